From an optimization exercise on the open Yosys and OpenROAD flow, aimed at small area; shortcuts taken in it are not production practice.
RTL that was checked went through simulation tests only; none was proved equivalent to the original.
Order is by start time. A run may have started before the one above it ended, and the first run may already hold edits.
Some runs may be left out. An edit can pass the tests and still lose a function that they never use.
No functional check of the RTL was part of runs 3, 4 and 12.
Power is estimated from default activity; no workload was simulated.

==> design.v <==
module zero_det_neg #(
    parameter IA_W = 16,
    parameter IB_W = 16,
    parameter TH_W = 2
)(
    input  logic [IA_W-1:0]   	i_a,	 
	input  logic [IB_W-1:0]		i_b,	 
	input  logic [TH_W-1:0]		i_thres,         
	output  logic               o_zero_det 	     
);
logic exact_zero_det, neg_det_a, neg_det_b, neg_det;
localparam dec_bits = 2**TH_W -1;
logic [dec_bits-1:0] thres_dec;
logic [IA_W-1:1] a_neg_inputs_p, a_neg_inputs_n;     
logic [IB_W-1:1] b_neg_inputs_p, b_neg_inputs_n;
localparam a_exp_bit_max = 14;
localparam a_exp_bit_min = 10;
localparam b_exp_bit_max = 14;
localparam b_exp_bit_min = 10;
logic [a_exp_bit_max:a_exp_bit_min+1] a_exp_inputs;      
logic [b_exp_bit_max:b_exp_bit_min+1] b_exp_inputs;
always_comb begin
    if ((i_a == 0) || (i_b == 0)) begin
        exact_zero_det = 1;
    end else begin
        exact_zero_det = 0;
    end
end
    always_comb begin
        for (integer b=0; b<dec_bits; b=b+1) begin
            if (b<i_thres) begin
                thres_dec[b] = 1;
            end else begin
                thres_dec[b] = 0;
            end
        end
    end
        always_comb begin
            if (i_thres==0) begin
                a_neg_inputs_p = '1;
                a_neg_inputs_n = '0;
                b_neg_inputs_p = '1;
                b_neg_inputs_n = '0;
            end else begin
                for (integer ba=1; ba<IA_W; ba=ba+1) begin
                    if(ba<dec_bits) begin
                        if (thres_dec[ba]) begin
                            a_neg_inputs_p[ba] = 0;            
                            a_neg_inputs_n[ba] = 1;            
                        end else begin
                            a_neg_inputs_p[ba] = i_a[ba];
                            a_neg_inputs_n[ba] = i_a[ba];
                        end
                    end else begin
                        a_neg_inputs_p[ba] = i_a[ba];
                        a_neg_inputs_n[ba] = i_a[ba];
                    end
                end
                for (integer bb=1; bb<IB_W; bb=bb+1) begin
                    if(bb<dec_bits) begin
                        if (thres_dec[bb]) begin
                            b_neg_inputs_p[bb] = 0;            
                            b_neg_inputs_n[bb] = 1;            
                        end else begin
                            b_neg_inputs_p[bb] = i_b[bb];
                            b_neg_inputs_n[bb] = i_b[bb];
                        end
                    end else begin
                        b_neg_inputs_p[bb] = i_b[bb];
                        b_neg_inputs_n[bb] = i_b[bb];
                    end
                end
            end
            neg_det_a = (a_neg_inputs_p=='0) || (a_neg_inputs_n=='1);
            neg_det_b = (b_neg_inputs_p=='0) || (b_neg_inputs_n=='1);
            neg_det = neg_det_a & neg_det_b;
        end
    assign o_zero_det = exact_zero_det | neg_det;
endmodule
module multiplier_ideal #(
    parameter SIGNED = 0,
	parameter STAGES = 0,    
    parameter IA_W = 16,
    parameter IB_W = 16,
    parameter MUL_W = 32
)(
	input logic 				i_clk,
    input logic                 i_en_ff,
	input logic					i_rstn,
    input  logic [IA_W-1:0]   	i_a,	 
	input  logic [IB_W-1:0]		i_b,	 
	output logic [MUL_W-1:0]  	o_prod 	 
);
logic signed [IA_W-1:0] a;
logic signed [IB_W-1:0] b;
logic signed [MUL_W-1:0] prod_d;
logic [0:STAGES][MUL_W-1:0] buff;         
assign a = i_a;
assign b = i_b;
generate
    if (SIGNED==1) begin
        assign prod_d = a * b;
    end else begin
        assign prod_d = i_a * i_b;
    end
endgenerate
assign buff[0] = prod_d;
genvar k;
generate
    for (k=1; k < STAGES+1; k++) begin
        always_ff @(posedge i_clk or negedge i_rstn) begin : a_b_reg
            if(~i_rstn) begin
                buff[k] <= 0;
            end else begin
                if (i_en_ff) begin
                    buff[k] <= buff[k-1];
                end
            end
        end
    end
endgenerate
generate
    if (STAGES>0) begin
        assign o_prod = buff[STAGES];
    end
    else begin
        assign o_prod = prod_d;
    end
endgenerate
endmodule
module multiplier_generic #(
    parameter MUL_TYPE = 0,
    parameter STAGES = 0,
    parameter SIGNED = 0,
    parameter M_APPROX = 0,
    parameter MM_APPROX = 0,
    parameter IA_W = 16,
    parameter IB_W = 16,
    localparam MUL_W = IA_W+IB_W
)(
	input logic 				i_clk,
    input logic                 i_en_ff,
	input logic					i_rstn,
    input  logic [IA_W-1:0]   	i_a,
	input  logic [IB_W-1:0]		i_b,
	output logic [MUL_W-1:0]  	o_prod
);
generate
    if (MUL_TYPE == 0) begin
        multiplier_ideal #(
                .SIGNED(SIGNED),
                .STAGES(STAGES),
                .IA_W(IA_W),
                .IB_W(IB_W),
                .MUL_W(MUL_W)
            ) multiplier_i
                (.i_clk		(i_clk),
                .i_rstn		(i_rstn),
                .i_en_ff    (i_en_ff),
                .i_a		(i_a),
                .i_b		(i_b),
                .o_prod		(o_prod));
    end else if (MUL_TYPE == 1) begin
        multiplier_wallace #(
                .APPROX_TYPE(0),
                .SIGNED(SIGNED),
                .STAGES(STAGES),
                .IA_W(IA_W),
                .IB_W(IB_W),
                .MUL_W(MUL_W)
            ) multiplier_i
                (.i_clk		(i_clk),
                .i_rstn		(i_rstn),
                .i_en_ff    (i_en_ff),
                .i_a		(i_a),
                .i_b		(i_b),
                .o_prod		(o_prod));
    end else if (MUL_TYPE == 2) begin
        multiplier_wallace #(
                .APPROX_TYPE(1),
                .SIGNED(SIGNED),
                .STAGES(STAGES),
                .IA_W(IA_W),
                .IB_W(IB_W),
                .MUL_W(MUL_W)
            ) multiplier_i
                (.i_clk		(i_clk),
                .i_rstn		(i_rstn),
                .i_en_ff    (i_en_ff),
                .i_a		(i_a),
                .i_b		(i_b),
                .o_prod		(o_prod));
    end else if (MUL_TYPE == 3) begin
        multiplier_wallace #(
                .APPROX_TYPE(2),
                .SIGNED(SIGNED),
                .STAGES(STAGES),
                .IA_W(IA_W),
                .IB_W(IB_W),
                .MUL_W(MUL_W)
            ) multiplier_i
                (.i_clk		(i_clk),
                .i_rstn		(i_rstn),
                .i_en_ff    (i_en_ff),
                .i_a		(i_a),
                .i_b		(i_b),
                .o_prod		(o_prod));
    end else if (MUL_TYPE == 4) begin
        multiplier_booth #(
                .APPROX_TYPE(0),
                .SIGNED(SIGNED),
                .M_APPROX(M_APPROX),
                .IA_W(IA_W),
                .IB_W(IB_W),
                .MUL_W(MUL_W)
            ) multiplier_i
                (.i_clk		(i_clk),
                .i_rstn		(i_rstn),
                .i_en_ff    (i_en_ff),
                .i_a		(i_a),
                .i_b		(i_b),
                .o_prod		(o_prod));
    end else if (MUL_TYPE == 5) begin
        multiplier_booth #(
                .APPROX_TYPE(1),
                .SIGNED(SIGNED),
                .M_APPROX(M_APPROX),
                .IA_W(IA_W),
                .IB_W(IB_W),
                .MUL_W(MUL_W)
            ) multiplier_i
                (.i_clk		(i_clk),
                .i_rstn		(i_rstn),
                .i_en_ff    (i_en_ff),
                .i_a		(i_a),
                .i_b		(i_b),
                .o_prod		(o_prod));
    end else if (MUL_TYPE == 6) begin
        multiplier_booth #(
                .APPROX_TYPE(2),
                .SIGNED(SIGNED),
                .M_APPROX(M_APPROX),
                .IA_W(IA_W),
                .IB_W(IB_W),
                .MUL_W(MUL_W)
            ) multiplier_i
                (.i_clk		(i_clk),
                .i_rstn		(i_rstn),
                .i_en_ff    (i_en_ff),
                .i_a		(i_a),
                .i_b		(i_b),
                .o_prod		(o_prod));
    end else if (MUL_TYPE == 7) begin
        multiplier_log #(
                .APPROX_TYPE(0),
                .SIGNED(SIGNED),
                .M_APPROX(M_APPROX),
                .IA_W(IA_W),
                .IB_W(IB_W),
                .MUL_W(MUL_W)
            ) multiplier_i
                (.i_clk		(i_clk),
                .i_rstn		(i_rstn),
                .i_en_ff    (i_en_ff),
                .i_a		(i_a),
                .i_b		(i_b),
                .o_prod		(o_prod));
    end else if (MUL_TYPE == 8) begin
        multiplier_log #(
                .APPROX_TYPE(1),
                .SIGNED(SIGNED),
                .M_APPROX(M_APPROX),
                .IA_W(IA_W),
                .IB_W(IB_W),
                .MUL_W(MUL_W)
            ) multiplier_i
                (.i_clk		(i_clk),
                .i_rstn		(i_rstn),
                .i_en_ff    (i_en_ff),
                .i_a		(i_a),
                .i_b		(i_b),
                .o_prod		(o_prod));
    end else if (MUL_TYPE == 9) begin
        multiplier_bam #(
                .SIGNED(SIGNED),
                .VBL(M_APPROX),
                .HBL(MM_APPROX),
                .IA_W(IA_W),
                .IB_W(IB_W),
                .MUL_W(MUL_W)
            ) multiplier_i
                (.i_clk		(i_clk),
                .i_rstn		(i_rstn),
                .i_en_ff    (i_en_ff),
                .i_a		(i_a),
                .i_b		(i_b),
                .o_prod		(o_prod));
    end
endgenerate
endmodule
module adder_ideal #(
    parameter IP_W = 16,
    parameter OC_W = 16
)(
    input  logic [IP_W-1:0]   	i_p,	     
	input  logic [OC_W-1:0]		i_c,	     
    input  logic                i_carry,     
	output logic [OC_W-1:0]     o_c 	         
);
logic signed                carry;
logic signed [IP_W-1:0]     p;
logic signed [OC_W-1:0]     c, sum;
assign carry = i_carry;
assign p = i_p;
assign c = i_c;
assign sum = p + c + carry;
assign o_c = sum;
endmodule
module adder_generic #(
    parameter ADD_TYPE = 0,
    parameter A_APPROX = 0,
    parameter AA_APPROX = 0,
    parameter IP_W = 16,
    parameter OC_W = 16
)(
    input  logic [IP_W-1:0]   	i_p,
    input  logic [OC_W-1:0]		i_c,
    input  logic                i_carry,
	output logic [OC_W-1:0]  	o_c 	 
);
generate
    if (ADD_TYPE == 0) begin
        adder_ideal #(
                .IP_W(IP_W),
                .OC_W(OC_W)
            ) adder_i
                (.i_p		(i_p),
                .i_c		(i_c),
                .i_carry    (i_carry),
                .o_c		(o_c));
    end else if (ADD_TYPE == 1) begin
        adder_gear #(
                .R(A_APPROX),
                .P(AA_APPROX),
                .IP_W(IP_W),
                .OC_W(OC_W)
            ) adder_i
                (.i_p		(i_p),
                .i_c		(i_c),
                .i_carry    (i_carry),
                .o_c		(o_c));
    end else if (ADD_TYPE == 2) begin
        adder_gear_2c #(
                .R(A_APPROX),
                .P(AA_APPROX),
                .IP_W(IP_W),
                .OC_W(OC_W)
            ) adder_i
                (.i_p		(i_p),
                .i_c		(i_c),
                .i_carry    (i_carry),
                .o_c		(o_c));
    end else if (ADD_TYPE == 3) begin
        adder_trua #(
                .A_APPROX(A_APPROX),
                .IP_W(IP_W),
                .OC_W(OC_W)
            ) adder_i
                (.i_p		(i_p),
                .i_c		(i_c),
                .i_carry    (i_carry),
                .o_c		(o_c));
    end else if (ADD_TYPE == 4) begin
        adder_truah #(
                .A_APPROX(A_APPROX),
                .IP_W(IP_W),
                .OC_W(OC_W)
            ) adder_i
                (.i_p		(i_p),
                .i_c		(i_c),
                .i_carry    (i_carry),
                .o_c		(o_c));
    end else if (ADD_TYPE == 5) begin
        adder_loa #(
                .A_APPROX(A_APPROX),
                .IP_W(IP_W),
                .OC_W(OC_W)
            ) adder_i
                (.i_p		(i_p),
                .i_c		(i_c),
                .i_carry    (i_carry),
                .o_c		(o_c));
    end
endgenerate
endmodule
module sa_processing_element #(
    parameter ARITHMETIC = 0,
	parameter MUL_TYPE = 0,         
	parameter M_APPROX = 0,
	parameter MM_APPROX = 0,
	parameter ADD_TYPE = 0,         
	parameter A_APPROX = 0,       	
	parameter AA_APPROX = 0,  
    parameter IA_W = 16,
    parameter IB_W = 16,
    parameter OC_W = 48,
    parameter TH_W = 2,
	parameter STAGES_MUL = 2,
    parameter INTERMEDIATE_PIPELINE_STAGE = 1,
    parameter ZERO_GATING_MULT = 1,
    parameter ZERO_GATING_ADD = 1,
    parameter ZD_LOOKAHEAD = 1,
    parameter EXTRA_CSREG = 0
)(
	input logic 				i_clk,
	input logic					i_rstn,
    input  logic [IA_W-1:0]   	i_a,	 
	input  logic [IB_W-1:0]		i_b,	 
	input  logic [OC_W-1:0] 	i_c,	 
    input logic                 i_reg_clear,     
	input logic					i_cell_en,       
	input logic					i_cell_sc_en,    
    input logic					i_pipeline_en,   
    input logic					i_cswitch,       
    input logic					i_cscan_en,      
    input logic [TH_W-1:0]      i_thres,         
	output  logic               o_cswitch, 	 
    output  logic               o_cell_en, 	 
	output  logic [IA_W-1:0]  	o_a, 	 
    output  logic [IB_W-1:0]  	o_b, 	 
	output  logic [OC_W-1:0]  	o_c 	 
);
localparam ZERO_DETECTOR = ZERO_GATING_MULT | ZERO_GATING_ADD;
localparam MUL_W = (ARITHMETIC == 0)? (IA_W + IB_W) : OC_W;
logic pipeline_ff_en;
logic [IA_W-1:0] a_q;
logic [IB_W-1:0] b_q;
logic            cswitch_q;
logic            cell_en_q;
logic            cswitch_q_ext;
logic               mul_mux_sel;
logic [MUL_W-1:0]   mul_d, mul_q, mul_q_zd;
logic [OC_W-1:0]    mac_d, mac_q, mac_q_mux, mac_q_zd;
logic                   zero_det_d, zero_det_q0, zero_det_q1;
logic                   zd_lookahead;
logic                   acc_read_en;
logic [STAGES_MUL:0]    zero_det_q_shim;     
logic [IA_W-1:0]        a_zd_q;
logic [IB_W-1:0]        b_zd_q;
logic [OC_W-1:0]        mhold_q;
logic [OC_W-1:0]        mac_sc_d, mac_sc_q;
logic                   sc_reg_en;
assign pipeline_ff_en = i_cell_en & i_pipeline_en;
generate
    if (ARITHMETIC == 0) begin
        multiplier_generic #(
                .MUL_TYPE(MUL_TYPE),
                .M_APPROX(M_APPROX),
                .MM_APPROX(MM_APPROX),
                .SIGNED(1'b1),
                .STAGES(STAGES_MUL),
                .IA_W(IA_W),
                .IB_W(IB_W)
            ) multiplier_i
                (.i_clk		(i_clk),
                .i_rstn		(i_rstn && (!i_reg_clear)),
                .i_en_ff    (pipeline_ff_en),
                .i_a		(a_zd_q),
                .i_b		(b_zd_q),
                .o_prod		(mul_d));
        adder_generic #(
                .ADD_TYPE(ADD_TYPE),
                .A_APPROX(A_APPROX),
                .AA_APPROX(AA_APPROX),
                .IP_W(MUL_W),
                .OC_W(OC_W)
            ) adder_i
                (.i_p		(mul_q_zd),
                .i_c		(mac_q_zd),
                .i_carry    (1'b0),
                .o_c		(mac_d));
    end else begin
        fma_wrapper #(
            .MUL_TYPE(MUL_TYPE),
            .M_APPROX(M_APPROX),
            .MM_APPROX(MM_APPROX),
            .ADD_TYPE(ADD_TYPE),
            .A_APPROX(A_APPROX),
            .AA_APPROX(AA_APPROX),
            .STAGES(STAGES_MUL),
            .INTERMEDIATE_PIPELINE_STAGE(INTERMEDIATE_PIPELINE_STAGE),
            .ZERO_GATING_MULT(ZERO_GATING_MULT),
            .FP_W(IA_W)
        ) fma_i
            (.i_clk		        (i_clk),
            .i_rstn		        (i_rstn && (!i_reg_clear)),
            .i_a		        (a_zd_q),
            .i_b		        (b_zd_q),
            .i_c                (mac_q_zd),
            .i_msel             (mul_mux_sel),
            .i_pipeline_en      (pipeline_ff_en),
            .o_c		        (mac_d));
    end
endgenerate
generate
    if(EXTRA_CSREG == 1) begin
        always_ff @(posedge i_clk or negedge i_rstn) begin : prop_reg
            if(~i_rstn) begin
                cswitch_q_ext <= 0;
            end else begin
                if (i_reg_clear) begin
                    cswitch_q_ext <= 0;
                end else if(pipeline_ff_en) begin
                    cswitch_q_ext <= i_cswitch;
                end
            end
        end
    end else begin
        assign cswitch_q_ext = i_cswitch;
    end
endgenerate
generate
    if(ZERO_DETECTOR == 1) begin
        zero_det_neg #(
            .IA_W(IA_W),
            .IB_W(IB_W),
            .TH_W(TH_W)
        ) zero_det_neg_i
        (.i_a		    (i_a),
            .i_b		    (i_b),
            .i_thres	    (i_thres),
            .o_zero_det		(zero_det_d));
        always_ff @(posedge i_clk or negedge i_rstn) begin : zd_reg0
            if(~i_rstn) begin
                zero_det_q0 <= 0;
            end else begin
                if (i_reg_clear) begin
                    zero_det_q0 <= 0;
                end else if(pipeline_ff_en) begin
                    zero_det_q0 <= zero_det_d;
                end
            end
        end
    end
endgenerate
generate
    if(ZERO_GATING_MULT == 1) begin
        always_ff @(posedge i_clk or negedge i_rstn) begin : sil_reg
            if(~i_rstn) begin
                a_zd_q <= 0;
                b_zd_q <= 0;
            end else begin
                if (i_reg_clear) begin
                    a_zd_q <= 0;
                    b_zd_q <= 0;
                end else if ((pipeline_ff_en) && !(zero_det_d)) begin
                    a_zd_q <= i_a;
                    b_zd_q <= i_b;
                end
            end
        end
    end else begin
        assign a_zd_q = i_a;
        assign b_zd_q = i_b;
    end
endgenerate
genvar k;
generate
    if(ZERO_DETECTOR == 1) begin
        if (STAGES_MUL>0) begin
            for (k=1; k<STAGES_MUL+1; k=k+1) begin
                always_ff @(posedge i_clk or negedge i_rstn) begin : buff_reg
                    if(~i_rstn) begin
                        zero_det_q_shim[k] <= 0;
                    end else begin
                        if (i_reg_clear) begin
                            zero_det_q_shim[k] <= 0;
                        end else if(pipeline_ff_en) begin
                            if (k==1) begin
                                zero_det_q_shim[1] <= zero_det_q0;
                            end else begin
                                zero_det_q_shim[k] <= zero_det_q_shim[k-1];
                            end
                        end
                    end
                end
            end
        end else begin
            assign zero_det_q_shim[0] = zero_det_q0;
        end
    end
endgenerate
generate
    if(INTERMEDIATE_PIPELINE_STAGE == 1) begin
        if (ARITHMETIC == 0) begin
            always_ff @(posedge i_clk or negedge i_rstn) begin : mul_reg
                if(~i_rstn) begin
                    mul_q <= 0;
                end else begin
                    if (i_reg_clear) begin
                        mul_q <= 0;
                    end else if(pipeline_ff_en) begin
                        mul_q <= mul_d;
                    end
                end
            end
        end
        if(ZERO_DETECTOR == 1) begin
            always_ff @(posedge i_clk or negedge i_rstn) begin : zd_reg1
                if(~i_rstn) begin
                    zero_det_q1 <= 0;
                end else begin
                    if (i_reg_clear) begin
                        zero_det_q1 <= 0;
                    end else if(pipeline_ff_en) begin
                        zero_det_q1 <= zero_det_q_shim[STAGES_MUL];
                    end
                end
            end
        end
    end else begin
        assign mul_q = mul_d;
        assign zero_det_q1 = zero_det_q_shim[STAGES_MUL];
    end
endgenerate
generate
    if(ZERO_DETECTOR == 1) begin
        assign mul_mux_sel = zero_det_q1 && cswitch_q_ext;
        if (ARITHMETIC == 0) begin
            assign mul_q_zd = (mul_mux_sel) ? 0 : mul_q;
        end
        assign acc_read_en = pipeline_ff_en & (cswitch_q_ext | (~zero_det_q1));
    end else begin
        assign mul_q_zd = mul_q;
        assign acc_read_en = pipeline_ff_en;
    end
endgenerate
generate
    if(ZERO_GATING_ADD == 1) begin
        if(ZD_LOOKAHEAD == 1) begin
            if(INTERMEDIATE_PIPELINE_STAGE == 1) begin
                assign zd_lookahead = zero_det_q_shim[STAGES_MUL];
            end else begin
                if (STAGES_MUL>0) begin
                    assign zd_lookahead = zero_det_q_shim[STAGES_MUL-1];
                end else begin
                    assign zd_lookahead = zero_det_d;
                end
            end
        end else begin
            assign zd_lookahead = 1;
        end
        always_ff @(posedge i_clk or negedge i_rstn) begin : mhold_reg
            if(~i_rstn) begin
                mhold_q <= 0;
            end else begin
                if (i_reg_clear) begin
                    mhold_q <= 0;
                end else if(zd_lookahead) begin
                    mhold_q <= mac_q_zd;
                end
            end
        end
        assign mac_q_zd = (zero_det_q1 && (!cswitch_q_ext)) ? mhold_q : mac_q_mux;
    end else begin
        assign mac_q_zd = mac_q_mux;
    end
endgenerate
always_ff @(posedge i_clk or negedge i_rstn) begin : acc_reg
	if(~i_rstn) begin
		mac_q <= 0;
	end else begin
        if (i_reg_clear) begin
            mac_q <= 0;
        end else if(acc_read_en) begin
		    mac_q <= mac_d;
        end
	end
end
assign mac_q_mux = (cswitch_q_ext) ? mac_sc_q : mac_q;
assign sc_reg_en = (i_cscan_en | cswitch_q_ext ) & i_pipeline_en;
assign mac_sc_d = (cswitch_q_ext) ? mac_q : i_c;
always_ff @(posedge i_clk or negedge i_rstn) begin : sc_reg
	if(~i_rstn) begin
		mac_sc_q <= 0;
	end else begin
        if (i_reg_clear) begin
            mac_sc_q <= 0;
        end else if(sc_reg_en) begin
		    mac_sc_q <= mac_sc_d;
        end
	end
end
always_ff @(posedge i_clk or negedge i_rstn) begin : prop_reg
	if(~i_rstn) begin
		a_q <= 0;
		b_q <= 0;
        cswitch_q <= 0;
	end else begin
        if (i_reg_clear) begin
            a_q <= 0;
            b_q <= 0;
            cswitch_q <= 0;
        end else if(pipeline_ff_en) begin
		    a_q <= i_a;
		    b_q <= i_b;
            cswitch_q <= i_cswitch;
        end
	end
end
always_ff @(posedge i_clk or negedge i_rstn) begin : cell_en_reg
	if(~i_rstn) begin
		cell_en_q <= 0;
	end else begin
        if (i_reg_clear) begin
            cell_en_q <= 0;
        end else if(i_cell_sc_en) begin
		    cell_en_q <= i_cell_en;
        end
	end
end
assign o_a = a_q;
assign o_b = b_q;
assign o_c = mac_sc_q;
assign o_cswitch = cswitch_q;
assign o_cell_en = cell_en_q;
endmodule
module sa_array #(
    parameter ARITHMETIC = 0,
	parameter MUL_TYPE = 0,         
	parameter M_APPROX = 0,
	parameter MM_APPROX = 0,
	parameter ADD_TYPE = 0,         
	parameter A_APPROX = 0,       	
	parameter AA_APPROX = 0,  
    parameter X = 3,
    parameter Y = 3,
    parameter IA_W = 16,
    parameter IB_W = 16,
    parameter OC_W = 48,
    parameter TH_W = 2,
	parameter STAGES_MUL = 2,
    parameter INTERMEDIATE_PIPELINE_STAGE = 1,
    parameter ZERO_GATING_MULT = 1,
    parameter ZERO_GATING_ADD = 1,
    parameter ZD_LOOKAHEAD = 1,
    parameter EXTRA_CSREG = 0
)(
	input logic 				        i_clk,
	input logic					        i_rstn,
    input  logic [0:Y-1][IA_W-1:0]      i_a_arr,	         
	input  logic [0:X-1][IB_W-1:0]	    i_b_arr,	         
	input  logic [0:Y-1][OC_W-1:0] 	    i_c_arr,	         
    input logic                         i_reg_clear,         
    input logic					        i_pipeline_en,       
    input logic	[0:X-1]				    i_cswitch_arr,       
    input logic					        i_cscan_en,          
    input logic [TH_W-1:0]              i_thres,             
	output  logic [0:Y-1][OC_W-1:0]  	o_c_arr              
);
logic [0:Y-1][0:X][IA_W-1:0]   	mat_A;
logic [0:Y][0:X-1][IB_W-1:0]	mat_B;
logic [0:Y-1][0:X][OC_W-1:0]	mat_C;
logic [0:Y][0:X-1]              mat_cswitch;
logic [0:Y][0:X-1]              mat_cell_en;
genvar jj;
    generate
        for (jj=0; jj < Y; jj++) begin : y_ios
            assign mat_A[jj][0] = i_a_arr[jj];       
            assign mat_C[jj][X] = i_c_arr[jj];       
            assign o_c_arr[jj] = mat_C[jj][0];       
        end
    endgenerate
genvar ii;
    generate
        for (ii=0; ii < X; ii++) begin : x_ios
            assign mat_B[0][ii] = i_b_arr[ii];                   
            assign mat_cswitch[0][ii] = i_cswitch_arr[ii];       
        end
    endgenerate
genvar i,j;
    generate
        for (j=0; j < Y; j++) begin : y_axis
			for (i=0; i < X; i++) begin : x_axis
                sa_processing_element #(
                    .ARITHMETIC(ARITHMETIC),
                    .MUL_TYPE(MUL_TYPE),
                    .M_APPROX(M_APPROX),
                    .MM_APPROX(MM_APPROX),
                    .ADD_TYPE(ADD_TYPE),
                    .A_APPROX(A_APPROX),
                    .AA_APPROX(AA_APPROX),
                    .IA_W(IA_W),
                    .IB_W(IB_W),
                    .OC_W(OC_W),
                    .TH_W(TH_W),
                    .STAGES_MUL(STAGES_MUL),
                    .INTERMEDIATE_PIPELINE_STAGE(INTERMEDIATE_PIPELINE_STAGE),
                    .ZERO_GATING_MULT(ZERO_GATING_MULT),
                    .ZERO_GATING_ADD(ZERO_GATING_ADD),
                    .ZD_LOOKAHEAD(ZD_LOOKAHEAD),
                    .EXTRA_CSREG(EXTRA_CSREG)
                ) sa_processing_element_i (
                    .i_clk		    (i_clk),
                    .i_rstn		    (i_rstn),
                    .i_a		    (mat_A[j][i]),          
                    .i_b		    (mat_B[j][i]),
                    .i_c		    (mat_C[j][i+1]),         
                    .i_thres        (i_thres),
                    .i_reg_clear    (i_reg_clear),
                    .i_cell_en		(1'b1),                  
                    .i_cell_sc_en   (1'b1),                  
                    .i_pipeline_en	(i_pipeline_en),
                    .i_cswitch		(mat_cswitch[j][i]),
                    .i_cscan_en		(i_cscan_en),
                    .o_cswitch		(mat_cswitch[j+1][i]),   
                    .o_cell_en		(),                      
                    .o_a		    (mat_A[j][i+1]),         
                    .o_b		    (mat_B[j+1][i]),         
                    .o_c		    (mat_C[j][i]));          
            end
        end
    endgenerate
endmodule
module sauria_sa_top #(
    parameter X = 4,
    parameter Y = 4,
    parameter IA_W = 8,
    parameter IB_W = 8,
    parameter OC_W = 32,
    parameter TH_W = 2
)(
    input  logic                 i_clk,
    input  logic                 i_rstn,
    input  logic [Y*IA_W-1:0]    i_a,
    input  logic [X*IB_W-1:0]    i_b,
    input  logic [Y*OC_W-1:0]    i_c,
    input  logic                 i_reg_clear,
    input  logic                 i_pipeline_en,
    input  logic [X-1:0]         i_cswitch,
    input  logic                 i_cscan_en,
    input  logic [TH_W-1:0]      i_thres,
    output logic [Y*OC_W-1:0]    o_c
);
logic [0:Y-1][IA_W-1:0] a_arr;
logic [0:X-1][IB_W-1:0] b_arr;
logic [0:Y-1][OC_W-1:0] c_arr, oc_arr;
logic [0:X-1]           cs_arr;
genvar j, i;
generate
    for (j = 0; j < Y; j++) begin : rows
        assign a_arr[j] = i_a[IA_W*j +: IA_W];
        assign c_arr[j] = i_c[OC_W*j +: OC_W];
        assign o_c[OC_W*j +: OC_W] = oc_arr[j];
    end
    for (i = 0; i < X; i++) begin : cols
        assign b_arr[i]  = i_b[IB_W*i +: IB_W];
        assign cs_arr[i] = i_cswitch[i];
    end
endgenerate
sa_array #(
    .X                           (X),
    .Y                           (Y),
    .ARITHMETIC                  (0),
    .MUL_TYPE                    (0),
    .M_APPROX                    (0),
    .MM_APPROX                   (0),
    .ADD_TYPE                    (0),
    .A_APPROX                    (0),
    .AA_APPROX                   (0),
    .STAGES_MUL                  (0),
    .INTERMEDIATE_PIPELINE_STAGE (1),
    .ZERO_GATING_MULT            (1),
    .ZERO_GATING_ADD             (0),
    .ZD_LOOKAHEAD                (1),
    .EXTRA_CSREG                 (1),
    .IA_W                        (IA_W),
    .IB_W                        (IB_W),
    .OC_W                        (OC_W),
    .TH_W                        (TH_W)
) sa_array_i (
    .i_clk         (i_clk),
    .i_rstn        (i_rstn),
    .i_a_arr       (a_arr),
    .i_b_arr       (b_arr),
    .i_c_arr       (c_arr),
    .i_reg_clear   (i_reg_clear),
    .i_pipeline_en (i_pipeline_en),
    .i_cswitch_arr (cs_arr),
    .i_cscan_en    (i_cscan_en),
    .i_thres       (i_thres),
    .o_c_arr       (oc_arr)
);
endmodule
==> run.sh <==
#!/bin/bash
# synth_recipe.tcl (not shown) runs the flow's synth.tcl, then flattens the netlist and writes it again
# the make line also repeats each setting of config.mk as NAME=value (left out here)
make -C /OpenROAD-flow-scripts/flow DESIGN_CONFIG=/design/flow/config.mk WORK_HOME=/design/flow/orfs CLKGATE_MAP_FILE= SYNTH_SCRIPT=/design/flow/synth_recipe.tcl finish
==> config.mk <==
export PLATFORM = sky130hd
export DESIGN_NAME = sauria_sa_top
export DESIGN_NICKNAME = sauria_sa_top
export VERILOG_FILES = /design/flow/design.v
export SDC_FILE = /design/flow/constraint.sdc
export NUM_CORES = 4
export LEC_CHECK = 0
export CAP_MARGIN = 20
export CORE_MARGIN = 2
export CORE_UTILIZATION = 40
export PLACE_DENSITY = 0.6
export SLEW_MARGIN = 20
==> constraint.sdc <==
create_clock -name core_clock -period 5.5 [get_ports {i_clk}]
set_input_delay 1.1000 -clock core_clock [delete_from_list [all_inputs] [get_ports {i_clk}]]
set_output_delay 1.1000 -clock core_clock [all_outputs]
set_load 0.01 [all_outputs]
==> results of run 1 <==
[through the flow]
stage	area, µm²	cells
after detailed placement	154000	20000
after global routing	161000	20400
after CTS	161000	20400
final	161000	20400
after global placement	154000	20000
after floorplan	146000	15500
[path summary, 6_finish.rpt]
kind                            depth (start not counted)  startpoint  slack, ns                    endpoint
worst min-delay path                                    1      i_rstn       0.03  asynchronous set/reset pin
min in group core_clock                                 2        flop       0.45                        flop
worst max register to register                         19        flop       0.48                        flop
max in group asynchronous                               2      i_rstn       3.75  asynchronous set/reset pin
worst max-delay path                                   19        flop       0.48                        flop
worst min register to register                          2        flop       0.45                        flop
[cell usage after synthesis, types with 10 or more instances]
master / n
nand4_1: 49
o21ai_1: 18
nand2b_1: 158
o31a_1: 11
and2_1: 950
xor2_1: 273
xnor2_1: 431
o22ai_1: 38
a211o_1: 43
and3_1: 51
a31oi_1: 62
a21o_1: 232
clkbuf_1: 538
nor3_1: 132
mux2_2: 515
o31ai_1: 563
and4_1: 10
nor4_1: 25
a2111oi_0: 11
o21ai_0: 742
a221oi_1: 10
nand2_1: 1455
nor2b_1: 170
a21oi_1: 618
nand3_1: 146
dfrtp_1: 1776
a211oi_1: 120
ha_1: 960
a32o_1: 29
or3_1: 34
a22o_1: 69
inv_1: 1498
o41ai_1: 34
fa_1: 896
o21a_1: 115
nor2_1: 1009
buf_2: 34
buf_4: 128
nor3b_1: 12
buf_1: 80
o21bai_1: 97
o211ai_1: 21
or2_2: 26
mux2i_1: 1162
[kinds of logic after synthesis]
kind of cell / synth area share [%]
XOR/XNOR: 4.22
AND/OR/NAND/NOR: 13.8
AO/OA/AOI/OAI: 13.0
buffers and inverters: 6.21
multiplexers: 11.9
adder cells (fa/ha/maj): 20.5
flip-flops: 30.4
[worst register-to-register path, delay by kind of cell, from the launching register on]
kind,cells,cell delay (ns)
AOI/OAI and AO/OA,6,1.36
adders and majority gates,5,2.36
xor gates and xnor gates,1,0.13
DFF,1,0.49
and+or+nand+nor,2,0.29
buffers and inverters,5,0.27
[state kept, by name, summed over array words and instances, names as in the netlist, named ones only]
register and cells:
sa_array_i.y_axis.x_axis.sa_processing_element_i.a_q 96, sa_array_i.y_axis.x_axis.sa_processing_element_i.mac_sc_q 512, sa_array_i.y_axis.x_axis.sa_processing_element_i.zero_det_q0 16, sa_array_i.y_axis.x_axis.sa_processing_element_i.mac_q 512, sa_array_i.y_axis.x_axis.sa_processing_element_i.cswitch_q 3, sa_array_i.y_axis.x_axis.sa_processing_element_i.zero_det_q1 16
sa_array_i.y_axis.x_axis.sa_processing_element_i.b_q 96, sa_array_i.y_axis.x_axis.sa_processing_element_i.b_zd_q 128, sa_array_i.y_axis.x_axis.sa_processing_element_i.a_zd_q 128, sa_array_i.y_axis.x_axis.sa_processing_element_i.mul_q 256
[final cells by class]
type | instances | area, µm² | share of cell area, %
Inverter | 1498 | 5620 | 3.48
Multi-Input combinational cell | 11400 | 93100 | 57.7
Clock buffer | 295 | 6150 | 3.81
Antenna cell | 17 | 42.5 | 0.0264
Timing Repair Buffer | 490 | 4840 | 3.00
Tap cell | 4816 | 6030 | 3.73
Sequential cell | 1776 | 44500 | 27.6
Clock inverter | 96 | 1080 | 0.670
[power breakdown]
group / internal, mW / total [mW] / switching [mW]
clock network: 8.66 / 14.8 / 6.19
logic: 1.72 / 4.41 / 2.69
registers: 13.6 / 14.4 / 0.796
[per-layer routing]
layer | vias to the layer above | share of wire (%)
li1 | 52300 | -
met1 | 53800 | 47
met2 | 2061 | 45
met3 | 514 | 4.1
met4 | 4 | 3.6
met5 | - | 0.0073
==> impl_metrics.py, run 1 <==
metrics = {
    "setup_path": {
        "criticalPathCategory": "flop to flop",
        "slowest_stage": "fa_1",
        "crit_path_frequent_cell": "inv_1",
        "cp_cell_sequence": "and2_1 -> fa_1 -> inv_1 -> fa_1 -> inv_1 -> fa_1 -> inv_1 -> fa_1 -> inv_1 -> ha_1 -> inv_1 -> o21bai_1 -> a211o_1 -> a31oi_1 -> nor2b_1 -> o21a_1 -> o41ai_1 -> xnor2_1 -> a211oi_1",
        "critPathLaunchType": "flop",
        "crit_fanout": 9,
        "end_kind": "flop",
        "required_ns": 6.31,
        "path_buf_inv": 5,
        "crit_family": "adder cells",
        "slowest_delay_ns": 0.57,
        "worstPathArrival_ns": 5.83,
    },
    "floorplanning": {
        "dieArea_um2": 371000,
        "core_area_um2": 365000,
        "pin_count": 331,
        "fp.dieH_um": 609,
        "fp.dieW_um": 609,
        "start_util_pct": 40.1,
        "rows": 222,
    },
    "timing": {
        "finalCritPeriodShare_pct": 91.4,
        "whs_ns": 0.0335,
        "fin_ws_ns": 0.475,
        "clock_skew_ns": 0.102,
        "drv_slew": 0,
        "max_freq_mhz": 199,
        "final-hold-violation-count": 0,
        "rsz0062_at_grt": "false",
        "relSlewSlack_pct": 26.9,
        "finalSetupTns_ns": 0,
        "worst_pin_slew_ns": 1.09,
        "min_period_ns": 5.03,
        "finalSetupViolations": 0,
    },
    "flow_run": {
        "drv_cap": 0,
    },
    "clock_network": {
        "ctsLongestPathBuffers": 4,
        "cts_buffers": 214,
        "cts.sinks": 1776,
        "ctsHoldBuffers": 0,
        "ctsResizeCount": 0,
        "root_buffer": "clkbuf_16",
        "clkSlewWorstSetupHoldPaths_ns": 0.06,
        "cts_setup_buffers": 0,
        "cts_max_level": 4,
        "cts_tree": "built",
        "insertion_delay_ns": 0.97,
    },
    "finish": {
        "post-route-util_pct": 44.3,
        "syn2layout_area_growth_pct": 10.3,
        "layout_commonest_cell": "dfrtp_1",
        "drive_gt1_share_pct": 7.48,
        "fin_nets": 17500,
        "fill_cells": 35100,
        "layout_common_cells": "dfrtp_1 (1760), inv_1 (1498), nand2_1 (1453)",
    },
    "yosys": {
        "seq_area_frac_synth_pct": 30.4,
        "synth_cell_types": 92,
        "synth_warnings": 2,
        "syn_inst": 15500,
        "synth-main-ff-cell": "dfrtp_1",
        "yosys.area.top_type": "dfrtp_1",
        "ys_seq_elements": 1776,
        "synth_area_leaders": "dfrtp_1 (30%), fa_1 (12%), ha_1 (8.2%)",
        "synth_top_cell_area_share_pct": 30.4,
        "syn_area_um2": 146000,
        "synth_edf_count": 0,
        "synth_area_per_cell_um2": 9.45,
        "async_flop_share_pct": 100,
    },
    "placed_design": {
        "place_hpwl_mm": 312,
        "port_buffers": 330,
        "pre_cts_ws_ns": 0.501,
        "gp_congestion": 0.903,
    },
    "power": {
        "leakage_nw": 75.8,
        "powerDensity_nw_per_um2": 209,
        "vdd_drop_max_mv": 0.267,
        "power_mw": 33.7,
    },
    "outcome": {
        "status": "finished clean",
    },
    "global_route": {
        "overflow": 0,
        "grt_first_pass_wirelength_mm": 648,
        "grt_use_met3_pct": 2.22,
        "busiest_layer": "met2",
        "grt_max_degree": 191,
        "antenna_found_initial": 39,
        "use_met2_pct": 34.9,
        "gr-usage-met1_pct": 31.4,
        "grt_use_total_pct": 22.0,
        "grt_pass1_vias": 108000,
    },
    "route": {
        "drt_iter0_markers": 7401,
        "drc": 0,
        "ant_nets": 0,
        "viasPerCell": 5.32,
        "firstDrtPassIters": 6,
        "vias": 109000,
        "routed_wl_mm": 411,
        "wl_per_cell_um": 20.1,
    },
    "worst_hold_path": {
        "hold_path.class": "input port to asynchronous set/reset pin",
    },
}
==> inputs of run 2 (changes only) <==
==> design.v (replaced) <==
module sauria_sa_top #(
    parameter X = 4,
    parameter Y = 4,
    parameter IA_W = 8,
    parameter IB_W = 8,
    parameter OC_W = 32,
    parameter TH_W = 2
)(
    input  logic                 i_clk,
    input  logic                 i_rstn,
    input  logic [Y*IA_W-1:0]    i_a,
    input  logic [X*IB_W-1:0]    i_b,
    input  logic [Y*OC_W-1:0]    i_c,
    input  logic                 i_reg_clear,
    input  logic                 i_pipeline_en,
    input  logic [X-1:0]         i_cswitch,
    input  logic                 i_cscan_en,
    input  logic [TH_W-1:0]      i_thres,
    output logic [Y*OC_W-1:0]    o_c
);
logic en, clr;
assign en  = i_pipeline_en;
assign clr = i_reg_clear;
logic [TH_W-1:0] thr1_q, thr2_q;
always_ff @(posedge i_clk or negedge i_rstn) begin
    if (!i_rstn) begin
        thr1_q <= '0;
        thr2_q <= '0;
    end else if (clr) begin
        thr1_q <= '0;
        thr2_q <= '0;
    end else if (en) begin
        thr1_q <= i_thres;
        thr2_q <= thr1_q;
    end
end
logic [Y*(X+1)*IA_W-1:0] a_w;
logic [(Y+1)*X*IB_W-1:0] b_w;
logic [Y*X-1:0]          cs_w;
logic [Y*(X+1)*OC_W-1:0] sc_w;
genvar j, i;
generate
    for (j = 0; j < Y; j++) begin : rows
        assign sc_w[((j)*(X+1)+(X))*OC_W +: OC_W] = i_c[OC_W*j +: OC_W];
        assign o_c[OC_W*j +: OC_W] = sc_w[((j)*(X+1)+(0))*OC_W +: OC_W];
        for (i = 0; i <= X; i++) begin : a_chain
            logic [IA_W-1:0] a_q, a_d;
            if (i == 0) begin : in
                assign a_d = i_a[IA_W*j +: IA_W];
            end else begin : prev
                assign a_d = a_w[((j)*(X+1)+(i-1))*IA_W +: IA_W];
            end
            always_ff @(posedge i_clk or negedge i_rstn) begin
                if (!i_rstn)  a_q <= '0;
                else if (clr) a_q <= '0;
                else if (en)  a_q <= a_d;
            end
            assign a_w[((j)*(X+1)+(i))*IA_W +: IA_W] = a_q;
        end
    end
    for (j = 0; j <= Y; j++) begin : b_rows
        for (i = 0; i < X; i++) begin : b_chain
            logic [IB_W-1:0] b_q, b_d;
            if (j == 0) begin : in
                assign b_d = i_b[IB_W*i +: IB_W];
            end else begin : prev
                assign b_d = b_w[((j-1)*X+(i))*IB_W +: IB_W];
            end
            always_ff @(posedge i_clk or negedge i_rstn) begin
                if (!i_rstn)  b_q <= '0;
                else if (clr) b_q <= '0;
                else if (en)  b_q <= b_d;
            end
            assign b_w[((j)*X+(i))*IB_W +: IB_W] = b_q;
        end
    end
    for (j = 0; j < Y; j++) begin : pe_rows
        for (i = 0; i < X; i++) begin : pe
            logic            cs_q, cs_d;
            logic [OC_W-1:0] acc_q, sc_q;
            logic [IA_W-1:0] opa;
            logic [IB_W-1:0] opb;
            logic            small_a, small_b, negl, kill;
            logic [IA_W-1:0] opa_g;
            logic signed [IA_W-1:0] mul_a;
            logic signed [IB_W-1:0] mul_b;
            logic signed [IA_W+IB_W-1:0] prod;
            logic [OC_W-1:0] addend, acc_d;
            logic            swap;
            if (j == 0) begin : in
                assign cs_d = i_cswitch[i];
            end else begin : prev
                assign cs_d = cs_w[(j-1)*X+(i)];
            end
            always_ff @(posedge i_clk or negedge i_rstn) begin
                if (!i_rstn)  cs_q <= 1'b0;
                else if (clr) cs_q <= 1'b0;
                else if (en)  cs_q <= cs_d;
            end
            assign cs_w[(j)*X+(i)] = cs_q;
            assign opa = a_w[((j)*(X+1)+(i+1))*IA_W +: IA_W];
            assign opb = b_w[((j+1)*X+(i))*IB_W +: IB_W];
            always_comb begin
                case (thr2_q)
                    2'd1:    begin small_a = &opa[7:1] | ~|opa[7:1]; small_b = &opb[7:1] | ~|opb[7:1]; end
                    2'd2:    begin small_a = &opa[7:2] | ~|opa[7:2]; small_b = &opb[7:2] | ~|opb[7:2]; end
                    2'd3:    begin small_a = &opa[7:3] | ~|opa[7:3]; small_b = &opb[7:3] | ~|opb[7:3]; end
                    default: begin small_a = 1'b0;                   small_b = 1'b0;                   end
                endcase
            end
            assign negl = small_a & small_b;
            assign kill  = negl | ~en | clr;
            assign opa_g = kill ? '0 : opa;
            assign mul_a = opa_g;
            assign mul_b = opb;
            assign prod  = mul_a * mul_b;
            assign swap   = en & cs_q;
            assign addend = clr ? '0 : (swap ? sc_q : acc_q);
            assign acc_d  = addend + {{(OC_W-IA_W-IB_W){prod[IA_W+IB_W-1]}}, prod};
            always_ff @(posedge i_clk or negedge i_rstn) begin
                if (!i_rstn) acc_q <= '0;
                else         acc_q <= acc_d;
            end
            always_ff @(posedge i_clk or negedge i_rstn) begin
                if (!i_rstn)              sc_q <= '0;
                else if (clr)             sc_q <= '0;
                else if (swap)            sc_q <= acc_q;
                else if (en & i_cscan_en) sc_q <= sc_w[((j)*(X+1)+(i+1))*OC_W +: OC_W];
            end
            assign sc_w[((j)*(X+1)+(i))*OC_W +: OC_W] = sc_q;
        end
    end
endgenerate
endmodule
==> run 2 against run 1 <==
  * The layout now fails its checks (setup timing)
  * Total power down 22%
  * Worst hold slack better by 0.075 ns
  * Clock-buffer cell count down 45
  * Sequential share of layout area down 6.3 points
  * Clock skew down 0.040 ns
  * Sequential cell count down 412
  * Via count down 0.74%
  * Non-clock buffer count up 2542
  * Final area down 0.45%
  * Clock power down 17%
  * Worst setup slack worse by 2.9 ns
==> impl_metrics.py, run 2 <==
metrics = {
    "power": {
        "vdd_drop_max_mv": 0.241,
        "leakage_nw": 81.9,
        "power_mw": 26.3,
        "powerDensity_nw_per_um2": 163,
    },
    "outcome": {
        "failed_checks": "setup timing",
        "status": "finished with violations",
    },
    "route": {
        "ant_nets": 0,
        "firstDrtPassIters": 8,
        "wl_per_cell_um": 18.4,
        "viasPerCell": 5.30,
        "drt_iter0_markers": 7308,
        "routed_wl_mm": 374,
        "vias": 108000,
        "drc": 0,
    },
    "setup_path": {
        "criticalPathCategory": "flop to flop",
        "end_kind": "flop",
        "crit_start": "thr2_q[0]",
        "worstPathArrival_ns": 8.70,
        "reg2reg_from": "thr2_q[0]",
        "r2r_cells": 36,
        "rrSetupSlack_ns": -2.45,
        "slowest_stage": "fa_1",
        "crit_path_frequent_cell": "fa_1",
        "reg2reg_to": "pe_rows[1].pe[2].acc_q[26]",
        "slowest_delay_ns": 0.56,
        "required_ns": 6.25,
        "crit_path_end": "pe_rows[1].pe[2].acc_q[26]",
        "crit_fanout": 7,
        "critPathLaunchType": "flop",
    },
    "yosys": {
        "synth-main-ff-cell": "dfrtp_1",
        "yosys.area.top_type": "dfrtp_1",
        "synth_warnings": 1,
        "synth_edf_count": 0,
        "synthMuxAreaShare_pct": 3.14,
        "synthAdderAreaFrac_pct": 23.8,
        "synth_xor_area_share_pct": 5.73,
        "synth_top_cell_area_share_pct": 28.0,
        "ys_seq_elements": 1364,
        "syn_inst": 13800,
        "synth_top_family_by_area": "adder cells",
        "synth_cell_types": 88,
        "synth.most_common_cell": "nand2_1",
        "async_flop_share_pct": 100,
        "yosys.area_share.simple_pct": 15.5,
        "ys_top_cells_by_count": "nand2_1 (1508), inv_1 (1488), dfrtp_1 (1364)",
        "synth_area_leaders": "dfrtp_1 (28%), fa_1 (15%), ha_1 (9.0%)",
        "synth_area_per_cell_um2": 8.87,
        "seq_area_frac_synth_pct": 28.0,
        "syn_area_um2": 122000,
        "synth_compound_area_share_pct": 17.1,
    },
    "finish": {
        "layout_common_cells": "buf_4 (2571), nand2_1 (1459), inv_1 (1419)",
        "post-route-util_pct": 53.0,
        "drive_gt1_share_pct": 24.3,
        "layout_commonest_cell": "buf_4",
        "syn2layout_area_growth_pct": 31.6,
        "fin_nets": 18200,
        "fin_area_um2": 161000,
        "finalNonFillerCells": 20400,
        "reg_top3": "pe_rows.pe.acc_q (512), pe_rows.pe.sc_q (512)",
    },
    "timing": {
        "max_freq_mhz": 126,
        "rsz0062_at_grt": "true",
        "finalCritPeriodShare_pct": 145,
        "relSlewSlack_pct": 32.8,
        "whs_ns": 0.109,
        "fin_ws_ns": -2.45,
        "clock_skew_ns": 0.0613,
        "finalSetupViolations": 399,
        "worst_pin_slew_ns": 1.01,
        "final-hold-violation-count": 0,
        "min_period_ns": 7.95,
        "drv_slew": 0,
        "finalSetupTns_ns": -615.32,
    },
    "clock_network": {
        "ctsLongestPathBuffers": 4,
        "cts.sinks": 1364,
        "cts_tree": "built",
        "clkSlewWorstSetupHoldPaths_ns": 0.06,
        "root_buffer": "clkbuf_16",
        "cts_max_level": 4,
        "insertion_delay_ns": 0.88,
        "cts_buffers": 173,
    },
    "worst_hold_path": {
        "hold_path.class": "input port to asynchronous set/reset pin",
    },
    "global_route": {
        "overflow": 0,
        "grt_pass1_vias": 107000,
        "grt_first_pass_wirelength_mm": 594,
        "grt_max_degree": 157,
        "grt_use_total_pct": 23.8,
        "antenna_found_initial": 17,
    },
    "flow_run": {
        "drv_cap": 0,
    },
    "floorplanning": {
        "core_area_um2": 303000,
        "pin_count": 331,
        "dieArea_um2": 310000,
        "start_util_pct": 40.2,
        "fp.dieW_um": 556,
        "fp.dieH_um": 556,
        "rows": 202,
    },
    "placed_design": {
        "place_hpwl_mm": 286,
        "pre_cts_ws_ns": -2.90,
        "gp_congestion": 0.918,
        "port_buffers": 330,
        "dp.cells": 19800,
        "dpl-instance-area_um2": 150000,
    },
}
==> run 2: cell count changes in the layout (fill, tap and decap cells not counted), sizes merged, moves of 176 or more <==
cell | previous run | this run
mux2 | 515 | 3
a311oi | 7 | 232
buf | 166 | 2696
and3 | 51 | 714
mux2i | 1162 | 379
and2 | 951 | 173
xnor2 | 431 | 607
o31ai | 566 | 27
a22o | 69 | 301
a22oi | 5 | 326
dfrtp | 1776 | 1364
==> run 2: logic make-up (layout without fill, tap and decap cells) <==
logic type / after synthesis / count (layout)
AO/OA/AOI/OAI: 3115 / 3117
XOR/XNOR: 782 / 782
adder cells (fa/ha/maj): 1780 / 1780
buffers and inverters: 2241 / 4849
flip-flops: 1364 / 1364
multiplexers: 382 / 382
other: 0 / 13
AND/OR/NAND/NOR: 4095 / 4096
==> run 2: timing repair <==
action / 4_1_cts / 5_1_grt
endpoints found under the setup margin: 406 / 412
pin swaps: 198 / 258
gates cloned: 10 / 12
setup buffers: 79 / 92
gates resized for setup: 395 / 331
hold buffers: 0 / 0
==> run 2: area by class of cell <==
type                       count  area, µm²
fill                       27700     143000
sequential                  1364      34100
clock inverter                62       1020
tap                         3978       4980
inverter                    1505       5680
timing repair buffer        3032      24900
clock buffer                 250       5060
multi-input combinational  10200      84900
antenna                       13       32.5
==> run 2: critical path: cells and delay by family, from the launching register on <==
family | cells | cell delay (ns)
xor gates and xnor gates | 2 | 0.38
buffers and inverters | 10 | 0.92
AOI/OAI and AO/OA | 11 | 2.14
DFF | 1 | 0.42
and+or+nand+nor | 7 | 1.49
adders and majority gates | 6 | 2.49
==> run 2: report_power, final <==
group | internal (mW) | switching (mW)
sequential | 10.4 | 0.424
clock | 7.42 | 4.88
combinational | 1.32 | 1.78
total | 19.2 | 7.09
==> run 2: metal layers <==
layer | global-route usage, % | share of wire (%)
met1 | 33.3 | 46
met3 | 2.32 | 4.4
met5 | 0 | 0
met4 | 6.74 | 3.0
met2 | 38.9 | 47
==> run 2: worst min path at each step <==
stage	from	end	slack, ns	cells past startpoint
4_1_cts	i_rstn	pe_rows[3].pe[0].acc_q[6]	0.05	1
6_report	i_rstn	pe_rows[3].pe[0].acc_q[6]	0.11	1
2_1_floorplan	pe_rows[1].pe[0].cs_q	pe_rows[1].pe[0].cs_q	0.46	1
5_1_grt	i_rstn	pe_rows[3].pe[0].sc_q[7]	0.09	1
3_3_place_gp	pe_rows[1].pe[1].sc_q[29]	pe_rows[1].pe[1].sc_q[29]	0.49	2
3_5_place_dp	pe_rows[1].pe[1].sc_q[29]	pe_rows[1].pe[1].sc_q[29]	0.50	2
==> inputs of run 3 (changes only) <==
==> design.v (replaced) <==
module sa_mac (
    input  logic [7:0]  a,
    input  logic [7:0]  b,
    input  logic        kill,
    input  logic [31:0] x,
    output logic [31:0] y
);
logic nk;
assign nk = ~kill;
logic pp1;
logic pp2;
logic pp3;
logic pp4;
logic pp5;
logic pp6;
logic pp7;
logic pp8;
logic pp9;
logic pp10;
logic pp11;
logic pp12;
logic pp13;
logic pp14;
logic pp15;
logic pp16;
logic pp17;
logic pp18;
logic pp19;
logic pp20;
logic pp21;
logic pp22;
logic pp23;
logic pp24;
logic pp25;
logic pp26;
logic pp27;
logic pp28;
logic pp29;
logic pp30;
logic pp31;
logic pp32;
logic pp33;
logic pp34;
logic pp35;
logic pp36;
logic pp37;
logic pp38;
logic pp39;
logic pp40;
logic pp41;
logic pp42;
logic pp43;
logic pp44;
logic pp45;
logic pp46;
logic pp47;
logic pp48;
logic pp49;
logic pp50;
logic pp51;
logic pp52;
logic pp53;
logic pp54;
logic pp55;
logic pp56;
logic pp57;
logic pp58;
logic pp59;
logic pp60;
logic pp61;
logic pp62;
logic pp63;
logic pp64;
logic s65;
logic c66;
logic s67;
logic c68;
logic s69;
logic c70;
logic s71;
logic c72;
logic s73;
logic c74;
logic s75;
logic c76;
logic s77;
logic c78;
logic s79;
logic c80;
logic s81;
logic c82;
logic s83;
logic c84;
logic s85;
logic c86;
logic s87;
logic c88;
logic s89;
logic c90;
logic s91;
logic c92;
logic s93;
logic c94;
logic s95;
logic c96;
logic s97;
logic c98;
logic s99;
logic c100;
logic s101;
logic c102;
logic s103;
logic c104;
logic s105;
logic c106;
logic s107;
logic c108;
logic s109;
logic c110;
logic s111;
logic c112;
logic s113;
logic c114;
logic s115;
logic c116;
logic s117;
logic c118;
logic s119;
logic c120;
logic s121;
logic c122;
logic s123;
logic c124;
logic s125;
logic c126;
logic s127;
logic c128;
logic s129;
logic c130;
logic s131;
logic c132;
logic s133;
logic c134;
logic s135;
logic c136;
logic s137;
logic c138;
logic s139;
logic c140;
logic s141;
logic c142;
logic s143;
logic c144;
logic s145;
logic c146;
logic s147;
logic c148;
logic s149;
logic c150;
logic s151;
logic c152;
logic s153;
logic c154;
logic s155;
logic c156;
logic s157;
logic c158;
logic s159;
logic c160;
logic s161;
logic c162;
logic s163;
logic c164;
logic s165;
logic c166;
logic s167;
logic c168;
logic s169;
logic c170;
logic s171;
logic c172;
logic s173;
logic c174;
logic s175;
logic c176;
logic s177;
assign pp1 = a[0] & b[0] & nk;
assign pp2 = a[1] & b[0] & nk;
assign pp3 = a[2] & b[0] & nk;
assign pp4 = a[3] & b[0] & nk;
assign pp5 = a[4] & b[0] & nk;
assign pp6 = a[5] & b[0] & nk;
assign pp7 = a[6] & b[0] & nk;
assign pp8 = ~(a[7] & b[0] & nk);
assign pp9 = a[0] & b[1] & nk;
assign pp10 = a[1] & b[1] & nk;
assign pp11 = a[2] & b[1] & nk;
assign pp12 = a[3] & b[1] & nk;
assign pp13 = a[4] & b[1] & nk;
assign pp14 = a[5] & b[1] & nk;
assign pp15 = a[6] & b[1] & nk;
assign pp16 = ~(a[7] & b[1] & nk);
assign pp17 = a[0] & b[2] & nk;
assign pp18 = a[1] & b[2] & nk;
assign pp19 = a[2] & b[2] & nk;
assign pp20 = a[3] & b[2] & nk;
assign pp21 = a[4] & b[2] & nk;
assign pp22 = a[5] & b[2] & nk;
assign pp23 = a[6] & b[2] & nk;
assign pp24 = ~(a[7] & b[2] & nk);
assign pp25 = a[0] & b[3] & nk;
assign pp26 = a[1] & b[3] & nk;
assign pp27 = a[2] & b[3] & nk;
assign pp28 = a[3] & b[3] & nk;
assign pp29 = a[4] & b[3] & nk;
assign pp30 = a[5] & b[3] & nk;
assign pp31 = a[6] & b[3] & nk;
assign pp32 = ~(a[7] & b[3] & nk);
assign pp33 = a[0] & b[4] & nk;
assign pp34 = a[1] & b[4] & nk;
assign pp35 = a[2] & b[4] & nk;
assign pp36 = a[3] & b[4] & nk;
assign pp37 = a[4] & b[4] & nk;
assign pp38 = a[5] & b[4] & nk;
assign pp39 = a[6] & b[4] & nk;
assign pp40 = ~(a[7] & b[4] & nk);
assign pp41 = a[0] & b[5] & nk;
assign pp42 = a[1] & b[5] & nk;
assign pp43 = a[2] & b[5] & nk;
assign pp44 = a[3] & b[5] & nk;
assign pp45 = a[4] & b[5] & nk;
assign pp46 = a[5] & b[5] & nk;
assign pp47 = a[6] & b[5] & nk;
assign pp48 = ~(a[7] & b[5] & nk);
assign pp49 = a[0] & b[6] & nk;
assign pp50 = a[1] & b[6] & nk;
assign pp51 = a[2] & b[6] & nk;
assign pp52 = a[3] & b[6] & nk;
assign pp53 = a[4] & b[6] & nk;
assign pp54 = a[5] & b[6] & nk;
assign pp55 = a[6] & b[6] & nk;
assign pp56 = ~(a[7] & b[6] & nk);
assign pp57 = ~(a[0] & b[7] & nk);
assign pp58 = ~(a[1] & b[7] & nk);
assign pp59 = ~(a[2] & b[7] & nk);
assign pp60 = ~(a[3] & b[7] & nk);
assign pp61 = ~(a[4] & b[7] & nk);
assign pp62 = ~(a[5] & b[7] & nk);
assign pp63 = ~(a[6] & b[7] & nk);
assign pp64 = a[7] & b[7] & nk;
assign s65 = pp13 ^ pp20;
assign c66 = pp13 & pp20;
assign s67 = pp14 ^ pp21 ^ pp28;
assign c68 = (pp14 & pp21) | (pp28 & (pp14 ^ pp21));
assign s69 = pp35 ^ pp42;
assign c70 = pp35 & pp42;
assign s71 = pp15 ^ pp22 ^ pp29;
assign c72 = (pp15 & pp22) | (pp29 & (pp15 ^ pp22));
assign s73 = pp36 ^ pp43 ^ pp50;
assign c74 = (pp36 & pp43) | (pp50 & (pp36 ^ pp43));
assign s75 = pp57 ^ pp8;
assign c76 = pp57 & pp8;
assign s77 = ~(pp16 ^ pp23);
assign c78 = pp16 | pp23;
assign s79 = pp30 ^ pp37 ^ pp44;
assign c80 = (pp30 & pp37) | (pp44 & (pp30 ^ pp37));
assign s81 = pp51 ^ pp58 ^ x[8];
assign c82 = (pp51 & pp58) | (x[8] & (pp51 ^ pp58));
assign s83 = pp24 ^ pp31 ^ pp38;
assign c84 = (pp24 & pp31) | (pp38 & (pp24 ^ pp31));
assign s85 = pp45 ^ pp52 ^ pp59;
assign c86 = (pp45 & pp52) | (pp59 & (pp45 ^ pp52));
assign s87 = pp32 ^ pp39 ^ pp46;
assign c88 = (pp32 & pp39) | (pp46 & (pp32 ^ pp39));
assign s89 = pp11 ^ pp18;
assign c90 = pp11 & pp18;
assign s91 = pp12 ^ pp19 ^ pp26;
assign c92 = (pp12 & pp19) | (pp26 & (pp12 ^ pp19));
assign s93 = pp33 ^ pp5;
assign c94 = pp33 & pp5;
assign s95 = pp27 ^ pp34 ^ pp41;
assign c96 = (pp27 & pp34) | (pp41 & (pp27 ^ pp34));
assign s97 = pp6 ^ x[5] ^ s65;
assign c98 = (pp6 & x[5]) | (s65 & (pp6 ^ x[5]));
assign s99 = pp49 ^ pp7 ^ x[6];
assign c100 = (pp49 & pp7) | (x[6] & (pp49 ^ pp7));
assign s101 = c66 ^ s69 ^ s67;
assign c102 = (c66 & s69) | (s67 & (c66 ^ s69));
assign s103 = x[7] ^ c70 ^ s75;
assign c104 = (x[7] & c70) | (s75 & (x[7] ^ c70));
assign s105 = c68 ^ s71 ^ s73;
assign c106 = (c68 & s71) | (s73 & (c68 ^ s71));
assign s107 = c76 ^ s77 ^ c72;
assign c108 = (c76 & s77) | (c72 & (c76 ^ s77));
assign s109 = c74 ^ s79 ^ s81;
assign c110 = (c74 & s79) | (s81 & (c74 ^ s79));
assign s111 = x[9] ^ c78 ^ c80;
assign c112 = (x[9] & c78) | (c80 & (x[9] ^ c78));
assign s113 = c82 ^ s83 ^ s85;
assign c114 = (c82 & s83) | (s85 & (c82 ^ s83));
assign s115 = pp53 ^ pp60 ^ x[10];
assign c116 = (pp53 & pp60) | (x[10] & (pp53 ^ pp60));
assign s117 = c84 ^ c86 ^ s87;
assign c118 = (c84 & c86) | (s87 & (c84 ^ c86));
assign s119 = pp40 ^ pp47 ^ pp54;
assign c120 = (pp40 & pp47) | (pp54 & (pp40 ^ pp47));
assign s121 = pp61 ^ x[11] ^ c88;
assign c122 = (pp61 & x[11]) | (c88 & (pp61 ^ x[11]));
assign s123 = pp48 ^ pp55 ^ pp62;
assign c124 = (pp48 & pp55) | (pp62 & (pp48 ^ pp55));
assign s125 = pp10 ^ pp17;
assign c126 = pp10 & pp17;
assign s127 = pp25 ^ pp4 ^ x[3];
assign c128 = (pp25 & pp4) | (x[3] & (pp25 ^ pp4));
assign s129 = x[4] ^ c90 ^ s93;
assign c130 = (x[4] & c90) | (s93 & (x[4] ^ c90));
assign s131 = c94 ^ c92 ^ s95;
assign c132 = (c94 & c92) | (s95 & (c94 ^ c92));
assign s133 = c96 ^ s99 ^ c98;
assign c134 = (c96 & s99) | (c98 & (c96 ^ s99));
assign s135 = c100 ^ s103 ^ c102;
assign c136 = (c100 & s103) | (c102 & (c100 ^ s103));
assign s137 = c104 ^ c106 ^ s107;
assign c138 = (c104 & c106) | (s107 & (c104 ^ c106));
assign s139 = c108 ^ c110 ^ s111;
assign c140 = (c108 & c110) | (s111 & (c108 ^ c110));
assign s141 = s115 ^ c112 ^ c114;
assign c142 = (s115 & c112) | (c114 & (s115 ^ c112));
assign s143 = c116 ^ s119 ^ c118;
assign c144 = (c116 & s119) | (c118 & (c116 ^ s119));
assign s145 = x[12] ^ c120 ^ s123;
assign c146 = (x[12] & c120) | (s123 & (x[12] ^ c120));
assign s147 = pp56 ^ pp63 ^ x[13];
assign c148 = (pp56 & pp63) | (x[13] & (pp56 ^ pp63));
assign s149 = pp2 ^ pp9;
assign c150 = pp2 & pp9;
assign s151 = pp3 ^ x[2] ^ s125;
assign c152 = (pp3 & x[2]) | (s125 & (pp3 ^ x[2]));
assign s153 = c126 ^ s89 ^ s127;
assign c154 = (c126 & s89) | (s127 & (c126 ^ s89));
assign s155 = c128 ^ s91 ^ s129;
assign c156 = (c128 & s91) | (s129 & (c128 ^ s91));
assign s157 = c130 ^ s97 ^ s131;
assign c158 = (c130 & s97) | (s131 & (c130 ^ s97));
assign s159 = c132 ^ s101 ^ s133;
assign c160 = (c132 & s101) | (s133 & (c132 ^ s101));
assign s161 = s105 ^ c134 ^ s135;
assign c162 = (s105 & c134) | (s135 & (s105 ^ c134));
assign s163 = s109 ^ c136 ^ s137;
assign c164 = (s109 & c136) | (s137 & (s109 ^ c136));
assign s165 = s113 ^ c138 ^ s139;
assign c166 = (s113 & c138) | (s139 & (s113 ^ c138));
assign s167 = s117 ^ c140 ^ s141;
assign c168 = (s117 & c140) | (s141 & (s117 ^ c140));
assign s169 = s121 ^ c142 ^ s143;
assign c170 = (s121 & c142) | (s143 & (s121 ^ c142));
assign s171 = c122 ^ s145 ^ c144;
assign c172 = (c122 & s145) | (c144 & (c122 ^ s145));
assign s173 = c124 ^ s147 ^ c146;
assign c174 = (c124 & s147) | (c146 & (c124 ^ s147));
assign s175 = pp64 ^ x[14] ^ c148;
assign c176 = (pp64 & x[14]) | (c148 & (pp64 ^ x[14]));
assign s177 = ~x[15];
logic [17:0] r0, r1;
logic [15:0] g, p, t;
logic [16:0] c;
assign r0[0] = pp1;
assign r1[0] = x[0];
assign r0[1] = s149;
assign r1[1] = x[1];
assign r0[2] = c150;
assign r1[2] = s151;
assign r0[3] = c152;
assign r1[3] = s153;
assign r0[4] = c154;
assign r1[4] = s155;
assign r0[5] = c156;
assign r1[5] = s157;
assign r0[6] = c158;
assign r1[6] = s159;
assign r0[7] = c160;
assign r1[7] = s161;
assign r0[8] = c162;
assign r1[8] = s163;
assign r0[9] = c164;
assign r1[9] = s165;
assign r0[10] = c166;
assign r1[10] = s167;
assign r0[11] = c168;
assign r1[11] = s169;
assign r0[12] = c170;
assign r1[12] = s171;
assign r0[13] = c172;
assign r1[13] = s173;
assign r0[14] = c174;
assign r1[14] = s175;
assign r0[15] = c176;
assign r1[15] = s177;
assign r0[16] = x[15];
assign r1[16] = 1'b0;
assign r0[17] = 1'b0;
assign r1[17] = 1'b0;
assign g = r0[15:0] & r1[15:0];
assign p = r0[15:0] ^ r1[15:0];
assign c[0] = 1'b0;
assign c[1] = g[0] | (p[0] & c[0]);
assign c[2] = g[1] | (p[1] & c[1]);
logic gg_0_0; assign gg_0_0 = g[2] | (p[2] & c[2]);
logic gg_0_1; assign gg_0_1 = g[3] | (p[3] & gg_0_0);
logic gg_2_3, pp_2_3; assign gg_2_3 = g[5] | (p[5] & g[4]); assign pp_2_3 = p[5] & p[4];
logic gg_0_2; assign gg_0_2 = g[4] | (p[4] & gg_0_1);
logic gg_0_3; assign gg_0_3 = gg_2_3 | (pp_2_3 & gg_0_1);
logic gg_4_5, pp_4_5; assign gg_4_5 = g[7] | (p[7] & g[6]); assign pp_4_5 = p[7] & p[6];
logic gg_4_6, pp_4_6; assign gg_4_6 = g[8] | (p[8] & gg_4_5); assign pp_4_6 = p[8] & pp_4_5;
logic gg_0_4; assign gg_0_4 = g[6] | (p[6] & gg_0_3);
logic gg_0_5; assign gg_0_5 = gg_4_5 | (pp_4_5 & gg_0_3);
logic gg_0_6; assign gg_0_6 = gg_4_6 | (pp_4_6 & gg_0_3);
logic gg_7_8, pp_7_8; assign gg_7_8 = g[10] | (p[10] & g[9]); assign pp_7_8 = p[10] & p[9];
logic gg_9_10, pp_9_10; assign gg_9_10 = g[12] | (p[12] & g[11]); assign pp_9_10 = p[12] & p[11];
logic gg_7_9, pp_7_9; assign gg_7_9 = g[11] | (p[11] & gg_7_8); assign pp_7_9 = p[11] & pp_7_8;
logic gg_7_10, pp_7_10; assign gg_7_10 = gg_9_10 | (pp_9_10 & gg_7_8); assign pp_7_10 = pp_9_10 & pp_7_8;
logic gg_11_12, pp_11_12; assign gg_11_12 = g[14] | (p[14] & g[13]); assign pp_11_12 = p[14] & p[13];
logic gg_11_13, pp_11_13; assign gg_11_13 = g[15] | (p[15] & gg_11_12); assign pp_11_13 = p[15] & pp_11_12;
logic gg_7_11, pp_7_11; assign gg_7_11 = g[13] | (p[13] & gg_7_10); assign pp_7_11 = p[13] & pp_7_10;
logic gg_7_12, pp_7_12; assign gg_7_12 = gg_11_12 | (pp_11_12 & gg_7_10); assign pp_7_12 = pp_11_12 & pp_7_10;
logic gg_7_13, pp_7_13; assign gg_7_13 = gg_11_13 | (pp_11_13 & gg_7_10); assign pp_7_13 = pp_11_13 & pp_7_10;
logic gg_0_7; assign gg_0_7 = g[9] | (p[9] & gg_0_6);
logic gg_0_8; assign gg_0_8 = gg_7_8 | (pp_7_8 & gg_0_6);
logic gg_0_9; assign gg_0_9 = gg_7_9 | (pp_7_9 & gg_0_6);
logic gg_0_10; assign gg_0_10 = gg_7_10 | (pp_7_10 & gg_0_6);
logic gg_0_11; assign gg_0_11 = gg_7_11 | (pp_7_11 & gg_0_6);
logic gg_0_12; assign gg_0_12 = gg_7_12 | (pp_7_12 & gg_0_6);
logic gg_0_13; assign gg_0_13 = gg_7_13 | (pp_7_13 & gg_0_6);
assign c[3] = gg_0_0;
assign c[4] = gg_0_1;
assign c[5] = gg_0_2;
assign c[6] = gg_0_3;
assign c[7] = gg_0_4;
assign c[8] = gg_0_5;
assign c[9] = gg_0_6;
assign c[10] = gg_0_7;
assign c[11] = gg_0_8;
assign c[12] = gg_0_9;
assign c[13] = gg_0_10;
assign c[14] = gg_0_11;
assign c[15] = gg_0_12;
assign c[16] = gg_0_13;
assign t = p ^ c[15:0];
logic [1:0] rh;
logic inc, dec;
assign rh = r0[17:16] + r1[17:16];
assign inc = rh[1] | (rh[0] & c[16]);
assign dec = ~rh[1] & ~rh[0] & ~c[16];
logic [15:0] xh, an, on;
assign xh = x[31:16];
assign an[0] = 1'b1;
assign on[0] = 1'b1;
assign an[1] = an[0] & xh[0];
assign on[1] = on[0] & ~xh[0];
assign an[2] = an[1] & xh[1];
assign on[2] = on[1] & ~xh[1];
assign an[3] = an[2] & xh[2];
assign on[3] = on[2] & ~xh[2];
assign an[4] = an[3] & xh[3];
assign on[4] = on[3] & ~xh[3];
assign an[5] = an[4] & xh[4];
assign on[5] = on[4] & ~xh[4];
assign an[6] = an[5] & xh[5];
assign on[6] = on[5] & ~xh[5];
assign an[7] = an[6] & xh[6];
assign on[7] = on[6] & ~xh[6];
assign an[8] = an[7] & xh[7];
assign on[8] = on[7] & ~xh[7];
assign an[9] = an[8] & xh[8];
assign on[9] = on[8] & ~xh[8];
assign an[10] = an[9] & xh[9];
assign on[10] = on[9] & ~xh[9];
assign an[11] = an[10] & xh[10];
assign on[11] = on[10] & ~xh[10];
assign an[12] = an[11] & xh[11];
assign on[12] = on[11] & ~xh[11];
assign an[13] = an[12] & xh[12];
assign on[13] = on[12] & ~xh[12];
assign an[14] = an[13] & xh[13];
assign on[14] = on[13] & ~xh[13];
assign an[15] = an[14] & xh[14];
assign on[15] = on[14] & ~xh[14];
assign y[15:0] = t;
assign y[31:16] = xh ^ (({16{inc}} & an) | ({16{dec}} & on));
endmodule
module sauria_sa_top #(
    parameter X = 4,
    parameter Y = 4,
    parameter IA_W = 8,
    parameter IB_W = 8,
    parameter OC_W = 32,
    parameter TH_W = 2
)(
    input  logic                 i_clk,
    input  logic                 i_rstn,
    input  logic [Y*IA_W-1:0]    i_a,
    input  logic [X*IB_W-1:0]    i_b,
    input  logic [Y*OC_W-1:0]    i_c,
    input  logic                 i_reg_clear,
    input  logic                 i_pipeline_en,
    input  logic [X-1:0]         i_cswitch,
    input  logic                 i_cscan_en,
    input  logic [TH_W-1:0]      i_thres,
    output logic [Y*OC_W-1:0]    o_c
);
logic en, clr;
assign en  = i_pipeline_en;
assign clr = i_reg_clear;
logic [TH_W-1:0] thr_q;
always_ff @(posedge i_clk or negedge i_rstn) begin
    if (!i_rstn)  thr_q <= '0;
    else if (clr) thr_q <= '0;
    else if (en)  thr_q <= i_thres;
end
logic [Y*(X+1)*IA_W-1:0] a_w;
logic [(Y+1)*X*IB_W-1:0] b_w;
logic [Y*X-1:0]          cs_w;
logic [Y*(X+1)*OC_W-1:0] sc_w;
genvar j, i;
generate
    for (j = 0; j < Y; j++) begin : rows
        assign sc_w[((j)*(X+1)+(X))*OC_W +: OC_W] = i_c[OC_W*j +: OC_W];
        assign o_c[OC_W*j +: OC_W] = sc_w[((j)*(X+1)+(0))*OC_W +: OC_W];
        for (i = 0; i <= X; i++) begin : a_chain
            logic [IA_W-1:0] a_q, a_d;
            if (i == 0) begin : in
                assign a_d = i_a[IA_W*j +: IA_W];
            end else begin : prev
                assign a_d = a_w[((j)*(X+1)+(i-1))*IA_W +: IA_W];
            end
            always_ff @(posedge i_clk or negedge i_rstn) begin
                if (!i_rstn)  a_q <= '0;
                else if (clr) a_q <= '0;
                else if (en)  a_q <= a_d;
            end
            assign a_w[((j)*(X+1)+(i))*IA_W +: IA_W] = a_q;
        end
    end
    for (j = 0; j <= Y; j++) begin : b_rows
        for (i = 0; i < X; i++) begin : b_chain
            logic [IB_W-1:0] b_q, b_d;
            if (j == 0) begin : in
                assign b_d = i_b[IB_W*i +: IB_W];
            end else begin : prev
                assign b_d = b_w[((j-1)*X+(i))*IB_W +: IB_W];
            end
            always_ff @(posedge i_clk or negedge i_rstn) begin
                if (!i_rstn)  b_q <= '0;
                else if (clr) b_q <= '0;
                else if (en)  b_q <= b_d;
            end
            assign b_w[((j)*X+(i))*IB_W +: IB_W] = b_q;
        end
    end
    for (j = 0; j < Y; j++) begin : pe_rows
        for (i = 0; i < X; i++) begin : pe
            logic            cs_q, cs_d;
            logic            negl_q, negl_d;
            logic [IA_W-1:0] za;
            logic [IB_W-1:0] zb;
            logic            small_a, small_b;
            logic [OC_W-1:0] acc_q, sc_q, sc_in, addend, acc_d;
            logic            swap, kill;
            if (j == 0) begin : in
                assign cs_d = i_cswitch[i];
            end else begin : prev
                assign cs_d = cs_w[(j-1)*X+(i)];
            end
            always_ff @(posedge i_clk or negedge i_rstn) begin
                if (!i_rstn)  cs_q <= 1'b0;
                else if (clr) cs_q <= 1'b0;
                else if (en)  cs_q <= cs_d;
            end
            assign cs_w[(j)*X+(i)] = cs_q;
            assign za = a_w[((j)*(X+1)+(i))*IA_W +: IA_W];
            assign zb = b_w[((j)*X+(i))*IB_W +: IB_W];
            always_comb begin
                case (thr_q)
                    2'd1:    begin small_a = &za[7:1] | ~|za[7:1]; small_b = &zb[7:1] | ~|zb[7:1]; end
                    2'd2:    begin small_a = &za[7:2] | ~|za[7:2]; small_b = &zb[7:2] | ~|zb[7:2]; end
                    2'd3:    begin small_a = &za[7:3] | ~|za[7:3]; small_b = &zb[7:3] | ~|zb[7:3]; end
                    default: begin small_a = 1'b0;                 small_b = 1'b0;                 end
                endcase
            end
            assign negl_d = small_a & small_b;
            always_ff @(posedge i_clk or negedge i_rstn) begin
                if (!i_rstn)  negl_q <= 1'b0;
                else if (clr) negl_q <= 1'b0;
                else if (en)  negl_q <= negl_d;
            end
            assign swap   = en & cs_q;
            assign kill   = negl_q | ~en | clr;
            assign addend = clr ? '0 : (swap ? sc_q : acc_q);
            sa_mac mac (
                .a    (a_w[((j)*(X+1)+(i+1))*IA_W +: IA_W]),
                .b    (b_w[((j+1)*X+(i))*IB_W +: IB_W]),
                .kill (kill),
                .x    (addend),
                .y    (acc_d)
            );
            always_ff @(posedge i_clk or negedge i_rstn) begin
                if (!i_rstn) acc_q <= '0;
                else         acc_q <= acc_d;
            end
            assign sc_in = sc_w[((j)*(X+1)+(i+1))*OC_W +: OC_W];
            always_ff @(posedge i_clk or negedge i_rstn) begin
                if (!i_rstn)              sc_q <= '0;
                else if (clr)             sc_q <= '0;
                else if (swap)            sc_q <= acc_q;
                else if (en & i_cscan_en) sc_q <= sc_in;
            end
            assign sc_w[((j)*(X+1)+(i))*OC_W +: OC_W] = sc_q;
        end
    end
endgenerate
endmodule
==> run 3 against run 2 <==
  * The layout still fails its checks (setup timing)
  * Fmax increased by 18%
  * Clock power fell by 5%
  * Die area decreased by 15%
  * Sequential share of layout area increased by 5.0 points
  * Critical path depth fell by 7
  * Synthesized area fell by 15%
  * Critical path type is now input port to flop
==> impl_metrics.py, run 3 <==
metrics = {
    "power": {
        "clock_power_share_pct": 32.7,
        "cellInternalPower_mw": 24.0,
        "powerDensity_nw_per_um2": 271,
        "p_seq_share_pct": 34.7,
        "vdd_drop_max_mv": 0.351,
        "p_sw_mw": 11.7,
        "combPwrFrac_pct": 32.6,
        "p_sw_share_pct": 32.7,
        "leakage_nw": 63.8,
    },
    "global_route": {
        "grt_pass1_vias": 92100,
        "grt_use_total_pct": 27.2,
        "grt_first_pass_wirelength_mm": 558,
        "grt_max_degree": 160,
        "antenna_found_initial": 14,
        "overflow": 0,
    },
    "timing": {
        "finalSetupViolations": 253,
        "fin_ws_ns": -1.25,
        "finalSetupTns_ns": -182.10,
        "min_period_ns": 6.75,
        "drv_slew": 0,
        "relSlewSlack_pct": 28.0,
        "max_freq_mhz": 148,
        "clock_skew_ns": 0.0657,
        "finalCritPeriodShare_pct": 123,
        "final-hold-violation-count": 0,
        "whs_ns": 0.211,
        "worst_pin_slew_ns": 1.08,
        "rsz0062_at_grt": "true",
    },
    "finish": {
        "reg_top3": "pe_rows.pe.acc_q (512), pe_rows.pe.sc_q (512)",
        "layout_common_cells": "nand2_1 (1536), buf_4 (1530), dfrtp_1 (1375)",
        "fin_nets": 14200,
        "drive_gt1_share_pct": 22.2,
        "final-seq-area_um2": 34500,
        "fill_cells": 23400,
        "finalNonFillerCells": 16300,
        "multi_input_area_um2": 64700,
        "syn2layout_area_growth_pct": 27.1,
        "layout_commonest_cell": "nand2_1",
    },
    "setup_path": {
        "crit_fanout": 7,
        "criticalPathCategory": "input port to flop",
        "critPathLaunchType": "input port",
        "slowest_stage": "fa_2",
        "required_ns": 6.23,
        "slowest_delay_ns": 0.59,
        "worstPathArrival_ns": 7.48,
        "end_kind": "flop",
    },
    "clock_network": {
        "cts_tree": "built",
        "cts.sinks": 1378,
        "insertion_delay_ns": 0.89,
        "ctsHoldBuffers": 0,
        "root_buffer": "clkbuf_16",
        "clkSlewWorstSetupHoldPaths_ns": 0.06,
        "ctsLongestPathBuffers": 3,
        "cts_buffers": 169,
        "cts_max_level": 4,
    },
    "floorplanning": {
        "fp.dieW_um": 513,
        "fp.dieH_um": 513,
        "rows": 186,
        "start_util_pct": 40.3,
        "pin_count": 331,
        "dieArea_um2": 263000,
        "core_area_um2": 257000,
    },
    "yosys": {
        "synth-main-ff-cell": "dfrtp_1",
        "synth_area_per_cell_um2": 9.13,
        "seq_area_frac_synth_pct": 33.3,
        "ys_top_cells_by_count": "nand2_1 (1589), dfrtp_1 (1378), inv_1 (1189)",
        "syn_inst": 11300,
        "yosys.area.top_type": "dfrtp_1",
        "synth_top_cell_area_share_pct": 33.3,
        "async_flop_share_pct": 100,
        "synth_cell_types": 90,
        "ys_seq_elements": 1378,
        "syn_area_um2": 104000,
        "synth_edf_count": 0,
        "synth_warnings": 1,
        "synth.most_common_cell": "nand2_1",
        "synth_area_leaders": "dfrtp_1 (33%), fa_1 (17%), nand2_1 (5.8%)",
    },
    "placed_design": {
        "dp.cells": 15700,
        "port_buffers": 330,
        "place_hpwl_mm": 269,
        "gp_congestion": 0.923,
    },
    "route": {
        "viasPerCell": 5.51,
        "drc": 0,
        "drt_iter0_markers": 7408,
        "firstDrtPassIters": 6,
        "vias": 89600,
        "ant_nets": 0,
        "routed_wl_mm": 361,
        "wl_per_cell_um": 22.2,
    },
    "outcome": {
        "failed_checks": "setup timing",
        "status": "finished with violations",
    },
    "worst_hold_path": {
        "hold_path.class": "input port to asynchronous set/reset pin",
    },
    "flow_run": {
        "drv_cap": 0,
    },
}
run 3: changes by cell type after synthesis, moves of 119 or more:
| cell | delta |
|---|---|
| a21o_1 | -138 |
| a21oi_1 | -416 |
| a22o_1 | -151 |
| and3_1 | -175 |
| ha_1 | -496 |
| inv_1 | -299 |
| nand3_1 | +415 |
| nor2_1 | -199 |
| o21ai_0 | -256 |
| o21bai_1 | -119 |
| xnor2_1 | -423 |
run 3: final cells by class:
type	instances	share of cell area, %
clock inverters	67	0.672
clock buffers	239	3.69
inverters	1190	3.41
well taps	3384	3.22
repair buffers	2055	13.6
multi-input cells	7945	49.2
diodes	9	0.0171
flip-flops and latches	1378	26.2
run 3: timing repair:
action / 4_1_cts / 5_1_grt
setup buffers: 191 / 89
resized for setup: 613 / 322
cloned: 17 / 2
endpoints found under the setup margin: 261 / 277
pin swaps: 341 / 287
run 3: worst paths after layout:
kind	startpoint	to	slack, ns	depth (start not counted)
worst max-delay path	i_reg_clear	pe_rows[0].pe[3].acc_q[28]	-1.25	29
min in group core_clock	pe_rows[1].pe[1].sc_q[14]	pe_rows[1].pe[1].sc_q[14]	0.51	2
worst min register to register	pe_rows[1].pe[1].sc_q[14]	pe_rows[1].pe[1].sc_q[14]	0.51	2
worst min-delay path	i_rstn	pe_rows[3].pe[3].sc_q[5]	0.21	1
max in group asynchronous	i_rstn	pe_rows[3].pe[0].acc_q[28]	3.86	3
worst max register to register	pe_rows[1].pe[0].negl_q	pe_rows[1].pe[0].acc_q[30]	-1.20	22
run 3: layer usage:
layer,part of all wire (%),track usage (%)
met1,43,36.9
met2,46,43.5
met3,5.5,3.63
met4,4.8,11.8
met5,0.021,0
run 3: metrics by stage:
stage	worst slack (ns)	total power [mW]	utilization [%]	instance area, µm²
2_1_floorplan	-2.52	18.7	-	104000
3_3_place_gp	-2.33	21.9	46.6	120000
3_5_place_dp	-2.44	22.2	46.6	120000
4_1_cts	-1.21	35.1	50.5	130000
5_1_grt	-1.43	37.5	51.1	132000
6_report	-1.25	35.7	51.2	132000
run 3: power groups by stage:
stage	combinational, mW	clock (mW)	sequential (mW)
after floorplan	6.60	0	12.1
after global placement	9.44	0	12.5
after detailed placement	9.66	0	12.5
after CTS	10.9	11.9	12.3
after global routing	12.7	12.3	12.5
final	11.6	11.7	12.4
run 3: cell families (layout without fill, tap and decap cells):
| kind of cell | Yosys count | after routing | synth area share, % |
|---|---|---|---|
| buffers and inverters | 2016 | 3551 | 7.53 |
| AND/OR/NAND/NOR | 4041 | 4041 | 17.8 |
| multiplexers | 416 | 416 | 4.02 |
| flip-flops | 1378 | 1378 | 33.3 |
| XOR/XNOR | 353 | 353 | 2.99 |
| adder cells (fa/ha/maj) | 1248 | 1248 | 21.3 |
| AO/OA/AOI/OAI | 1887 | 1887 | 13.0 |
| other | 0 | 9 | 0 |
run 3: critical path, delay by kind of cell:
kind,cells,cell delay (ns)
AOI/OAI and AO/OA,7,1.16
and+or+nand+nor,7,1.92
buffers and inverters,8,0.76
xor gates and xnor gates,1,0.17
adders and majority gates,6,2.36
==> inputs of run 4 (changes only) <==
--- a/design.v
+++ b/design.v
@@ -248,118 +248,63 @@
 assign pp62 = ~(a[5] & b[7] & nk);
 assign pp63 = ~(a[6] & b[7] & nk);
 assign pp64 = a[7] & b[7] & nk;
-assign s65 = pp13 ^ pp20;
-assign c66 = pp13 & pp20;
-assign s67 = pp14 ^ pp21 ^ pp28;
-assign c68 = (pp14 & pp21) | (pp28 & (pp14 ^ pp21));
-assign s69 = pp35 ^ pp42;
-assign c70 = pp35 & pp42;
-assign s71 = pp15 ^ pp22 ^ pp29;
-assign c72 = (pp15 & pp22) | (pp29 & (pp15 ^ pp22));
-assign s73 = pp36 ^ pp43 ^ pp50;
-assign c74 = (pp36 & pp43) | (pp50 & (pp36 ^ pp43));
-assign s75 = pp57 ^ pp8;
-assign c76 = pp57 & pp8;
+sa_ha u_s65 (.a(pp13), .b(pp20), .s(s65), .co(c66));
+sa_fa u_s67 (.a(pp14), .b(pp21), .ci(pp28), .s(s67), .co(c68));
+sa_ha u_s69 (.a(pp35), .b(pp42), .s(s69), .co(c70));
+sa_fa u_s71 (.a(pp15), .b(pp22), .ci(pp29), .s(s71), .co(c72));
+sa_fa u_s73 (.a(pp36), .b(pp43), .ci(pp50), .s(s73), .co(c74));
+sa_ha u_s75 (.a(pp57), .b(pp8), .s(s75), .co(c76));
 assign s77 = ~(pp16 ^ pp23);
 assign c78 = pp16 | pp23;
-assign s79 = pp30 ^ pp37 ^ pp44;
-assign c80 = (pp30 & pp37) | (pp44 & (pp30 ^ pp37));
-assign s81 = pp51 ^ pp58 ^ x[8];
-assign c82 = (pp51 & pp58) | (x[8] & (pp51 ^ pp58));
-assign s83 = pp24 ^ pp31 ^ pp38;
-assign c84 = (pp24 & pp31) | (pp38 & (pp24 ^ pp31));
-assign s85 = pp45 ^ pp52 ^ pp59;
-assign c86 = (pp45 & pp52) | (pp59 & (pp45 ^ pp52));
-assign s87 = pp32 ^ pp39 ^ pp46;
-assign c88 = (pp32 & pp39) | (pp46 & (pp32 ^ pp39));
-assign s89 = pp11 ^ pp18;
-assign c90 = pp11 & pp18;
-assign s91 = pp12 ^ pp19 ^ pp26;
-assign c92 = (pp12 & pp19) | (pp26 & (pp12 ^ pp19));
-assign s93 = pp33 ^ pp5;
-assign c94 = pp33 & pp5;
-assign s95 = pp27 ^ pp34 ^ pp41;
-assign c96 = (pp27 & pp34) | (pp41 & (pp27 ^ pp34));
-assign s97 = pp6 ^ x[5] ^ s65;
-assign c98 = (pp6 & x[5]) | (s65 & (pp6 ^ x[5]));
-assign s99 = pp49 ^ pp7 ^ x[6];
-assign c100 = (pp49 & pp7) | (x[6] & (pp49 ^ pp7));
-assign s101 = c66 ^ s69 ^ s67;
-assign c102 = (c66 & s69) | (s67 & (c66 ^ s69));
-assign s103 = x[7] ^ c70 ^ s75;
-assign c104 = (x[7] & c70) | (s75 & (x[7] ^ c70));
-assign s105 = c68 ^ s71 ^ s73;
-assign c106 = (c68 & s71) | (s73 & (c68 ^ s71));
-assign s107 = c76 ^ s77 ^ c72;
-assign c108 = (c76 & s77) | (c72 & (c76 ^ s77));
-assign s109 = c74 ^ s79 ^ s81;
-assign c110 = (c74 & s79) | (s81 & (c74 ^ s79));
-assign s111 = x[9] ^ c78 ^ c80;
-assign c112 = (x[9] & c78) | (c80 & (x[9] ^ c78));
-assign s113 = c82 ^ s83 ^ s85;
-assign c114 = (c82 & s83) | (s85 & (c82 ^ s83));
-assign s115 = pp53 ^ pp60 ^ x[10];
-assign c116 = (pp53 & pp60) | (x[10] & (pp53 ^ pp60));
-assign s117 = c84 ^ c86 ^ s87;
-assign c118 = (c84 & c86) | (s87 & (c84 ^ c86));
-assign s119 = pp40 ^ pp47 ^ pp54;
-assign c120 = (pp40 & pp47) | (pp54 & (pp40 ^ pp47));
-assign s121 = pp61 ^ x[11] ^ c88;
-assign c122 = (pp61 & x[11]) | (c88 & (pp61 ^ x[11]));
-assign s123 = pp48 ^ pp55 ^ pp62;
-assign c124 = (pp48 & pp55) | (pp62 & (pp48 ^ pp55));
-assign s125 = pp10 ^ pp17;
-assign c126 = pp10 & pp17;
-assign s127 = pp25 ^ pp4 ^ x[3];
-assign c128 = (pp25 & pp4) | (x[3] & (pp25 ^ pp4));
-assign s129 = x[4] ^ c90 ^ s93;
-assign c130 = (x[4] & c90) | (s93 & (x[4] ^ c90));
-assign s131 = c94 ^ c92 ^ s95;
-assign c132 = (c94 & c92) | (s95 & (c94 ^ c92));
-assign s133 = c96 ^ s99 ^ c98;
-assign c134 = (c96 & s99) | (c98 & (c96 ^ s99));
-assign s135 = c100 ^ s103 ^ c102;
-assign c136 = (c100 & s103) | (c102 & (c100 ^ s103));
-assign s137 = c104 ^ c106 ^ s107;
-assign c138 = (c104 & c106) | (s107 & (c104 ^ c106));
-assign s139 = c108 ^ c110 ^ s111;
-assign c140 = (c108 & c110) | (s111 & (c108 ^ c110));
-assign s141 = s115 ^ c112 ^ c114;
-assign c142 = (s115 & c112) | (c114 & (s115 ^ c112));
-assign s143 = c116 ^ s119 ^ c118;
-assign c144 = (c116 & s119) | (c118 & (c116 ^ s119));
-assign s145 = x[12] ^ c120 ^ s123;
-assign c146 = (x[12] & c120) | (s123 & (x[12] ^ c120));
-assign s147 = pp56 ^ pp63 ^ x[13];
-assign c148 = (pp56 & pp63) | (x[13] & (pp56 ^ pp63));
-assign s149 = pp2 ^ pp9;
-assign c150 = pp2 & pp9;
-assign s151 = pp3 ^ x[2] ^ s125;
-assign c152 = (pp3 & x[2]) | (s125 & (pp3 ^ x[2]));
-assign s153 = c126 ^ s89 ^ s127;
-assign c154 = (c126 & s89) | (s127 & (c126 ^ s89));
-assign s155 = c128 ^ s91 ^ s129;
-assign c156 = (c128 & s91) | (s129 & (c128 ^ s91));
-assign s157 = c130 ^ s97 ^ s131;
-assign c158 = (c130 & s97) | (s131 & (c130 ^ s97));
-assign s159 = c132 ^ s101 ^ s133;
-assign c160 = (c132 & s101) | (s133 & (c132 ^ s101));
-assign s161 = s105 ^ c134 ^ s135;
-assign c162 = (s105 & c134) | (s135 & (s105 ^ c134));
-assign s163 = s109 ^ c136 ^ s137;
-assign c164 = (s109 & c136) | (s137 & (s109 ^ c136));
-assign s165 = s113 ^ c138 ^ s139;
-assign c166 = (s113 & c138) | (s139 & (s113 ^ c138));
-assign s167 = s117 ^ c140 ^ s141;
-assign c168 = (s117 & c140) | (s141 & (s117 ^ c140));
-assign s169 = s121 ^ c142 ^ s143;
-assign c170 = (s121 & c142) | (s143 & (s121 ^ c142));
-assign s171 = c122 ^ s145 ^ c144;
-assign c172 = (c122 & s145) | (c144 & (c122 ^ s145));
-assign s173 = c124 ^ s147 ^ c146;
-assign c174 = (c124 & s147) | (c146 & (c124 ^ s147));
-assign s175 = pp64 ^ x[14] ^ c148;
-assign c176 = (pp64 & x[14]) | (c148 & (pp64 ^ x[14]));
+sa_fa u_s79 (.a(pp30), .b(pp37), .ci(pp44), .s(s79), .co(c80));
+sa_fa u_s81 (.a(pp51), .b(pp58), .ci(x[8]), .s(s81), .co(c82));
+sa_fa u_s83 (.a(pp24), .b(pp31), .ci(pp38), .s(s83), .co(c84));
+sa_fa u_s85 (.a(pp45), .b(pp52), .ci(pp59), .s(s85), .co(c86));
+sa_fa u_s87 (.a(pp32), .b(pp39), .ci(pp46), .s(s87), .co(c88));
+sa_ha u_s89 (.a(pp11), .b(pp18), .s(s89), .co(c90));
+sa_fa u_s91 (.a(pp12), .b(pp19), .ci(pp26), .s(s91), .co(c92));
+sa_ha u_s93 (.a(pp33), .b(pp5), .s(s93), .co(c94));
+sa_fa u_s95 (.a(pp27), .b(pp34), .ci(pp41), .s(s95), .co(c96));
+sa_fa u_s97 (.a(pp6), .b(x[5]), .ci(s65), .s(s97), .co(c98));
+sa_fa u_s99 (.a(pp49), .b(pp7), .ci(x[6]), .s(s99), .co(c100));
+sa_fa u_s101 (.a(c66), .b(s69), .ci(s67), .s(s101), .co(c102));
+sa_fa u_s103 (.a(x[7]), .b(c70), .ci(s75), .s(s103), .co(c104));
+sa_fa u_s105 (.a(c68), .b(s71), .ci(s73), .s(s105), .co(c106));
+sa_fa u_s107 (.a(c76), .b(s77), .ci(c72), .s(s107), .co(c108));
+sa_fa u_s109 (.a(c74), .b(s79), .ci(s81), .s(s109), .co(c110));
+sa_fa u_s111 (.a(x[9]), .b(c78), .ci(c80), .s(s111), .co(c112));
+sa_fa u_s113 (.a(c82), .b(s83), .ci(s85), .s(s113), .co(c114));
+sa_fa u_s115 (.a(pp53), .b(pp60), .ci(x[10]), .s(s115), .co(c116));
+sa_fa u_s117 (.a(c84), .b(c86), .ci(s87), .s(s117), .co(c118));
+sa_fa u_s119 (.a(pp40), .b(pp47), .ci(pp54), .s(s119), .co(c120));
+sa_fa u_s121 (.a(pp61), .b(x[11]), .ci(c88), .s(s121), .co(c122));
+sa_fa u_s123 (.a(pp48), .b(pp55), .ci(pp62), .s(s123), .co(c124));
+sa_ha u_s125 (.a(pp10), .b(pp17), .s(s125), .co(c126));
+sa_fa u_s127 (.a(pp25), .b(pp4), .ci(x[3]), .s(s127), .co(c128));
+sa_fa u_s129 (.a(x[4]), .b(c90), .ci(s93), .s(s129), .co(c130));
+sa_fa u_s131 (.a(c94), .b(c92), .ci(s95), .s(s131), .co(c132));
+sa_fa u_s133 (.a(c96), .b(s99), .ci(c98), .s(s133), .co(c134));
+sa_fa u_s135 (.a(c100), .b(s103), .ci(c102), .s(s135), .co(c136));
+sa_fa u_s137 (.a(c104), .b(c106), .ci(s107), .s(s137), .co(c138));
+sa_fa u_s139 (.a(c108), .b(c110), .ci(s111), .s(s139), .co(c140));
+sa_fa u_s141 (.a(s115), .b(c112), .ci(c114), .s(s141), .co(c142));
+sa_fa u_s143 (.a(c116), .b(s119), .ci(c118), .s(s143), .co(c144));
+sa_fa u_s145 (.a(x[12]), .b(c120), .ci(s123), .s(s145), .co(c146));
+sa_fa u_s147 (.a(pp56), .b(pp63), .ci(x[13]), .s(s147), .co(c148));
+sa_ha u_s149 (.a(pp2), .b(pp9), .s(s149), .co(c150));
+sa_fa u_s151 (.a(pp3), .b(x[2]), .ci(s125), .s(s151), .co(c152));
+sa_fa u_s153 (.a(c126), .b(s89), .ci(s127), .s(s153), .co(c154));
+sa_fa u_s155 (.a(c128), .b(s91), .ci(s129), .s(s155), .co(c156));
+sa_fa u_s157 (.a(c130), .b(s97), .ci(s131), .s(s157), .co(c158));
+sa_fa u_s159 (.a(c132), .b(s101), .ci(s133), .s(s159), .co(c160));
+sa_fa u_s161 (.a(s105), .b(c134), .ci(s135), .s(s161), .co(c162));
+sa_fa u_s163 (.a(s109), .b(c136), .ci(s137), .s(s163), .co(c164));
+sa_fa u_s165 (.a(s113), .b(c138), .ci(s139), .s(s165), .co(c166));
+sa_fa u_s167 (.a(s117), .b(c140), .ci(s141), .s(s167), .co(c168));
+sa_fa u_s169 (.a(s121), .b(c142), .ci(s143), .s(s169), .co(c170));
+sa_fa u_s171 (.a(c122), .b(s145), .ci(c144), .s(s171), .co(c172));
+sa_fa u_s173 (.a(c124), .b(s147), .ci(c146), .s(s173), .co(c174));
+sa_fa u_s175 (.a(pp64), .b(x[14]), .ci(c148), .s(s175), .co(c176));
 assign s177 = ~x[15];
 logic [17:0] r0, r1;
 logic [15:0] g, p, t;
@@ -400,37 +345,78 @@
 assign r1[16] = 1'b0;
 assign r0[17] = 1'b0;
 assign r1[17] = 1'b0;
-assign g = r0[15:0] & r1[15:0];
-assign p = r0[15:0] ^ r1[15:0];
 assign c[0] = 1'b0;
-assign c[1] = g[0] | (p[0] & c[0]);
-assign c[2] = g[1] | (p[1] & c[1]);
-logic gg_0_0; assign gg_0_0 = g[2] | (p[2] & c[2]);
-logic gg_0_1; assign gg_0_1 = g[3] | (p[3] & gg_0_0);
-logic gg_2_3, pp_2_3; assign gg_2_3 = g[5] | (p[5] & g[4]); assign pp_2_3 = p[5] & p[4];
-logic gg_0_2; assign gg_0_2 = g[4] | (p[4] & gg_0_1);
-logic gg_0_3; assign gg_0_3 = gg_2_3 | (pp_2_3 & gg_0_1);
-logic gg_4_5, pp_4_5; assign gg_4_5 = g[7] | (p[7] & g[6]); assign pp_4_5 = p[7] & p[6];
-logic gg_4_6, pp_4_6; assign gg_4_6 = g[8] | (p[8] & gg_4_5); assign pp_4_6 = p[8] & pp_4_5;
-logic gg_0_4; assign gg_0_4 = g[6] | (p[6] & gg_0_3);
-logic gg_0_5; assign gg_0_5 = gg_4_5 | (pp_4_5 & gg_0_3);
-logic gg_0_6; assign gg_0_6 = gg_4_6 | (pp_4_6 & gg_0_3);
-logic gg_7_8, pp_7_8; assign gg_7_8 = g[10] | (p[10] & g[9]); assign pp_7_8 = p[10] & p[9];
-logic gg_9_10, pp_9_10; assign gg_9_10 = g[12] | (p[12] & g[11]); assign pp_9_10 = p[12] & p[11];
-logic gg_7_9, pp_7_9; assign gg_7_9 = g[11] | (p[11] & gg_7_8); assign pp_7_9 = p[11] & pp_7_8;
-logic gg_7_10, pp_7_10; assign gg_7_10 = gg_9_10 | (pp_9_10 & gg_7_8); assign pp_7_10 = pp_9_10 & pp_7_8;
-logic gg_11_12, pp_11_12; assign gg_11_12 = g[14] | (p[14] & g[13]); assign pp_11_12 = p[14] & p[13];
-logic gg_11_13, pp_11_13; assign gg_11_13 = g[15] | (p[15] & gg_11_12); assign pp_11_13 = p[15] & pp_11_12;
-logic gg_7_11, pp_7_11; assign gg_7_11 = g[13] | (p[13] & gg_7_10); assign pp_7_11 = p[13] & pp_7_10;
-logic gg_7_12, pp_7_12; assign gg_7_12 = gg_11_12 | (pp_11_12 & gg_7_10); assign pp_7_12 = pp_11_12 & pp_7_10;
-logic gg_7_13, pp_7_13; assign gg_7_13 = gg_11_13 | (pp_11_13 & gg_7_10); assign pp_7_13 = pp_11_13 & pp_7_10;
-logic gg_0_7; assign gg_0_7 = g[9] | (p[9] & gg_0_6);
-logic gg_0_8; assign gg_0_8 = gg_7_8 | (pp_7_8 & gg_0_6);
-logic gg_0_9; assign gg_0_9 = gg_7_9 | (pp_7_9 & gg_0_6);
-logic gg_0_10; assign gg_0_10 = gg_7_10 | (pp_7_10 & gg_0_6);
-logic gg_0_11; assign gg_0_11 = gg_7_11 | (pp_7_11 & gg_0_6);
-logic gg_0_12; assign gg_0_12 = gg_7_12 | (pp_7_12 & gg_0_6);
-logic gg_0_13; assign gg_0_13 = gg_7_13 | (pp_7_13 & gg_0_6);
+logic [15:0] t_r;
+sa_fa u_cpa0 (.a(r0[0]), .b(r1[0]), .ci(c[0]), .s(t_r[0]), .co(c[1]));
+assign g[0] = 1'b0; assign p[0] = 1'b0;
+sa_fa u_cpa1 (.a(r0[1]), .b(r1[1]), .ci(c[1]), .s(t_r[1]), .co(c[2]));
+assign g[1] = 1'b0; assign p[1] = 1'b0;
+sa_ha u_pg2 (.a(r0[2]), .b(r1[2]), .s(p[2]), .co(g[2]));
+assign t_r[2] = p[2] ^ c[2];
+sa_ha u_pg3 (.a(r0[3]), .b(r1[3]), .s(p[3]), .co(g[3]));
+assign t_r[3] = p[3] ^ c[3];
+sa_ha u_pg4 (.a(r0[4]), .b(r1[4]), .s(p[4]), .co(g[4]));
+assign t_r[4] = p[4] ^ c[4];
+sa_ha u_pg5 (.a(r0[5]), .b(r1[5]), .s(p[5]), .co(g[5]));
+assign t_r[5] = p[5] ^ c[5];
+sa_ha u_pg6 (.a(r0[6]), .b(r1[6]), .s(p[6]), .co(g[6]));
+assign t_r[6] = p[6] ^ c[6];
+sa_ha u_pg7 (.a(r0[7]), .b(r1[7]), .s(p[7]), .co(g[7]));
+assign t_r[7] = p[7] ^ c[7];
+sa_ha u_pg8 (.a(r0[8]), .b(r1[8]), .s(p[8]), .co(g[8]));
+assign t_r[8] = p[8] ^ c[8];
+sa_ha u_pg9 (.a(r0[9]), .b(r1[9]), .s(p[9]), .co(g[9]));
+assign t_r[9] = p[9] ^ c[9];
+sa_ha u_pg10 (.a(r0[10]), .b(r1[10]), .s(p[10]), .co(g[10]));
+assign t_r[10] = p[10] ^ c[10];
+sa_ha u_pg11 (.a(r0[11]), .b(r1[11]), .s(p[11]), .co(g[11]));
+assign t_r[11] = p[11] ^ c[11];
+sa_ha u_pg12 (.a(r0[12]), .b(r1[12]), .s(p[12]), .co(g[12]));
+assign t_r[12] = p[12] ^ c[12];
+sa_ha u_pg13 (.a(r0[13]), .b(r1[13]), .s(p[13]), .co(g[13]));
+assign t_r[13] = p[13] ^ c[13];
+sa_ha u_pg14 (.a(r0[14]), .b(r1[14]), .s(p[14]), .co(g[14]));
+assign t_r[14] = p[14] ^ c[14];
+sa_ha u_pg15 (.a(r0[15]), .b(r1[15]), .s(p[15]), .co(g[15]));
+assign t_r[15] = p[15] ^ c[15];
+logic gg_0_0; sa_ao21 u_gg_0_0 (.a1(p[2]), .a2(c[2]), .b1(g[2]), .x(gg_0_0));
+logic gg_0_1; sa_ao21 u_gg_0_1 (.a1(p[3]), .a2(gg_0_0), .b1(g[3]), .x(gg_0_1));
+logic gg_2_3; sa_ao21 u_gg_2_3 (.a1(p[5]), .a2(g[4]), .b1(g[5]), .x(gg_2_3));
+logic pp_2_3; assign pp_2_3 = p[5] & p[4];
+logic gg_0_2; sa_ao21 u_gg_0_2 (.a1(p[4]), .a2(gg_0_1), .b1(g[4]), .x(gg_0_2));
+logic gg_0_3; sa_ao21 u_gg_0_3 (.a1(pp_2_3), .a2(gg_0_1), .b1(gg_2_3), .x(gg_0_3));
+logic gg_4_5; sa_ao21 u_gg_4_5 (.a1(p[7]), .a2(g[6]), .b1(g[7]), .x(gg_4_5));
+logic pp_4_5; assign pp_4_5 = p[7] & p[6];
+logic gg_4_6; sa_ao21 u_gg_4_6 (.a1(p[8]), .a2(gg_4_5), .b1(g[8]), .x(gg_4_6));
+logic pp_4_6; assign pp_4_6 = p[8] & pp_4_5;
+logic gg_0_4; sa_ao21 u_gg_0_4 (.a1(p[6]), .a2(gg_0_3), .b1(g[6]), .x(gg_0_4));
+logic gg_0_5; sa_ao21 u_gg_0_5 (.a1(pp_4_5), .a2(gg_0_3), .b1(gg_4_5), .x(gg_0_5));
+logic gg_0_6; sa_ao21 u_gg_0_6 (.a1(pp_4_6), .a2(gg_0_3), .b1(gg_4_6), .x(gg_0_6));
+logic gg_7_8; sa_ao21 u_gg_7_8 (.a1(p[10]), .a2(g[9]), .b1(g[10]), .x(gg_7_8));
+logic pp_7_8; assign pp_7_8 = p[10] & p[9];
+logic gg_9_10; sa_ao21 u_gg_9_10 (.a1(p[12]), .a2(g[11]), .b1(g[12]), .x(gg_9_10));
+logic pp_9_10; assign pp_9_10 = p[12] & p[11];
+logic gg_7_9; sa_ao21 u_gg_7_9 (.a1(p[11]), .a2(gg_7_8), .b1(g[11]), .x(gg_7_9));
+logic pp_7_9; assign pp_7_9 = p[11] & pp_7_8;
+logic gg_7_10; sa_ao21 u_gg_7_10 (.a1(pp_9_10), .a2(gg_7_8), .b1(gg_9_10), .x(gg_7_10));
+logic pp_7_10; assign pp_7_10 = pp_9_10 & pp_7_8;
+logic gg_11_12; sa_ao21 u_gg_11_12 (.a1(p[14]), .a2(g[13]), .b1(g[14]), .x(gg_11_12));
+logic pp_11_12; assign pp_11_12 = p[14] & p[13];
+logic gg_11_13; sa_ao21 u_gg_11_13 (.a1(p[15]), .a2(gg_11_12), .b1(g[15]), .x(gg_11_13));
+logic pp_11_13; assign pp_11_13 = p[15] & pp_11_12;
+logic gg_7_11; sa_ao21 u_gg_7_11 (.a1(p[13]), .a2(gg_7_10), .b1(g[13]), .x(gg_7_11));
+logic pp_7_11; assign pp_7_11 = p[13] & pp_7_10;
+logic gg_7_12; sa_ao21 u_gg_7_12 (.a1(pp_11_12), .a2(gg_7_10), .b1(gg_11_12), .x(gg_7_12));
+logic pp_7_12; assign pp_7_12 = pp_11_12 & pp_7_10;
+logic gg_7_13; sa_ao21 u_gg_7_13 (.a1(pp_11_13), .a2(gg_7_10), .b1(gg_11_13), .x(gg_7_13));
+logic pp_7_13; assign pp_7_13 = pp_11_13 & pp_7_10;
+logic gg_0_7; sa_ao21 u_gg_0_7 (.a1(p[9]), .a2(gg_0_6), .b1(g[9]), .x(gg_0_7));
+logic gg_0_8; sa_ao21 u_gg_0_8 (.a1(pp_7_8), .a2(gg_0_6), .b1(gg_7_8), .x(gg_0_8));
+logic gg_0_9; sa_ao21 u_gg_0_9 (.a1(pp_7_9), .a2(gg_0_6), .b1(gg_7_9), .x(gg_0_9));
+logic gg_0_10; sa_ao21 u_gg_0_10 (.a1(pp_7_10), .a2(gg_0_6), .b1(gg_7_10), .x(gg_0_10));
+logic gg_0_11; sa_ao21 u_gg_0_11 (.a1(pp_7_11), .a2(gg_0_6), .b1(gg_7_11), .x(gg_0_11));
+logic gg_0_12; sa_ao21 u_gg_0_12 (.a1(pp_7_12), .a2(gg_0_6), .b1(gg_7_12), .x(gg_0_12));
+logic gg_0_13; sa_ao21 u_gg_0_13 (.a1(pp_7_13), .a2(gg_0_6), .b1(gg_7_13), .x(gg_0_13));
 assign c[3] = gg_0_0;
 assign c[4] = gg_0_1;
 assign c[5] = gg_0_2;
@@ -445,7 +431,7 @@
 assign c[14] = gg_0_11;
 assign c[15] = gg_0_12;
 assign c[16] = gg_0_13;
-assign t = p ^ c[15:0];
+assign t = t_r;
 logic [1:0] rh;
 logic inc, dec;
 assign rh = r0[17:16] + r1[17:16];
@@ -486,7 +472,36 @@
 assign an[15] = an[14] & xh[14];
 assign on[15] = on[14] & ~xh[14];
 assign y[15:0] = t;
-assign y[31:16] = xh ^ (({16{inc}} & an) | ({16{dec}} & on));
+sa_hsel u_hs0 (.x(xh[0]), .an(an[0]), .on(on[0]), .inc(inc), .dec(dec), .y(y[16]));
+sa_hsel u_hs1 (.x(xh[1]), .an(an[1]), .on(on[1]), .inc(inc), .dec(dec), .y(y[17]));
+sa_hsel u_hs2 (.x(xh[2]), .an(an[2]), .on(on[2]), .inc(inc), .dec(dec), .y(y[18]));
+sa_hsel u_hs3 (.x(xh[3]), .an(an[3]), .on(on[3]), .inc(inc), .dec(dec), .y(y[19]));
+sa_hsel u_hs4 (.x(xh[4]), .an(an[4]), .on(on[4]), .inc(inc), .dec(dec), .y(y[20]));
+sa_hsel u_hs5 (.x(xh[5]), .an(an[5]), .on(on[5]), .inc(inc), .dec(dec), .y(y[21]));
+sa_hsel u_hs6 (.x(xh[6]), .an(an[6]), .on(on[6]), .inc(inc), .dec(dec), .y(y[22]));
+sa_hsel u_hs7 (.x(xh[7]), .an(an[7]), .on(on[7]), .inc(inc), .dec(dec), .y(y[23]));
+sa_hsel u_hs8 (.x(xh[8]), .an(an[8]), .on(on[8]), .inc(inc), .dec(dec), .y(y[24]));
+sa_hsel u_hs9 (.x(xh[9]), .an(an[9]), .on(on[9]), .inc(inc), .dec(dec), .y(y[25]));
+sa_hsel u_hs10 (.x(xh[10]), .an(an[10]), .on(on[10]), .inc(inc), .dec(dec), .y(y[26]));
+sa_hsel u_hs11 (.x(xh[11]), .an(an[11]), .on(on[11]), .inc(inc), .dec(dec), .y(y[27]));
+sa_hsel u_hs12 (.x(xh[12]), .an(an[12]), .on(on[12]), .inc(inc), .dec(dec), .y(y[28]));
+sa_hsel u_hs13 (.x(xh[13]), .an(an[13]), .on(on[13]), .inc(inc), .dec(dec), .y(y[29]));
+sa_hsel u_hs14 (.x(xh[14]), .an(an[14]), .on(on[14]), .inc(inc), .dec(dec), .y(y[30]));
+sa_hsel u_hs15 (.x(xh[15]), .an(an[15]), .on(on[15]), .inc(inc), .dec(dec), .y(y[31]));
+endmodule
+module sa_fa (input logic a, b, ci, output logic s, co);
+assign s  = a ^ b ^ ci;
+assign co = (a & b) | (ci & (a ^ b));
+endmodule
+module sa_ha (input logic a, b, output logic s, co);
+assign s  = a ^ b;
+assign co = a & b;
+endmodule
+module sa_ao21 (input logic a1, a2, b1, output logic x);
+assign x = (a1 & a2) | b1;
+endmodule
+module sa_hsel (input logic x, an, on, inc, dec, output logic y);
+assign y = x ^ ((inc & an) | (dec & on));
 endmodule
 module sauria_sa_top #(
     parameter X = 4,
@@ -511,11 +526,12 @@
 logic en, clr;
 assign en  = i_pipeline_en;
 assign clr = i_reg_clear;
+logic ld, hd;
+sa_ld_hd u_ld_hd (.en(en), .clr(clr), .ld(ld), .hd(hd));
 logic [TH_W-1:0] thr_q;
 always_ff @(posedge i_clk or negedge i_rstn) begin
-    if (!i_rstn)  thr_q <= '0;
-    else if (clr) thr_q <= '0;
-    else if (en)  thr_q <= i_thres;
+    if (!i_rstn) thr_q <= '0;
+    else         thr_q <= ({TH_W{ld}} & i_thres) | ({TH_W{hd}} & thr_q);
 end
 logic [Y*(X+1)*IA_W-1:0] a_w;
 logic [(Y+1)*X*IB_W-1:0] b_w;
@@ -534,9 +550,8 @@
                 assign a_d = a_w[((j)*(X+1)+(i-1))*IA_W +: IA_W];
             end
             always_ff @(posedge i_clk or negedge i_rstn) begin
-                if (!i_rstn)  a_q <= '0;
-                else if (clr) a_q <= '0;
-                else if (en)  a_q <= a_d;
+                if (!i_rstn) a_q <= '0;
+                else         a_q <= ({IA_W{ld}} & a_d) | ({IA_W{hd}} & a_q);
             end
             assign a_w[((j)*(X+1)+(i))*IA_W +: IA_W] = a_q;
         end
@@ -550,9 +565,8 @@
                 assign b_d = b_w[((j-1)*X+(i))*IB_W +: IB_W];
             end
             always_ff @(posedge i_clk or negedge i_rstn) begin
-                if (!i_rstn)  b_q <= '0;
-                else if (clr) b_q <= '0;
-                else if (en)  b_q <= b_d;
+                if (!i_rstn) b_q <= '0;
+                else         b_q <= ({IB_W{ld}} & b_d) | ({IB_W{hd}} & b_q);
             end
             assign b_w[((j)*X+(i))*IB_W +: IB_W] = b_q;
         end
@@ -565,16 +579,15 @@
             logic [IB_W-1:0] zb;
             logic            small_a, small_b;
             logic [OC_W-1:0] acc_q, sc_q, sc_in, addend, acc_d;
-            logic            swap, kill;
+            logic            kill, x_sc, x_acc, s_acc, s_in, s_hold;
             if (j == 0) begin : in
                 assign cs_d = i_cswitch[i];
             end else begin : prev
                 assign cs_d = cs_w[(j-1)*X+(i)];
             end
             always_ff @(posedge i_clk or negedge i_rstn) begin
-                if (!i_rstn)  cs_q <= 1'b0;
-                else if (clr) cs_q <= 1'b0;
-                else if (en)  cs_q <= cs_d;
+                if (!i_rstn) cs_q <= 1'b0;
+                else         cs_q <= (ld & cs_d) | (hd & cs_q);
             end
             assign cs_w[(j)*X+(i)] = cs_q;
             assign za = a_w[((j)*(X+1)+(i))*IA_W +: IA_W];
@@ -589,13 +602,14 @@
             end
             assign negl_d = small_a & small_b;
             always_ff @(posedge i_clk or negedge i_rstn) begin
-                if (!i_rstn)  negl_q <= 1'b0;
-                else if (clr) negl_q <= 1'b0;
-                else if (en)  negl_q <= negl_d;
+                if (!i_rstn) negl_q <= 1'b0;
+                else         negl_q <= (ld & negl_d) | (hd & negl_q);
             end
-            assign swap   = en & cs_q;
-            assign kill   = negl_q | ~en | clr;
-            assign addend = clr ? '0 : (swap ? sc_q : acc_q);
+            sa_pe_sel u_sel (
+                .en(en), .clr(clr), .cscan(i_cscan_en), .cs(cs_q), .negl(negl_q),
+                .kill(kill), .x_sc(x_sc), .x_acc(x_acc), .s_acc(s_acc), .s_in(s_in), .s_hold(s_hold)
+            );
+            assign addend = ({OC_W{x_sc}} & sc_q) | ({OC_W{x_acc}} & acc_q);
             sa_mac mac (
                 .a    (a_w[((j)*(X+1)+(i+1))*IA_W +: IA_W]),
                 .b    (b_w[((j+1)*X+(i))*IB_W +: IB_W]),
@@ -609,13 +623,42 @@
             end
             assign sc_in = sc_w[((j)*(X+1)+(i+1))*OC_W +: OC_W];
             always_ff @(posedge i_clk or negedge i_rstn) begin
-                if (!i_rstn)              sc_q <= '0;
-                else if (clr)             sc_q <= '0;
-                else if (swap)            sc_q <= acc_q;
-                else if (en & i_cscan_en) sc_q <= sc_in;
+                if (!i_rstn) sc_q <= '0;
+                else         sc_q <= ({OC_W{s_acc}} & acc_q) | ({OC_W{s_in}} & sc_in) | ({OC_W{s_hold}} & sc_q);
             end
             assign sc_w[((j)*(X+1)+(i))*OC_W +: OC_W] = sc_q;
         end
     end
 endgenerate
 endmodule
+module sa_ld_hd (
+    input  logic en,
+    input  logic clr,
+    output logic ld,
+    output logic hd
+);
+assign ld = en & ~clr;
+assign hd = ~en & ~clr;
+endmodule
+module sa_pe_sel (
+    input  logic en,
+    input  logic clr,
+    input  logic cscan,
+    input  logic cs,
+    input  logic negl,
+    output logic kill,
+    output logic x_sc,
+    output logic x_acc,
+    output logic s_acc,
+    output logic s_in,
+    output logic s_hold
+);
+logic swap;
+assign swap   = en & cs;
+assign kill   = negl | ~en | clr;
+assign x_sc   = swap & ~clr;
+assign x_acc  = ~swap & ~clr;
+assign s_acc  = swap & ~clr;
+assign s_in   = ~swap & en & cscan & ~clr;
+assign s_hold = ~swap & ~(en & cscan) & ~clr;
+endmodule
--- a/config.mk
+++ b/config.mk
@@ -10,3 +10,4 @@
 export CORE_UTILIZATION = 40
 export PLACE_DENSITY = 0.6
 export SLEW_MARGIN = 20
+export SYNTH_HIERARCHICAL = 1
==> run 4 against run 3 <==
  * The run now finishes clean
  * Global-route usage is 3.8 points lower
  * Worst hold slack gained 0.069 ns
  * First-iteration DRC count down 5.0%
  * Clock-buffer cell count is 13 lower
  * Largest cell class unchanged
  * Synthesized cell count down 25%
  * Final area is 12% lower
  * Wire length shrank 20%
  * Final cell count fell by 21%
  * Critical endpoint is now pe_rows[1].pe[3].acc_q[25]
  * Clock skew shrank 0.019 ns
  * Register-to-register slack improved by 1.6 ns
==> impl_metrics.py, run 4 <==
metrics = {
    "clock_network": {
        "cts_tree": "built",
        "root_buffer": "clkbuf_16",
        "cts_max_level": 4,
        "cts.sinks": 1378,
        "cts_setup_buffers": 0,
        "cts_buffers": 161,
        "clkSlewWorstSetupHoldPaths_ns": 0.06,
        "insertion_delay_ns": 0.86,
        "ctsLongestPathBuffers": 3,
    },
    "global_route": {
        "overflow": 0,
        "grt_max_degree": 171,
        "grt_use_total_pct": 23.4,
        "grt_first_pass_wirelength_mm": 450,
        "gr-usage-met1_pct": 31.4,
        "use_met2_pct": 38.7,
        "grt_pass1_vias": 76100,
        "antenna_found_initial": 11,
        "busiest_layer": "met2",
        "grt_use_met3_pct": 3.33,
    },
    "route": {
        "viasPerCell": 5.72,
        "firstDrtPassIters": 10,
        "wl_per_cell_um": 22.4,
        "drt_iter0_markers": 7034,
        "vias": 73300,
        "drc": 0,
        "routed_wl_mm": 288,
        "ant_nets": 0,
    },
    "yosys": {
        "ys_seq_elements": 1378,
        "syn_area_um2": 96500,
        "async_flop_share_pct": 100,
        "synth_cell_types": 51,
        "synth_edf_count": 0,
        "seq_area_frac_synth_pct": 35.7,
        "yosys.area.top_type": "dfrtp_1",
        "ys_top_cells_by_count": "dfrtp_1 (1378), and2_1 (945), a22o_1 (850)",
        "synth-main-ff-cell": "dfrtp_1",
        "synth_area_per_cell_um2": 11.3,
        "syn_inst": 8560,
        "synth_warnings": 7,
        "synth.most_common_cell": "dfrtp_1",
        "synth_area_leaders": "dfrtp_1 (36%), fa_1 (17%), a22o_1 (7.7%)",
        "synth_top_cell_area_share_pct": 35.7,
    },
    "finish": {
        "fin_area_um2": 115000,
        "post-route-util_pct": 48.0,
        "syn2layout_area_growth_pct": 19.5,
        "layout_commonest_cell": "dfrtp_1",
        "fill_cells": 21700,
        "drive_gt1_share_pct": 17.2,
        "layout_common_cells": "dfrtp_1 (1376), and2_1 (929), a22o_1 (850)",
        "fin_nets": 10900,
        "reg_top3": "pe_rows.pe.acc_q (512), pe_rows.pe.sc_q (512)",
    },
    "setup_path": {
        "cp_cell_sequence": "buf_4 -> buf_12 -> or3b_4 -> nor2b_1 -> nand2_1 -> fa_1 -> fa_1 -> fa_1 -> fa_1 -> ha_1 -> a21o_1 -> a21o_1 -> a21o_1 -> a21o_1 -> and2_4 -> a22oi_2 -> xnor2_1",
        "slowest_stage": "fa_1",
        "criticalPathCategory": "input port to flop",
        "required_ns": 6.23,
        "slowest_delay_ns": 0.52,
        "critPathLaunchType": "input port",
        "worstPathArrival_ns": 6.08,
        "crit_fanout": 16,
        "end_kind": "flop",
    },
    "timing": {
        "finalSetupViolations": 0,
        "finalCritPeriodShare_pct": 97.3,
        "worst_pin_slew_ns": 1.14,
        "final-hold-violation-count": 0,
        "min_period_ns": 5.35,
        "rsz0062_at_grt": "false",
        "finalSetupTns_ns": 0,
        "drv_slew": 0,
        "relSlewSlack_pct": 24.1,
        "max_freq_mhz": 187,
        "clock_skew_ns": 0.0470,
    },
    "outcome": {
        "status": "finished clean",
    },
    "placed_design": {
        "port_buffers": 330,
        "gp_congestion": 0.896,
        "dpl-instance-area_um2": 110000,
        "place_hpwl_mm": 214,
    },
    "power": {
        "leakage_nw": 59.5,
        "powerDensity_nw_per_um2": 296,
        "vdd_drop_max_mv": 0.294,
    },
    "floorplanning": {
        "pin_count": 331,
        "fp.dieH_um": 495,
        "rows": 180,
        "dieArea_um2": 245000,
        "core_area_um2": 240000,
        "fp.dieW_um": 495,
        "start_util_pct": 40.2,
    },
    "worst_hold_path": {
        "hold_path.class": "input port to asynchronous set/reset pin",
    },
    "flow_run": {
        "drv_cap": 0,
    },
}
run 4: layout make-up:
type	instances	area, µm²	share of cell area [%]
diodes	5	12.5	0.0109
clock buffers	226	4660	4.04
multi-input cells	6130	58800	51.0
clock inverters	63	912	0.791
repair buffers	1144	9900	8.59
inverters	690	2590	2.25
well taps	3185	3990	3.46
flip-flops and latches	1378	34500	29.9
run 4: path summary, 6_finish.rpt:
check                                           startpoint  cells past startpoint  slack, ns                    endpoint
worst max-delay path                         i_pipeline_en                     17       0.15  pe_rows[1].pe[3].acc_q[25]
worst min-delay path                                i_rstn                      1       0.28   pe_rows[1].pe[2].sc_q[26]
worst max register to register     pe_rows[1].pe[3].negl_q                     15       0.36  pe_rows[1].pe[3].acc_q[25]
worst min register to register  pe_rows[1].pe[2].acc_q[16]                      2       0.47   pe_rows[1].pe[2].sc_q[16]
max in group asynchronous                           i_rstn                      3       3.69   rows[2].a_chain[3].a_q[3]
min in group core_clock         pe_rows[1].pe[2].acc_q[16]                      2       0.47   pe_rows[1].pe[2].sc_q[16]
run 4: repair_timing:
action | in CTS | in global routing
hold endpoints to repair | 0 | 0
hold buffers | 0 | 0
setup endpoints to repair | 0 | 152
gates resized for setup | 0 | 30
run 4: kinds of logic (layout without fill, tap and decap cells):
family                     after synthesis  count (layout)  synth area share, %
other                                   32              53                0.124
adders and majority gates             1152            1152                 21.2
DFF                                   1378            1378                 35.7
buffers and inverters                 1068            2123                 4.24
xor gates and xnor gates               480             480                 4.36
AOI/OAI and AO/OA                     2209            2209                 20.7
and+or+nand+nor                       2241            2241                 13.6
run 4: metal layers:
layer  vias to the layer above  routed length, µm
li1                      33000                  -
met2                      1903             139000
met1                     38000             123000
met3                       395              15200
met5                         -                  0
met4                         0              10300
run 4: worst max-delay path, delay by kind of cell:
family                   cells  cell delay [ns]
adder cells (fa/ha/maj)      5             2.21
AND/OR/NAND/NOR              4             1.16
AO/OA/AOI/OAI                5             1.01
buffers and inverters        2             0.42
XOR/XNOR                     1             0.15
run 4: power by group:
group	internal, mW	total (mW)	switching (mW)
clock network	6.66	11.3	4.66
logic	4.89	10.6	5.66
registers	11.4	12.2	0.836
total	22.9	34.1	11.2
run 4: stage by stage:
step | hold WS, ns | setup WS, ns | cells | power (mW)
2_1_floorplan | 0.453 | 0.0201 | 8576 | 19.6
4_1_cts | 0.259 | 0.118 | 12800 | 34.4
3_3_place_gp | 0.464 | -0.726 | 12500 | 22.6
3_5_place_dp | 0.469 | -0.758 | 12500 | 22.9
5_1_grt | 0.283 | 0.000191 | 12800 | 35.9
6_report | 0.281 | 0.151 | 12800 | 34.1
run 4: per-module statistics from Yosys, one instance, submodules excluded:
module | cells | copies in the design | area, µm² | flip-flops and latches
sauria_sa_top | 3902 | 1 | 52000 | 1378
sa_pe_sel | 7 | 16 | 52.6 | 0
sa_ao21 | 1 | 416 | 7.51 | 0
sa_fa | 1 | 800 | 20.0 | 0
sa_hsel | 2 | 256 | 21.3 | 0
sa_mac | 155 | 16 | 926 | 0
sa_ld_hd | 2 | 1 | 17.5 | 0
sa_ha | 1 | 336 | 12.5 | 0
==> inputs of run 5 (changes only) <==
--- a/design.v
+++ b/design.v
@@ -605,9 +605,10 @@
                 if (!i_rstn) negl_q <= 1'b0;
                 else         negl_q <= (ld & negl_d) | (hd & negl_q);
             end
+            assign kill   = negl_q;
             sa_pe_sel u_sel (
-                .en(en), .clr(clr), .cscan(i_cscan_en), .cs(cs_q), .negl(negl_q),
-                .kill(kill), .x_sc(x_sc), .x_acc(x_acc), .s_acc(s_acc), .s_in(s_in), .s_hold(s_hold)
+                .en(en), .clr(clr), .cscan(i_cscan_en), .cs(cs_q),
+                .x_sc(x_sc), .x_acc(x_acc), .s_acc(s_acc), .s_in(s_in), .s_hold(s_hold)
             );
             assign addend = ({OC_W{x_sc}} & sc_q) | ({OC_W{x_acc}} & acc_q);
             sa_mac mac (
@@ -619,7 +620,7 @@
             );
             always_ff @(posedge i_clk or negedge i_rstn) begin
                 if (!i_rstn) acc_q <= '0;
-                else         acc_q <= acc_d;
+                else         acc_q <= ({OC_W{ld}} & acc_d) | ({OC_W{hd}} & acc_q);
             end
             assign sc_in = sc_w[((j)*(X+1)+(i+1))*OC_W +: OC_W];
             always_ff @(posedge i_clk or negedge i_rstn) begin
@@ -645,8 +646,6 @@
     input  logic clr,
     input  logic cscan,
     input  logic cs,
-    input  logic negl,
-    output logic kill,
     output logic x_sc,
     output logic x_acc,
     output logic s_acc,
@@ -655,9 +654,8 @@
 );
 logic swap;
 assign swap   = en & cs;
-assign kill   = negl | ~en | clr;
-assign x_sc   = swap & ~clr;
-assign x_acc  = ~swap & ~clr;
+assign x_sc   = cs;
+assign x_acc  = ~cs;
 assign s_acc  = swap & ~clr;
 assign s_in   = ~swap & en & cscan & ~clr;
 assign s_hold = ~swap & ~(en & cscan) & ~clr;
==> run 5 against run 4 <==
  * Non-clock buffer count decreased by 529
  * Global-route usage increased by 0.89 points
  * Worst hold slack improved by 0.013 ns
  * Highest routed layer is now met5
  * Final cell count increased by 1.1%
==> impl_metrics.py, run 5 <==
metrics = {
    "yosys": {
        "synth-main-ff-cell": "dfrtp_1",
        "synth.most_common_cell": "dfrtp_1",
        "synth_edf_count": 0,
        "ys_seq_elements": 1378,
        "yosys.area.top_type": "dfrtp_1",
        "synth_area_per_cell_um2": 11.1,
        "syn_inst": 9168,
        "synth_top_cell_area_share_pct": 34.0,
        "synth_cell_types": 51,
        "ys_top_cells_by_count": "dfrtp_1 (1378), a22o_1 (1362), and2_1 (944)",
        "seq_area_frac_synth_pct": 34.0,
        "async_flop_share_pct": 100,
        "synth_area_leaders": "dfrtp_1 (34%), fa_1 (16%), a22o_1 (12%)",
        "synth_warnings": 7,
        "syn_area_um2": 101000,
    },
    "global_route": {
        "grt_pass1_vias": 80100,
        "overflow": 0,
        "grt_first_pass_wirelength_mm": 492,
        "grt_max_degree": 173,
        "grt_use_total_pct": 24.3,
        "antenna_found_initial": 7,
    },
    "timing": {
        "final-hold-violation-count": 0,
        "relSlewSlack_pct": 25.9,
        "rsz0062_at_grt": "false",
        "finalSetupViolations": 0,
        "drv_slew": 0,
        "finalCritPeriodShare_pct": 95.2,
        "fin_ws_ns": 0.263,
        "max_freq_mhz": 191,
        "clock_skew_ns": 0.0323,
        "worst_pin_slew_ns": 1.11,
        "whs_ns": 0.293,
        "min_period_ns": 5.24,
        "finalSetupTns_ns": 0,
    },
    "route": {
        "wl_per_cell_um": 24.4,
        "drt_iter0_markers": 9142,
        "viasPerCell": 6.04,
        "ant_nets": 0,
        "vias": 78200,
        "drc": 0,
        "firstDrtPassIters": 10,
        "routed_wl_mm": 316,
    },
    "clock_network": {
        "cts_tree": "built",
        "clkSlewWorstSetupHoldPaths_ns": 0.06,
        "root_buffer": "clkbuf_16",
        "ctsLongestPathBuffers": 3,
        "insertion_delay_ns": 0.85,
        "cts_max_level": 4,
        "cts.sinks": 1378,
        "cts_buffers": 165,
        "ctsHoldBuffers": 0,
    },
    "setup_path": {
        "criticalPathCategory": "flop to flop",
        "crit_start": "pe_rows[1].pe[1].negl_q",
        "worstPathArrival_ns": 5.94,
        "reg2reg_from": "pe_rows[1].pe[1].negl_q",
        "required_ns": 6.21,
        "crit_fanout": 16,
        "end_kind": "flop",
        "critPathLaunchType": "flop",
    },
    "finish": {
        "fin_nets": 10800,
        "fill_cells": 23000,
        "post-route-util_pct": 45.8,
        "drive_gt1_share_pct": 10.6,
        "fin_area_um2": 115000,
        "layout_commonest_cell": "dfrtp_1",
        "reg_top3": "pe_rows.pe.acc_q (512), pe_rows.pe.sc_q (512)",
        "syn2layout_area_growth_pct": 13.7,
        "layout_common_cells": "dfrtp_1 (1376), a22o_1 (1362), and2_1 (929)",
    },
    "power": {
        "cellInternalPower_mw": 25.4,
        "p_sw_mw": 14.6,
        "combPwrFrac_pct": 40.7,
        "p_seq_share_pct": 30.4,
        "p_sw_share_pct": 36.5,
        "leakage_nw": 58.6,
        "powerDensity_nw_per_um2": 347,
        "vdd_drop_max_mv": 0.419,
        "clock_power_share_pct": 29.0,
    },
    "floorplanning": {
        "pin_count": 331,
        "fp.dieH_um": 507,
        "rows": 184,
        "start_util_pct": 40.3,
        "dieArea_um2": 257000,
        "core_area_um2": 252000,
        "fp.dieW_um": 507,
    },
    "worst_hold_path": {
        "hold_path.class": "input port to asynchronous set/reset pin",
    },
    "placed_design": {
        "port_buffers": 330,
        "dpl-instance-area_um2": 110000,
        "gp_congestion": 0.891,
        "place_hpwl_mm": 227,
        "pre_cts_ws_ns": -0.000879,
    },
    "flow_run": {
        "drv_cap": 0,
    },
    "outcome": {
        "status": "finished clean",
    },
}
==> run 5: cell count changes in the layout (fill, tap and decap cells not counted), moves of 16 or more <==
cell / previous run / this run
buf_4: 777 / 263
a22o_1: 850 / 1362
nor2b_1: 58 / 129
nor2b_2: 58 / 1
nor2_1: 216 / 234
a21oi_2: 16 / 0
and3b_2: 16 / 0
and4bb_2: 0 / 16
nor3b_4: 0 / 16
nor4bb_4: 16 / 0
or3b_4: 16 / 0
==> run 5: cell type report <==
| type | count | area (µm²) | area share (%) |
|---|---|---|---|
| Multi-Input combinational cell | 6609 | 62500 | 54.2 |
| Antenna cell | 3 | 7.51 | 0.00651 |
| Tap cell | 3348 | 4190 | 3.63 |
| Clock buffer | 220 | 4600 | 3.99 |
| Clock inverter | 81 | 1110 | 0.959 |
| Sequential cell | 1378 | 34500 | 29.9 |
| Inverter | 706 | 2650 | 2.30 |
| Timing Repair Buffer | 615 | 5750 | 4.99 |
==> run 5: worst paths after layout <==
kind	to	slack [ns]	cells after the start
setup / recovery	pe_rows[1].pe[1].acc_q[28]	0.26	15
hold / removal	pe_rows[1].pe[0].sc_q[24]	0.29	1
setup reg to reg	pe_rows[1].pe[1].acc_q[28]	0.26	15
hold reg to reg	rows[3].a_chain[4].a_q[6]	0.48	1
max in group asynchronous	pe_rows[3].pe[0].sc_q[20]	3.62	2
min in group core_clock	rows[3].a_chain[4].a_q[6]	0.48	1
==> run 5: stage by stage <==
| step | std cells | power, mW |
|---|---|---|
| 6_report | 13000 | 40.0 |
| 3_3_place_gp | 12700 | 28.1 |
| 2_1_floorplan | 9184 | 25.0 |
| 5_1_grt | 13000 | 42.3 |
| 3_5_place_dp | 12700 | 28.4 |
| 4_1_cts | 13000 | 40.2 |
==> run 5: modules after synthesis (local to each module, per instance) <==
module,cells inside,copies in the design
sauria_sa_top,4526,1
sa_ha,1,336
sa_ld_hd,2,1
sa_fa,1,800
sa_ao21,1,416
sa_pe_sel,6,16
sa_mac,155,16
sa_hsel,2,256
==> run 5: power groups by stage <==
stage	Combinational, mW	Clock, mW	Sequential, mW
3_3_place_gp	15.9	0	12.2
4_1_cts	16.2	11.8	12.1
5_1_grt	17.8	12.2	12.3
6_report	16.3	11.6	12.1
2_1_floorplan	13.1	0	11.9
3_5_place_dp	16.1	0	12.3
==> run 5: what timing repair did <==
action / in CTS / in global routing
gates resized for setup: 2 / 14
setup buffers: 0 / 0
endpoints found under the setup margin: 2 / 209
==> run 5: metal layers <==
layer | up-vias | GRT usage [%] | part of all wire, %
met4 | 4 | 7.91 | 3.3
li1 | 34400 | - | -
met1 | 40700 | 33.4 | 43
met5 | - | 0 | 0.0082
met2 | 2626 | 39.1 | 47
met3 | 412 | 3.99 | 6.9
==> run 5: cells by family after synthesis <==
logic type / count (synthesis) / share of synthesized area [%]
flops: 1378 / 34.0
fa+ha+maj: 1152 / 20.1
other cells: 32 / 0.118
simple gates: 2224 / 12.9
xor+xnor: 480 / 4.15
buf+inv: 1197 / 4.58
compound gates: 2705 / 24.1
==> run 5: worst max-delay path, cell delays in order (launching register included) <==
cell and delay, ns:
dfrtp_1 0.48, nor2b_1 0.54, nand2_1 0.17, fa_1 0.54, fa_1 0.44, fa_1 0.51, fa_1 0.42, ha_1 0.33
a21o_1 0.22, a21o_1 0.20, a21o_1 0.16, a21o_1 0.19, and2_2 0.35, a22oi_2 0.26, xnor2_1 0.09, a22o_1 0.19
==> inputs of run 6 (changes only) <==
--- a/config.mk
+++ b/config.mk
@@ -8,6 +8,8 @@
 export CAP_MARGIN = 20
 export CORE_MARGIN = 2
 export CORE_UTILIZATION = 40
+export CTS_BUF_LIST = sky130_fd_sc_hd__clkbuf_8
+export CTS_CLUSTER_SIZE = 20
 export PLACE_DENSITY = 0.6
 export SLEW_MARGIN = 20
 export SYNTH_HIERARCHICAL = 1
==> run 6 against run 5 <==
  * Critical endpoint is now pe_rows[3].pe[3].acc_q[25]
  * Critical path depth stayed put
  * Final area hardly changed
  * Total power is 1.6% lower
  * Global-route usage is 0.098 points higher
  * Largest power group unchanged
  * Clock power is 5% lower
  * Synthesized cell count stayed put
==> impl_metrics.py, run 6 <==
metrics = {
    "flow_run": {
        "drv_cap": 0,
    },
    "finish": {
        "syn2layout_area_growth_pct": 13.6,
        "fin_nets": 10900,
        "finalNonFillerCells": 13100,
        "reg_top3": "pe_rows.pe.acc_q (512), pe_rows.pe.sc_q (512)",
        "layout_commonest_cell": "dfrtp_1",
        "drive_gt1_share_pct": 11.8,
        "layout_common_cells": "dfrtp_1 (1376), a22o_1 (1362), and2_1 (929)",
        "post-route-util_pct": 45.8,
    },
    "floorplanning": {
        "start_util_pct": 40.3,
        "dieArea_um2": 257000,
        "fp.dieH_um": 507,
        "core_area_um2": 252000,
        "rows": 184,
        "fp.dieW_um": 507,
        "pin_count": 331,
    },
    "route": {
        "firstDrtPassIters": 11,
        "drc": 0,
        "ant_nets": 0,
        "drt_iter0_markers": 8556,
        "wl_per_cell_um": 24.3,
        "vias": 78900,
        "viasPerCell": 6.01,
        "routed_wl_mm": 319,
    },
    "clock_network": {
        "cts_buffers": 281,
        "cts_max_level": 5,
        "root_buffer": "clkbuf_8",
        "ctsLongestPathBuffers": 4,
        "insertion_delay_ns": 1.05,
        "cts_setup_buffers": 0,
        "cts.sinks": 1378,
        "cts_tree": "built",
        "clkSlewWorstSetupHoldPaths_ns": 0.05,
    },
    "yosys": {
        "synth_compound_area_share_pct": 24.1,
        "syn_inst": 9168,
        "yosys.area_share.simple_pct": 12.9,
        "synth_edf_count": 0,
        "synth_top_family_by_area": "compound AO/OA/AOI/OAI gates",
        "synth_warnings": 7,
        "yosys.area.top_type": "dfrtp_1",
        "seq_area_frac_synth_pct": 34.0,
        "synth_xor_area_share_pct": 4.15,
        "synth.most_common_cell": "dfrtp_1",
        "synth_cell_types": 51,
        "synth_area_leaders": "dfrtp_1 (34%), fa_1 (16%), a22o_1 (12%)",
        "synthMuxAreaShare_pct": 0,
        "ys_seq_elements": 1378,
        "synth_top_cell_area_share_pct": 34.0,
        "synth-main-ff-cell": "dfrtp_1",
        "synthAdderAreaFrac_pct": 20.1,
        "syn_area_um2": 101000,
        "async_flop_share_pct": 100,
        "ys_top_cells_by_count": "dfrtp_1 (1378), a22o_1 (1362), and2_1 (944)",
        "synth_area_per_cell_um2": 11.1,
    },
    "timing": {
        "whs_ns": 0.0898,
        "finalSetupViolations": 0,
        "clock_skew_ns": 0.0635,
        "worst_pin_slew_ns": 1.11,
        "max_freq_mhz": 191,
        "rsz0062_at_grt": "false",
        "drv_slew": 0,
        "relSlewSlack_pct": 25.7,
        "finalCritPeriodShare_pct": 95.3,
        "min_period_ns": 5.24,
        "final-hold-violation-count": 0,
    },
    "setup_path": {
        "reg2reg_from": "pe_rows[3].pe[3].negl_q",
        "required_ns": 6.38,
        "reg2reg_to": "pe_rows[3].pe[3].acc_q[25]",
        "critPathLaunchType": "flop",
        "end_kind": "flop",
        "criticalPathCategory": "flop to flop",
        "worstPathArrival_ns": 6.12,
        "r2r_cells": 15,
        "crit_fanout": 16,
        "rrSetupSlack_ns": 0.26,
    },
    "placed_design": {
        "dp.cells": 12700,
        "place_hpwl_mm": 227,
        "port_buffers": 330,
        "gp_congestion": 0.891,
    },
    "global_route": {
        "grt_first_pass_wirelength_mm": 494,
        "grt_pass1_vias": 81100,
        "grt_max_degree": 173,
        "overflow": 0,
        "antenna_found_initial": 8,
        "grt_use_total_pct": 24.4,
    },
    "power": {
        "vdd_drop_max_mv": 0.365,
        "powerDensity_nw_per_um2": 342,
        "leakage_nw": 59.0,
    },
    "outcome": {
        "status": "finished clean",
    },
    "worst_hold_path": {
        "hold_path.class": "input port to asynchronous set/reset pin",
    },
}
[run 6: cell count changes in the layout (fill, tap and decap cells not counted), moves of 6 or more]
cell,change
bufinv_16,-10
clkbuf_16,-166
clkinv_2,+10
inv_6,-6
inv_1,+66
clkinv_8,-6
clkbuf_8,+325
clkbuf_1,-30
[run 6: area by class of cell]
type	count	area (µm²)
tap	3348	4190
fill	23200	136000
sequential	1378	34500
timing repair buffer	615	5750
clock inverter	128	823
multi-input combinational	6609	62500
clock buffer	349	4800
antenna	4	10.0
inverter	706	2650
[run 6: layer usage]
metal	routed length, µm	up-vias	GRT usage [%]	share of wire [%]
met5	28	-	0	0.0088
met4	11400	4	8.54	3.6
met3	21800	540	4.13	6.8
met2	150000	2754	39.1	47
met1	136000	40900	33.3	43
li1	-	34700	-	-
[run 6: repair_timing]
item                                    in CTS  in global routing
hold buffers                                 0                  0
cloned                                       0                  0
endpoints found under the setup margin       1                224
resized for setup                            1                 14
[run 6: logic make-up (layout without fill, tap and decap cells)]
family          Yosys count  in the layout
simple gates           2224           2224
flops                  1378           1378
compound gates         2705           2705
buf+inv                1197           1798
other cells              32             52
fa+ha+maj              1152           1152
xor+xnor                480            480
[run 6: worst max-delay path, cell delays in order, from the launching register on]
cell and delay (ns):
dfrtp_1 0.50, nor2b_1 0.59, and2_1 0.24, fa_1 0.45, fa_1 0.41, fa_1 0.46, fa_1 0.43, ha_1 0.37
a21o_1 0.24, a21o_1 0.20, a21o_1 0.16, a21o_1 0.17, and2_2 0.34, a22oi_2 0.26, xnor2_1 0.09, a22o_1 0.19
[run 6: power by group]
part	leakage, nW	total (mW)	switching, mW	internal (mW)
combinational	36.9	16.2	8.80	7.44
sequential	19.0	12.2	1.01	11.1
clock	3.15	11.0	4.83	6.13
total	59.0	39.4	14.6	24.7
[run 6: worst max path at each step]
| stage | slack, ns | start | to | depth (start not counted) |
|---|---|---|---|---|
| 3_5_place_dp | -0.0009 | pe_rows[0].pe[3].negl_q | pe_rows[0].pe[3].acc_q[17] | 15 |
| 5_1_grt | 0.02 | pe_rows[1].pe[3].negl_q | pe_rows[1].pe[3].acc_q[24] | 15 |
| 3_3_place_gp | 0.08 | pe_rows[1].pe[1].negl_q | pe_rows[1].pe[1].acc_q[24] | 15 |
| 2_1_floorplan | 0.25 | pe_rows[3].pe[3].cs_q | pe_rows[3].pe[3].acc_q[30] | 16 |
| 4_1_cts | 0.005 | rows[2].a_chain[1].a_q[3] | pe_rows[2].pe[0].acc_q[21] | 15 |
| 6_report | 0.26 | pe_rows[3].pe[3].negl_q | pe_rows[3].pe[3].acc_q[25] | 15 |
[run 6: metrics by stage]
stage                     power (mW)  setup slack [ns]   TNS (ns)  instance area [µm²]
final                           39.4             0.257          0               115000
after global routing            41.7            0.0158          0               115000
after CTS                       39.6           0.00463          0               115000
after detailed placement        28.4         -0.000879  -0.000879               110000
after global placement          28.1            0.0779          0               110000
after floorplan                 25.0             0.250          0               101000
[run 6: Yosys stat by module (local to each module, per instance)]
| module | copies in the design | flip-flops and latches | cell area [µm²] | cells |
|---|---|---|---|---|
| sa_ao21 | 416 | 0 | 7.51 | 1 |
| sa_fa | 800 | 0 | 20.0 | 1 |
| sa_ha | 336 | 0 | 12.5 | 1 |
| sa_hsel | 256 | 0 | 21.3 | 2 |
| sa_ld_hd | 1 | 0 | 17.5 | 2 |
| sa_mac | 16 | 0 | 926 | 155 |
| sa_pe_sel | 16 | 0 | 47.5 | 6 |
| sauria_sa_top | 1 | 1378 | 57000 | 4526 |
==> inputs of run 7 (changes only) <==
==> flow/run.sh (new file) <==
#!/bin/bash
set -euo pipefail
export BUFFER_PORTS_ARGS="-buffer_cell sky130_fd_sc_hd__buf_1"
export CTS_ARGS="-sink_clustering_enable -repair_clock_nets -dont_use_dummy_load -buf_list sky130_fd_sc_hd__clkbuf_8 -sink_clustering_size 20"
bash standard.sh > standard.log 2>&1
==> standard.sh (new file) <==
#!/bin/bash
# synth_recipe.tcl (not shown) runs the flow's synth.tcl, then flattens the netlist and writes it again
# the make line also repeats each setting of config.mk as NAME=value (left out here)
make -C /OpenROAD-flow-scripts/flow DESIGN_CONFIG=/design/flow/config.mk WORK_HOME=/design/flow/orfs CLKGATE_MAP_FILE= SYNTH_SCRIPT=/design/flow/synth_recipe.tcl "${@:-finish}"
--- a/config.mk
+++ b/config.mk
@@ -8,8 +8,6 @@
 export CAP_MARGIN = 20
 export CORE_MARGIN = 2
 export CORE_UTILIZATION = 40
-export CTS_BUF_LIST = sky130_fd_sc_hd__clkbuf_8
-export CTS_CLUSTER_SIZE = 20
 export PLACE_DENSITY = 0.6
 export SLEW_MARGIN = 20
 export SYNTH_HIERARCHICAL = 1
removed: run.sh
==> run 7 against run 6 <==
  * Worst setup slack lost 0.0039 ns
  * Highest routed layer unchanged
  * Combinational power is essentially flat
  * Critical path type unchanged
  * Register-to-register slack is essentially flat
  * Die area is the same
==> impl_metrics.py, run 7 <==
metrics = {
    "clock_network": {
        "ctsLongestPathBuffers": 4,
        "cts_max_level": 5,
        "cts.sinks": 1378,
        "clkSlewWorstSetupHoldPaths_ns": 0.06,
        "insertion_delay_ns": 1.03,
        "cts_buffers": 281,
        "cts_setup_buffers": 0,
        "ctsHoldBuffers": 0,
        "cts_tree": "built",
        "root_buffer": "clkbuf_8",
    },
    "yosys": {
        "ys_top_cells_by_count": "dfrtp_1 (1378), a22o_1 (1362), and2_1 (944)",
        "synth_top_cell_area_share_pct": 34.0,
        "yosys.area.top_type": "dfrtp_1",
        "synth-main-ff-cell": "dfrtp_1",
        "async_flop_share_pct": 100,
        "ys_seq_elements": 1378,
        "seq_area_frac_synth_pct": 34.0,
        "synth_area_leaders": "dfrtp_1 (34%), fa_1 (16%), a22o_1 (12%)",
        "synth_cell_types": 51,
        "synth_warnings": 7,
        "synth.most_common_cell": "dfrtp_1",
        "synth_edf_count": 0,
        "syn_inst": 9168,
        "synth_area_per_cell_um2": 11.1,
        "syn_area_um2": 101000,
    },
    "placed_design": {
        "port_buffers": 330,
        "pre_cts_ws_ns": -0.00492,
        "gp_congestion": 0.884,
        "dp.cells": 12700,
        "place_hpwl_mm": 228,
        "dpl-instance-area_um2": 108000,
    },
    "timing": {
        "fin_ws_ns": 0.253,
        "final-hold-violation-count": 0,
        "max_freq_mhz": 191,
        "worst_pin_slew_ns": 1.13,
        "whs_ns": 0.260,
        "rsz0062_at_grt": "false",
        "finalCritPeriodShare_pct": 95.4,
        "finalSetupTns_ns": 0,
        "relSlewSlack_pct": 24.4,
        "drv_slew": 0,
        "clock_skew_ns": 0.0666,
        "min_period_ns": 5.25,
        "finalSetupViolations": 0,
    },
    "finish": {
        "reg_top3": "pe_rows.pe.acc_q (512), pe_rows.pe.sc_q (512)",
        "layout_common_cells": "dfrtp_1 (1376), a22o_1 (1362), and2_1 (928)",
        "fin_nets": 11000,
        "syn2layout_area_growth_pct": 10.1,
        "post-route-util_pct": 44.4,
        "finalNonFillerCells": 13000,
        "fin_area_um2": 112000,
        "drive_gt1_share_pct": 11.0,
        "layout_commonest_cell": "dfrtp_1",
    },
    "setup_path": {
        "worstPathArrival_ns": 6.10,
        "critPathLaunchType": "flop",
        "reg2reg_from": "pe_rows[1].pe[3].negl_q",
        "end_kind": "flop",
        "required_ns": 6.35,
        "crit_fanout": 16,
        "rrSetupSlack_ns": 0.25,
        "criticalPathCategory": "flop to flop",
        "reg2reg_to": "pe_rows[1].pe[3].acc_q[24]",
        "r2r_cells": 15,
    },
    "global_route": {
        "use_met2_pct": 38.7,
        "grt_max_degree": 194,
        "overflow": 0,
        "grt_pass1_vias": 80600,
        "grt_use_met3_pct": 4.44,
        "antenna_found_initial": 5,
        "grt_use_total_pct": 24.3,
        "busiest_layer": "met2",
        "grt_first_pass_wirelength_mm": 493,
        "gr-usage-met1_pct": 33.1,
    },
    "outcome": {
        "status": "finished clean",
    },
    "floorplanning": {
        "fp.dieH_um": 507,
        "pin_count": 331,
        "core_area_um2": 252000,
        "rows": 184,
        "start_util_pct": 40.3,
        "dieArea_um2": 257000,
        "fp.dieW_um": 507,
    },
    "flow_run": {
        "drv_cap": 0,
    },
    "worst_hold_path": {
        "hp-start": "i_a[14]",
        "hold_path.class": "input port to flop",
        "whs_path_depth": 2,
        "worstHoldEndpoint": "rows[1].a_chain[0].a_q[6]",
    },
    "power": {
        "leakage_nw": 57.2,
        "powerDensity_nw_per_um2": 331,
        "power_mw": 37.0,
        "vdd_drop_max_mv": 0.279,
    },
    "route": {
        "routed_wl_mm": 316,
        "drc": 0,
        "wl_per_cell_um": 24.4,
        "firstDrtPassIters": 13,
        "drt_iter0_markers": 8565,
        "viasPerCell": 6.02,
        "ant_nets": 0,
        "vias": 78100,
    },
}
## run 7: worst max path at each step
stage	from	to	slack, ns	depth (start not counted)
6_report	pe_rows[1].pe[3].negl_q	pe_rows[1].pe[3].acc_q[24]	0.25	15
5_1_grt	pe_rows[1].pe[3].negl_q	pe_rows[1].pe[3].acc_q[22]	0.001	15
4_1_cts	pe_rows[3].pe[2].negl_q	pe_rows[3].pe[2].acc_q[19]	0.01	15
3_5_place_dp	rows[2].a_chain[1].a_q[4]	pe_rows[2].pe[0].acc_q[27]	-0.005	15
3_3_place_gp	rows[2].a_chain[2].a_q[7]	pe_rows[2].pe[1].acc_q[16]	0.11	15
2_1_floorplan	pe_rows[3].pe[3].cs_q	pe_rows[3].pe[3].acc_q[30]	0.25	16
## run 7: critical path, cell delays in order, from the launching register on
cell and delay [ns]:
dfrtp_1 0.47, nor2b_1 0.57, and2_1 0.26, fa_1 0.46, fa_1 0.43, fa_1 0.43, fa_1 0.47, ha_1 0.33
a21o_1 0.22, a21o_1 0.20, a21o_1 0.18, a21o_1 0.17, and2_2 0.33, a22oi_2 0.25, xnor2_1 0.09, a22o_1 0.19
## run 7: Yosys stat by module (local to each module, per instance), a selection
module	cells inside	area, µm²	copies in the design
sa_fa	1	20.0	800
sa_pe_sel	6	47.5	16
sa_hsel	2	21.3	256
sa_ld_hd	2	17.5	1
sauria_sa_top	4526	57000	1
sa_ha	1	12.5	336
## run 7: cell type report
type / count / area, µm²
Fill cell: 23700 / 140000
Timing Repair Buffer: 647 / 3960
Antenna cell: 3 / 7.51
Sequential cell: 1378 / 34500
Tap cell: 3348 / 4190
Inverter: 706 / 2650
Multi-Input combinational cell: 6609 / 62500
Clock buffer: 281 / 3870
## run 7: power by group
| group | internal (mW) | switching, mW |
|---|---|---|
| Sequential | 11.2 | 0.976 |
| Clock | 4.49 | 4.27 |
| Combinational | 7.32 | 8.79 |
| Total | 23.0 | 14.0 |
## run 7: layer usage
metal	vias up	share of wire, %
li1	34500	-
met1	40400	43
met2	2655	47
met3	475	6.7
met4	4	3.7
met5	-	0.0070
## run 7: repair_timing
action / CTS / global route
resized for setup: 1 / 16
hold endpoints to repair: 0 / 0
endpoints found under the setup margin: 7 / 240
## run 7: logic make-up (layout without fill, tap and decap cells)
family                     Yosys count  after routing  synth area share, %
AOI/OAI and AO/OA                 2705           2705                 24.1
and+or+nand+nor                   2224           2224                 12.9
DFF                               1378           1378                 34.0
buffers and inverters             1197           1634                 4.58
adders and majority gates         1152           1152                 20.1
xor gates and xnor gates           480            480                 4.15
other                               32             51                0.118
==> inputs of run 8 (changes only) <==
--- a/design.v
+++ b/design.v
@@ -2,7 +2,7 @@
     input  logic [7:0]  a,
     input  logic [7:0]  b,
     input  logic        kill,
-    input  logic [31:0] x,
+    input  logic [31:0] x_n,
     output logic [31:0] y
 );
 logic nk;
@@ -184,104 +184,103 @@
 logic s175;
 logic c176;
 logic s177;
-assign pp1 = a[0] & b[0] & nk;
-assign pp2 = a[1] & b[0] & nk;
-assign pp3 = a[2] & b[0] & nk;
-assign pp4 = a[3] & b[0] & nk;
-assign pp5 = a[4] & b[0] & nk;
-assign pp6 = a[5] & b[0] & nk;
-assign pp7 = a[6] & b[0] & nk;
-assign pp8 = ~(a[7] & b[0] & nk);
-assign pp9 = a[0] & b[1] & nk;
-assign pp10 = a[1] & b[1] & nk;
-assign pp11 = a[2] & b[1] & nk;
-assign pp12 = a[3] & b[1] & nk;
-assign pp13 = a[4] & b[1] & nk;
-assign pp14 = a[5] & b[1] & nk;
-assign pp15 = a[6] & b[1] & nk;
-assign pp16 = ~(a[7] & b[1] & nk);
-assign pp17 = a[0] & b[2] & nk;
-assign pp18 = a[1] & b[2] & nk;
-assign pp19 = a[2] & b[2] & nk;
-assign pp20 = a[3] & b[2] & nk;
-assign pp21 = a[4] & b[2] & nk;
-assign pp22 = a[5] & b[2] & nk;
-assign pp23 = a[6] & b[2] & nk;
-assign pp24 = ~(a[7] & b[2] & nk);
-assign pp25 = a[0] & b[3] & nk;
-assign pp26 = a[1] & b[3] & nk;
-assign pp27 = a[2] & b[3] & nk;
-assign pp28 = a[3] & b[3] & nk;
-assign pp29 = a[4] & b[3] & nk;
-assign pp30 = a[5] & b[3] & nk;
-assign pp31 = a[6] & b[3] & nk;
-assign pp32 = ~(a[7] & b[3] & nk);
-assign pp33 = a[0] & b[4] & nk;
-assign pp34 = a[1] & b[4] & nk;
-assign pp35 = a[2] & b[4] & nk;
-assign pp36 = a[3] & b[4] & nk;
-assign pp37 = a[4] & b[4] & nk;
-assign pp38 = a[5] & b[4] & nk;
-assign pp39 = a[6] & b[4] & nk;
-assign pp40 = ~(a[7] & b[4] & nk);
-assign pp41 = a[0] & b[5] & nk;
-assign pp42 = a[1] & b[5] & nk;
-assign pp43 = a[2] & b[5] & nk;
-assign pp44 = a[3] & b[5] & nk;
-assign pp45 = a[4] & b[5] & nk;
-assign pp46 = a[5] & b[5] & nk;
-assign pp47 = a[6] & b[5] & nk;
-assign pp48 = ~(a[7] & b[5] & nk);
-assign pp49 = a[0] & b[6] & nk;
-assign pp50 = a[1] & b[6] & nk;
-assign pp51 = a[2] & b[6] & nk;
-assign pp52 = a[3] & b[6] & nk;
-assign pp53 = a[4] & b[6] & nk;
-assign pp54 = a[5] & b[6] & nk;
-assign pp55 = a[6] & b[6] & nk;
-assign pp56 = ~(a[7] & b[6] & nk);
-assign pp57 = ~(a[0] & b[7] & nk);
-assign pp58 = ~(a[1] & b[7] & nk);
-assign pp59 = ~(a[2] & b[7] & nk);
-assign pp60 = ~(a[3] & b[7] & nk);
-assign pp61 = ~(a[4] & b[7] & nk);
-assign pp62 = ~(a[5] & b[7] & nk);
-assign pp63 = ~(a[6] & b[7] & nk);
-assign pp64 = a[7] & b[7] & nk;
-sa_ha u_s65 (.a(pp13), .b(pp20), .s(s65), .co(c66));
+assign pp1 = ~(a[0] & b[0] & nk);
+assign pp2 = ~(a[1] & b[0] & nk);
+assign pp3 = ~(a[2] & b[0] & nk);
+assign pp4 = ~(a[3] & b[0] & nk);
+assign pp5 = ~(a[4] & b[0] & nk);
+assign pp6 = ~(a[5] & b[0] & nk);
+assign pp7 = ~(a[6] & b[0] & nk);
+assign pp8 = a[7] & b[0] & nk;
+assign pp9 = ~(a[0] & b[1] & nk);
+assign pp10 = ~(a[1] & b[1] & nk);
+assign pp11 = ~(a[2] & b[1] & nk);
+assign pp12 = ~(a[3] & b[1] & nk);
+assign pp13 = ~(a[4] & b[1] & nk);
+assign pp14 = ~(a[5] & b[1] & nk);
+assign pp15 = ~(a[6] & b[1] & nk);
+assign pp16 = a[7] & b[1] & nk;
+assign pp17 = ~(a[0] & b[2] & nk);
+assign pp18 = ~(a[1] & b[2] & nk);
+assign pp19 = ~(a[2] & b[2] & nk);
+assign pp20 = ~(a[3] & b[2] & nk);
+assign pp21 = ~(a[4] & b[2] & nk);
+assign pp22 = ~(a[5] & b[2] & nk);
+assign pp23 = ~(a[6] & b[2] & nk);
+assign pp24 = a[7] & b[2] & nk;
+assign pp25 = ~(a[0] & b[3] & nk);
+assign pp26 = ~(a[1] & b[3] & nk);
+assign pp27 = ~(a[2] & b[3] & nk);
+assign pp28 = ~(a[3] & b[3] & nk);
+assign pp29 = ~(a[4] & b[3] & nk);
+assign pp30 = ~(a[5] & b[3] & nk);
+assign pp31 = ~(a[6] & b[3] & nk);
+assign pp32 = a[7] & b[3] & nk;
+assign pp33 = ~(a[0] & b[4] & nk);
+assign pp34 = ~(a[1] & b[4] & nk);
+assign pp35 = ~(a[2] & b[4] & nk);
+assign pp36 = ~(a[3] & b[4] & nk);
+assign pp37 = ~(a[4] & b[4] & nk);
+assign pp38 = ~(a[5] & b[4] & nk);
+assign pp39 = ~(a[6] & b[4] & nk);
+assign pp40 = a[7] & b[4] & nk;
+assign pp41 = ~(a[0] & b[5] & nk);
+assign pp42 = ~(a[1] & b[5] & nk);
+assign pp43 = ~(a[2] & b[5] & nk);
+assign pp44 = ~(a[3] & b[5] & nk);
+assign pp45 = ~(a[4] & b[5] & nk);
+assign pp46 = ~(a[5] & b[5] & nk);
+assign pp47 = ~(a[6] & b[5] & nk);
+assign pp48 = a[7] & b[5] & nk;
+assign pp49 = ~(a[0] & b[6] & nk);
+assign pp50 = ~(a[1] & b[6] & nk);
+assign pp51 = ~(a[2] & b[6] & nk);
+assign pp52 = ~(a[3] & b[6] & nk);
+assign pp53 = ~(a[4] & b[6] & nk);
+assign pp54 = ~(a[5] & b[6] & nk);
+assign pp55 = ~(a[6] & b[6] & nk);
+assign pp56 = a[7] & b[6] & nk;
+assign pp57 = a[0] & b[7] & nk;
+assign pp58 = a[1] & b[7] & nk;
+assign pp59 = a[2] & b[7] & nk;
+assign pp60 = a[3] & b[7] & nk;
+assign pp61 = a[4] & b[7] & nk;
+assign pp62 = a[5] & b[7] & nk;
+assign pp63 = a[6] & b[7] & nk;
+assign pp64 = ~(a[7] & b[7] & nk);
+sa_hai u_s65 (.a(pp13), .b(pp20), .s(s65), .co(c66));
 sa_fa u_s67 (.a(pp14), .b(pp21), .ci(pp28), .s(s67), .co(c68));
-sa_ha u_s69 (.a(pp35), .b(pp42), .s(s69), .co(c70));
+sa_hai u_s69 (.a(pp35), .b(pp42), .s(s69), .co(c70));
 sa_fa u_s71 (.a(pp15), .b(pp22), .ci(pp29), .s(s71), .co(c72));
 sa_fa u_s73 (.a(pp36), .b(pp43), .ci(pp50), .s(s73), .co(c74));
-sa_ha u_s75 (.a(pp57), .b(pp8), .s(s75), .co(c76));
-assign s77 = ~(pp16 ^ pp23);
-assign c78 = pp16 | pp23;
+sa_hai u_s75 (.a(pp57), .b(pp8), .s(s75), .co(c76));
+sa_ha u_s77 (.a(pp16), .b(pp23), .s(s77), .co(c78));
 sa_fa u_s79 (.a(pp30), .b(pp37), .ci(pp44), .s(s79), .co(c80));
-sa_fa u_s81 (.a(pp51), .b(pp58), .ci(x[8]), .s(s81), .co(c82));
+sa_fa u_s81 (.a(pp51), .b(pp58), .ci(x_n[8]), .s(s81), .co(c82));
 sa_fa u_s83 (.a(pp24), .b(pp31), .ci(pp38), .s(s83), .co(c84));
 sa_fa u_s85 (.a(pp45), .b(pp52), .ci(pp59), .s(s85), .co(c86));
 sa_fa u_s87 (.a(pp32), .b(pp39), .ci(pp46), .s(s87), .co(c88));
-sa_ha u_s89 (.a(pp11), .b(pp18), .s(s89), .co(c90));
+sa_hai u_s89 (.a(pp11), .b(pp18), .s(s89), .co(c90));
 sa_fa u_s91 (.a(pp12), .b(pp19), .ci(pp26), .s(s91), .co(c92));
-sa_ha u_s93 (.a(pp33), .b(pp5), .s(s93), .co(c94));
+sa_hai u_s93 (.a(pp33), .b(pp5), .s(s93), .co(c94));
 sa_fa u_s95 (.a(pp27), .b(pp34), .ci(pp41), .s(s95), .co(c96));
-sa_fa u_s97 (.a(pp6), .b(x[5]), .ci(s65), .s(s97), .co(c98));
-sa_fa u_s99 (.a(pp49), .b(pp7), .ci(x[6]), .s(s99), .co(c100));
+sa_fa u_s97 (.a(pp6), .b(x_n[5]), .ci(s65), .s(s97), .co(c98));
+sa_fa u_s99 (.a(pp49), .b(pp7), .ci(x_n[6]), .s(s99), .co(c100));
 sa_fa u_s101 (.a(c66), .b(s69), .ci(s67), .s(s101), .co(c102));
-sa_fa u_s103 (.a(x[7]), .b(c70), .ci(s75), .s(s103), .co(c104));
+sa_fa u_s103 (.a(x_n[7]), .b(c70), .ci(s75), .s(s103), .co(c104));
 sa_fa u_s105 (.a(c68), .b(s71), .ci(s73), .s(s105), .co(c106));
 sa_fa u_s107 (.a(c76), .b(s77), .ci(c72), .s(s107), .co(c108));
 sa_fa u_s109 (.a(c74), .b(s79), .ci(s81), .s(s109), .co(c110));
-sa_fa u_s111 (.a(x[9]), .b(c78), .ci(c80), .s(s111), .co(c112));
+sa_fa u_s111 (.a(x_n[9]), .b(c78), .ci(c80), .s(s111), .co(c112));
 sa_fa u_s113 (.a(c82), .b(s83), .ci(s85), .s(s113), .co(c114));
-sa_fa u_s115 (.a(pp53), .b(pp60), .ci(x[10]), .s(s115), .co(c116));
+sa_fa u_s115 (.a(pp53), .b(pp60), .ci(x_n[10]), .s(s115), .co(c116));
 sa_fa u_s117 (.a(c84), .b(c86), .ci(s87), .s(s117), .co(c118));
 sa_fa u_s119 (.a(pp40), .b(pp47), .ci(pp54), .s(s119), .co(c120));
-sa_fa u_s121 (.a(pp61), .b(x[11]), .ci(c88), .s(s121), .co(c122));
+sa_fa u_s121 (.a(pp61), .b(x_n[11]), .ci(c88), .s(s121), .co(c122));
 sa_fa u_s123 (.a(pp48), .b(pp55), .ci(pp62), .s(s123), .co(c124));
-sa_ha u_s125 (.a(pp10), .b(pp17), .s(s125), .co(c126));
-sa_fa u_s127 (.a(pp25), .b(pp4), .ci(x[3]), .s(s127), .co(c128));
-sa_fa u_s129 (.a(x[4]), .b(c90), .ci(s93), .s(s129), .co(c130));
+sa_hai u_s125 (.a(pp10), .b(pp17), .s(s125), .co(c126));
+sa_fa u_s127 (.a(pp25), .b(pp4), .ci(x_n[3]), .s(s127), .co(c128));
+sa_fa u_s129 (.a(x_n[4]), .b(c90), .ci(s93), .s(s129), .co(c130));
 sa_fa u_s131 (.a(c94), .b(c92), .ci(s95), .s(s131), .co(c132));
 sa_fa u_s133 (.a(c96), .b(s99), .ci(c98), .s(s133), .co(c134));
 sa_fa u_s135 (.a(c100), .b(s103), .ci(c102), .s(s135), .co(c136));
@@ -289,10 +288,10 @@
 sa_fa u_s139 (.a(c108), .b(c110), .ci(s111), .s(s139), .co(c140));
 sa_fa u_s141 (.a(s115), .b(c112), .ci(c114), .s(s141), .co(c142));
 sa_fa u_s143 (.a(c116), .b(s119), .ci(c118), .s(s143), .co(c144));
-sa_fa u_s145 (.a(x[12]), .b(c120), .ci(s123), .s(s145), .co(c146));
-sa_fa u_s147 (.a(pp56), .b(pp63), .ci(x[13]), .s(s147), .co(c148));
-sa_ha u_s149 (.a(pp2), .b(pp9), .s(s149), .co(c150));
-sa_fa u_s151 (.a(pp3), .b(x[2]), .ci(s125), .s(s151), .co(c152));
+sa_fa u_s145 (.a(x_n[12]), .b(c120), .ci(s123), .s(s145), .co(c146));
+sa_fa u_s147 (.a(pp56), .b(pp63), .ci(x_n[13]), .s(s147), .co(c148));
+sa_hai u_s149 (.a(pp2), .b(pp9), .s(s149), .co(c150));
+sa_fa u_s151 (.a(pp3), .b(x_n[2]), .ci(s125), .s(s151), .co(c152));
 sa_fa u_s153 (.a(c126), .b(s89), .ci(s127), .s(s153), .co(c154));
 sa_fa u_s155 (.a(c128), .b(s91), .ci(s129), .s(s155), .co(c156));
 sa_fa u_s157 (.a(c130), .b(s97), .ci(s131), .s(s157), .co(c158));
@@ -304,15 +303,15 @@
 sa_fa u_s169 (.a(s121), .b(c142), .ci(s143), .s(s169), .co(c170));
 sa_fa u_s171 (.a(c122), .b(s145), .ci(c144), .s(s171), .co(c172));
 sa_fa u_s173 (.a(c124), .b(s147), .ci(c146), .s(s173), .co(c174));
-sa_fa u_s175 (.a(pp64), .b(x[14]), .ci(c148), .s(s175), .co(c176));
-assign s177 = ~x[15];
+sa_fa u_s175 (.a(pp64), .b(x_n[14]), .ci(c148), .s(s175), .co(c176));
+assign s177 = ~x_n[15];
 logic [17:0] r0, r1;
 logic [15:0] g, p, t;
 logic [16:0] c;
 assign r0[0] = pp1;
-assign r1[0] = x[0];
+assign r1[0] = x_n[0];
 assign r0[1] = s149;
-assign r1[1] = x[1];
+assign r1[1] = x_n[1];
 assign r0[2] = c150;
 assign r1[2] = s151;
 assign r0[3] = c152;
@@ -341,44 +340,44 @@
 assign r1[14] = s175;
 assign r0[15] = c176;
 assign r1[15] = s177;
-assign r0[16] = x[15];
-assign r1[16] = 1'b0;
-assign r0[17] = 1'b0;
-assign r1[17] = 1'b0;
-assign c[0] = 1'b0;
+assign r0[16] = x_n[15];
+assign r1[16] = 1'b1;
+assign r0[17] = 1'b1;
+assign r1[17] = 1'b1;
+assign c[0] = 1'b1;
 logic [15:0] t_r;
-sa_fa u_cpa0 (.a(r0[0]), .b(r1[0]), .ci(c[0]), .s(t_r[0]), .co(c[1]));
+logic ts0; sa_fa u_cpa0 (.a(r0[0]), .b(r1[0]), .ci(c[0]), .s(ts0), .co(c[1])); assign t_r[0] = ~ts0;
 assign g[0] = 1'b0; assign p[0] = 1'b0;
-sa_fa u_cpa1 (.a(r0[1]), .b(r1[1]), .ci(c[1]), .s(t_r[1]), .co(c[2]));
+logic ts1; sa_fa u_cpa1 (.a(r0[1]), .b(r1[1]), .ci(c[1]), .s(ts1), .co(c[2])); assign t_r[1] = ~ts1;
 assign g[1] = 1'b0; assign p[1] = 1'b0;
 sa_ha u_pg2 (.a(r0[2]), .b(r1[2]), .s(p[2]), .co(g[2]));
-assign t_r[2] = p[2] ^ c[2];
+assign t_r[2] = ~(p[2] ^ c[2]);
 sa_ha u_pg3 (.a(r0[3]), .b(r1[3]), .s(p[3]), .co(g[3]));
-assign t_r[3] = p[3] ^ c[3];
+assign t_r[3] = ~(p[3] ^ c[3]);
 sa_ha u_pg4 (.a(r0[4]), .b(r1[4]), .s(p[4]), .co(g[4]));
-assign t_r[4] = p[4] ^ c[4];
+assign t_r[4] = ~(p[4] ^ c[4]);
 sa_ha u_pg5 (.a(r0[5]), .b(r1[5]), .s(p[5]), .co(g[5]));
-assign t_r[5] = p[5] ^ c[5];
+assign t_r[5] = ~(p[5] ^ c[5]);
 sa_ha u_pg6 (.a(r0[6]), .b(r1[6]), .s(p[6]), .co(g[6]));
-assign t_r[6] = p[6] ^ c[6];
+assign t_r[6] = ~(p[6] ^ c[6]);
 sa_ha u_pg7 (.a(r0[7]), .b(r1[7]), .s(p[7]), .co(g[7]));
-assign t_r[7] = p[7] ^ c[7];
+assign t_r[7] = ~(p[7] ^ c[7]);
 sa_ha u_pg8 (.a(r0[8]), .b(r1[8]), .s(p[8]), .co(g[8]));
-assign t_r[8] = p[8] ^ c[8];
+assign t_r[8] = ~(p[8] ^ c[8]);
 sa_ha u_pg9 (.a(r0[9]), .b(r1[9]), .s(p[9]), .co(g[9]));
-assign t_r[9] = p[9] ^ c[9];
+assign t_r[9] = ~(p[9] ^ c[9]);
 sa_ha u_pg10 (.a(r0[10]), .b(r1[10]), .s(p[10]), .co(g[10]));
-assign t_r[10] = p[10] ^ c[10];
+assign t_r[10] = ~(p[10] ^ c[10]);
 sa_ha u_pg11 (.a(r0[11]), .b(r1[11]), .s(p[11]), .co(g[11]));
-assign t_r[11] = p[11] ^ c[11];
+assign t_r[11] = ~(p[11] ^ c[11]);
 sa_ha u_pg12 (.a(r0[12]), .b(r1[12]), .s(p[12]), .co(g[12]));
-assign t_r[12] = p[12] ^ c[12];
+assign t_r[12] = ~(p[12] ^ c[12]);
 sa_ha u_pg13 (.a(r0[13]), .b(r1[13]), .s(p[13]), .co(g[13]));
-assign t_r[13] = p[13] ^ c[13];
+assign t_r[13] = ~(p[13] ^ c[13]);
 sa_ha u_pg14 (.a(r0[14]), .b(r1[14]), .s(p[14]), .co(g[14]));
-assign t_r[14] = p[14] ^ c[14];
+assign t_r[14] = ~(p[14] ^ c[14]);
 sa_ha u_pg15 (.a(r0[15]), .b(r1[15]), .s(p[15]), .co(g[15]));
-assign t_r[15] = p[15] ^ c[15];
+assign t_r[15] = ~(p[15] ^ c[15]);
 logic gg_0_0; sa_ao21 u_gg_0_0 (.a1(p[2]), .a2(c[2]), .b1(g[2]), .x(gg_0_0));
 logic gg_0_1; sa_ao21 u_gg_0_1 (.a1(p[3]), .a2(gg_0_0), .b1(g[3]), .x(gg_0_1));
 logic gg_2_3; sa_ao21 u_gg_2_3 (.a1(p[5]), .a2(g[4]), .b1(g[5]), .x(gg_2_3));
@@ -435,59 +434,59 @@
 logic [1:0] rh;
 logic inc, dec;
 assign rh = r0[17:16] + r1[17:16];
-assign inc = rh[1] | (rh[0] & c[16]);
-assign dec = ~rh[1] & ~rh[0] & ~c[16];
+assign inc = (rh == 2'd1 & ~c[16]) | (rh == 2'd0 & c[16]);
+assign dec = (rh == 2'd3 & ~c[16]) | (rh == 2'd2 & c[16]);
 logic [15:0] xh, an, on;
-assign xh = x[31:16];
+assign xh = x_n[31:16];
 assign an[0] = 1'b1;
 assign on[0] = 1'b1;
-assign an[1] = an[0] & xh[0];
-assign on[1] = on[0] & ~xh[0];
-assign an[2] = an[1] & xh[1];
-assign on[2] = on[1] & ~xh[1];
-assign an[3] = an[2] & xh[2];
-assign on[3] = on[2] & ~xh[2];
-assign an[4] = an[3] & xh[3];
-assign on[4] = on[3] & ~xh[3];
-assign an[5] = an[4] & xh[4];
-assign on[5] = on[4] & ~xh[4];
-assign an[6] = an[5] & xh[5];
-assign on[6] = on[5] & ~xh[5];
-assign an[7] = an[6] & xh[6];
-assign on[7] = on[6] & ~xh[6];
-assign an[8] = an[7] & xh[7];
-assign on[8] = on[7] & ~xh[7];
-assign an[9] = an[8] & xh[8];
-assign on[9] = on[8] & ~xh[8];
-assign an[10] = an[9] & xh[9];
-assign on[10] = on[9] & ~xh[9];
-assign an[11] = an[10] & xh[10];
-assign on[11] = on[10] & ~xh[10];
-assign an[12] = an[11] & xh[11];
-assign on[12] = on[11] & ~xh[11];
-assign an[13] = an[12] & xh[12];
-assign on[13] = on[12] & ~xh[12];
-assign an[14] = an[13] & xh[13];
-assign on[14] = on[13] & ~xh[13];
-assign an[15] = an[14] & xh[14];
-assign on[15] = on[14] & ~xh[14];
+assign an[1] = an[0] & ~xh[0];
+assign on[1] = on[0] & xh[0];
+assign an[2] = an[1] & ~xh[1];
+assign on[2] = on[1] & xh[1];
+assign an[3] = an[2] & ~xh[2];
+assign on[3] = on[2] & xh[2];
+assign an[4] = an[3] & ~xh[3];
+assign on[4] = on[3] & xh[3];
+assign an[5] = an[4] & ~xh[4];
+assign on[5] = on[4] & xh[4];
+assign an[6] = an[5] & ~xh[5];
+assign on[6] = on[5] & xh[5];
+assign an[7] = an[6] & ~xh[6];
+assign on[7] = on[6] & xh[6];
+assign an[8] = an[7] & ~xh[7];
+assign on[8] = on[7] & xh[7];
+assign an[9] = an[8] & ~xh[8];
+assign on[9] = on[8] & xh[8];
+assign an[10] = an[9] & ~xh[9];
+assign on[10] = on[9] & xh[9];
+assign an[11] = an[10] & ~xh[10];
+assign on[11] = on[10] & xh[10];
+assign an[12] = an[11] & ~xh[11];
+assign on[12] = on[11] & xh[11];
+assign an[13] = an[12] & ~xh[12];
+assign on[13] = on[12] & xh[12];
+assign an[14] = an[13] & ~xh[13];
+assign on[14] = on[13] & xh[13];
+assign an[15] = an[14] & ~xh[14];
+assign on[15] = on[14] & xh[14];
 assign y[15:0] = t;
-sa_hsel u_hs0 (.x(xh[0]), .an(an[0]), .on(on[0]), .inc(inc), .dec(dec), .y(y[16]));
-sa_hsel u_hs1 (.x(xh[1]), .an(an[1]), .on(on[1]), .inc(inc), .dec(dec), .y(y[17]));
-sa_hsel u_hs2 (.x(xh[2]), .an(an[2]), .on(on[2]), .inc(inc), .dec(dec), .y(y[18]));
-sa_hsel u_hs3 (.x(xh[3]), .an(an[3]), .on(on[3]), .inc(inc), .dec(dec), .y(y[19]));
-sa_hsel u_hs4 (.x(xh[4]), .an(an[4]), .on(on[4]), .inc(inc), .dec(dec), .y(y[20]));
-sa_hsel u_hs5 (.x(xh[5]), .an(an[5]), .on(on[5]), .inc(inc), .dec(dec), .y(y[21]));
-sa_hsel u_hs6 (.x(xh[6]), .an(an[6]), .on(on[6]), .inc(inc), .dec(dec), .y(y[22]));
-sa_hsel u_hs7 (.x(xh[7]), .an(an[7]), .on(on[7]), .inc(inc), .dec(dec), .y(y[23]));
-sa_hsel u_hs8 (.x(xh[8]), .an(an[8]), .on(on[8]), .inc(inc), .dec(dec), .y(y[24]));
-sa_hsel u_hs9 (.x(xh[9]), .an(an[9]), .on(on[9]), .inc(inc), .dec(dec), .y(y[25]));
-sa_hsel u_hs10 (.x(xh[10]), .an(an[10]), .on(on[10]), .inc(inc), .dec(dec), .y(y[26]));
-sa_hsel u_hs11 (.x(xh[11]), .an(an[11]), .on(on[11]), .inc(inc), .dec(dec), .y(y[27]));
-sa_hsel u_hs12 (.x(xh[12]), .an(an[12]), .on(on[12]), .inc(inc), .dec(dec), .y(y[28]));
-sa_hsel u_hs13 (.x(xh[13]), .an(an[13]), .on(on[13]), .inc(inc), .dec(dec), .y(y[29]));
-sa_hsel u_hs14 (.x(xh[14]), .an(an[14]), .on(on[14]), .inc(inc), .dec(dec), .y(y[30]));
-sa_hsel u_hs15 (.x(xh[15]), .an(an[15]), .on(on[15]), .inc(inc), .dec(dec), .y(y[31]));
+sa_hseli u_hs0 (.x(xh[0]), .an(an[0]), .on(on[0]), .inc(inc), .dec(dec), .y(y[16]));
+sa_hseli u_hs1 (.x(xh[1]), .an(an[1]), .on(on[1]), .inc(inc), .dec(dec), .y(y[17]));
+sa_hseli u_hs2 (.x(xh[2]), .an(an[2]), .on(on[2]), .inc(inc), .dec(dec), .y(y[18]));
+sa_hseli u_hs3 (.x(xh[3]), .an(an[3]), .on(on[3]), .inc(inc), .dec(dec), .y(y[19]));
+sa_hseli u_hs4 (.x(xh[4]), .an(an[4]), .on(on[4]), .inc(inc), .dec(dec), .y(y[20]));
+sa_hseli u_hs5 (.x(xh[5]), .an(an[5]), .on(on[5]), .inc(inc), .dec(dec), .y(y[21]));
+sa_hseli u_hs6 (.x(xh[6]), .an(an[6]), .on(on[6]), .inc(inc), .dec(dec), .y(y[22]));
+sa_hseli u_hs7 (.x(xh[7]), .an(an[7]), .on(on[7]), .inc(inc), .dec(dec), .y(y[23]));
+sa_hseli u_hs8 (.x(xh[8]), .an(an[8]), .on(on[8]), .inc(inc), .dec(dec), .y(y[24]));
+sa_hseli u_hs9 (.x(xh[9]), .an(an[9]), .on(on[9]), .inc(inc), .dec(dec), .y(y[25]));
+sa_hseli u_hs10 (.x(xh[10]), .an(an[10]), .on(on[10]), .inc(inc), .dec(dec), .y(y[26]));
+sa_hseli u_hs11 (.x(xh[11]), .an(an[11]), .on(on[11]), .inc(inc), .dec(dec), .y(y[27]));
+sa_hseli u_hs12 (.x(xh[12]), .an(an[12]), .on(on[12]), .inc(inc), .dec(dec), .y(y[28]));
+sa_hseli u_hs13 (.x(xh[13]), .an(an[13]), .on(on[13]), .inc(inc), .dec(dec), .y(y[29]));
+sa_hseli u_hs14 (.x(xh[14]), .an(an[14]), .on(on[14]), .inc(inc), .dec(dec), .y(y[30]));
+sa_hseli u_hs15 (.x(xh[15]), .an(an[15]), .on(on[15]), .inc(inc), .dec(dec), .y(y[31]));
 endmodule
 module sa_fa (input logic a, b, ci, output logic s, co);
 assign s  = a ^ b ^ ci;
@@ -501,7 +500,27 @@
 assign x = (a1 & a2) | b1;
 endmodule
 module sa_hsel (input logic x, an, on, inc, dec, output logic y);
-assign y = x ^ ((inc & an) | (dec & on));
+logic f;
+sa_ao22 u_f (.a1(inc), .a2(an), .b1(dec), .b2(on), .x(f));
+assign y = x ^ f;
+endmodule
+module sa_hseli (input logic x, an, on, inc, dec, output logic y);
+logic f;
+sa_ao22 u_f (.a1(inc), .a2(an), .b1(dec), .b2(on), .x(f));
+assign y = ~(x ^ f);
+endmodule
+module sa_ao22 (input logic a1, a2, b1, b2, output logic x);
+assign x = (a1 & a2) | (b1 & b2);
+endmodule
+module sa_hai (input logic a, b, output logic s, co);
+sa_xnor2 u_s (.a(a), .b(b), .y(s));
+sa_or2 u_co (.a(a), .b(b), .x(co));
+endmodule
+module sa_xnor2 (input logic a, b, output logic y);
+assign y = ~(a ^ b);
+endmodule
+module sa_or2 (input logic a, b, output logic x);
+assign x = a | b;
 endmodule
 module sauria_sa_top #(
     parameter X = 4,
@@ -578,7 +597,7 @@
             logic [IA_W-1:0] za;
             logic [IB_W-1:0] zb;
             logic            small_a, small_b;
-            logic [OC_W-1:0] acc_q, sc_q, sc_in, addend, acc_d;
+            logic [OC_W-1:0] acc_q, sc_q, sc_in, addend_n, acc_d;
             logic            kill, x_sc, x_acc, s_acc, s_in, s_hold;
             if (j == 0) begin : in
                 assign cs_d = i_cswitch[i];
@@ -610,12 +629,12 @@
                 .en(en), .clr(clr), .cscan(i_cscan_en), .cs(cs_q),
                 .x_sc(x_sc), .x_acc(x_acc), .s_acc(s_acc), .s_in(s_in), .s_hold(s_hold)
             );
-            assign addend = ({OC_W{x_sc}} & sc_q) | ({OC_W{x_acc}} & acc_q);
+            assign addend_n = ~(({OC_W{x_sc}} & sc_q) | ({OC_W{x_acc}} & acc_q));
             sa_mac mac (
                 .a    (a_w[((j)*(X+1)+(i+1))*IA_W +: IA_W]),
                 .b    (b_w[((j+1)*X+(i))*IB_W +: IB_W]),
                 .kill (kill),
-                .x    (addend),
+                .x_n  (addend_n),
                 .y    (acc_d)
             );
             always_ff @(posedge i_clk or negedge i_rstn) begin
==> flow/run.sh (replaced) <==
#!/bin/bash
set -euo pipefail
export BUFFER_PORTS_ARGS="-buffer_cell sky130_fd_sc_hd__buf_1"
export CTS_ARGS="-sink_clustering_enable -repair_clock_nets -dont_use_dummy_load -buf_list sky130_fd_sc_hd__clkbuf_8 -sink_clustering_size 12 -sink_clustering_max_diameter 80"
bash standard.sh > standard.log 2>&1
--- a/config.mk
+++ b/config.mk
@@ -8,6 +8,7 @@
 export CAP_MARGIN = 20
 export CORE_MARGIN = 2
 export CORE_UTILIZATION = 40
+export GPL_TIMING_DRIVEN = 0
 export PLACE_DENSITY = 0.6
 export SLEW_MARGIN = 20
 export SYNTH_HIERARCHICAL = 1
==> run 8 against run 7 <==
  * Via count up 2.3%
  * Final cell count increased by 2.6%
  * Sequential cell count stayed put
  * Synthesized cell count grew 3.1%
  * Worst hold slack worse by 0.049 ns
  * Synthesized area is 2.1% lower
  * Wire length is 1.6% higher
  * Clock power down 33%
  * Non-clock buffer count is 399 higher
  * Highest routed layer unchanged
==> impl_metrics.py, run 8 <==
metrics = {
    "outcome": {
        "status": "finished clean",
    },
    "finish": {
        "drive_gt1_share_pct": 5.35,
        "fin_nets": 11200,
        "fin_area_um2": 108000,
        "layout_common_cells": "dfrtp_1 (1368), a22o_1 (1106), nand2_1 (881)",
        "syn2layout_area_growth_pct": 8.80,
        "reg_top3": "pe_rows.pe.acc_q (512), pe_rows.pe.sc_q (512)",
        "layout_commonest_cell": "dfrtp_1",
        "fill_cells": 23600,
    },
    "yosys": {
        "synth_cell_types": 51,
        "ys_seq_elements": 1378,
        "synth_area_leaders": "dfrtp_1 (35%), fa_1 (16%), a22o_1 (9.8%)",
        "synth_area_per_cell_um2": 10.5,
        "synth_edf_count": 0,
        "seq_area_frac_synth_pct": 34.7,
        "synth_warnings": 7,
        "async_flop_share_pct": 100,
        "synth-main-ff-cell": "dfrtp_1",
        "yosys.area.top_type": "dfrtp_1",
        "syn_inst": 9456,
        "synth.most_common_cell": "dfrtp_1",
        "ys_top_cells_by_count": "dfrtp_1 (1378), a22o_1 (1106), nand2_1 (881)",
        "synth_top_cell_area_share_pct": 34.7,
        "syn_area_um2": 99300,
    },
    "clock_network": {
        "ctsResizeCount": 47,
        "cts.sinks": 1378,
        "cts_buffers": 140,
        "ctsHoldBuffers": 0,
        "insertion_delay_ns": 0.96,
        "root_buffer": "clkbuf_8",
        "cts_setup_buffers": 0,
        "cts_max_level": 4,
        "clkSlewWorstSetupHoldPaths_ns": 0.09,
        "ctsLongestPathBuffers": 3,
        "cts_tree": "built",
    },
    "worst_hold_path": {
        "hold_path.class": "input port to asynchronous set/reset pin",
    },
    "setup_path": {
        "r2r_cells": 15,
        "reg2reg_to": "pe_rows[3].pe[3].acc_q[30]",
        "required_ns": 6.28,
        "worstPathArrival_ns": 6.13,
        "criticalPathCategory": "flop to flop",
        "reg2reg_from": "pe_rows[3].pe[3].negl_q",
        "crit_fanout": 16,
        "critPathLaunchType": "flop",
        "crit_start": "pe_rows[3].pe[3].negl_q",
        "end_kind": "flop",
        "crit_path_end": "pe_rows[3].pe[3].acc_q[30]",
        "rrSetupSlack_ns": 0.15,
    },
    "global_route": {
        "grt_pass1_vias": 80600,
        "grt_use_total_pct": 25.1,
        "antenna_found_initial": 11,
        "grt_max_degree": 35,
        "overflow": 0,
        "grt_first_pass_wirelength_mm": 494,
    },
    "floorplanning": {
        "fp.dieH_um": 502,
        "core_area_um2": 246000,
        "dieArea_um2": 252000,
        "rows": 182,
        "fp.dieW_um": 502,
        "start_util_pct": 40.3,
        "pin_count": 331,
    },
    "timing": {
        "drv_slew": 0,
        "worst_pin_slew_ns": 1.23,
        "final-hold-violation-count": 0,
        "finalCritPeriodShare_pct": 97.3,
        "finalSetupViolations": 0,
        "relSlewSlack_pct": 18.0,
        "max_freq_mhz": 187,
        "min_period_ns": 5.35,
        "rsz0062_at_grt": "true",
        "whs_ns": 0.211,
        "clock_skew_ns": 0.0967,
    },
    "route": {
        "firstDrtPassIters": 13,
        "drc": 0,
        "viasPerCell": 6.01,
        "wl_per_cell_um": 24.1,
        "drt_iter0_markers": 8809,
        "ant_nets": 0,
        "routed_wl_mm": 321,
        "vias": 79900,
    },
    "placed_design": {
        "gp_congestion": 0.899,
        "place_hpwl_mm": 253,
        "dpl-instance-area_um2": 106000,
        "port_buffers": 330,
    },
    "power": {
        "leakage_nw": 48.0,
        "powerDensity_nw_per_um2": 304,
        "vdd_drop_max_mv": 0.275,
    },
    "flow_run": {
        "drv_cap": 0,
    },
}
==> run 8: cell types whose count changed in the layout (fill, tap and decap cells not counted), sizes merged <==
cell,previous run,this run
ha,352,240
xor2,224,0
and2,960,384
or2,0,112
nand2,305,881
a22o,1362,1106
xnor2,256,592
a22oi,256,512
clkbuf,285,582
buf,643,604
diode,3,4
==> run 8: stage by stage <==
stage          utilization [%]  TNS [ns]  cells  setup WS, ns  power (mW)
6_report                  43.8         0  13300         0.148        32.8
5_1_grt                   43.8  -0.00916  13300      -0.00916        34.9
4_1_cts                   43.8         0  13300       0.00316        32.8
3_5_place_dp              43.0   -110.82  13200        -0.695        26.7
3_3_place_gp              42.5         -  13100        -70.96        26.4
2_1_floorplan                -         0   9488         0.612        23.6
==> run 8: worst min path at each step <==
stage	startpoint	to	slack, ns	cells past startpoint
2_1_floorplan	rows[0].a_chain[4].a_q[0]	rows[0].a_chain[4].a_q[0]	0.46	1
3_3_place_gp	rows[3].a_chain[4].a_q[1]	rows[3].a_chain[4].a_q[1]	0.47	1
3_5_place_dp	rows[0].a_chain[4].a_q[3]	rows[0].a_chain[4].a_q[3]	0.48	1
4_1_cts	i_rstn	pe_rows[3].pe[3].acc_q[16]	0.14	1
5_1_grt	i_rstn	pe_rows[3].pe[3].acc_q[20]	0.20	1
6_report	i_rstn	pe_rows[3].pe[3].acc_q[16]	0.21	1
==> run 8: power breakdown <==
group | internal [mW] | total (mW) | switching [mW] | leakage, nW
logic | 6.97 | 14.9 | 7.90 | 28.0
clock network | 2.27 | 5.88 | 3.62 | 1.01
registers | 11.1 | 12.0 | 0.953 | 19.0
==> run 8: area by class of cell <==
cell class	instances	area (µm²)	area share (%)
multi-input combinational	6721	59700	55.3
sequential	1378	34500	31.9
tap	3312	4140	3.84
buffer	659	2660	2.47
inverter	706	2650	2.45
timing repair buffer	387	2410	2.23
clock buffer	140	1930	1.78
antenna	4	10.0	0.00927
==> run 8: critical path, cell delays in order, from the launching register on <==
cell	delay (ns)
dfrtp_1	0.51
nor2b_1	0.63
and2_1	0.25
fa_1	0.42
fa_1	0.42
fa_1	0.50
fa_1	0.42
ha_1	0.33
a21o_1	0.23
a21o_1	0.20
a21o_1	0.17
a21o_1	0.19
and2_2	0.31
a22o_1	0.25
xnor2_1	0.15
a22o_1	0.22
==> run 8: kinds of logic (layout without fill, tap and decap cells) <==
group | after synthesis | count (layout) | share of synthesized area (%)
buf+inv | 1389 | 1892 | 5.41
flops | 1378 | 1378 | 34.7
fa+ha+maj | 1040 | 1040 | 19.2
simple gates | 2336 | 2336 | 12.4
other cells | 16 | 52 | 0.0605
compound gates | 2705 | 2705 | 23.0
xor+xnor | 592 | 592 | 5.22
==> run 8: Yosys stat by module (local to each module, per instance), a selection <==
module / area (µm²) / flip-flops and latches
sa_xnor2: 8.76 / 0
sa_ha: 12.5 / 0
sa_or2: 6.26 / 0
sa_ao22: 8.76 / 0
sa_fa: 20.0 / 0
sa_hseli: 8.76 / 0
sauria_sa_top: 56400 / 1378
sa_pe_sel: 47.5 / 0
sa_mac: 865 / 0
sa_ao21: 7.51 / 0
sa_ld_hd: 17.5 / 0
==> run 8: metal layers <==
metal / part of all wire [%] / GRT usage, %
met1: 42 / 34.0
met2: 46 / 39.9
met3: 7.3 / 4.54
met4: 4.4 / 9.98
met5: 0.027 / 0
==> inputs of run 9 (changes only) <==
--- a/design.v
+++ b/design.v
@@ -624,10 +624,9 @@
                 if (!i_rstn) negl_q <= 1'b0;
                 else         negl_q <= (ld & negl_d) | (hd & negl_q);
             end
-            assign kill   = negl_q;
             sa_pe_sel u_sel (
-                .en(en), .clr(clr), .cscan(i_cscan_en), .cs(cs_q),
-                .x_sc(x_sc), .x_acc(x_acc), .s_acc(s_acc), .s_in(s_in), .s_hold(s_hold)
+                .en(en), .clr(clr), .cscan(i_cscan_en), .cs(cs_q), .negl(negl_q),
+                .kill(kill), .x_sc(x_sc), .x_acc(x_acc), .s_acc(s_acc), .s_in(s_in), .s_hold(s_hold)
             );
             assign addend_n = ~(({OC_W{x_sc}} & sc_q) | ({OC_W{x_acc}} & acc_q));
             sa_mac mac (
@@ -639,7 +638,7 @@
             );
             always_ff @(posedge i_clk or negedge i_rstn) begin
                 if (!i_rstn) acc_q <= '0;
-                else         acc_q <= ({OC_W{ld}} & acc_d) | ({OC_W{hd}} & acc_q);
+                else         acc_q <= acc_d;
             end
             assign sc_in = sc_w[((j)*(X+1)+(i+1))*OC_W +: OC_W];
             always_ff @(posedge i_clk or negedge i_rstn) begin
@@ -665,6 +664,8 @@
     input  logic clr,
     input  logic cscan,
     input  logic cs,
+    input  logic negl,
+    output logic kill,
     output logic x_sc,
     output logic x_acc,
     output logic s_acc,
@@ -673,8 +674,9 @@
 );
 logic swap;
 assign swap   = en & cs;
-assign x_sc   = cs;
-assign x_acc  = ~cs;
+assign kill   = negl | ~en | clr;
+assign x_sc   = swap & ~clr;
+assign x_acc  = ~swap & ~clr;
 assign s_acc  = swap & ~clr;
 assign s_in   = ~swap & en & cscan & ~clr;
 assign s_hold = ~swap & ~(en & cscan) & ~clr;
==> config.mk (replaced) <==
export PLATFORM = sky130hd
export DESIGN_NAME = sauria_sa_top
export DESIGN_NICKNAME = sauria_sa_top
export VERILOG_FILES = /design/flow/design.v
export SDC_FILE = /design/flow/constraint.sdc
export NUM_CORES = 4
export LEC_CHECK = 0
export CAP_MARGIN = 10
export CORE_MARGIN = 2
export CORE_UTILIZATION = 55
export GPL_TIMING_DRIVEN = 0
export PLACE_DENSITY = 0.72
export SETUP_SLACK_MARGIN = 0.12
export SLEW_MARGIN = 10
export SYNTH_HIERARCHICAL = 1
==> run 9 against run 8 <==
  * Utilization grew 17 points
  * Register-to-register slack gained 0.11 ns
  * Die area shrank 31%
  * Sequential cell count is the same
  * Final cell count shrank 12%
  * Clock-buffer cell count shrank 4
  * Final area shrank 3.1%
  * Global-route usage grew 5.9 points
  * Critical endpoint is now pe_rows[2].pe[0].acc_q[20]
  * Largest power group unchanged
==> impl_metrics.py, run 9 <==
metrics = {
    "global_route": {
        "grt_first_pass_wirelength_mm": 427,
        "grt_pass1_vias": 75200,
        "grt_use_total_pct": 31.1,
        "antenna_found_initial": 7,
        "grt_max_degree": 39,
        "overflow": 0,
    },
    "clock_network": {
        "cts_max_level": 4,
        "cts_buffers": 136,
        "cts_tree": "built",
        "ctsLongestPathBuffers": 3,
        "clkSlewWorstSetupHoldPaths_ns": 0.09,
        "cts.sinks": 1378,
        "insertion_delay_ns": 0.96,
        "root_buffer": "clkbuf_8",
    },
    "setup_path": {
        "reg2reg_from": "pe_rows[0].pe[2].cs_q",
        "required_ns": 6.30,
        "crit_path_end": "pe_rows[2].pe[0].acc_q[20]",
        "crit_fanout": 8,
        "reg2reg_to": "pe_rows[0].pe[2].acc_q[24]",
        "path_buf_inv": 6,
        "worst-path-stages": 21,
        "cp_cell_sequence": "buf_16 -> buf_16 -> buf_16 -> or3b_4 -> buf_12 -> nor2b_4 -> buf_8 -> and2_1 -> fa_2 -> fa_2 -> fa_1 -> fa_1 -> ha_4 -> a21o_1 -> a21o_1 -> a21o_1 -> a21o_4 -> nor2_4 -> buf_12 -> a22o_1 -> xnor2_2",
        "rrSetupSlack_ns": 0.26,
        "r2r_cells": 15,
        "crit_family": "adder cells",
        "end_kind": "flop",
        "slowest_stage": "or3b_4",
        "slowest_delay_ns": 0.50,
        "crit_start": "i_reg_clear",
        "worstPathArrival_ns": 6.16,
        "criticalPathCategory": "input port to flop",
        "critPathLaunchType": "input port",
    },
    "yosys": {
        "synth-main-ff-cell": "dfrtp_1",
        "ys_seq_elements": 1378,
        "yosys.area.top_type": "dfrtp_1",
        "synth_warnings": 7,
        "syn_area_um2": 94400,
        "ys_top_cells_by_count": "dfrtp_1 (1378), nand2_1 (881), fa_1 (800)",
        "async_flop_share_pct": 100,
        "synth_edf_count": 0,
        "synth_area_leaders": "dfrtp_1 (37%), fa_1 (17%), a22o_1 (5.5%)",
        "synth_area_per_cell_um2": 10.7,
        "synth_cell_types": 51,
        "syn_inst": 8847,
        "synth_top_cell_area_share_pct": 36.5,
        "seq_area_frac_synth_pct": 36.5,
        "synth.most_common_cell": "dfrtp_1",
    },
    "route": {
        "wl_per_cell_um": 23.7,
        "routed_wl_mm": 278,
        "viasPerCell": 6.40,
        "ant_nets": 0,
        "drc": 0,
        "drt_iter0_markers": 8761,
        "vias": 75100,
        "firstDrtPassIters": 11,
    },
    "worst_hold_path": {
        "hold_path.class": "input port to asynchronous set/reset pin",
    },
    "finish": {
        "reg_top3": "pe_rows.pe.acc_q (512), pe_rows.pe.sc_q (512)",
        "layout_common_cells": "dfrtp_1 (1374), nand2_1 (879), fa_1 (742)",
        "final-seq-area_um2": 34500,
        "fill_cells": 13900,
        "post-route-util_pct": 61.2,
        "fin_area_um2": 105000,
        "syn2layout_area_growth_pct": 10.9,
        "fin_nets": 10700,
        "drive_gt1_share_pct": 9.12,
        "multi_input_area_um2": 56700,
        "layout_commonest_cell": "dfrtp_1",
    },
    "floorplanning": {
        "rows": 152,
        "core_area_um2": 171000,
        "pin_count": 331,
        "dieArea_um2": 175000,
        "fp.dieH_um": 418,
        "fp.dieW_um": 418,
        "start_util_pct": 55.2,
    },
    "timing": {
        "clock_skew_ns": 0.107,
        "min_period_ns": 5.36,
        "whs_ns": 0.211,
        "final-hold-violation-count": 0,
        "rsz0062_at_grt": "true",
        "relSlewSlack_pct": 28.7,
        "max_freq_mhz": 186,
        "finalCritPeriodShare_pct": 97.5,
        "worst_pin_slew_ns": 1.07,
        "finalSetupViolations": 0,
        "drv_slew": 0,
        "fin_ws_ns": 0.138,
    },
    "flow_run": {
        "drv_cap": 0,
    },
    "power": {
        "powerDensity_nw_per_um2": 292,
        "leakage_nw": 46.7,
        "vdd_drop_max_mv": 0.276,
        "power_mw": 30.6,
    },
    "outcome": {
        "status": "finished clean",
    },
    "placed_design": {
        "dpl-instance-area_um2": 100000,
        "gp_congestion": 0.941,
        "pre_cts_ws_ns": -1.62,
        "place_hpwl_mm": 210,
        "port_buffers": 330,
    },
}
run 9: layer usage:
| layer | part of all wire (%) | up-vias | wire length [µm] | GRT usage, % |
|---|---|---|---|---|
| met3 | 8.1 | 549 | 22600 | 5.29 |
| li1 | - | 32800 | - | - |
| met5 | 0.0040 | - | 11 | 0 |
| met1 | 40 | 38400 | 112000 | 41.9 |
| met2 | 47 | 3280 | 130000 | 49.4 |
| met4 | 4.9 | 2 | 13600 | 14.2 |
run 9: through the flow:
stage,instances,setup TNS [ns]
floorplan,8879,0
CTS,11700,0
global route,11700,0
detailed placement,11500,-473.36
global placement,11400,-
finish,11700,0
run 9: worst min path at each step:
| stage | to | slack (ns) | cells past startpoint |
|---|---|---|---|
| finish | pe_rows[3].pe[0].acc_q[26] | 0.21 | 1 |
| global route | pe_rows[3].pe[0].acc_q[26] | 0.27 | 1 |
| detailed placement | pe_rows[0].pe[0].sc_q[20] | 0.47 | 2 |
| CTS | pe_rows[3].pe[0].acc_q[26] | 0.16 | 1 |
| global placement | pe_rows[2].pe[1].sc_q[28] | 0.46 | 2 |
| floorplan | rows[0].a_chain[4].a_q[7] | 0.45 | 1 |
run 9: what timing repair did:
action                                  CTS  global route
setup buffers                            22            73
pin swaps                                17            74
hold buffers                              0             0
resized for setup                        90           353
endpoints found under the setup margin  293           256
gates cloned                              7            15
run 9: final cells by class:
type	count	share of cell area, %
antenna	5	0.0120
buffer	553	2.48
clock buffer	136	1.79
inverter	690	2.47
multi-input combinational	6253	54.2
sequential	1378	32.9
tap	2233	2.67
timing repair buffer	485	3.44
run 9: power by group:
group	total, mW	internal (mW)	switching (mW)
Combinational	12.5	5.95	6.57
Sequential	12.4	11.5	0.857
Clock	5.70	2.20	3.50
run 9: per-module statistics from Yosys, one instance, submodules excluded, a selection:
| module | flops+latches | cells | copies in the design |
|---|---|---|---|
| sa_mac | 0 | 165 | 16 |
| sa_pe_sel | 0 | 7 | 16 |
| sa_fa | 0 | 1 | 800 |
| sa_ld_hd | 0 | 2 | 1 |
| sa_ha | 0 | 1 | 240 |
| sa_ao22 | 0 | 1 | 256 |
| sa_xnor2 | 0 | 1 | 112 |
| sa_ao21 | 0 | 1 | 416 |
| sa_or2 | 0 | 1 | 112 |
run 9: logic make-up after synthesis:
family	Yosys count	synth area share [%]
DFF	1378	36.5
and+or+nand+nor	2352	13.1
buffers and inverters	1259	5.12
xor gates and xnor gates	592	5.49
AOI/OAI and AO/OA	2210	19.5
adders and majority gates	1040	20.1
other	16	0.0636
==> inputs of run 10 (changes only) <==
==> config.mk (replaced) <==
export PLATFORM = sky130hd
export DESIGN_NAME = sauria_sa_top
export DESIGN_NICKNAME = sauria_sa_top
export VERILOG_FILES = /design/flow/design.v
export SDC_FILE = /design/flow/constraint.sdc
export NUM_CORES = 4
export LEC_CHECK = 0
export CAP_MARGIN = 20
export CORE_MARGIN = 2
export CORE_UTILIZATION = 40
export PLACE_DENSITY = 0.6
export SLEW_MARGIN = 20
export SYNTH_HIERARCHICAL = 1
==> run 10 against run 9 <==
  * Largest power group unchanged
  * Sequential power about the same
  * Highest routed layer is now met4
  * Non-clock buffer count increased by 253
  * Utilization decreased by 15 points
  * Critical path type unchanged
  * Clock skew decreased by 0.020 ns
  * Critical endpoint is now pe_rows[1].pe[1].acc_q[24]
==> impl_metrics.py, run 10 <==
metrics = {
    "outcome": {
        "status": "finished clean",
    },
    "setup_path": {
        "crit_fanout": 16,
        "critPathLaunchType": "input port",
        "required_ns": 6.28,
        "worstPathArrival_ns": 6.13,
        "criticalPathCategory": "input port to flop",
        "crit_start": "i_reg_clear",
        "cp_cell_sequence": "clkbuf_4 -> buf_4 -> or3b_4 -> nor2b_1 -> nand2_1 -> fa_1 -> fa_1 -> fa_1 -> fa_1 -> ha_1 -> a21o_1 -> a21o_1 -> a21o_1 -> a21o_1 -> and2_2 -> a22o_1 -> xnor2_1",
        "crit_family": "adder cells",
        "path_buf_inv": 2,
        "slowest_delay_ns": 0.53,
        "end_kind": "flop",
        "reg2reg_from": "pe_rows[2].pe[3].negl_q",
        "slowest_stage": "fa_1",
    },
    "global_route": {
        "antenna_found_initial": 13,
        "grt_first_pass_wirelength_mm": 443,
        "overflow": 0,
        "grt_use_total_pct": 23.5,
        "grt_max_degree": 179,
        "grt_pass1_vias": 76000,
    },
    "worst_hold_path": {
        "hold_path.class": "input port to flop",
        "hp-start": "i_c[87]",
    },
    "finish": {
        "syn2layout_area_growth_pct": 13.9,
        "drive_gt1_share_pct": 13.9,
        "post-route-util_pct": 45.8,
        "reg_top3": "pe_rows.pe.acc_q (512), pe_rows.pe.sc_q (512)",
        "layout_commonest_cell": "dfrtp_1",
        "layout_common_cells": "dfrtp_1 (1376), buf_4 (935), nand2_1 (881)",
        "fill_cells": 21800,
        "fin_nets": 11000,
        "fin_area_um2": 108000,
    },
    "timing": {
        "clock_skew_ns": 0.0874,
        "fin_ws_ns": 0.143,
        "finalCritPeriodShare_pct": 97.4,
        "drv_slew": 0,
        "max_freq_mhz": 187,
        "worst_pin_slew_ns": 1.08,
        "finalSetupViolations": 0,
        "rsz0062_at_grt": "false",
        "finalSetupTns_ns": 0,
        "final-hold-violation-count": 0,
        "min_period_ns": 5.36,
        "relSlewSlack_pct": 27.5,
    },
    "yosys": {
        "synth_area_per_cell_um2": 10.7,
        "syn_inst": 8847,
        "async_flop_share_pct": 100,
        "synth-main-ff-cell": "dfrtp_1",
        "yosys.area.top_type": "dfrtp_1",
        "synth.most_common_cell": "dfrtp_1",
        "ys_top_cells_by_count": "dfrtp_1 (1378), nand2_1 (881), fa_1 (800)",
        "ys_seq_elements": 1378,
        "seq_area_frac_synth_pct": 36.5,
        "synth_top_cell_area_share_pct": 36.5,
        "synth_cell_types": 51,
        "syn_area_um2": 94400,
        "synth_warnings": 7,
        "synth_edf_count": 0,
        "synth_area_leaders": "dfrtp_1 (37%), fa_1 (17%), a22o_1 (5.5%)",
    },
    "clock_network": {
        "cts_buffers": 143,
        "cts_tree": "built",
        "ctsHoldBuffers": 0,
        "clkSlewWorstSetupHoldPaths_ns": 0.09,
        "cts_max_level": 4,
        "ctsLongestPathBuffers": 3,
        "insertion_delay_ns": 0.95,
        "root_buffer": "clkbuf_8",
        "cts.sinks": 1378,
    },
    "placed_design": {
        "port_buffers": 330,
        "pre_cts_ws_ns": -0.738,
        "gp_congestion": 0.900,
        "dpl-instance-area_um2": 106000,
        "place_hpwl_mm": 213,
    },
    "route": {
        "wl_per_cell_um": 21.8,
        "drt_iter0_markers": 8228,
        "firstDrtPassIters": 13,
        "vias": 73900,
        "routed_wl_mm": 282,
        "drc": 0,
        "viasPerCell": 5.72,
        "ant_nets": 0,
    },
    "floorplanning": {
        "start_util_pct": 40.2,
        "core_area_um2": 235000,
        "rows": 178,
        "fp.dieH_um": 490,
        "fp.dieW_um": 490,
        "pin_count": 331,
        "dieArea_um2": 240000,
    },
    "power": {
        "vdd_drop_max_mv": 0.304,
        "power_mw": 31.1,
        "leakage_nw": 49.0,
        "powerDensity_nw_per_um2": 289,
    },
    "flow_run": {
        "drv_cap": 0,
    },
}
## run 10: cell counts after synthesis
No cell type changed its count.
## run 10: logic make-up after synthesis
group	synth area share, %
AOI/OAI and AO/OA	19.5
xor gates and xnor gates	5.49
adders and majority gates	20.1
buffers and inverters	5.12
DFF	36.5
other	0.0636
and+or+nand+nor	13.1
## run 10: metrics by stage
stage	hold WS (ns)	cells
6_report	0.363	12900
2_1_floorplan	0.455	8879
5_1_grt	0.315	12900
3_5_place_dp	0.469	12800
4_1_cts	0.243	12900
3_3_place_gp	0.462	12800
## run 10: worst register-to-register path, stage by stage (launching register included)
cell and delay [ns]:
dfrtp_1 0.48, or3b_4 0.45, nor2b_1 0.14, buf_4 0.17, nand2_1 0.09, fa_1 0.55
fa_1 0.44, fa_1 0.43, fa_1 0.47, ha_1 0.30, a21o_1 0.19, a21o_1 0.20
a21o_1 0.17, a21o_1 0.19, and2_2 0.32, a22o_1 0.25, xnor2_1 0.21
## run 10: layout make-up
cell class | count | area, µm² | area share [%]
tap | 3150 | 3940 | 3.66
timing repair buffer | 1291 | 8790 | 8.17
antenna | 10 | 25.0 | 0.0233
sequential | 1378 | 34500 | 32.1
clock buffer | 143 | 1970 | 1.83
inverter | 690 | 2590 | 2.41
multi-input combinational | 6242 | 55700 | 51.8
## run 10: worst paths after layout
| check | end | cells after the start | slack, ns |
|---|---|---|---|
| min in group asynchronous | pe_rows[1].pe[2].acc_q[7] | 1 | 0.38 |
| max | pe_rows[1].pe[1].acc_q[24] | 17 | 0.14 |
| max in group asynchronous | pe_rows[2].pe[0].sc_q[28] | 2 | 3.72 |
| max reg2reg | pe_rows[2].pe[3].acc_q[30] | 16 | 0.34 |
| min reg2reg | pe_rows[0].pe[0].sc_q[23] | 2 | 0.45 |
| min | pe_rows[2].pe[3].sc_q[23] | 3 | 0.36 |
## run 10: layer usage
metal  GRT usage, %  wire (µm)  vias to the layer above
met3           3.89      17700                      374
met5              0          0                        -
met4           7.41       8970                        0
met1           31.6     120000                    37900
met2           38.6     135000                     2178
li1               -          -                    33300
## run 10: Yosys stat by module, one instance, submodules excluded, excerpt
module	flops+latches	copies in the design
sa_hseli	0	256
sa_xnor2	0	112
sa_ao21	0	416
sa_or2	0	112
sa_mac	0	16
sa_pe_sel	0	16
sa_fa	0	800
sauria_sa_top	1378	1
## run 10: where the power goes
group,switching [mW],total (mW),internal (mW)
Sequential,0.886,12.4,11.5
Clock,3.65,5.97,2.31
Combinational,6.47,12.7,6.24
Total,11.0,31.1,20.1
## run 10: what timing repair did
action	4_1_cts	5_1_grt
setup buffers	0	0
setup endpoints to repair	0	1
gates resized for setup	0	1
==> inputs of run 11 (changes only) <==
==> config.mk (replaced) <==
export PLATFORM = sky130hd
export DESIGN_NAME = sauria_sa_top
export DESIGN_NICKNAME = sauria_sa_top
export VERILOG_FILES = /design/flow/design.v
export SDC_FILE = /design/flow/constraint.sdc
export NUM_CORES = 4
export LEC_CHECK = 0
export CAP_MARGIN = 10
export CORE_MARGIN = 2
export CORE_UTILIZATION = 55
export GPL_TIMING_DRIVEN = 0
export PLACE_DENSITY = 0.72
export SETUP_SLACK_MARGIN = 0.12
export SLEW_MARGIN = 10
export SYNTH_HIERARCHICAL = 1
==> run 11 against run 10 <==
  * Largest power group unchanged
  * Clock power is 4.5% lower
  * Sequential cell count did not move
  * Combinational power about the same
  * Largest cell class unchanged
  * Total power decreased by 1.6%
  * Sequential share of layout area rose by 0.88 points
  * Utilization rose by 15 points
  * Still clean
  * Clock-buffer cell count fell by 7
  * Worst hold slack worse by 0.15 ns
  * Global-route usage rose by 7.6 points
  * Fmax decreased by 0.10%
  * Worst setup slack worse by 0.0054 ns
==> impl_metrics.py, run 11 <==
metrics = {
    "yosys": {
        "ys_top_cells_by_count": "dfrtp_1 (1378), nand2_1 (881), fa_1 (800)",
        "synth_top_cell_area_share_pct": 36.5,
        "seq_area_frac_synth_pct": 36.5,
        "yosys.area.top_type": "dfrtp_1",
        "synth_warnings": 7,
        "synth.most_common_cell": "dfrtp_1",
        "async_flop_share_pct": 100,
        "synth_cell_types": 51,
        "synth_edf_count": 0,
        "ys_seq_elements": 1378,
        "synth_area_leaders": "dfrtp_1 (37%), fa_1 (17%), a22o_1 (5.5%)",
        "synth_area_per_cell_um2": 10.7,
        "syn_area_um2": 94400,
        "syn_inst": 8847,
        "synth-main-ff-cell": "dfrtp_1",
    },
    "power": {
        "clock_power_share_pct": 18.6,
        "p_sw_share_pct": 35.7,
        "p_seq_share_pct": 40.4,
        "cellInternalPower_mw": 19.7,
        "p_sw_mw": 10.9,
        "vdd_drop_max_mv": 0.276,
        "leakage_nw": 46.7,
        "powerDensity_nw_per_um2": 292,
        "power_mw": 30.6,
        "combPwrFrac_pct": 40.9,
    },
    "global_route": {
        "grt_max_degree": 39,
        "overflow": 0,
        "gr-usage-met1_pct": 41.9,
        "busiest_layer": "met2",
        "grt_first_pass_wirelength_mm": 427,
        "grt_use_total_pct": 31.1,
        "grt_use_met3_pct": 5.29,
        "use_met2_pct": 49.4,
        "antenna_found_initial": 7,
        "grt_pass1_vias": 75200,
    },
    "clock_network": {
        "insertion_delay_ns": 0.96,
        "root_buffer": "clkbuf_8",
        "ctsLongestPathBuffers": 3,
        "cts_max_level": 4,
        "clkSlewWorstSetupHoldPaths_ns": 0.09,
        "cts_buffers": 136,
        "cts.sinks": 1378,
        "ctsHoldBuffers": 0,
        "cts_tree": "built",
    },
    "setup_path": {
        "required_ns": 6.30,
        "rrSetupSlack_ns": 0.26,
        "criticalPathCategory": "input port to flop",
        "critPathLaunchType": "input port",
        "worstPathArrival_ns": 6.16,
        "crit_fanout": 8,
        "end_kind": "flop",
    },
    "floorplanning": {
        "pin_count": 331,
        "start_util_pct": 55.2,
        "core_area_um2": 171000,
        "rows": 152,
        "dieArea_um2": 175000,
        "fp.dieW_um": 418,
        "fp.dieH_um": 418,
    },
    "timing": {
        "relSlewSlack_pct": 28.7,
        "finalCritPeriodShare_pct": 97.5,
        "final-hold-violation-count": 0,
        "finalSetupViolations": 0,
        "min_period_ns": 5.36,
        "drv_slew": 0,
        "max_freq_mhz": 186,
        "worst_pin_slew_ns": 1.07,
        "clock_skew_ns": 0.107,
        "rsz0062_at_grt": "true",
        "finalSetupTns_ns": 0,
    },
    "route": {
        "drt_iter0_markers": 8761,
        "firstDrtPassIters": 11,
        "routed_wl_mm": 278,
        "viasPerCell": 6.40,
        "ant_nets": 0,
        "wl_per_cell_um": 23.7,
        "drc": 0,
        "vias": 75100,
    },
    "outcome": {
        "status": "finished clean",
    },
    "placed_design": {
        "place_hpwl_mm": 210,
        "dpl-instance-area_um2": 100000,
        "dp.cells": 11500,
        "gp_congestion": 0.941,
        "port_buffers": 330,
    },
    "finish": {
        "syn2layout_area_growth_pct": 10.9,
        "finalNonFillerCells": 11700,
        "drive_gt1_share_pct": 9.12,
        "fin_area_um2": 105000,
        "fin_nets": 10700,
        "reg_top3": "pe_rows.pe.acc_q (512), pe_rows.pe.sc_q (512)",
        "layout_commonest_cell": "dfrtp_1",
        "layout_common_cells": "dfrtp_1 (1374), nand2_1 (879), fa_1 (742)",
    },
    "worst_hold_path": {
        "hold_path.class": "input port to asynchronous set/reset pin",
    },
    "flow_run": {
        "drv_cap": 0,
    },
}
==> run 11: final cells by class <==
class                      count  area [µm²]
tap                         2233        2790
antenna                        5        12.5
sequential                  1378       34500
clock buffer                 136        1870
buffer                       553        2600
timing repair buffer         485        3600
fill                       13900       66300
multi-input combinational   6253       56700
inverter                     690        2590
==> run 11: metrics by stage <==
stage	setup slack [ns]	hold slack, ns	utilization, %
5_1_grt	0.104	0.272	61.2
3_5_place_dp	-1.62	0.469	58.7
6_report	0.138	0.211	61.2
4_1_cts	0.0996	0.159	60.3
2_1_floorplan	0.122	0.455	-
3_3_place_gp	-69.34	0.463	58.1
==> run 11: path summary, 6_finish.rpt <==
| check | start | endpoint | cells past startpoint |
|---|---|---|---|
| min reg2reg | pe_rows[3].pe[1].acc_q[0] | pe_rows[3].pe[1].sc_q[0] | 2 |
| max | i_reg_clear | pe_rows[2].pe[0].acc_q[20] | 21 |
| min | i_rstn | pe_rows[3].pe[0].acc_q[26] | 1 |
| max in group asynchronous | i_rstn | pe_rows[1].pe[0].acc_q[19] | 13 |
| min in group core_clock | i_c[56] | pe_rows[1].pe[3].sc_q[24] | 3 |
| max reg2reg | pe_rows[0].pe[2].cs_q | pe_rows[0].pe[2].acc_q[24] | 15 |
==> run 11: metal layers <==
layer	wire, µm	vias to the layer above
met3	22600	549
met1	112000	38400
met5	11	-
met2	130000	3280
met4	13600	2
li1	-	32800
==> run 11: Yosys stat by module (local to each module, per instance), a selection <==
module | cells inside | copies in the design
sa_mac | 165 | 16
sa_pe_sel | 7 | 16
sa_ha | 1 | 240
sa_hseli | 1 | 256
sa_xnor2 | 1 | 112
sa_ao22 | 1 | 256
sa_ao21 | 1 | 416
==> run 11: power groups by stage <==
stage               registers, mW  clock network, mW  logic, mW
global route                 12.5               6.20       13.7
global placement             12.6                  0       11.0
floorplan                    12.2                  0       9.09
detailed placement           12.5                  0       11.5
finish                       12.4               5.70       12.5
CTS                          12.3               5.81       11.8
==> run 11: cells by family (layout without fill, tap and decap cells) <==
group / after synthesis / after routing / share of synthesized area [%]
xor+xnor: 592 / 592 / 5.49
fa+ha+maj: 1040 / 1040 / 20.1
other cells: 16 / 53 / 0.0636
buf+inv: 1259 / 1864 / 5.12
simple gates: 2352 / 2363 / 13.1
flops: 1378 / 1378 / 36.5
compound gates: 2210 / 2210 / 19.5
==> run 11: worst max-delay path: stages <==
cell and delay, ns:
buf_16 0.14, buf_16 0.17, buf_16 0.18, or3b_4 0.50, buf_12 0.17, nor2b_4 0.14
buf_8 0.14, and2_1 0.17, fa_2 0.47, fa_2 0.37, fa_1 0.48, fa_1 0.44
ha_4 0.28, a21o_1 0.20, a21o_1 0.20, a21o_1 0.18, a21o_4 0.21, nor2_4 0.16
buf_12 0.15, a22o_1 0.18, xnor2_2 0.09
==> run 11: timing repair <==
| action | 4_1_cts | 5_1_grt |
|---|---|---|
| buffers inserted | 22 | 73 |
| resized for setup | 90 | 353 |
| pin swaps | 17 | 74 |
| cloned | 7 | 15 |
| endpoints found under the setup margin | 293 | 256 |
==> inputs of run 12 (changes only) <==
--- a/design.v
+++ b/design.v
@@ -598,7 +598,7 @@
             logic [IB_W-1:0] zb;
             logic            small_a, small_b;
             logic [OC_W-1:0] acc_q, sc_q, sc_in, addend_n, acc_d;
-            logic            kill, x_sc, x_acc, s_acc, s_in, s_hold;
+            logic            kill, s_acc, s_in, s_hold;
             if (j == 0) begin : in
                 assign cs_d = i_cswitch[i];
             end else begin : prev
@@ -624,11 +624,16 @@
                 if (!i_rstn) negl_q <= 1'b0;
                 else         negl_q <= (ld & negl_d) | (hd & negl_q);
             end
-            sa_pe_sel u_sel (
-                .en(en), .clr(clr), .cscan(i_cscan_en), .cs(cs_q), .negl(negl_q),
-                .kill(kill), .x_sc(x_sc), .x_acc(x_acc), .s_acc(s_acc), .s_in(s_in), .s_hold(s_hold)
-            );
-            assign addend_n = ~(({OC_W{x_sc}} & sc_q) | ({OC_W{x_acc}} & acc_q));
+            logic x_sc_lo, x_acc_lo, x_sc_hi, x_acc_hi;
+            sa_xsel u_xsel_lo (.en(en), .clr(clr), .cs(cs_q), .x_sc(x_sc_lo), .x_acc(x_acc_lo));
+            sa_xsel u_xsel_hi (.en(en), .clr(clr), .cs(cs_q), .x_sc(x_sc_hi), .x_acc(x_acc_hi));
+            sa_kill u_kill (.en(en), .clr(clr), .negl(negl_q), .kill(kill));
+            sa_scsel u_scsel (.en(en), .clr(clr), .cscan(i_cscan_en), .cs(cs_q),
+                              .s_acc(s_acc), .s_in(s_in), .s_hold(s_hold));
+            assign addend_n[OC_W/2-1:0] = ~(({(OC_W/2){x_sc_lo}} & sc_q[OC_W/2-1:0]) |
+                                            ({(OC_W/2){x_acc_lo}} & acc_q[OC_W/2-1:0]));
+            assign addend_n[OC_W-1:OC_W/2] = ~(({(OC_W/2){x_sc_hi}} & sc_q[OC_W-1:OC_W/2]) |
+                                               ({(OC_W/2){x_acc_hi}} & acc_q[OC_W-1:OC_W/2]));
             sa_mac mac (
                 .a    (a_w[((j)*(X+1)+(i+1))*IA_W +: IA_W]),
                 .b    (b_w[((j+1)*X+(i))*IB_W +: IB_W]),
@@ -659,24 +664,35 @@
 assign ld = en & ~clr;
 assign hd = ~en & ~clr;
 endmodule
-module sa_pe_sel (
+module sa_xsel (
     input  logic en,
     input  logic clr,
-    input  logic cscan,
     input  logic cs,
-    input  logic negl,
-    output logic kill,
     output logic x_sc,
-    output logic x_acc,
+    output logic x_acc
+);
+assign x_sc  = en & cs & ~clr;
+assign x_acc = ~(en & cs) & ~clr;
+endmodule
+module sa_kill (
+    input  logic en,
+    input  logic clr,
+    input  logic negl,
+    output logic kill
+);
+assign kill = negl | ~en | clr;
+endmodule
+module sa_scsel (
+    input  logic en,
+    input  logic clr,
+    input  logic cscan,
+    input  logic cs,
     output logic s_acc,
     output logic s_in,
     output logic s_hold
 );
 logic swap;
 assign swap   = en & cs;
-assign kill   = negl | ~en | clr;
-assign x_sc   = swap & ~clr;
-assign x_acc  = ~swap & ~clr;
 assign s_acc  = swap & ~clr;
 assign s_in   = ~swap & en & cscan & ~clr;
 assign s_hold = ~swap & ~(en & cscan) & ~clr;
==> run 12 against run 11 <==
  * Now fails the layout checks on setup timing
  * Clock-buffer cell count increased by 3
  * Total power grew 2.4%
  * First-iteration DRC count up 2.3%
  * Largest cell class unchanged
  * Largest power group unchanged
==> impl_metrics.py, run 12 <==
metrics = {
    "finish": {
        "fin_area_um2": 107000,
        "multi_input_area_um2": 58200,
        "syn2layout_area_growth_pct": 13.3,
        "fill_cells": 13700,
        "drive_gt1_share_pct": 12.6,
        "layout_common_cells": "dfrtp_1 (1371), nand2_1 (851), inv_1 (690)",
        "fin_nets": 10900,
        "reg_top3": "pe_rows.pe.acc_q (512), pe_rows.pe.sc_q (512)",
        "final-seq-area_um2": 34500,
        "layout_commonest_cell": "dfrtp_1",
    },
    "flow_run": {
        "drv_cap": 0,
    },
    "global_route": {
        "grt_max_degree": 46,
        "gr-usage-met1_pct": 42.0,
        "use_met2_pct": 50.3,
        "busiest_layer": "met2",
        "grt_use_total_pct": 31.6,
        "grt_pass1_vias": 75700,
        "overflow": 0,
        "antenna_found_initial": 4,
        "grt_first_pass_wirelength_mm": 433,
        "grt_use_met3_pct": 5.95,
    },
    "clock_network": {
        "cts.sinks": 1378,
        "clkSlewWorstSetupHoldPaths_ns": 0.08,
        "insertion_delay_ns": 0.97,
        "root_buffer": "clkbuf_8",
        "cts_tree": "built",
        "cts_buffers": 139,
        "ctsLongestPathBuffers": 3,
        "cts_max_level": 4,
    },
    "setup_path": {
        "r2r_cells": 16,
        "worstPathArrival_ns": 6.31,
        "crit_fanout": 8,
        "critPathLaunchType": "input port",
        "reg2reg_to": "pe_rows[1].pe[3].acc_q[16]",
        "required_ns": 6.26,
        "criticalPathCategory": "input port to flop",
        "rrSetupSlack_ns": 0.17,
        "reg2reg_from": "pe_rows[1].pe[3].cs_q",
        "end_kind": "flop",
    },
    "placed_design": {
        "port_buffers": 330,
        "place_hpwl_mm": 212,
        "dpl-instance-area_um2": 101000,
        "gp_congestion": 0.941,
    },
    "route": {
        "firstDrtPassIters": 12,
        "drc": 0,
        "wl_per_cell_um": 23.5,
        "routed_wl_mm": 283,
        "drt_iter0_markers": 8960,
        "ant_nets": 0,
        "viasPerCell": 6.34,
        "vias": 76100,
    },
    "yosys": {
        "synth_area_leaders": "dfrtp_1 (36%), fa_1 (17%), a22o_1 (5.5%)",
        "syn_inst": 8912,
        "synth_cell_types": 52,
        "seq_area_frac_synth_pct": 36.4,
        "yosys.area.top_type": "dfrtp_1",
        "synth_edf_count": 0,
        "synth_top_cell_area_share_pct": 36.4,
        "async_flop_share_pct": 100,
        "ys_seq_elements": 1378,
        "synth_warnings": 7,
        "synth-main-ff-cell": "dfrtp_1",
        "ys_top_cells_by_count": "dfrtp_1 (1378), nand2_1 (882), fa_1 (800)",
        "synth_area_per_cell_um2": 10.6,
        "syn_area_um2": 94800,
        "synth.most_common_cell": "dfrtp_1",
    },
    "floorplanning": {
        "dieArea_um2": 176000,
        "fp.dieH_um": 419,
        "fp.dieW_um": 419,
        "rows": 152,
        "core_area_um2": 171000,
        "start_util_pct": 55.3,
        "pin_count": 331,
    },
    "timing": {
        "whs_ns": 0.368,
        "finalSetupViolations": 9,
        "relSlewSlack_pct": 22.7,
        "worst_pin_slew_ns": 1.16,
        "clock_skew_ns": 0.104,
        "finalCritPeriodShare_pct": 101,
        "min_period_ns": 5.54,
        "rsz0062_at_grt": "true",
        "final-hold-violation-count": 0,
        "max_freq_mhz": 180,
        "drv_slew": 0,
        "fin_ws_ns": -0.0427,
    },
    "worst_hold_path": {
        "worstHoldEndpoint": "pe_rows[0].pe[3].sc_q[24]",
        "hold_path.class": "input port to flop",
        "hp-start": "i_c[24]",
        "whs_path_depth": 3,
    },
    "power": {
        "powerDensity_nw_per_um2": 292,
        "leakage_nw": 47.9,
        "vdd_drop_max_mv": 0.302,
    },
    "outcome": {
        "failed_checks": "setup timing",
        "status": "finished with violations",
    },
}
run 12: metal layers:
metal	routed length [µm]	vias up
met3	23100	607
li1	-	33400
met5	30	-
met1	112000	38900
met2	133000	3257
met4	14900	4
run 12: modules after synthesis, one instance, submodules excluded, excerpt:
| module | cells inside | copies in the design | flip-flops and latches |
|---|---|---|---|
| sa_kill | 1 | 16 | 0 |
| sauria_sa_top | 3934 | 1 | 1378 |
| sa_mac | 165 | 16 | 0 |
| sa_scsel | 4 | 16 | 0 |
| sa_ao21 | 1 | 416 | 0 |
| sa_ld_hd | 2 | 1 | 0 |
run 12: where the power goes:
group          switching, mW  total (mW)  leakage [nW]  internal (mW)
sequential             0.896        12.4          18.7           11.5
clock                   3.56        5.81         0.999           2.25
combinational           6.80        13.1          28.2           6.30
run 12: kinds of logic (layout without fill, tap and decap cells):
family / Yosys count / after routing / synth area share (%)
buf+inv: 1276 / 2014 / 5.08
simple gates: 2385 / 2401 / 13.4
xor+xnor: 592 / 592 / 5.47
flops: 1378 / 1378 / 36.4
fa+ha+maj: 1040 / 1040 / 20.1
compound gates: 2225 / 2225 / 19.5
other cells: 16 / 51 / 0.0634
run 12: worst max-delay path by stage:
| stage | startpoint | end | slack, ns | cells after the start |
|---|---|---|---|---|
| floorplan | i_reg_clear | pe_rows[0].pe[0].acc_q[16] | 0.13 | 16 |
| global placement | i_rstn | pe_rows[1].pe[0].acc_q[24] | -69.52 | 1 |
| detailed placement | i_pipeline_en | pe_rows[2].pe[3].acc_q[20] | -1.57 | 21 |
| CTS | i_pipeline_en | pe_rows[2].pe[3].acc_q[29] | 0.07 | 21 |
| global route | i_pipeline_en | pe_rows[3].pe[2].acc_q[16] | -0.09 | 22 |
| finish | i_pipeline_en | pe_rows[3].pe[2].acc_q[16] | -0.04 | 22 |
run 12: cell type report:
class                   instances  area share, %
flip-flops and latches       1378           32.1
plain buffers                 586           2.72
clock buffers                 139           1.78
well taps                    2310           2.69
inverters                     690           2.41
diodes                          3        0.00699
repair buffers                599           4.13
multi-input cells            6306           54.2
run 12: worst max-delay path, cell delays in order:
cell and delay [ns]:
buf_12 0.08, buf_12 0.10, buf_16 0.11, buf_16 0.15
buf_6 0.13, buf_16 0.12, or3b_4 0.48, nor2b_1 0.17
clkbuf_2 0.24, and2_1 0.19, xnor2_1 0.19, fa_1 0.51
fa_1 0.50, fa_1 0.55, ha_4 0.23, a21o_1 0.19
a21o_1 0.17, a21o_4 0.22, a21o_4 0.28, and2_4 0.22
a22o_1 0.21, xnor2_1 0.12
run 12: metrics by stage:
step / cells / total power [mW] / setup slack [ns] / utilization [%] / setup TNS (ns)
global placement: 11600 / 23.7 / -69.52 / 58.1 / -
global route: 12000 / 33.1 / -0.0880 / 62.7 / -1.46
CTS: 11800 / 30.4 / 0.0727 / 61.0 / 0
floorplan: 8944 / 21.3 / 0.129 / - / 0
detailed placement: 11600 / 24.0 / -1.57 / 58.8 / -445.96
finish: 12000 / 31.3 / -0.0427 / 62.7 / -0.149
run 12: repair_timing:
action,in CTS,in global routing
hold buffers,1,0
cloned,11,11
pin swaps,60,270
endpoints found under the hold margin,7,0
setup endpoints to repair,274,256
buffers inserted,53,157
gates resized for setup,285,581

[afterwards: timing with drivers on the ports]
How much do the figures lean on ideal ports? The routed layouts below were timed once more, with nothing changed but the port constraints. Step 1 sets driving cells, clkbuf_16 on the clock port and buf_2 on the other inputs (assumed; they add their load-dependent delay and slew). Step 2 adds t to the input delays and takes it off the output delays; t is the mean of the earliest and latest rising clock arrival at the registers after step 1. Input paths then give back, and output paths get back, about the clock's delay inside the block. Three values: ideal, step 1, step 2; two values: the first two.
| run | shift t [ns] | setup slack, ns | hold slack, ns | latest minus earliest clock arrival (ns) | worst register clock-pin slew, ns |
|---|---|---|---|---|---|
| run 1 | 1.017 | 0.475 / 0.475 / 0.475 | 0.034 / 0.026 / 0.454 | 0.108 / 0.108 | 0.07 / 0.07 |
| run 2 | 0.953 | -2.449 / -2.449 / -2.823 | 0.109 / 0.103 / 0.504 | 0.064 / 0.064 | 0.07 / 0.07 |
| run 3 | 0.965 | -1.249 / -1.250 / -2.215 | 0.211 / 0.192 / 0.511 | 0.075 / 0.074 | 0.07 / 0.07 |
| run 4 | 0.922 | 0.151 / 0.214 / -0.708 | 0.281 / 0.272 / 0.469 | 0.053 / 0.053 | 0.07 / 0.07 |
| run 5 | 0.930 | 0.263 / 0.263 / 0.263 | 0.293 / 0.283 / 0.485 | 0.039 / 0.039 | 0.07 / 0.07 |
| run 6 | 1.109 | 0.257 / 0.257 / 0.257 | 0.090 / 0.082 / 0.484 | 0.071 / 0.070 | 0.07 / 0.07 |
| run 7 | 1.103 | 0.253 / 0.253 / 0.253 | 0.260 / 0.194 / 0.484 | 0.084 / 0.083 | 0.07 / 0.07 |
| run 8 | 1.005 | 0.148 / 0.148 / 0.148 | 0.211 / 0.152 / 0.458 | 0.112 / 0.112 | 0.09 / 0.09 |
| run 9 | 0.988 | 0.138 / 0.033 / -0.955 | 0.211 / 0.153 / 0.444 | 0.107 / 0.107 | 0.10 / 0.10 |
| run 10 | 0.996 | 0.143 / 0.105 / -0.892 | 0.363 / 0.305 / 0.450 | 0.091 / 0.091 | 0.10 / 0.10 |
| run 11 | 0.988 | 0.138 / 0.033 / -0.955 | 0.211 / 0.153 / 0.444 | 0.107 / 0.107 | 0.10 / 0.10 |
| run 12 | 0.998 | -0.043 / -0.028 / -1.025 | 0.368 / 0.314 / 0.443 | 0.106 / 0.105 | 0.10 / 0.10 |
Met with ideal ports but missed after step 2: setup timing in run 4, run 9, run 10 and run 11.
